Context: an optimization exercise on an open-source flow, tuned for small area. The choices shown serve that exercise and are no tape-out recipe. Function was checked by simulation only, so behaviour that the tests miss may differ from the original. The runs stand in the order in which they began. Some may have run side by side, so a run need not build on the results above it, and the first need not be the original design. Not every run is shown, and edits may drop behaviour that the tests do not exercise. Power figures rest on the tool's default switching activity, not on a simulated workload.

<file path="flow/run.sh">
#!/bin/bash
# synth_recipe.tcl (not shown) runs the flow's synth.tcl, then flattens the netlist and writes it again
# the make line also repeats each setting of config.mk as NAME=value (left out here)
make -C /OpenROAD-flow-scripts/flow DESIGN_CONFIG=/design/flow/config.mk WORK_HOME=/design/flow/orfs CLKGATE_MAP_FILE= SYNTH_SCRIPT=/design/flow/synth_recipe.tcl finish
</file>
<file path="flow/config.mk">
export PLATFORM = sky130hd
export DESIGN_NAME = InternalNode
export DESIGN_NICKNAME = InternalNode
export VERILOG_FILES = /design/flow/design.v
export SDC_FILE = /design/flow/constraint.sdc
export NUM_CORES = 4
export LEC_CHECK = 0
export CAP_MARGIN = 20
export CORE_MARGIN = 2
export CORE_UTILIZATION = 40
export SLEW_MARGIN = 20
</file>
<file path="flow/constraint.sdc">
create_clock -name core_clock -period 10.0 [get_ports {clk}]
set_input_delay 2.0000 -clock core_clock [delete_from_list [all_inputs] [get_ports {clk}]]
set_output_delay 2.0000 -clock core_clock [all_outputs]
set_load 0.01 [all_outputs]
</file>
<file path="flow/design.v">
module fifo_sync # (
  parameter     BIT_WIDTH             = 8,           
  parameter     FIFO_DEPTH            = 8            
) (
  input wire                          clk,           
  input wire                          rst,           
  input wire                          read_en,       
  output wire   [BIT_WIDTH-1:0]       read_data,     
  input wire                          write_en,      
  input wire    [BIT_WIDTH-1:0]       write_data,    
  output wire                         fifo_empty,    
  output wire                         fifo_full,     
  output reg                          fifo_empty_next,
  output reg                          fifo_full_next
);
localparam ADDR_WIDTH = clog2(FIFO_DEPTH);
reg [BIT_WIDTH-1:0] fifo_array [FIFO_DEPTH-1:0];
reg fifo_full_reg ;
reg fifo_empty_reg ;
generate
if (FIFO_DEPTH == 1) begin: gen_depth_eq_1
always @ (posedge clk or posedge rst) begin
  if (rst) begin
    fifo_full_reg   <= 1'b0;
    fifo_empty_reg  <= 1'b1;
  end else begin
    fifo_full_reg   <= fifo_full_next;
    fifo_empty_reg  <= fifo_empty_next;
  end
end
assign fifo_empty = fifo_empty_reg;
assign fifo_full = fifo_full_reg;
always @ (posedge clk) begin
  if (write_en && ~fifo_full_reg) begin
    fifo_array[0] <= write_data;
  end
end
assign read_data = (~fifo_empty_reg) ? fifo_array[0] : 0;
always @ (*) begin
  fifo_full_next  = fifo_full_reg;
  fifo_empty_next = fifo_empty_reg;
  case({read_en, write_en})
    2'b00, 2'b11: begin
    end
    2'b01: begin
      if (~fifo_full_reg) begin
        fifo_empty_next = 1'b0;
        fifo_full_next  = 1'b1;
      end
    end
    2'b10: begin
      if (~fifo_empty_reg) begin
        fifo_empty_next = 1'b1;
        fifo_full_next  = 1'b0;
      end
    end
  endcase
end
end  
else begin: gen_depth_greater_1
reg [ADDR_WIDTH-1:0] read_ptr_reg, read_ptr_next;
reg [ADDR_WIDTH-1:0] write_ptr_reg, write_ptr_next;
wire [ADDR_WIDTH-1:0] read_ptr_incre = (read_ptr_reg == FIFO_DEPTH-1) ? 0 :
  read_ptr_reg + 1;
wire [ADDR_WIDTH-1:0] write_ptr_incre = (write_ptr_reg == FIFO_DEPTH-1) ? 0 :
  write_ptr_reg + 1;
always @ (posedge clk or posedge rst) begin
  if (rst) begin
    read_ptr_reg    <= 0;
    write_ptr_reg   <= 0;
    fifo_full_reg   <= 1'b0;
    fifo_empty_reg  <= 1'b1;
  end else begin
    read_ptr_reg    <= read_ptr_next;
    write_ptr_reg   <= write_ptr_next;
    fifo_full_reg   <= fifo_full_next;
    fifo_empty_reg  <= fifo_empty_next;
  end
end
assign fifo_empty = fifo_empty_reg;
assign fifo_full  = fifo_full_reg;
always @ (posedge clk) begin
  if (write_en && ~fifo_full_reg) begin
    fifo_array[write_ptr_reg] <= write_data;
  end
end
assign read_data = (~fifo_empty_reg) ? fifo_array[read_ptr_reg] : 0;
always @ (*) begin
  read_ptr_next   = read_ptr_reg;
  write_ptr_next  = write_ptr_reg;
  fifo_full_next  = fifo_full_reg;
  fifo_empty_next = fifo_empty_reg;
  case ({read_en, write_en})
    2'b00: begin
    end
    2'b01: begin
      if (~fifo_full_reg) begin
        write_ptr_next    = write_ptr_incre;
        fifo_empty_next   = 1'b0;
        if (write_ptr_incre == read_ptr_reg) begin
          fifo_full_next  = 1'b1;
        end
      end
    end
    2'b10: begin
      if (~fifo_empty_reg) begin
        read_ptr_next     = read_ptr_incre;
        fifo_full_next    = 1'b0;
        if (read_ptr_incre == write_ptr_reg) begin
          fifo_empty_next = 1'b1;
        end
      end
    end
    2'b11: begin
      read_ptr_next       = read_ptr_incre;
      write_ptr_next      = write_ptr_incre;
    end
  endcase
end
end  
endgenerate
function integer clog2(input integer x);
  integer i;
  begin
    clog2 = 0;
    for (i = x - 1; i > 0; i = i >> 1) begin
      clog2 = clog2 + 1;
    end
  end
endfunction
endmodule
module PriorityArbiter # (
  parameter                           N = 4        
) (
  input wire  [N-1:0]                 request,     
  input wire  [N-1:0]                 p,           
  output wire [N-1:0]                 grant        
);
genvar g;
wire [N:0] carry_0;
wire [N-1:0] grant_0;
wire [N:0] carry_1;
wire [N-1:0] grant_1;
assign carry_0[0] = 1'b0;
assign carry_1[0] = carry_0[N];
generate
for (g = 0; g < N; g = g + 1) begin: gen_priority_arbiter_0
  assign grant_0[g] = request[g] & (p[g] | carry_0[g]);
  assign carry_0[g+1] = (~request[g]) & (p[g] | carry_0[g]);
end
for (g = 0; g < N; g = g + 1) begin: gen_priority_arbiter_1
  assign grant_1[g] = request[g] & (p[g] | carry_1[g]);
  assign carry_1[g+1] = (~request[g]) & (p[g] | carry_1[g]);
end
endgenerate
assign grant = grant_0 | grant_1;
endmodule
module RoundRobinArbiter #(
  parameter                           N = 4          
) (
  input wire                          clk,           
  input wire                          rst,           
  input wire  [N-1:0]                 request,       
  output wire [N-1:0]                 grant          
);
reg [N-1:0] p;
wire [N-1:0] p_next;
always @ (posedge clk or posedge rst) begin
  if (rst) begin
    p       <= 1;
  end else begin
    p       <= p_next;
  end
end
assign p_next = (|grant) ? {grant[N-2:0], grant[N-1]} : p;
PriorityArbiter # (
  .N            (N)            
) priority_arbiter (
  .request      (request),     
  .p            (p),           
  .grant        (grant)        
);
endmodule
module InputUnitDemux (
  input wire                            clk,             
  input wire                            rst,             
  input wire                            in_data_valid,   
  input wire  [2-1:0]  fifo_read_en,    
  output reg  [2-1:0]  fifo_write_en    
);
generate
if (2 == 1) begin: gen_fifo_split_1
  always @(*) begin
    fifo_write_en = in_data_valid;
  end
end
else if (2 == 2) begin: gen_fifo_split_2
  reg [clog2(4):0] fifo_cnt_0, fifo_cnt_1;
  always @(posedge clk or posedge rst) begin
    if (rst) begin
      fifo_cnt_0      <= 0;
    end else begin
      case({fifo_read_en[0], fifo_write_en[0]})
        2'b10: begin
          fifo_cnt_0  <= fifo_cnt_0 - 1;
        end
        2'b01: begin
          fifo_cnt_0  <= fifo_cnt_0 + 1;
        end
      endcase
    end
  end
  always @ (posedge clk or posedge rst) begin
    if (rst) begin
      fifo_cnt_1      <= 0;
    end else begin
      case ({fifo_read_en[1], fifo_write_en[1]})
        2'b10: begin
          fifo_cnt_1  <= fifo_cnt_1 - 1;
        end
        2'b01: begin
          fifo_cnt_1  <= fifo_cnt_1 + 1;
        end
      endcase
    end
  end
  always @ (*) begin
    if (in_data_valid) begin
      if (fifo_cnt_1 < fifo_cnt_0) begin
        fifo_write_en = 2'b10;
      end else begin
        fifo_write_en = 2'b01;
      end
    end else begin
      fifo_write_en   = 2'b00;
    end
  end
end
else begin: gen_fifo_split_unsupported
  initial begin
    $display("[ERROR]: unsupported FIFO split");
  end
end
endgenerate
function integer clog2(input integer x);
  integer i;
  begin
    clog2 = 0;
    for (i = x - 1; i > 0; i = i >> 1) begin
      clog2 = clog2 + 1;
    end
  end
endfunction
endmodule
module InputUnitController (
  input wire                      clk,             
  input wire                      rst,             
  input wire                      fifo_write_en,   
  input wire                      fifo_empty,      
  input wire                      fifo_empty_next, 
  input wire  [(4+16+16)-1:0] fifo_data,       
  output reg                      fifo_read_en,    
  input wire  [5-1:0]    out_credit_avail,  
  output wire                     in_credit,       
  output reg [5-1:0]     out_credit_decre,  
  input wire                      rc_grant,        
  output reg                      rc_request,      
  output reg  [4-1:0]
                                  route_info,      
  output reg  [16-1:0]
                                  route_addr,      
  input wire  [5-1:0]    route_port,      
  output reg                      sa_request,      
  output reg  [4-1:0]
                                  sa_info,         
  output reg  [16-1:0]
                                  sa_addr,         
  input wire                      sa_grant,        
  output wire [(4+16+16)-1:0] st_data_in,      
  output wire [5-1:0]    st_ctrl_in       
);
localparam  STATE_IDLE              = 2'b00,
            STATE_ROUTING           = 2'b01,
            STATE_ACTIVE            = 2'b10;
reg [1:0] state_reg, state_next;
reg [5-1:0] route_reg, route_next;
reg in_credit_reg, in_credit_next;
reg [5-1:0] st_ctrl_in_reg, st_ctrl_in_next;
reg [(4+16+16)-1:0] st_data_in_reg, st_data_in_next;
reg [4-1:0] route_info_reg, route_info_next;
reg [16-1:0] route_addr_reg, route_addr_next;
always @ (posedge clk or posedge rst) begin
  if (rst) begin
    route_info_reg    <= 0;
    route_addr_reg    <= 0;
  end else begin
    route_info_reg    <= route_info_next;
    route_addr_reg    <= route_addr_next;
  end
end
always @ (posedge clk or posedge rst) begin
  if (rst) begin
    state_reg   <= STATE_IDLE;
  end else begin
    state_reg   <= state_next;
  end
end
always @ (posedge clk or posedge rst) begin
  if (rst) begin
    route_reg   <= 0;
  end else begin
    route_reg   <= route_next;
  end
end
always @ (posedge clk or posedge rst) begin
  if (rst) begin
    in_credit_reg <= 0;
  end else begin
    in_credit_reg <= in_credit_next;
  end
end
assign in_credit = in_credit_reg;
always @ (posedge clk or posedge rst) begin
  if (rst) begin
    st_ctrl_in_reg  <= 0;
    st_data_in_reg  <= 0;
  end else begin
    st_ctrl_in_reg  <= st_ctrl_in_next;
    st_data_in_reg  <= st_data_in_next;
  end
end
assign st_data_in = st_data_in_reg;
assign st_ctrl_in = st_ctrl_in_reg;
always @ (*) begin
  state_next        = state_reg;
  fifo_read_en      = 1'b0;
  in_credit_next    = 1'b0;
  out_credit_decre  = 0;
  route_next        = route_reg;
  rc_request        = 1'b0;
  route_info        = 0;
  route_addr        = 0;
  sa_request        = 1'b0;
  sa_info           = 0;
  sa_addr           = 0;
  st_ctrl_in_next   = 0;
  st_data_in_next   = 0;
  route_info_next   = route_info_reg;
  route_addr_next   = route_addr_reg;
  case (state_reg)
    STATE_IDLE: begin
      if (fifo_write_en || !fifo_empty) begin
        state_next  = STATE_ROUTING;
      end
    end
    STATE_ROUTING: begin
      rc_request    = 1'b1;
      route_info    = fifo_data[35:32];
      route_addr    = fifo_data[31:16];
      route_info_next = fifo_data[35:32];
      route_addr_next = fifo_data[31:16];
      if (rc_grant) begin
        route_next  = route_port;
        state_next  = STATE_ACTIVE;
      end
    end
    STATE_ACTIVE: begin
      sa_info           = route_info_reg;
      sa_addr           = route_addr_reg;
      if ((out_credit_avail & route_reg) == route_reg) begin
        sa_request      = 1'b1;
      end else begin
        sa_request      = 1'b0;
      end
      if (sa_grant) begin
        if (!fifo_empty_next) begin
          state_next    = STATE_ROUTING;
        end else begin
          state_next    = STATE_IDLE;
        end
        out_credit_decre= route_reg;   
        st_ctrl_in_next = route_reg;
        st_data_in_next = fifo_data;
        fifo_read_en    = 1'b1;  
        in_credit_next  = 1'b1;  
      end
    end
  endcase
end
endmodule
module InputUnitMux (
  input wire  [2-1:0]    in_credit_split,   
  input wire  [2*
                5-1:0]           out_credit_decre_split,
  output wire                             in_credit,         
  output wire [5-1:0]            out_credit_decre,  
  input wire  [2-1:0]    rc_grant_split,    
  input wire  [2*
                4-1:0]   route_info_split,  
  input wire  [2*
                16-1:0]   route_addr_split,  
  output wire                             rc_en,             
  output wire [4-1:0]    route_info,        
  output wire [16-1:0]    route_addr,        
  input wire  [2-1:0]    sa_grant_split,    
  input wire  [2*
                4-1:0]   sa_info_split,     
  input wire  [2*
                16-1:0]   sa_addr_split,     
  output wire                             sa_request,        
  output wire [4-1:0]    sa_info,           
  output wire [16-1:0]    sa_addr,           
  input wire  [2*
                (4+16+16)-1:0]        st_data_in_split,  
  input wire  [2*
                5-1:0]           st_ctrl_in_split,  
  output wire [(4+16+16)-1:0]         st_data_in,        
  output wire [5-1:0]            st_ctrl_in         
);
genvar g, h;
wire [2-1:0] out_credit_decre_split_2d [5-1:0];
assign in_credit = |in_credit_split;
generate
for (g = 0; g < 5; g = g + 1) begin: gen_out_credit_decre_2d_g
  for (h = 0; h < 2; h = h + 1) begin: gen_out_credit_decre_2d_h
    assign out_credit_decre_split_2d[g][h] =
      out_credit_decre_split[h*5+g];
  end
end
for (g = 0; g < 5; g = g + 1) begin: gen_out_credit_decre
  assign out_credit_decre[g] = |out_credit_decre_split_2d[g];
end
endgenerate
wire [2-1:0] route_info_split_mask [4-1:0];
wire [2-1:0] route_addr_split_mask [16-1:0];
assign rc_en = |rc_grant_split;
generate
for (g = 0; g < 4; g = g + 1) begin: gen_route_info_mask_g
  for (h = 0; h < 2; h = h + 1) begin: gen_route_info_mask_h
    assign route_info_split_mask[g][h] = rc_grant_split[h] &
      route_info_split[h*4+g];
  end
end
for (g = 0; g < 4; g = g + 1) begin: gen_route_info
  assign route_info[g] = |route_info_split_mask[g];
end
endgenerate
generate
for (g = 0; g < 16; g = g + 1) begin: gen_route_addr_mask_g
  for (h = 0; h < 2; h = h + 1) begin: gen_route_addr_mask_h
    assign route_addr_split_mask[g][h] = rc_grant_split[h] &
      route_addr_split[h*16+g];
  end
end
for (g = 0; g < 16; g = g + 1) begin: gen_route_addr
  assign route_addr[g] = |route_addr_split_mask[g];
end
endgenerate
wire [2-1:0] sa_info_split_mask [4-1:0];
wire [2-1:0] sa_addr_split_mask [16-1:0];
assign sa_request = |sa_grant_split;
generate
for (g = 0; g < 4; g = g + 1) begin: gen_sa_info_mask_g
  for (h = 0; h < 2; h = h + 1) begin: gen_sa_info_mask_h
    assign sa_info_split_mask[g][h] = sa_grant_split[h] &
      sa_info_split[h*4+g];
  end
end
for (g = 0; g < 4; g = g + 1) begin: gen_sa_info
  assign sa_info[g] = |sa_info_split_mask[g];
end
endgenerate
generate
for (g = 0; g < 16; g = g + 1) begin: gen_sa_addr_mask_g
  for (h = 0; h < 2; h = h + 1) begin: gen_sa_addr_mask_h
    assign sa_addr_split_mask[g][h] = sa_grant_split[h] &
      sa_addr_split[h*16+g];
  end
end
for (g = 0; g < 16; g = g + 1) begin: gen_sa_addr
  assign sa_addr[g] = |sa_addr_split_mask[g];
end
endgenerate
wire [2-1:0] st_data_in_2d [(4+16+16)-1:0];
wire [2-1:0] st_ctrl_in_2d [5-1:0];
generate
for (g = 0; g < (4+16+16); g = g + 1) begin: gen_st_data_in_2d_g
  for (h = 0; h < 2; h = h + 1) begin: gen_st_data_in_2d_h
    assign st_data_in_2d[g][h] = st_data_in_split[h*(4+16+16)+g];
  end
end
for (g = 0; g < (4+16+16); g = g + 1) begin: geb_st_data_in
  assign st_data_in[g] = |st_data_in_2d[g];
end
endgenerate
generate
for (g = 0; g < 5; g = g + 1) begin: gen_st_ctrl_in_2d_g
  for (h = 0; h < 2; h = h + 1) begin: gen_st_ctrl_in_2d_h
    assign st_ctrl_in_2d[g][h] = st_ctrl_in_split[h*5+g];
  end
end
for (g = 0; g < 5; g = g + 1) begin: gen_st_ctrl_in
  assign st_ctrl_in[g] = |st_ctrl_in_2d[g];
end
endgenerate
endmodule
module InputUnit (
  input wire                      clk,             
  input wire                      rst,             
  input wire                      in_data_valid,   
  input wire  [(4+16+16)-1:0] in_data,         
  input wire  [5-1:0]    out_credit_avail,  
  output wire                     in_credit,       
  output wire [5-1:0]    out_credit_decre,  
  output wire                     rc_en,           
  output wire [4-1:0]
                                  route_info,      
  output wire [16-1:0]
                                  route_addr,      
  input wire  [5-1:0]    route_port,      
  output wire                     sa_request,      
  output wire [4-1:0]
                                  sa_info,         
  output wire [16-1:0]
                                  sa_addr,         
  input wire                      sa_grant,        
  output wire [(4+16+16)-1:0] st_data_in,      
  output wire [5-1:0]    st_ctrl_in       
);
genvar g;
wire [2-1:0] in_credit_split;
wire [2*5-1:0] out_credit_decre_split;
wire [2-1:0] fifo_read_en;
wire [2-1:0] fifo_write_en;
wire [(4+16+16)-1:0] fifo_read_data [2-1:0];
wire fifo_empty [2-1:0];
wire fifo_full [2-1:0];
wire fifo_empty_next [2-1:0];
wire fifo_full_next [2-1:0];
wire [2-1:0] rc_request_split;
wire [2-1:0] rc_grant_split;
wire [2*4-1:0] route_info_split;
wire [2*16-1:0] route_addr_split;
wire [2-1:0] sa_request_split;
wire [2-1:0] sa_grant_split;
wire [2*4-1:0] sa_info_split;
wire [2*16-1:0] sa_addr_split;
wire [2*(4+16+16)-1:0] st_data_in_split;
wire [2*5-1:0] st_ctrl_in_split;
InputUnitDemux input_unit_demux (
  .clk              (clk),                         
  .rst              (rst),                         
  .in_data_valid    (in_data_valid),               
  .fifo_read_en     (fifo_read_en),                
  .fifo_write_en    (fifo_write_en)                
);
generate
for (g = 0; g < 2; g = g + 1) begin: gen_input_fifo
fifo_sync # (
  .BIT_WIDTH        ((4+16+16)),               
  .FIFO_DEPTH       (4)           
) input_fifo (
  .clk              (clk),                         
  .rst              (rst),                         
  .read_en          (fifo_read_en[g]),             
  .read_data        (fifo_read_data[g]),           
  .write_en         (fifo_write_en[g]),            
  .write_data       (in_data),                     
  .fifo_empty       (fifo_empty[g]),               
  .fifo_full        (fifo_full[g]),                
  .fifo_empty_next  (fifo_empty_next[g]),
  .fifo_full_next   (fifo_full_next[g])
);
end
endgenerate
generate
for (g = 0; g < 2; g = g + 1) begin: gen_input_controller
InputUnitController input_unit_controller (
  .clk              (clk),                         
  .rst              (rst),                         
  .fifo_write_en    (fifo_write_en[g]),            
  .fifo_empty       (fifo_empty[g]),               
  .fifo_empty_next  (fifo_empty_next[g]),          
  .fifo_data        (fifo_read_data[g]),           
  .fifo_read_en     (fifo_read_en[g]),             
  .out_credit_avail (out_credit_avail),            
  .in_credit        (in_credit_split[g]),          
  .out_credit_decre (out_credit_decre_split[g*5
                      +:5]),              
  .rc_grant         (rc_grant_split[g]),           
  .rc_request       (rc_request_split[g]),         
  .route_info       (route_info_split[g*4
                      +:4]),      
  .route_addr       (route_addr_split[g*16
                      +:16]),      
  .route_port       (route_port),                  
  .sa_request       (sa_request_split[g]),         
  .sa_info          (sa_info_split[g*4
                      +:4]),      
  .sa_addr          (sa_addr_split[g*16
                      +:16]),      
  .sa_grant         (sa_grant_split[g]&sa_grant),  
  .st_data_in       (st_data_in_split[g*(4+16+16)
                      +:(4+16+16)]),           
  .st_ctrl_in       (st_ctrl_in_split[g*5
                      +:5])               
);
end
endgenerate
generate
if (2 == 1) begin: gen_rc_arbiter_split_one
assign rc_grant_split = rc_request_split;
end else begin: gen_rc_arbiter_split_non_one
RoundRobinArbiter #(
  .N                (2)           
) rc_arbiter (
  .clk              (clk),                         
  .rst              (rst),                         
  .request          (rc_request_split),            
  .grant            (rc_grant_split)               
);
end
endgenerate
wire [2-1:0] sa_priority;
generate
if (2 == 1) begin: gen_sa_priority_split_1
  assign sa_priority = 1'b1;
end else if (2 == 2) begin: gen_sa_priority_split_2
  wire [4+12-1:0]  split_0_priority,
                                    split_1_priority;
  assign split_0_priority = {
    sa_info_split[4-1:0],
    sa_addr_split[11:0]
  };
  assign split_1_priority = {
    sa_info_split[2*4-1:4],
    sa_addr_split[16+11:16]
  };
  assign sa_priority = (split_0_priority < split_1_priority) ? 2'b01 : 2'b10;
end
else begin: gen_sa_priority_undef_split
  initial begin
    $display("ERROR: undefined input buffer split");
    $finish;
  end
end
endgenerate
PriorityArbiter # (
  .N                (2)           
) sa_arbiter (
  .request          (sa_request_split),            
  .p                (sa_priority),                 
  .grant            (sa_grant_split)               
);
InputUnitMux input_unit_mux (
  .in_credit_split  (in_credit_split),             
  .out_credit_decre_split
                    (out_credit_decre_split),
  .in_credit        (in_credit),                   
  .out_credit_decre (out_credit_decre),            
  .rc_grant_split   (rc_grant_split),              
  .route_info_split (route_info_split),            
  .route_addr_split (route_addr_split),            
  .rc_en            (rc_en),                       
  .route_info       (route_info),                  
  .route_addr       (route_addr),                  
  .sa_grant_split   (sa_grant_split),              
  .sa_info_split    (sa_info_split),               
  .sa_addr_split    (sa_addr_split),               
  .sa_request       (sa_request),                  
  .sa_info          (sa_info),                     
  .sa_addr          (sa_addr),                     
  .st_data_in_split (st_data_in_split),            
  .st_ctrl_in_split (st_ctrl_in_split),            
  .st_data_in       (st_data_in),                  
  .st_ctrl_in       (st_ctrl_in)                   
);
endmodule
module RoutingComputer #(
  parameter   level               = 0    
) (
  input wire  [3-1:0]    direction,       
  input wire                      rc_en,           
  input wire  [4-1:0]
                                  route_info,      
  input wire  [16-1:0]
                                  route_addr,      
  output reg  [5-1:0]    route_port       
);
generate
if (level == 0) begin: gen_root_rc
  always @ (*) begin
    route_port          = 5'b0;
    if (direction == 4) begin
      if ((rc_en && route_info == 4'd0) ||
          (rc_en && route_info == 4'd6)) begin
        case(route_addr[15:14])
          2'b00: begin
            route_port  = 5'b00001;
          end
          2'b01: begin
            route_port  = 5'b00010;
          end
          2'b10: begin
            route_port  = 5'b00100;
          end
          2'b11: begin
            route_port  = 5'b01000;
          end
        endcase
      end
      else if (rc_en && route_info == 4'd1) begin
        route_port      = 5'b01111;
      end
      else if (rc_en && route_info == 4'd4) begin
        route_port      = 5'b01111;
      end
      else if (rc_en && route_info == 4'd5) begin
        route_port      = 5'b01111;
      end
      else if (rc_en && route_info == 4'd2) begin
        route_port      = 5'b01111;
      end
    end else begin   
      if (rc_en && route_info == 4'd3) begin
        route_port      = 5'b01111;
      end
      else if (rc_en && route_info == 4'd4) begin
        route_port      = 5'b10000;
      end
      else if (rc_en && route_info == 4'd5) begin
        route_port      = 5'b10000;
      end
      else if (rc_en && route_info == 4'd6) begin
        route_port      = 5'b10000;
      end
      else if (rc_en && route_info == 4'd2) begin
        route_port      = 5'b10000;
      end
    end
  end
end
else if (level == 1) begin: gen_internal_rc
  always @ (*) begin
    route_port          = 5'b0;
    if (direction == 4) begin
      if ((rc_en && route_info == 4'd0) ||
          (rc_en && route_info == 4'd6)) begin
        case (route_addr[13:12])
          2'b00: begin
            route_port  = 5'b00001;
          end
          2'b01: begin
            route_port  = 5'b00010;
          end
          2'b10: begin
            route_port  = 5'b00100;
          end
          2'b11: begin
            route_port  = 5'b01000;
          end
        endcase
      end
      else if (rc_en && route_info == 4'd1) begin
        route_port      = 5'b01111;
      end
      else if (rc_en && route_info == 4'd3) begin
        route_port      = 5'b01111;
      end
      else if (rc_en && route_info == 4'd4) begin
        route_port      = 5'b01111;
      end
      else if (rc_en && route_info == 4'd5) begin
        route_port      = 5'b01111;
      end
      else if (rc_en && route_info == 4'd2) begin
        route_port      = 5'b01111;
      end
    end else begin     
      if (rc_en && route_info == 4'd3) begin
        route_port      = 5'b10000;
      end
      else if (rc_en && route_info == 4'd4) begin
        route_port      = 5'b10000;
      end
      else if (rc_en && route_info == 4'd5) begin
        route_port      = 5'b10000;
      end
      else if (rc_en && route_info == 4'd6) begin
        route_port      = 5'b10000;
      end
      else if (rc_en && route_info == 4'd2) begin
        route_port      = 5'b10000;
      end
    end
  end
end
else if (level == 2) begin: gen_internal_rc
  always @ (*) begin
    route_port          = 5'b0;
    if (direction == 4) begin
      if ((rc_en && route_info == 4'd0) ||
          (rc_en && route_info == 4'd6)) begin
        case (route_addr[11:10])
          2'b00: begin
            route_port  = 5'b00001;
          end
          2'b01: begin
            route_port  = 5'b00010;
          end
          2'b10: begin
            route_port  = 5'b00100;
          end
          2'b11: begin
            route_port  = 5'b01000;
          end
        endcase
      end
      else if (rc_en && route_info == 4'd1) begin
        route_port      = 5'b01111;
      end
      else if (rc_en && route_info == 4'd3) begin
        route_port      = 5'b01111;
      end
      else if (rc_en && route_info == 4'd4) begin
        route_port      = 5'b01111;
      end
      else if (rc_en && route_info == 4'd5) begin
        route_port      = 5'b01111;
      end
      else if (rc_en && route_info == 4'd2) begin
        route_port      = 5'b01111;
      end
    end else begin     
      if (rc_en && route_info == 4'd3) begin
        route_port      = 5'b10000;
      end
      else if (rc_en && route_info == 4'd4) begin
        route_port      = 5'b10000;
      end
      else if (rc_en && route_info == 4'd5) begin
        route_port      = 5'b10000;
      end
      else if (rc_en && route_info == 4'd6) begin
        route_port      = 5'b10000;
      end
      else if (rc_en && route_info == 4'd2) begin
        route_port      = 5'b10000;
      end
    end
  end
end
else begin: gen_undef
  initial begin
    $display("[ERROR]: unexpected DIR: %d", direction);
    $finish;
  end
end
endgenerate
endmodule
module SwitchAllocator (
  input wire  [5-1:0]      sa_request,            
  input wire  [5*4-1:0]
                                    sa_info,               
  input wire  [5*16-1:0]
                                    sa_addr,               
  output reg  [5-1:0]      sa_grant               
);
wire [4-1:0] sa_info_dir [5-1:0];
assign sa_info_dir[0] = sa_info[0*4 +:
                                      4];
assign sa_info_dir[1] = sa_info[1*4 +:
                                      4];
assign sa_info_dir[2] = sa_info[2*4 +:
                                      4];
assign sa_info_dir[3] = sa_info[3*4 +:
                                      4];
assign sa_info_dir[4] = sa_info[4*4 +:
                                      4];
always @ (*) begin
  sa_grant[4] = sa_request[4];
  if (sa_request[4] && sa_info_dir[4] ==
    4'd4) begin
    if ( (sa_request[0] && sa_info_dir[0] == 4'd3)
      || (sa_request[1] && sa_info_dir[1] == 4'd3)
      || (sa_request[2] && sa_info_dir[2] == 4'd3)
      || (sa_request[3] && sa_info_dir[3] == 4'd3)
      ) begin
      sa_grant[4] = 1'b0;
    end
  end
end
reg [2:0] dir_level_0_0, dir_level_0_1, dir_level_1;
wire [16-1:0] sa_addr_dir [5-2:0];
assign sa_addr_dir[0] = sa_addr[0*16 +:
                                      16];
assign sa_addr_dir[1] = sa_addr[1*16 +:
                                      16];
assign sa_addr_dir[2] = sa_addr[2*16 +:
                                      16];
assign sa_addr_dir[3] = sa_addr[3*16 +:
                                      16];
always @ (*) begin
  case (sa_request[1:0])
    2'b00: begin
      dir_level_0_0   = 5;
    end
    2'b01: begin
      dir_level_0_0   = 0;
    end
    2'b10: begin
      dir_level_0_0   = 1;
    end
    2'b11: begin
      if (sa_addr_dir[0] < sa_addr_dir[1]) begin
        dir_level_0_0 = 0;
      end else begin
        dir_level_0_0 = 1;
      end
    end
  endcase
end
always @ (*) begin
  case (sa_request[3:2])
    2'b00: begin
      dir_level_0_1   = 5;
    end
    2'b01: begin
      dir_level_0_1   = 2;
    end
    2'b10: begin
      dir_level_0_1   = 3;
    end
    2'b11: begin
      if (sa_addr_dir[2] < sa_addr_dir[3]) begin
        dir_level_0_1 = 2;
      end else begin
        dir_level_0_1 = 3;
      end
    end
  endcase
end
always @ (*) begin
  case ({dir_level_0_1, dir_level_0_0})
    {3'd5, 3'd5}: begin
      dir_level_1     = 5;
    end
    {3'd5, 3'd0}, {3'd5, 3'd1}: begin
      dir_level_1     = dir_level_0_0;
    end
    {3'd2, 3'd5}, {3'd3, 3'd5}: begin
      dir_level_1     = dir_level_0_1;
    end
    {3'd2, 3'd0}: begin
      if (sa_addr_dir[2] < sa_addr_dir[0]) begin
        dir_level_1   = 2;
      end else begin
        dir_level_1   = 0;
      end
    end
    {3'd2, 3'd1}: begin
      if (sa_addr_dir[2] < sa_addr_dir[1]) begin
        dir_level_1   = 2;
      end else begin
        dir_level_1   = 1;
      end
    end
    {3'd3, 3'd0}: begin
      if (sa_addr_dir[3] < sa_addr_dir[0]) begin
        dir_level_1   = 3;
      end else begin
        dir_level_1   = 0;
      end
    end
    {3'd3, 3'd1}: begin
      if (sa_addr_dir[3] < sa_addr_dir[1]) begin
        dir_level_1   = 3;
      end else begin
        dir_level_1   = 1;
      end
    end
    default: begin
      dir_level_1     = 5;
    end
  endcase
end
wire [3:0] sa_uv_merge;
assign sa_uv_merge[0] = (sa_info_dir[0] == 4'd2);
assign sa_uv_merge[1] = (sa_info_dir[1] == 4'd2);
assign sa_uv_merge[2] = (sa_info_dir[2] == 4'd2);
assign sa_uv_merge[3] = (sa_info_dir[3] == 4'd2);
wire sa_uv_addr_equal = (sa_addr_dir[0][6-1:0] ==
  sa_addr_dir[1][6-1:0]) && (sa_addr_dir[2][6-1:0] ==
  sa_addr_dir[3][6-1:0]) && (sa_addr_dir[0][6-1:0] ==
  sa_addr_dir[3][6-1:0]);
always @ (*) begin
  if (|sa_uv_merge) begin
    if (&sa_uv_merge && sa_uv_addr_equal) begin
      sa_grant[3:0]   = 4'b1111;
    end else begin
      sa_grant[3:0]   = 4'b0000;
    end
  end
  else if (dir_level_1 == 0) begin
    sa_grant[3:0]     = 4'b0001;
  end else if (dir_level_1 == 1) begin
    sa_grant[3:0]     = 4'b0010;
  end else if (dir_level_1 == 2) begin
    sa_grant[3:0]     = 4'b0100;
  end else if (dir_level_1 == 3) begin
    sa_grant[3:0]     = 4'b1000;
  end else begin
    sa_grant[3:0]     = 4'b0000;
  end
end
endmodule
module Switch (
  input wire  [5*(4+16+16)-1:0]  st_data_in,    
  input wire  [5*5-1:0]     st_ctrl_in,    
  output reg  [5-1:0]                out_unit_en,   
  output reg  [5*(4+16+16)-1:0]  st_data_out    
);
wire [(4+16+16)-1:0] st_data_in_2d [5-1:0];
wire [5-1:0] st_ctrl_in_2d [5-1:0];
genvar g;
generate
for (g = 0; g < 5; g = g + 1) begin: gen_in_2d
  assign st_data_in_2d[g] = st_data_in[g*(4+16+16) +: (4+16+16)];
  assign st_ctrl_in_2d[g] = st_ctrl_in[g*5 +: 5];
end
endgenerate
always @ (*) begin
  case ({st_ctrl_in_2d[0][4], st_ctrl_in_2d[1][4],
         st_ctrl_in_2d[2][4], st_ctrl_in_2d[3][4]})
    4'b1000: begin
      st_data_out[4*(4+16+16) +: (4+16+16)] =
        st_data_in_2d[0];
      out_unit_en[4] = 1'b1;
    end
    4'b0100: begin
      st_data_out[4*(4+16+16) +: (4+16+16)] =
        st_data_in_2d[1];
      out_unit_en[4] = 1'b1;
    end
    4'b0010: begin
      st_data_out[4*(4+16+16) +: (4+16+16)] =
        st_data_in_2d[2];
      out_unit_en[4] = 1'b1;
    end
    4'b0001: begin
      st_data_out[4*(4+16+16) +: (4+16+16)] =
        st_data_in_2d[3];
      out_unit_en[4] = 1'b1;
    end
    default: begin
      st_data_out[4*(4+16+16) +: (4+16+16)] =
        0;
      out_unit_en[4] = 1'b0;
    end
  endcase
end
always @ (*) begin
  case ({st_ctrl_in_2d[4][0], st_ctrl_in_2d[0][0],
         st_ctrl_in_2d[1][0], st_ctrl_in_2d[2][0],
         st_ctrl_in_2d[3][0]})
    5'b10000: begin
      st_data_out[0*(4+16+16) +: (4+16+16)] =
        st_data_in_2d[4];
      out_unit_en[0] = 1'b1;
    end
    5'b01000: begin
      st_data_out[0*(4+16+16) +: (4+16+16)] =
        st_data_in_2d[0];
      out_unit_en[0] = 1'b1;
    end
    5'b00100: begin
      st_data_out[0*(4+16+16) +: (4+16+16)] =
        st_data_in_2d[1];
      out_unit_en[0] = 1'b1;
    end
    5'b00010: begin
      st_data_out[0*(4+16+16) +: (4+16+16)] =
        st_data_in_2d[2];
      out_unit_en[0] = 1'b1;
    end
    5'b00001: begin
      st_data_out[0*(4+16+16) +: (4+16+16)] =
        st_data_in_2d[3];
      out_unit_en[0] = 1'b1;
    end
    default: begin
      st_data_out[0*(4+16+16) +: (4+16+16)] =
        0;
      out_unit_en[0] = 1'b0;
    end
  endcase
end
always @ (*) begin
  case ({st_ctrl_in_2d[4][1], st_ctrl_in_2d[0][1],
         st_ctrl_in_2d[1][1], st_ctrl_in_2d[2][1],
         st_ctrl_in_2d[3][1]})
    5'b10000: begin
      st_data_out[1*(4+16+16) +: (4+16+16)] =
        st_data_in_2d[4];
      out_unit_en[1] = 1'b1;
    end
    5'b01000: begin
      st_data_out[1*(4+16+16) +: (4+16+16)] =
        st_data_in_2d[0];
      out_unit_en[1] = 1'b1;
    end
    5'b00100: begin
      st_data_out[1*(4+16+16) +: (4+16+16)] =
        st_data_in_2d[1];
      out_unit_en[1] = 1'b1;
    end
    5'b00010: begin
      st_data_out[1*(4+16+16) +: (4+16+16)] =
        st_data_in_2d[2];
      out_unit_en[1] = 1'b1;
    end
    5'b00001: begin
      st_data_out[1*(4+16+16) +: (4+16+16)] =
        st_data_in_2d[3];
      out_unit_en[1] = 1'b1;
    end
    default: begin
      st_data_out[1*(4+16+16) +: (4+16+16)] =
        0;
      out_unit_en[1] = 1'b0;
    end
  endcase
end
always @ (*) begin
  case ({st_ctrl_in_2d[4][2], st_ctrl_in_2d[0][2],
         st_ctrl_in_2d[1][2], st_ctrl_in_2d[2][2],
         st_ctrl_in_2d[3][2]})
    5'b10000: begin
      st_data_out[2*(4+16+16) +: (4+16+16)] =
        st_data_in_2d[4];
      out_unit_en[2] = 1'b1;
    end
    5'b01000: begin
      st_data_out[2*(4+16+16) +: (4+16+16)] =
        st_data_in_2d[0];
      out_unit_en[2] = 1'b1;
    end
    5'b00100: begin
      st_data_out[2*(4+16+16) +: (4+16+16)] =
        st_data_in_2d[1];
      out_unit_en[2] = 1'b1;
    end
    5'b00010: begin
      st_data_out[2*(4+16+16) +: (4+16+16)] =
        st_data_in_2d[2];
      out_unit_en[2] = 1'b1;
    end
    5'b00001: begin
      st_data_out[2*(4+16+16) +: (4+16+16)] =
        st_data_in_2d[3];
      out_unit_en[2] = 1'b1;
    end
    default: begin
      st_data_out[2*(4+16+16) +: (4+16+16)] =
        0;
      out_unit_en[2] = 1'b0;
    end
  endcase
end
always @ (*) begin
  case ({st_ctrl_in_2d[4][3], st_ctrl_in_2d[0][3],
         st_ctrl_in_2d[1][3], st_ctrl_in_2d[2][3],
         st_ctrl_in_2d[3][3]})
    5'b10000: begin
      st_data_out[3*(4+16+16) +: (4+16+16)] =
        st_data_in_2d[4];
      out_unit_en[3] = 1'b1;
    end
    5'b01000: begin
      st_data_out[3*(4+16+16) +: (4+16+16)] =
        st_data_in_2d[0];
      out_unit_en[3] = 1'b1;
    end
    5'b00100: begin
      st_data_out[3*(4+16+16) +: (4+16+16)] =
        st_data_in_2d[1];
      out_unit_en[3] = 1'b1;
    end
    5'b00010: begin
      st_data_out[3*(4+16+16) +: (4+16+16)] =
        st_data_in_2d[2];
      out_unit_en[3] = 1'b1;
    end
    5'b00001: begin
      st_data_out[3*(4+16+16) +: (4+16+16)] =
        st_data_in_2d[3];
      out_unit_en[3] = 1'b1;
    end
    default: begin
      st_data_out[3*(4+16+16) +: (4+16+16)] =
        0;
      out_unit_en[3] = 1'b0;
    end
  endcase
end
endmodule
module RouterMerge (
  input wire    [(5-1)*(4+16+16)-1:0]
                                              st_data_in,  
  output reg                                  merge_en,    
  output reg    [(4+16+16)-1:0]           merge_data   
);
genvar g;
wire [(4+16+16)-1:0] st_data_in_2d [5-2:0];
wire [4-1:0] st_data_info [5-2:0];
wire [16-1:0] st_data_data [5-2:0];
reg [16-1:0] merge_result;
generate
for (g = 0; g < 5-1; g = g + 1) begin: gen_in_2d
  assign st_data_in_2d[g] = st_data_in[g*(4+16+16) +: (4+16+16)];
  assign st_data_info[g] = st_data_in_2d[g][35:32];
  assign st_data_data[g] = st_data_in_2d[g][15:0];
end
endgenerate
always @ (*) begin
  if (merge_en) begin
    merge_result  = st_data_data[0] + st_data_data[1] +
      st_data_data[3] + st_data_data[2];
  end else begin
    merge_result  = 0;
  end
end
always @ (*) begin
  if ((st_data_info[0] == 4'd2) &&
      (st_data_info[1] == 4'd2) &&
      (st_data_info[3] == 4'd2) &&
      (st_data_info[2] == 4'd2)) begin
    merge_en    = 1'b1;
  end else begin
    merge_en    = 1'b0;
  end
end
always @ (*) begin
  if (merge_en) begin
    merge_data[35:32] = 4'd2;
    merge_data[31:16] = st_data_in_2d[0][31:16];
    merge_data[15:0]  = merge_result;
  end else begin
    merge_data        = 0;
  end
end
endmodule
module OutputUnit #(
  parameter   level               = 0,   
  parameter   direction           = 4     
) (
  input wire                      clk,             
  input wire                      rst,             
  input wire                      credit_decre,    
  input wire                      credit_incre,    
  output wire                     credit_avail,    
  input wire                      out_unit_en,     
  input wire  [(4+16+16)-1:0] st_data_out,     
  input wire                      merge_en,        
  input wire  [(4+16+16)-1:0] merge_data,      
  output reg  [(4+16+16)-1:0] out_data,        
  output reg                      out_data_valid   
);
generate
if (direction == 4) begin: gen_output_datapath_local
always @ (posedge clk or posedge rst) begin
  if (rst) begin
    out_data_valid  <= 1'b0;
    out_data        <= 0;
  end else if (merge_en) begin
    out_data_valid  <= 1'b1;
    out_data        <= merge_data;
  end else if (out_unit_en) begin
    out_data_valid  <= 1'b1;
    out_data        <= st_data_out;
  end else begin
    out_data_valid  <= 1'b0;
    out_data        <= 0;
  end
end
end
else begin: gen_output_datapath_nonlocal
always @ (posedge clk or posedge rst) begin
  if (rst) begin
    out_data_valid  <= 1'b0;
    out_data        <= 0;
  end else if (out_unit_en) begin
    out_data_valid  <= 1'b1;
    out_data        <= st_data_out;
  end else begin
    out_data_valid  <= 1'b0;
    out_data        <= 0;
  end
end
end
endgenerate
generate
if (level == 2 && direction != 4)
begin: gen_output_unit_leaf_nonlocal
reg [4-1:0] credit_count_reg;
always @ (posedge clk or posedge rst) begin
  if (rst) begin
    credit_count_reg      <= 8;
  end else begin
    case({credit_decre, credit_incre})
      2'b00, 2'b11: begin
        credit_count_reg  <= credit_count_reg;
      end
      2'b01: begin
        credit_count_reg  <= credit_count_reg + 1;
      end
      2'b10: begin
        credit_count_reg  <= credit_count_reg - 1;
      end
    endcase
  end
end
assign credit_avail = (credit_count_reg > 0);
end  
else begin: gen_output_unit_non_leaf_nonlocal
reg [4-1:0] credit_count_reg;
always @ (posedge clk or posedge rst) begin
  if (rst) begin
    credit_count_reg      <= 4*2;
  end else begin
    case({credit_decre, credit_incre})
      2'b00, 2'b11: begin
        credit_count_reg  <= credit_count_reg;
      end
      2'b01: begin
        credit_count_reg  <= credit_count_reg + 1;
      end
      2'b10: begin
        credit_count_reg  <= credit_count_reg - 1;
      end
    endcase
  end
end
assign credit_avail = (credit_count_reg > 0);
end  
endgenerate
endmodule
module QuadtreeRouter #(
  parameter   level             = 0      
) (
  input wire                    clk,               
  input wire                    rst,               
  input wire  [5-1:0]  in_data_valid,     
  input wire  [5*(4+16+16)-1:0]
                                in_data,           
  output wire [5-1:0]  in_credit,         
  output wire [5-1:0]  out_data_valid,    
  output wire [5*(4+16+16)-1:0]
                                out_data,          
  input wire  [5-1:0]  out_credit         
);
genvar g;
wire [5-1:0] out_credit_avail;
wire [5-1:0] out_credit_decre [5-1:0];
wire [5-1:0] credit_decre;
wire [5-1:0] rc_en;
wire [4-1:0] route_info [5-1:0];
wire [16-1:0] route_addr [5-1:0];
wire [5-1:0] route_port [5-1:0];
wire [5-1:0] sa_request;
wire [5*4-1:0] sa_info;
wire [5*16-1:0] sa_addr;
wire [5-1:0] sa_grant;
wire [5*(4+16+16)-1:0] st_data_in;
wire [5*5-1:0] st_ctrl_in;
wire merge_en;
wire [(4+16+16)-1:0] merge_data;
wire [5-1:0] out_unit_en;
wire [5*(4+16+16)-1:0] st_data_out;
generate
for (g = 0; g < 5; g = g + 1) begin: gen_input_unit
InputUnit input_unit (
  .clk              (clk),                         
  .rst              (rst),                         
  .in_data_valid    (in_data_valid[g]),            
  .in_data          (in_data[g*(4+16+16)+:(4+16+16)]),
  .out_credit_avail (out_credit_avail),            
  .in_credit        (in_credit[g]),                
  .out_credit_decre (out_credit_decre[g]),         
  .rc_en            (rc_en[g]),                    
  .route_info       (route_info[g]),               
  .route_addr       (route_addr[g]),               
  .route_port       (route_port[g]),               
  .sa_request       (sa_request[g]),               
  .sa_info          (sa_info[g*4 +: 4]),
  .sa_addr          (sa_addr[g*16 +: 16]),
  .sa_grant         (sa_grant[g]),                 
  .st_data_in       (st_data_in[(4+16+16)*g +: (4+16+16)]),
  .st_ctrl_in       (st_ctrl_in[5*g +: 5])
);
end
endgenerate
generate
for (g = 0; g < 5; g = g + 1) begin: gen_rc
RoutingComputer #(
  .level            (level)                        
) rc (
  .direction        (g[2:0]),                      
  .rc_en            (rc_en[g]),                    
  .route_info       (route_info[g]),               
  .route_addr       (route_addr[g]),               
  .route_port       (route_port[g])                
);
end
endgenerate
SwitchAllocator sa (
  .sa_request       (sa_request),                  
  .sa_info          (sa_info),                     
  .sa_addr          (sa_addr),                     
  .sa_grant         (sa_grant)                     
);
Switch switch (
  .st_data_in       (st_data_in),                  
  .st_ctrl_in       (st_ctrl_in),                  
  .out_unit_en      (out_unit_en),                 
  .st_data_out      (st_data_out)                  
);
RouterMerge router_merge (
  .st_data_in       (st_data_in[(5-1)*(4+16+16)-1:0]),
  .merge_en         (merge_en),                    
  .merge_data       (merge_data)                   
);
assign credit_decre = out_credit_decre[0] | out_credit_decre[1] |
                      out_credit_decre[2] | out_credit_decre[3] |
                      out_credit_decre[4];
generate
for (g = 0; g < 5; g = g + 1) begin: gen_output_unit
OutputUnit #(
  .level            (level),                       
  .direction        (g)                            
) output_unit (
  .clk              (clk),                         
  .rst              (rst),                         
  .credit_decre     (credit_decre[g]),             
  .credit_incre     (out_credit[g]),               
  .credit_avail     (out_credit_avail[g]),         
  .out_unit_en      (out_unit_en[g]),              
  .st_data_out      (st_data_out[g*(4+16+16) +: (4+16+16)]),
  .merge_en         (merge_en),                    
  .merge_data       (merge_data),                  
  .out_data         (out_data[g*(4+16+16) +: (4+16+16)]),
  .out_data_valid   (out_data_valid[g])            
);
end
endgenerate
endmodule
module InternalNode (
  input wire                    clk,             
  input wire                    rst,             
  input wire  [5-1:0]  in_data_valid,   
  input wire  [5*(4+16+16)-1:0]
                                in_data,         
  output wire [5-1:0]  out_data_valid,  
  output wire [5*(4+16+16)-1:0]
                                out_data,        
  input wire  [5-1:0]  downstream_credit,   
  output wire [5-1:0]  upstream_credit      
);
QuadtreeRouter #(
  .level            (1)              
) internal_router (
  .clk              (clk),                         
  .rst              (rst),                         
  .in_data_valid    (in_data_valid),               
  .in_data          (in_data),                     
  .in_credit        (upstream_credit),             
  .out_data_valid   (out_data_valid),              
  .out_data         (out_data),                    
  .out_credit       (downstream_credit)            
);
endmodule
</file>
==> qor.yml, run 1 <==
synth_cell_types: 93
initialDrtViolationCount: 4169
grt_pass1_vias: 54800
final_cell_mix: "1440 x edfxtp_1, 879 x dfrtp_1, 517 x nor2_1"
cts_sinks: 2359
io_pins: 382
drt_wl_total_mm: 247
clock-root-buffer: "clkbuf_16"
drv_slew: 0
hold_path.class: "flip-flop to flip-flop"
setup.worst_path.end_class: "flip-flop"
maxSlewHeadroom: 0.263
ant_nets: 0
numCtsBuffers: 236
reg2reg_depth: 27
grt_overflow: 0
ys.flop_type: "edfxtp_1"
pre_cts_ws_ps: 1420
area_delta_synth_final_pct: 16.5
dieArea_um2: 244000
leakage_nw: 41.7
cp_max_fo: 28
grt_use_total: 0.202
synth_fp_nets: 6762
post-dp-hpwl_mm: 163
cts_setup_buffers: 0
cts_hold_buf: 0
gp_congestion: 0.910
synthAdderAreaFrac: 0.0467
fin_hold_ws_ps: 472
wl_per_cell_um: 24.5
ys_seq_area_frac: 0.691
synthCells: 6239
layout_commonest_cell: "edfxtp_1"
synth-compound-area-share: 0.0581
cts.clk_slew.worst_paths_ps: 60
synth_seq_cells: 2359
synthSimpleGateAreaFrac: 0.0883
hold_viol_final: 0
fin_ws_ps: 1480
final_nets: 7214
initial_core_util: 0.403
finalClockSkew_ps: 167
htree_levels: 4
avgSynthCellArea_um2: 15.4
antenna_found_initial: 52
peakVddDrop_mv: 0.184
fmax_mhz: 117
max-cap-violations: 0
outcome: "no timing/DRC/antenna violations"
cts_resized: 0
cts_tree: "done"
grt_first_pass_wirelength_mm: 365
fin_crit_ps: 8520
firstDrtPassIters: 6
async_flop_share: 0.390
ys_warn_count: 16
cts_buffer_depth: 3
reg2reg_slack_ps: 1480
synthTopCellsByArea: "edfxtp_1 45%, dfrtp_1 23%, mux4_2 8.4%, ha_1 3.7%, nor2_1 2.0%"
synthMuxAreaShare: 0.0886
cp.arrival_ps: 9280
tightest_slew_ps: 1110
powerDensity_nw_per_um2: 227
grt_max_degree: 175
rsz0062_at_grt: "no"
synth_top_area_frac: 0.451
drc_errors: 0
worstSkewPairLatency_ps: 970
total_power_mw: 25.4
netlist_area_um2: 96000
coreArea_um2: 238000
worstPathRequired_ps: 10760
synth_top_area_cell: "edfxtp_1"
die_y_um: 494
final-setup-viol-count: 0
viasPerCell: 5.31
synth_top_family_by_area: "multiplexers"
worstSetupPathType: "flip-flop to flip-flop"
portBuffers: 381
whs_path_depth: 2
via_count: 53500
synth-xor-area-share: 0.00904
synth_edf_count: 1440
dieWidth_um: 494
timing.final.crit_share: 0.852
fp-row-count: 179
crit_path_start_kind: "flip-flop"
drive_gt1_frac: 0.153
kinds of logic (layout without fill, tap and decap cells):
logic type      count (synthesis)  count (layout)
flops                        2359            2359
simple gates                 1727            1727
fa+ha+maj                     331             331
mux                           401             401
xor+xnor                       99              99
compound gates                868             868
other cells                     0               6
buf+inv                       454            1119
critical path, stage by stage (launching register included):
cell and delay, ps:
dfrtp_1 420, nor2b_1 850, and2_1 240, ha_1 170, o211ai_1 80, a41o_1 220
a2111oi_2 340, nor3_1 150, a21oi_2 800, a22o_1 330, ha_1 260, a211oi_1 240
nor2_1 90, o41ai_1 560, nand4bb_1 220, o211a_1 190, a32oi_1 240, o41a_1 260
o2111a_1 220, o21ai_1 170, nand2_1 560, buf_4 470, inv_1 110, ha_1 240
or3_1 380, o21ai_0 120, o211ai_1 130, a221oi_1 320
layout make-up:
class / count / area, um^2
antenna: 6 / 15.0
clock buffer: 327 / 6520
clock inverter: 124 / 1610
fill: 20500 / 127000
inverter: 175 / 661
multi-input combinational: 3426 / 28000
sequential: 2359 / 66300
tap: 3167 / 3960
timing repair buffer: 493 / 4720
worst max-delay path by stage:
stage                         start                    endpoint  slack (ps)  depth (start not counted)
after global routing      flip-flop                   flip-flop         870                         27
after global placement    flip-flop                   flip-flop        1760                         28
after floorplan                 rst  asynchronous set/reset pin       -4630                          1
after detailed placement  flip-flop                   flip-flop        1420                         28
after CTS                 flip-flop                   flip-flop        1380                         28
final                     flip-flop                   flip-flop        1480                         27
layer usage:
layer	vias up	routed length [um]	track usage
met1	27700	104000	0.270
li1	23900	-	-
met4	50	7730	0.0619
met2	1406	120000	0.332
met5	-	313	0
met3	394	15300	0.0430
synthesized netlist by cell type, types with 18 or more instances:
| cell type | instances |
|---|---|
| dfstp_2 | 20 |
| fa_1 | 45 |
| a21o_1 | 41 |
| nor3b_1 | 53 |
| buf_2 | 20 |
| a21oi_1 | 109 |
| xor2_1 | 35 |
| o211ai_1 | 18 |
| a22o_1 | 31 |
| clkbuf_1 | 201 |
| inv_1 | 175 |
| nor3_1 | 20 |
| and2_1 | 114 |
| nand2b_1 | 223 |
| a22oi_1 | 60 |
| nand2_1 | 446 |
| mux2_2 | 29 |
| nor2b_1 | 136 |
| xnor2_1 | 64 |
| o21ai_0 | 380 |
| mux4_2 | 356 |
| dfrtp_1 | 899 |
| nor2_1 | 521 |
| nand3_1 | 33 |
| ha_1 | 286 |
| buf_1 | 44 |
| a211oi_1 | 31 |
| or2_2 | 75 |
| edfxtp_1 | 1440 |
| nand4_1 | 27 |
| and3_1 | 20 |
| o22ai_1 | 33 |
metrics by stage:
stage          instances  setup TNS, ps  utilization  instance area, um^2
5_1_grt            10100              0        0.469               112000
2_1_floorplan       6239       -4181720            -                96000
4_1_cts            10100              0        0.469               112000
3_5_place_dp        9620              0        0.435               104000
3_3_place_gp        9620              0        0.435               104000
6_report           10100              0        0.469               112000
power by group:
part / switching, mW / total [mW] / leakage [nW] / internal [mW]
Combinational: 2.46 / 4.51 / 12.8 / 2.05
Clock: 3.85 / 9.04 / 3.88 / 5.19
Sequential: 0.719 / 11.8 / 25.0 / 11.1
Total: 7.02 / 25.4 / 41.7 / 18.4
==> run 2: changes to the inputs <==
==> flow/design.v (replaced) <==
module InternalNode (
  input wire          clk,
  input wire          rst,
  input wire  [4:0]   in_data_valid,
  input wire  [179:0] in_data,
  output wire [4:0]   out_data_valid,
  output wire [179:0] out_data,
  input wire  [4:0]   downstream_credit,
  output wire [4:0]   upstream_credit
);
localparam LOC = 4;
function [4:0] route_of;
  input        local_in;
  input [3:0]  info;
  input [1:0]  sel;
  begin
    route_of = 5'b0;
    if (local_in) begin
      case (info)
        4'd0, 4'd6: route_of = 5'b00001 << sel;
        4'd1, 4'd2, 4'd3, 4'd4, 4'd5: route_of = 5'b01111;
        default: route_of = 5'b0;
      endcase
    end else begin
      case (info)
        4'd2, 4'd3, 4'd4, 4'd5, 4'd6: route_of = 5'b10000;
        default: route_of = 5'b0;
      endcase
    end
  end
endfunction
wire [10*36-1:0] head;         
wire [10*5-1:0]  hroute;       
wire [9:0]       hact;         
wire [9:0]       sreq;         
wire [9:0]       gsel;         
wire [5*36-1:0]  phead;        
wire [5*5-1:0]   proute;       
wire [4:0]       preq;         
wire [4:0]       pg;           
wire [4:0]       avail;        
wire [5*36-1:0]  pdata;        
reg  [4:0]       ucred;        
reg  [4:0]       lasthalf;     
assign upstream_credit = ucred;
genvar p, h;
generate
for (p = 0; p < 5; p = p + 1) begin: g_port
  wire [2:0] cnt0, cnt1;
  wire       wsel1 = (cnt1 < cnt0);
  wire       vin   = in_data_valid[p];
  wire [35:0] din  = in_data[36*p +: 36];
  wire [1:0] routing;
  reg        rr;               
  wire       rcg0 = routing[0] & (~rr | ~routing[1]);
  wire       rcg1 = routing[1] & ( rr | ~routing[0]);
  wire [35:0] pd0, pd1;
  always @(posedge clk or posedge rst) begin
    if (rst)       rr <= 1'b0;
    else if (rcg0) rr <= 1'b1;
    else if (rcg1) rr <= 1'b0;
  end
  for (h = 0; h < 2; h = h + 1) begin: g_half
    reg  [2:0]  cnt;
    reg  [1:0]  rp;
    reg         act;
    reg  [35:0] q0, q1, q2, q3;
    wire [1:0]  wp  = rp + cnt[1:0];
    wire        wr  = vin & (h == 1 ? wsel1 : ~wsel1);
    wire        pop = gsel[2*p+h] & pg[p];
    wire        rcg = (h == 0) ? rcg0 : rcg1;
    wire [1:0]  rpm = rp - 2'd1;
    always @(posedge clk) begin
      if (wr && wp == 2'd0) q0 <= din;
      if (wr && wp == 2'd1) q1 <= din;
      if (wr && wp == 2'd2) q2 <= din;
      if (wr && wp == 2'd3) q3 <= din;
    end
    always @(posedge clk or posedge rst) begin
      if (rst) begin
        cnt <= 3'd0;
        rp  <= 2'd0;
        act <= 1'b0;
      end else begin
        cnt <= cnt + {2'b0, wr} - {2'b0, pop};
        if (pop) rp <= rp + 2'd1;
        if (pop)      act <= 1'b0;
        else if (rcg) act <= 1'b1;
      end
    end
    wire [35:0] hd = ({36{rp == 2'd0}} & q0) | ({36{rp == 2'd1}} & q1) |
                     ({36{rp == 2'd2}} & q2) | ({36{rp == 2'd3}} & q3);
    wire [35:0] pd = ({36{rpm == 2'd0}} & q0) | ({36{rpm == 2'd1}} & q1) |
                     ({36{rpm == 2'd2}} & q2) | ({36{rpm == 2'd3}} & q3);
    if (h == 0) begin: g_h0
      assign cnt0 = cnt;
      assign pd0  = pd;
    end else begin: g_h1
      assign cnt1 = cnt;
      assign pd1  = pd;
    end
    assign routing[h] = (cnt != 3'd0) & ~act;
    assign head[36*(2*p+h) +: 36] = hd;
    assign hroute[5*(2*p+h) +: 5] = route_of(p == LOC, hd[35:32], hd[29:28]);
    assign hact[2*p+h] = act;
    assign sreq[2*p+h] = act & ((avail & hroute[5*(2*p+h) +: 5]) ==
                                hroute[5*(2*p+h) +: 5]);
  end
  wire [15:0] pri0 = {head[36*(2*p)   + 32 +: 4], head[36*(2*p)   + 16 +: 12]};
  wire [15:0] pri1 = {head[36*(2*p+1) + 32 +: 4], head[36*(2*p+1) + 16 +: 12]};
  wire        lt   = pri0 < pri1;
  assign gsel[2*p]   = sreq[2*p]   & (~sreq[2*p+1] | lt);
  assign gsel[2*p+1] = sreq[2*p+1] & (~sreq[2*p]   | ~lt);
  assign preq[p]     = sreq[2*p] | sreq[2*p+1];
  assign phead[36*p +: 36] = sreq[2*p] & (~sreq[2*p+1] | lt) ?
                             head[36*(2*p) +: 36] : head[36*(2*p+1) +: 36];
  assign proute[5*p +: 5]  = sreq[2*p] & (~sreq[2*p+1] | lt) ?
                             hroute[5*(2*p) +: 5] : hroute[5*(2*p+1) +: 5];
  assign pdata[36*p +: 36] = lasthalf[p] ? pd1 : pd0;
  always @(posedge clk) begin
    lasthalf[p] <= gsel[2*p+1];
  end
  reg  [3:0] ocnt;
  wire       dec;
  if (p == LOC) begin: g_dec_up
    assign dec = |(pg[3:0] & {proute[5*3+4], proute[5*2+4], proute[5*1+4],
                              proute[5*0+4]});
  end else begin: g_dec_down
    assign dec = pg[LOC] & proute[5*LOC + p];
  end
  always @(posedge clk or posedge rst) begin
    if (rst) ocnt <= 4'd8;
    else     ocnt <= ocnt - {3'b0, dec} + {3'b0, downstream_credit[p]};
  end
  assign avail[p] = (ocnt != 4'd0);
end
endgenerate
always @(posedge clk or posedge rst) begin
  if (rst) ucred <= 5'b0;
  else     ucred <= pg;
end
wire [3:0]  info_c [0:3];
wire [15:0] addr_c [0:3];
genvar c;
generate
for (c = 0; c < 4; c = c + 1) begin: g_child
  assign info_c[c] = phead[36*c + 32 +: 4];
  assign addr_c[c] = phead[36*c + 16 +: 16];
end
endgenerate
wire [3:0] info_l = phead[36*LOC + 32 +: 4];
wire [3:0] bc_c, uv_c;
generate
for (c = 0; c < 4; c = c + 1) begin: g_kind
  assign bc_c[c] = preq[c] & (info_c[c] == 4'd3);
  assign uv_c[c] = preq[c] & (info_c[c] == 4'd2);
end
endgenerate
assign pg[LOC] = preq[LOC] & ~((info_l == 4'd4) & (|bc_c));
wire uv_eq = (addr_c[0][5:0] == addr_c[1][5:0]) &&
             (addr_c[2][5:0] == addr_c[3][5:0]) &&
             (addr_c[0][5:0] == addr_c[3][5:0]);
wire merge = (&uv_c) & uv_eq;
wire        w0_1 = preq[1] & (~preq[0] | ~(addr_c[0] < addr_c[1]));
wire [15:0] a01  = w0_1 ? addr_c[1] : addr_c[0];
wire        v01  = preq[0] | preq[1];
wire        w1_3 = preq[3] & (~preq[2] | ~(addr_c[2] < addr_c[3]));
wire [15:0] a23  = w1_3 ? addr_c[3] : addr_c[2];
wire        v23  = preq[2] | preq[3];
wire        hi   = v23 & (~v01 | (a23 < a01));
wire [3:0]  tgrant = hi  ? (w1_3 ? 4'b1000 : 4'b0100) :
                     v01 ? (w0_1 ? 4'b0010 : 4'b0001) : 4'b0000;
assign pg[3:0] = (|uv_c) ? {4{merge}} : tgrant;
reg  [3:0]  dvalid1;            
reg         uvalid1;            
reg  [17:0] dhdr1;              
reg  [19:0] uhdr1;              
wire [3:0]  usel = merge ? 4'b0001 : tgrant;
wire [19:0] uhdr = ({20{usel[0]}} & phead[36*0 + 16 +: 20]) |
                   ({20{usel[1]}} & phead[36*1 + 16 +: 20]) |
                   ({20{usel[2]}} & phead[36*2 + 16 +: 20]) |
                   ({20{usel[3]}} & phead[36*3 + 16 +: 20]);
always @(posedge clk or posedge rst) begin
  if (rst) begin
    dvalid1 <= 4'b0;
    uvalid1 <= 1'b0;
  end else begin
    dvalid1 <= {4{pg[LOC]}} & proute[5*LOC +: 4];
    uvalid1 <= |(pg[3:0] & {proute[5*3+4], proute[5*2+4], proute[5*1+4],
                            proute[5*0+4]});
  end
end
always @(posedge clk) begin
  dhdr1 <= {phead[36*LOC + 32 +: 4], phead[36*LOC + 16 +: 14]};
  uhdr1 <= uhdr;
end
reg  [4:0]  ovalid;
reg  [35:0] odown, oup;
wire [15:0] usum = ({16{ucred[0]}} & pdata[36*0 +: 16]) +
                   ({16{ucred[1]}} & pdata[36*1 +: 16]) +
                   ({16{ucred[2]}} & pdata[36*2 +: 16]) +
                   ({16{ucred[3]}} & pdata[36*3 +: 16]);
always @(posedge clk or posedge rst) begin
  if (rst) ovalid <= 5'b0;
  else     ovalid <= {uvalid1, dvalid1};
end
always @(posedge clk) begin
  odown <= {dhdr1[17:14], pdata[36*LOC + 30 +: 2], dhdr1[13:0],
            pdata[36*LOC +: 16]};
  oup   <= {uhdr1, usum};
end
assign out_data_valid = ovalid;
assign out_data = {oup, odown, odown, odown, odown};
endmodule
==> flow/flow/run.sh (new file) <==
#!/bin/bash
# Standard ORFS layout (standard.sh) with two changes in how it is built:
# - port buffers use the smallest buffer (buf_1) instead of the resizer's pick
# - CTS uses small clock buffers and no dummy balancing loads
set -euo pipefail
export BUFFER_PORTS_ARGS="-buffer_cell sky130_fd_sc_hd__buf_1"
export CTS_ARGS="-sink_clustering_enable -repair_clock_nets -dont_use_dummy_load -buf_list {sky130_fd_sc_hd__clkbuf_4 sky130_fd_sc_hd__clkbuf_8}"
bash standard.sh > standard.log 2>&1
==> flow/standard.sh (new file) <==
#!/bin/bash
# synth_recipe.tcl (not shown) runs the flow's synth.tcl, then flattens the netlist and writes it again
# the make line also repeats each setting of config.mk as NAME=value (left out here)
make -C /OpenROAD-flow-scripts/flow DESIGN_CONFIG=/design/flow/config.mk WORK_HOME=/design/flow/orfs CLKGATE_MAP_FILE= SYNTH_SCRIPT=/design/flow/synth_recipe.tcl "${@:-finish}"
removed: flow/run.sh
==> run 2 against run 1 <==
Compared with the run above: worst hold slack worse by 190 ps; global-route usage is 0.53 points higher; final area is 32% lower; first-iteration DRC count is 2.0% higher; die area is 29% lower; worst setup slack worse by 1000 ps; critical path depth is 14 higher; routed wire length is 26% lower; core utilization is 2.0 points lower; clock skew is 63 ps lower.
==> qor.yml, run 2 <==
tns_ps: 0  # unchanged
finalClockSkew_ps: 104  # -62.8 ps
reg2reg_from: "g_port[2].g_half[1].rp[0]$_DFFE_PP0P_"
drc_errors: 0  # unchanged
viasPerCell: 5.65  # +6.4%
antenna_found_initial: 54  # +3.8%
hp-start: "uhdr1[8]$_DFF_P_"
worstSkewPairLatency_ps: 1010  # +40 ps
timing.final.crit_share: 0.953  # +0.101
synth_top_area_frac: 0.638  # +0.187
coreArea_um2: 169000  # -29%
die_y_um: 416  # -16%
grt_max_degree: 60  # -66%
cts_sinks: 1655  # -30%
busiest_layer: "met2"
area_delta_synth_final_pct: 11.9
ant_nets: 0  # unchanged
synth_cell_types: 100  # +7.5%
fp-row-count: 151  # -16%
numCtsBuffers: 293  # +24%
fmax_mhz: 105  # -11%
reg2reg_depth: 41  # +52%
grt_pass1_vias: 40000  # -27%
cp.arrival_ps: 10390  # +1110 ps
via_count: 40900  # -23%
ys.flop_type: "edfxtp_1"
grt_use_total: 0.207  # +0.00525
dieWidth_um: 416  # -16%
async_flop_share: 0.0604  # -0.329
netlist_area_um2: 67800  # -29%
synthTopCellsByArea: "edfxtp_1 64%, ha_1 4.4%, a22oi_1 4.0%, dfrtp_1 3.5%, dfxtp_1 3.4%"
ys_seq_area_frac: 0.709  # +0.0181
io_pins: 382  # unchanged
globalRouteMet2Util: 0.337  # +0.00548
met3_usage: 0.0414  # -0.00163
crit_path_start_kind: "flip-flop"
initial_core_util: 0.401  # -0.00120
synth_top_area_cell: "edfxtp_1"
worstPathRequired_ps: 10860  # +100 ps
gp_congestion: 0.903  # -0.69%
initialDrtViolationCount: 4252  # +2.0%
htree_levels: 5  # +1
dieArea_um2: 173000  # -29%
final_cell_mix: "1440 x edfxtp_1, 381 x buf_1, 363 x nand2_1"
final-setup-viol-count: 0  # unchanged
portBuffers: 381  # unchanged
maxSlewHeadroom: 0.261  # -0.00146
cts.clk_slew.worst_paths_ps: 60  # about the same
synth_fp_nets: 4991  # -26%
cp_slowest_stage_delay_ps: 500  # -350 ps
crit_family: "compound AO/OA/AOI/OAI gates"
hold_end: "oup[24]$_DFF_P_"
layout_commonest_cell: "edfxtp_1"
post-dp-hpwl_mm: 117  # -28%
place_inst: 6932  # -28%
cts_buffer_depth: 4  # +1
synth_edf_count: 1440  # unchanged
drt_wl_total_mm: 184  # -26%
clock-root-buffer: "clkbuf_8"
worstSetupPathType: "flip-flop to flip-flop"
reg2reg_slack_ps: 470  # -1010 ps
path_buf_inv: 7  # +5
hold_path.class: "flip-flop to flip-flop"
drv_slew: 0  # unchanged
wl_per_cell_um: 25.3  # +3.3%
use_met1: 0.276  # +0.00630
stdcell_count: 7245  # -28%
synthMostInstantiatedCell: "edfxtp_1"
tightest_slew_ps: 1110  # +2.19 ps
synthCells: 4517  # -28%
cts_tree: "done"
ys_warn_count: 1  # -15
critPathLaunch: "g_port[2].g_half[1].rp[0]$_DFFE_PP0P_"
synth_seq_cells: 1655  # -30%
r2r-end: "g_port[1].g_half[0].cnt[2]$_DFF_PP0_"
drive_gt1_frac: 0.113  # -0.0399
avgSynthCellArea_um2: 15.0  # -2.4%
grt_overflow: 0  # unchanged
whs_path_depth: 0  # -2
setup.worst_path.end_class: "flip-flop"
grt_first_pass_wirelength_mm: 266  # -27%
crit_top_cell: "ha_1"
ys_top_cells_by_count: "1440 x edfxtp_1, 363 x nand2_1, 357 x a22oi_1"
cp_max_fo: 15  # -46%
cpMaxStageDelayCell: "ha_1"
firstDrtPassIters: 7  # +1
final_nets: 5488  # -24%
hold_viol_final: 0  # unchanged
outcome: "no timing/DRC/antenna violations"
fin_crit_ps: 9530  # +1010 ps
max-cap-violations: 0  # unchanged
run 2: cells by family (layout without fill, tap and decap cells):
group,count (synthesis),in the layout,share of synthesized area
DFF,1655,1655,0.709
AOI/OAI and AO/OA,1073,1073,0.121
and+or+nand+nor,793,793,0.0530
buffers and inverters,562,1057,0.0383
adders and majority gates,284,284,0.0573
xor gates and xnor gates,85,85,0.0110
muxes,65,65,0.0104
other,0,15,0
run 2: layout make-up:
type                    instances  area, um^2
diodes                         15        37.5
multi-input cells            2300       17500
well taps                    2218        2780
repair buffers                524        2560
clock buffers                 293        4030
fillers                     14900       93100
flip-flops and latches       1655       48100
inverters                     240         903
run 2: metrics by stage:
stage | utilization | hold slack [ps] | instance area (um^2) | setup WS, ps
2_1_floorplan | - | 310 | 67800 | 873
3_3_place_gp | 0.424 | 310 | 71600 | 412
3_5_place_dp | 0.424 | 312 | 71600 | 130
4_1_cts | 0.448 | 278 | 75600 | 97.1
5_1_grt | 0.449 | 290 | 75800 | -80.4
6_report | 0.449 | 278 | 75800 | 469
run 2: worst max path at each step:
stage,to,cells after the start
global route,g_port[1].g_half[0].cnt[2]$_DFF_PP0_,41
CTS,g_port[1].g_half[0].cnt[2]$_DFF_PP0_,40
floorplan,g_port[4].ocnt[2]$_DFF_PP0_,47
finish,g_port[1].g_half[0].cnt[2]$_DFF_PP0_,41
global placement,g_port[0].g_half[0].cnt[2]$_DFF_PP0_,39
detailed placement,g_port[0].g_half[0].cnt[2]$_DFF_PP0_,39
run 2: timing repair:
action / in CTS / in global routing
setup buffers: 0 / 4
setup endpoints to repair: 0 / 30
hold buffers: 0 / 0
endpoints found under the hold margin: 0 / 0
resized for setup: 0 / 20
run 2: per-layer routing:
| layer | part of all wire | up-vias |
|---|---|---|
| li1 | - | 18300 |
| met1 | 0.41 | 20600 |
| met2 | 0.48 | 1644 |
| met3 | 0.070 | 366 |
| met4 | 0.033 | 32 |
| met5 | 0.0011 | - |
Power of run 2 is left out: the tool's default activity adds up to more than one toggle a clock period on the data nets, which glitch-free logic cannot reach.
==> run 3: changes to the inputs <==
==> flow/run.sh (new file) <==
#!/bin/bash
# synth_recipe.tcl (not shown) runs the flow's synth.tcl, then flattens the netlist and writes it again
# the make line also repeats each setting of config.mk as NAME=value (left out here)
make -C /OpenROAD-flow-scripts/flow DESIGN_CONFIG=/design/flow/config.mk WORK_HOME=/design/flow/orfs CLKGATE_MAP_FILE= SYNTH_SCRIPT=/design/flow/synth_recipe.tcl finish
removed: flow/flow/run.sh
removed: flow/standard.sh
==> run 3 against run 2 <==
Compared with the run above: synthesized area unchanged; flip-flop and latch count did not move; fmax increased by 1.8%; final area rose by 5.2%; register-to-register slack gained 170 ps; cell count rose by 0.46%; synthesized cell count unchanged; largest cell class unchanged.
==> qor.yml, run 3 <==
outcome: "no timing/DRC/antenna violations"
drive_gt1_frac: 0.105  # -0.00747
cts_buffer_depth: 3  # -1
fin_ws_ps: 637  # +168 ps
cts_sinks: 1655  # unchanged
io_pins: 382  # unchanged
synth_top_area_cell: "edfxtp_1"
maxSlewHeadroom: 0.237  # -0.0247
worstSkewPairLatency_ps: 830  # -180 ps
coreArea_um2: 169000  # unchanged
clock-root-buffer: "clkbuf_16"
die_y_um: 416  # unchanged
tightest_slew_ps: 1140  # +31.8 ps
cts_tree: "done"
synthMostInstantiatedCell: "edfxtp_1"
viasPerCell: 5.54  # -1.9%
highest_layer: "met5"
numCtsBuffers: 169  # -42%
rsz0062_at_grt: "no"
ys.flop_type: "edfxtp_1"
synth_seq_cells: 1655  # unchanged
synth_top_area_frac: 0.638  # unchanged
grt_use_total: 0.208  # +0.000614
final_nets: 5381  # -1.9%
fp-row-count: 151  # unchanged
tns_ps: 0  # unchanged
cpMaxStageDelayCell: "o31a_1"
finalClockSkew_ps: 50.0  # -54.3 ps
netlist_area_um2: 67800  # unchanged
via_count: 40300  # -1.4%
wl_met3_mm: 11.5  # -11%
max-cap-violations: 0  # unchanged
cp.arrival_ps: 10060  # -330 ps
grt_pass1_vias: 39700  # -0.65%
n_fill_cell: 14500  # -2.8%
firstDrtPassIters: 9  # +2
ys_top_cells_by_count: "1440 x edfxtp_1, 363 x nand2_1, 357 x a22oi_1"
setup.worst_path.end_class: "flip-flop"
worstSetupPathType: "flip-flop to flip-flop"
fmax_mhz: 107  # +1.8%
final_cell_mix: "1440 x edfxtp_1, 381 x clkdlybuf4s50_1, 363 x nand2_1"
area_delta_synth_final_pct: 17.6
wl_met1_mm: 76.0  # about the same
multiInputGateArea_um2: 17400  # -0.31%
initial_core_util: 0.401  # unchanged
ant_nets: 0  # unchanged
initialDrtViolationCount: 4058  # -4.6%
hold_viol_final: 0  # unchanged
cp_slowest_stage_delay_ps: 520  # +20 ps
grt_overflow: 0  # unchanged
cts_setup_buffers: 0  # unchanged
cp_max_fo: 19  # +4
post-dp-hpwl_mm: 120  # +2.8%
fin_crit_ps: 9360  # -168 ps
crit_path_start_kind: "flip-flop"
grt_first_pass_wirelength_mm: 267  # +0.34%
reg2reg_from: "g_port[2].g_half[1].rp[1]$_DFFE_PP0P_"
portBuffers: 381  # unchanged
dieArea_um2: 173000  # unchanged
critPathLaunch: "g_port[2].g_half[1].rp[1]$_DFFE_PP0P_"
grt_max_degree: 63  # +5.0%
hold_path.class: "flip-flop to flip-flop"
ys_warn_count: 1  # unchanged
wl_met2_mm: 89.4  # +1.1%
synth_cell_types: 100  # unchanged
synthCells: 4517  # unchanged
synth_fp_nets: 4991  # unchanged
gp_congestion: 0.900  # -0.35%
drv_slew: 0  # unchanged
pre_cts_ws_ps: 244  # +114 ps
hp-start: "uhdr1[5]$_DFF_P_"
seq_area_um2: 48100  # unchanged
synthTopCellsByArea: "edfxtp_1 64%, ha_1 4.4%, a22oi_1 4.0%, dfrtp_1 3.5%, dfxtp_1 3.4%"
antenna_found_initial: 41  # -24%
timing.final.crit_share: 0.936  # -0.0168
ys_seq_area_frac: 0.709  # unchanged
wl_per_cell_um: 25.2  # -0.70%
drc_errors: 0  # unchanged
worstPathRequired_ps: 10700  # -160 ps
avgSynthCellArea_um2: 15.0  # unchanged
synth_edf_count: 1440  # unchanged
dieWidth_um: 416  # unchanged
cts.clk_slew.worst_paths_ps: 60  # about the same
drt_wl_total_mm: 183  # -0.25%
async_flop_share: 0.0604  # unchanged
htree_levels: 4  # -1
final-setup-viol-count: 0  # unchanged
layout_commonest_cell: "edfxtp_1"
run 3: cell types whose count changed in the layout (fill, tap and decap cells not counted), moves of 8 or more:
cell	change
buf_4	+20
diode_2	-9
clkdlybuf4s50_1	+381
clkinv_1	+23
clkbuf_1	+42
clkbuf_16	+170
buf_1	-381
clkinv_2	+29
clkinv_4	+8
bufinv_16	+8
clkbuf_8	-275
run 3: cell type report:
type / instances / share of cell area
clock inverters: 87 / 0.0110
clock buffers: 231 / 0.0585
inverters: 240 / 0.0113
repair buffers: 541 / 0.0632
multi-input cells: 2300 / 0.219
well taps: 2218 / 0.0348
diodes: 6 / 0.000188
flip-flops and latches: 1655 / 0.603
run 3: worst paths after layout:
path / end / slack, ps / depth (start not counted)
worst max register to register: g_port[1].g_half[0].cnt[2]$_DFF_PP0_ / 640 / 40
min in group asynchronous: g_port[3].ocnt[0]$_DFF_PP0_ / 1650 / 2
worst min-delay path: oup[21]$_DFF_P_ / 320 / 0
worst min register to register: oup[21]$_DFF_P_ / 320 / 0
max in group asynchronous: g_port[2].g_half[0].cnt[0]$_DFF_PP0_ / 6990 / 3
worst max-delay path: g_port[1].g_half[0].cnt[2]$_DFF_PP0_ / 640 / 40
run 3: logic make-up after synthesis:
group / count (synthesis) / synth area share
buffers and inverters: 562 / 0.0383
adders and majority gates: 284 / 0.0573
and+or+nand+nor: 793 / 0.0530
xor gates and xnor gates: 85 / 0.0110
DFF: 1655 / 0.709
muxes: 65 / 0.0104
AOI/OAI and AO/OA: 1073 / 0.121
run 3: metal layers:
metal	global-route usage	vias up
met1	0.274	20300
li1	-	18300
met2	0.343	1427
met5	0	-
met4	0.0744	32
met3	0.0400	315
run 3: stage by stage:
step | hold slack, ps | cells | util | instance area (um^2)
final | 321 | 7278 | 0.472 | 79800
after global placement | 310 | 6953 | 0.439 | 74100
after detailed placement | 312 | 6953 | 0.439 | 74100
after global routing | 326 | 7276 | 0.472 | 79700
after CTS | 321 | 7271 | 0.472 | 79700
after floorplan | 310 | 4517 | - | 67800
run 3: timing repair:
action                     CTS  global route
hold endpoints to repair     0             0
resized for setup            0             9
setup endpoints to repair    0            21
hold buffers                 0             0
run 3: critical path: cells and delay by family, from the launching register on:
kind / cells / cell delay (ps)
flops: 1 / 440
compound gates: 21 / 4100
fa+ha+maj: 7 / 2130
buf+inv: 8 / 1320
mux: 2 / 730
xor+xnor: 1 / 140
simple gates: 1 / 330
Power of run 3 is left out for the same reason.
==> run 4: changes to the inputs <==
--- a/flow/design.v
+++ b/flow/design.v
@@ -108,7 +108,8 @@
   end
   wire [15:0] pri0 = {head[36*(2*p)   + 32 +: 4], head[36*(2*p)   + 16 +: 12]};
   wire [15:0] pri1 = {head[36*(2*p+1) + 32 +: 4], head[36*(2*p+1) + 16 +: 12]};
-  wire        lt   = pri0 < pri1;
+  reg         lt;
+  always @(posedge clk) lt <= pri0 < pri1;
   assign gsel[2*p]   = sreq[2*p]   & (~sreq[2*p+1] | lt);
   assign gsel[2*p+1] = sreq[2*p+1] & (~sreq[2*p]   | ~lt);
   assign preq[p]     = sreq[2*p] | sreq[2*p+1];
@@ -129,10 +130,10 @@
     assign dec = pg[LOC] & proute[5*LOC + p];
   end
   always @(posedge clk or posedge rst) begin
-    if (rst) ocnt <= 4'd8;
-    else     ocnt <= ocnt - {3'b0, dec} + {3'b0, downstream_credit[p]};
-  end
-  assign avail[p] = (ocnt != 4'd0);
+    if (rst) ocnt <= 4'd0;
+    else     ocnt <= ocnt + {3'b0, dec} - {3'b0, downstream_credit[p]};
+  end
+  assign avail[p] = ~ocnt[3];
 end
 endgenerate
 always @(posedge clk or posedge rst) begin
==> flow/flow/run.sh (new file) <==
#!/bin/bash
# The standard ORFS layout (standard.sh), with these changes in how it is built:
# - synthesis maps with an area-oriented ABC script (flow/abc_area.script) in place
#   of ORFS's speed script; everything else in synthesis is unchanged, so the
#   registers are the standard synthesis's
# - port buffers use the smallest buffer (buf_1) instead of the resizer's pick
# - CTS clusters up to 15 sinks per clkbuf_8 leaf buffer, without dummy loads
# Each tool's output goes to ORFS's logs under orfs/logs; make's output to *.log here.
set -euo pipefail
W=$PWD
rm -rf "$W/scripts"
cp -r "$FLOW_HOME/scripts" "$W/scripts"
cp "$W/flow/abc_area.script" "$W/scripts/abc_speed.script"
export BUFFER_PORTS_ARGS="-buffer_cell sky130_fd_sc_hd__buf_1"
export CTS_ARGS="-sink_clustering_enable -repair_clock_nets -dont_use_dummy_load -sink_clustering_size 15 -sink_clustering_max_diameter 100 -buf_list {sky130_fd_sc_hd__clkbuf_8}"
bash standard.sh SCRIPTS_DIR="$W/scripts" finish > standard.log 2>&1
==> flow/flow/abc_area.script (new file) <==
&get -n
&st
&dc2
&syn3
&dch -f
&nf -a -R 1000
&put
topo
dnsize -c
==> flow/standard.sh (new file) <==
#!/bin/bash
# synth_recipe.tcl (not shown) runs the flow's synth.tcl, then flattens the netlist and writes it again
# the make line also repeats each setting of config.mk as NAME=value (left out here)
make -C /OpenROAD-flow-scripts/flow DESIGN_CONFIG=/design/flow/config.mk WORK_HOME=/design/flow/orfs CLKGATE_MAP_FILE= SYNTH_SCRIPT=/design/flow/synth_recipe.tcl "${@:-finish}"
removed: flow/run.sh
==> run 4 against run 3 <==
Compared with the run above: count of clock-buffer cells in the layout is 101 lower; routed wire length fell by 4.0%; global-route usage is 0.085 points lower; via count shrank 3.4%; die area down 3.5%; highest routed layer unchanged.
==> qor.yml, run 4 <==
setup.worst_path.end_class: "flip-flop"
drt_wl_total_mm: 176  # -4.0%
antenna_found_initial: 42  # +2.4%
initialDrtViolationCount: 4673  # +15%
final_nets: 5212  # -3.1%
grt_first_pass_wirelength_mm: 256  # -3.8%
outcome: "no timing/DRC/antenna violations"
wl_per_cell_um: 25.4  # +0.98%
cts_tree: "done"
htree_levels: 4  # unchanged
cp_slowest_stage_delay_ps: 530  # about the same
grt_use_total: 0.207  # -0.000846
worstPathRequired_ps: 10750  # +50 ps
synthMostInstantiatedCell: "edfxtp_1"
ys.flop_type: "edfxtp_1"
timing.final.crit_share: 0.912  # -0.0246
rsz0062_at_grt: "no"
final_cell_mix: "1440 x edfxtp_1, 452 x nand2_1, 381 x buf_1"
dieArea_um2: 167000  # -3.5%
path_buf_inv: 4  # -4
grt_max_degree: 55  # -13%
post-dp-hpwl_mm: 113  # -6.3%
tns_ps: 0  # unchanged
cts_sinks: 1660  # +0.30%
crit_path_start_kind: "flip-flop"
pre_cts_ws_ps: 118  # -126 ps
portBuffers: 381  # unchanged
hold_viol_final: 0  # unchanged
dieWidth_um: 408  # -1.8%
ys_top_cells_by_count: "1440 x edfxtp_1, 452 x nand2_1, 288 x a222oi_1"
cp_max_fo: 29  # +10
cts_hold_buf: 0  # unchanged
synth_cell_types: 46  # -54%
synth_top_area_frac: 0.661  # +0.0232
maxSlewHeadroom: 0.310  # +0.0737
clock-root-buffer: "clkbuf_8"
firstDrtPassIters: 9  # unchanged
cts_buffer_depth: 3  # unchanged
drive_gt1_frac: 0.0680  # -0.0373
drc_errors: 0  # unchanged
via_count: 39000  # -3.4%
synthTopCellsByArea: "edfxtp_1 66%, ha_1 4.5%, a222oi_1 4.4%, dfrtp_1 3.8%, dfxtp_1 3.7%"
synthCells: 4194  # -7.2%
gp_congestion: 0.889  # -1.2%
crit_family: "compound AO/OA/AOI/OAI gates"
final-setup-viol-count: 0  # unchanged
avgSynthCellArea_um2: 15.6  # +3.9%
fin_crit_ps: 9120  # -246 ps
grt_overflow: 0  # unchanged
hold_path.class: "flip-flop to flip-flop"
area_delta_synth_final_pct: 9.98
place_area_um2: 70100  # -5.4%
synth_edf_count: 1440  # unchanged
synth_top_area_cell: "edfxtp_1"
synth_seq_cells: 1660  # +0.30%
ys_warn_count: 1  # unchanged
initial_core_util: 0.402  # +0.000972
seq_area_um2: 48100  # +0.20%
worstSetupPathType: "flip-flop to flip-flop"
final_area_um2: 72000  # -9.8%
async_flop_share: 0.0602  # -0.000182
n_fill_cell: 14600  # +0.52%
max-cap-violations: 0  # unchanged
finalClockSkew_ps: 145  # +94.7 ps
multiInputGateArea_um2: 16200  # -7.3%
io_pins: 382  # unchanged
drv_slew: 0  # unchanged
grt_pass1_vias: 37900  # -4.6%
cts.clk_slew.worst_paths_ps: 100  # +40 ps
ys_seq_area_frac: 0.736  # +0.0272
tightest_slew_ps: 1030  # -105 ps
fin_hold_ws_ps: 316  # -5.85 ps
fmax_mhz: 110  # +2.7%
worstSkewPairLatency_ps: 930  # +100 ps
numCtsBuffers: 130  # -23%
coreArea_um2: 163000  # -3.7%
netlist_area_um2: 65400  # -3.5%
synth_fp_nets: 4666  # -6.5%
cp.arrival_ps: 9870  # -190 ps
cpMaxStageDelayCell: "ha_1"
layout_commonest_cell: "edfxtp_1"
die_y_um: 408  # -1.8%
viasPerCell: 5.63  # +1.6%
fin_ws_ps: 882  # +246 ps
fp-row-count: 148  # -2.0%
ant_nets: 0  # unchanged
run 4: cell types whose count changed in the layout (fill, tap and decap cells not counted), moves of 45 or more:
| cell | before | now |
|---|---|---|
| a21boi_0 | 2 | 81 |
| a22oi_1 | 357 | 119 |
| clkinv_1 | 23 | 161 |
| buf_1 | 0 | 381 |
| a31oi_1 | 68 | 23 |
| o21ai_0 | 49 | 115 |
| clkbuf_16 | 170 | 0 |
| a21oi_1 | 158 | 267 |
| inv_1 | 238 | 0 |
| clkdlybuf4s50_1 | 381 | 0 |
| a22o_1 | 80 | 5 |
| nand2_1 | 363 | 452 |
| a222oi_1 | 128 | 288 |
| clkbuf_8 | 18 | 130 |
run 4: cells by family (layout without fill, tap and decap cells):
family	after synthesis	count (layout)	share of synthesized area
fa+ha+maj	280	280	0.0587
buf+inv	270	813	0.0217
mux	10	10	0.00157
other cells	0	9	0
flops	1660	1660	0.736
xor+xnor	97	97	0.0130
simple gates	868	869	0.0572
compound gates	1009	1009	0.112
run 4: layer usage:
| layer | global-route usage | wire length, um | up-vias |
|---|---|---|---|
| met3 | 0.0508 | 15500 | 296 |
| met2 | 0.324 | 81400 | 1505 |
| met5 | 0 | 245 | - |
| li1 | - | - | 17500 |
| met4 | 0.0519 | 4330 | 38 |
| met1 | 0.290 | 74400 | 19600 |
run 4: per-stage QoR:
stage,std cells,utilization
floorplan,4194,-
global placement,6780,0.431
detailed placement,6780,0.431
CTS,6910,0.442
global route,6918,0.443
finish,6922,0.443
run 4: worst paths after layout:
path,from,endpoint,slack [ps],cells past startpoint
max in group asynchronous,rst,g_port[0].g_half[1].cnt[1]$_DFF_PP0_,7610,3
min in group asynchronous,rst,g_port[2].g_half[0].rp[0]$_DFFE_PP0P_,1190,2
min,uhdr1[18]$_DFF_P_,oup[34]$_DFF_P_,320,0
min reg2reg,uhdr1[18]$_DFF_P_,oup[34]$_DFF_P_,320,0
max reg2reg,g_port[1].g_half[1].rp[0]$_DFFE_PP0P_,g_port[4].ocnt[2]$_DFF_PP0_,880,45
max,g_port[1].g_half[1].rp[0]$_DFFE_PP0P_,g_port[4].ocnt[2]$_DFF_PP0_,880,45
run 4: layout make-up:
type                            count  area share
Antenna cell                        9    0.000313
Timing Repair Buffer              521      0.0347
Tap cell                         2175      0.0378
Sequential cell                  1660       0.669
Multi-Input combinational cell   2265       0.225
Clock buffer                      130      0.0249
Inverter                          162     0.00852
run 4: repair_timing:
action                     4_1_cts  5_1_grt
buffers inserted                 0        2
gates resized for setup          0       12
setup endpoints to repair        0       30
Power of run 4 is left out for the same reason.
==> run 5: changes to the inputs <==
--- a/flow/config.mk
+++ b/flow/config.mk
@@ -7,5 +7,5 @@
 export LEC_CHECK = 0
 export CAP_MARGIN = 20
 export CORE_MARGIN = 2
-export CORE_UTILIZATION = 40
+export CORE_UTILIZATION = 65
 export SLEW_MARGIN = 20
==> run 5 against run 4 <==
Compared with the run above: highest routed layer unchanged; die area is 38% lower; synthesized area stayed put; register-to-register slack hardly changed.
==> qor.yml, run 5 <==
outcome: "no timing/DRC/antenna violations"
viasPerCell: 6.50  # +15%
grt_use_total: 0.315  # +0.108
finish.utilization: 0.707  # +0.264
worstPathRequired_ps: 10690  # -60 ps
reg2reg_depth: 43  # -4.4%
synth_top_area_frac: 0.661  # unchanged
cts_sinks: 1660  # unchanged
clock-root-buffer: "clkbuf_8"
cts.clk_slew.worst_paths_ps: 100  # about the same
worstSkewPairLatency_ps: 830  # -100 ps
htree_levels: 3  # -1
ant_nets: 0  # unchanged
dieArea_um2: 103000  # -38%
area_delta_synth_final_pct: 8.04
whs_path_depth: 0  # unchanged
final_nets: 5192  # -0.38%
firstDrtPassIters: 8  # -1
async_flop_share: 0.0602  # unchanged
crit_path_start_kind: "flip-flop"
hold_path.class: "flip-flop to flip-flop"
synthMostInstantiatedCell: "edfxtp_1"
wl_per_cell_um: 27.1  # +6.5%
final-setup-viol-count: 0  # unchanged
initialDrtViolationCount: 5361  # +15%
initial_core_util: 0.654  # +0.252
cp_slowest_stage_delay_ps: 490  # -40 ps
tns_ps: 0  # unchanged
antenna_found_initial: 32  # -24%
portBuffers: 381  # unchanged
dieWidth_um: 321  # -21%
avgSynthCellArea_um2: 15.6  # unchanged
fmax_mhz: 110  # +0.14%
ys.flop_type: "edfxtp_1"
maxSlewHeadroom: 0.224  # -0.0862
drt_wl_total_mm: 163  # -7.3%
numCtsBuffers: 120  # -7.7%
synth_cell_types: 46  # unchanged
ys_warn_count: 1  # unchanged
rsz0062_at_grt: "no"
cp_max_fo: 13  # -55%
n_fill_cell: 6626  # -55%
stdcell_count: 6026  # -13%
grt_max_degree: 67  # +22%
cts_setup_buffers: 0  # unchanged
synth_top_area_cell: "edfxtp_1"
cts_tree: "done"
layout_commonest_cell: "edfxtp_1"
cpMaxStageDelayCell: "a21boi_0"
ys_seq_area_frac: 0.736  # unchanged
cp.arrival_ps: 9790  # -80 ps
synthCells: 4194  # unchanged
finalClockSkew_ps: 59.3  # -85.4 ps
drv_slew: 0  # unchanged
synth_seq_cells: 1660  # unchanged
synth_edf_count: 1440  # unchanged
hold_viol_final: 0  # unchanged
io_pins: 382  # unchanged
post-dp-hpwl_mm: 103  # -8.7%
die_y_um: 321  # -21%
drive_gt1_frac: 0.0636  # -0.00437
timing.final.crit_share: 0.911  # -0.00129
grt_pass1_vias: 37700  # -0.51%
grt_first_pass_wirelength_mm: 240  # -6.5%
synthTopCellsByArea: "edfxtp_1 66%, ha_1 4.5%, a222oi_1 4.4%, dfrtp_1 3.8%, dfxtp_1 3.7%"
max-cap-violations: 0  # unchanged
worstSetupPathType: "flip-flop to flip-flop"
place_inst: 5896  # -13%
ys_top_cells_by_count: "1440 x edfxtp_1, 452 x nand2_1, 288 x a222oi_1"
final_cell_mix: "1440 x edfxtp_1, 452 x nand2_1, 381 x buf_1"
fin_crit_ps: 9110  # -12.9 ps
synth_fp_nets: 4666  # unchanged
via_count: 39200  # +0.53%
tightest_slew_ps: 1160  # +129 ps
gp_congestion: 0.912  # +2.5%
netlist_area_um2: 65400  # unchanged
fp-row-count: 116  # -22%
cts_buffer_depth: 3  # unchanged
crit_top_cell: "a21oi_1"
coreArea_um2: 100000  # -38%
setup.worst_path.end_class: "flip-flop"
grt_overflow: 0  # unchanged
drc_errors: 0  # unchanged
run 5: cell counts after synthesis:
No cell type changed its count.
run 5: final cells by class:
type	instances	area, um^2	share of cell area
Antenna cell	10	25.0	0.000354
Clock buffer	120	1650	0.0234
Inverter	162	611	0.00864
Multi-Input combinational cell	2264	16200	0.229
Sequential cell	1660	48100	0.681
Tap cell	1298	1620	0.0230
Timing Repair Buffer	512	2460	0.0348
run 5: repair_timing:
action / in CTS / in global routing
hold buffers: 0 / 0
endpoints found under the setup margin: 0 / 11
gates resized for setup: 0 / 11
run 5: through the flow:
step / instance area (um^2) / setup WS [ps] / hold WS [ps]
finish: 70700 / 895 / 332
detailed placement: 69000 / 622 / 312
CTS: 70600 / 592 / 330
floorplan: 65400 / 25.8 / 310
global placement: 68900 / 709 / 310
global route: 70700 / 25.6 / 337
run 5: cell families after synthesis:
logic type,count (synthesis),synth area share
mux,10,0.00157
compound gates,1009,0.112
xor+xnor,97,0.0130
simple gates,868,0.0572
flops,1660,0.736
buf+inv,270,0.0217
fa+ha+maj,280,0.0587
run 5: path summary, 6_finish.rpt:
kind                                                       start                          end  slack (ps)
max                        g_port[1].g_half[1].rp[0]$_DFFE_PP0P_  g_port[4].ocnt[2]$_DFF_PP0_         890
min                                             dhdr1[3]$_DFF_P_            odown[19]$_DFF_P_         330
max reg2reg                g_port[1].g_half[1].rp[0]$_DFFE_PP0P_  g_port[4].ocnt[2]$_DFF_PP0_         890
min reg2reg                                     dhdr1[3]$_DFF_P_            odown[19]$_DFF_P_         330
max in group asynchronous                                    rst     g_port[2].rr$_DFFE_PP0P_        7470
min in group asynchronous                                    rst          ovalid[2]$_DFF_PP0_        1210
run 5: critical path, delay by kind of cell, from the launching register on:
family                     cells  cell delay (ps)
adders and majority gates      6             1690
AOI/OAI and AO/OA             22             5000
DFF                            1              430
buffers and inverters          3              440
and+or+nand+nor               11             1250
xor gates and xnor gates       1              170
run 5: layer usage:
metal	track usage	share of wire
met1	0.445	0.39
met2	0.506	0.48
met3	0.0646	0.10
met4	0.0904	0.026
met5	0	0.0014
Power of run 5 is left out for the same reason.
==> run 6: changes to the inputs <==
--- a/flow/design.v
+++ b/flow/design.v
@@ -27,6 +27,18 @@
         default: route_of = 5'b0;
       endcase
     end
+  end
+endfunction
+function lt16;
+  input [15:0] a;
+  input [15:0] b;
+  integer i;
+  reg c;
+  begin
+    c = 1'b0;
+    for (i = 0; i < 16; i = i + 1)
+      c = (~a[i] & b[i]) | ((~a[i] | b[i]) & c);
+    lt16 = c;
   end
 endfunction
 wire [10*36-1:0] head;         
@@ -69,7 +81,6 @@
     wire        wr  = vin & (h == 1 ? wsel1 : ~wsel1);
     wire        pop = gsel[2*p+h] & pg[p];
     wire        rcg = (h == 0) ? rcg0 : rcg1;
-    wire [1:0]  rpm = rp - 2'd1;
     always @(posedge clk) begin
       if (wr && wp == 2'd0) q0 <= din;
       if (wr && wp == 2'd1) q1 <= din;
@@ -88,10 +99,12 @@
         else if (rcg) act <= 1'b1;
       end
     end
-    wire [35:0] hd = ({36{rp == 2'd0}} & q0) | ({36{rp == 2'd1}} & q1) |
-                     ({36{rp == 2'd2}} & q2) | ({36{rp == 2'd3}} & q3);
-    wire [35:0] pd = ({36{rpm == 2'd0}} & q0) | ({36{rpm == 2'd1}} & q1) |
-                     ({36{rpm == 2'd2}} & q2) | ({36{rpm == 2'd3}} & q3);
+    wire [3:0]  rsel = {rp == 2'd3, rp == 2'd2, rp == 2'd1, rp == 2'd0};
+    wire [3:0]  psel = {4{ucred[p] & (lasthalf[p] == h)}} & {rsel[0], rsel[3:1]};
+    wire [35:0] hd = ({36{rsel[0]}} & q0) | ({36{rsel[1]}} & q1) |
+                     ({36{rsel[2]}} & q2) | ({36{rsel[3]}} & q3);
+    wire [35:0] pd = ({36{psel[0]}} & q0) | ({36{psel[1]}} & q1) |
+                     ({36{psel[2]}} & q2) | ({36{psel[3]}} & q3);
     if (h == 0) begin: g_h0
       assign cnt0 = cnt;
       assign pd0  = pd;
@@ -109,7 +122,7 @@
   wire [15:0] pri0 = {head[36*(2*p)   + 32 +: 4], head[36*(2*p)   + 16 +: 12]};
   wire [15:0] pri1 = {head[36*(2*p+1) + 32 +: 4], head[36*(2*p+1) + 16 +: 12]};
   reg         lt;
-  always @(posedge clk) lt <= pri0 < pri1;
+  always @(posedge clk) lt <= lt16(pri0, pri1);
   assign gsel[2*p]   = sreq[2*p]   & (~sreq[2*p+1] | lt);
   assign gsel[2*p+1] = sreq[2*p+1] & (~sreq[2*p]   | ~lt);
   assign preq[p]     = sreq[2*p] | sreq[2*p+1];
@@ -117,7 +130,7 @@
                              head[36*(2*p) +: 36] : head[36*(2*p+1) +: 36];
   assign proute[5*p +: 5]  = sreq[2*p] & (~sreq[2*p+1] | lt) ?
                              hroute[5*(2*p) +: 5] : hroute[5*(2*p+1) +: 5];
-  assign pdata[36*p +: 36] = lasthalf[p] ? pd1 : pd0;
+  assign pdata[36*p +: 36] = pd0 | pd1;
   always @(posedge clk) begin
     lasthalf[p] <= gsel[2*p+1];
   end
@@ -172,8 +185,6 @@
 wire [3:0]  tgrant = hi  ? (w1_3 ? 4'b1000 : 4'b0100) :
                      v01 ? (w0_1 ? 4'b0010 : 4'b0001) : 4'b0000;
 assign pg[3:0] = (|uv_c) ? {4{merge}} : tgrant;
-reg  [3:0]  dvalid1;            
-reg         uvalid1;            
 reg  [17:0] dhdr1;              
 reg  [19:0] uhdr1;              
 wire [3:0]  usel = merge ? 4'b0001 : tgrant;
@@ -181,26 +192,18 @@
                    ({20{usel[1]}} & phead[36*1 + 16 +: 20]) |
                    ({20{usel[2]}} & phead[36*2 + 16 +: 20]) |
                    ({20{usel[3]}} & phead[36*3 + 16 +: 20]);
-always @(posedge clk or posedge rst) begin
-  if (rst) begin
-    dvalid1 <= 4'b0;
-    uvalid1 <= 1'b0;
-  end else begin
-    dvalid1 <= {4{pg[LOC]}} & proute[5*LOC +: 4];
-    uvalid1 <= |(pg[3:0] & {proute[5*3+4], proute[5*2+4], proute[5*1+4],
-                            proute[5*0+4]});
-  end
-end
+wire [4:0]  rdown = route_of(1'b1, dhdr1[17:14], dhdr1[13:12]);
+wire [4:0]  rup   = route_of(1'b0, uhdr1[19:16], 2'b00);
+wire [3:0]  dvalid1 = {4{ucred[LOC]}} & rdown[3:0];
+wire        uvalid1 = (|ucred[3:0]) & rup[4];
 always @(posedge clk) begin
   dhdr1 <= {phead[36*LOC + 32 +: 4], phead[36*LOC + 16 +: 14]};
   uhdr1 <= uhdr;
 end
 reg  [4:0]  ovalid;
 reg  [35:0] odown, oup;
-wire [15:0] usum = ({16{ucred[0]}} & pdata[36*0 +: 16]) +
-                   ({16{ucred[1]}} & pdata[36*1 +: 16]) +
-                   ({16{ucred[2]}} & pdata[36*2 +: 16]) +
-                   ({16{ucred[3]}} & pdata[36*3 +: 16]);
+wire [15:0] usum = pdata[36*0 +: 16] + pdata[36*1 +: 16] +
+                   pdata[36*2 +: 16] + pdata[36*3 +: 16];
 always @(posedge clk or posedge rst) begin
   if (rst) ovalid <= 5'b0;
   else     ovalid <= {uvalid1, dvalid1};
--- a/flow/config.mk
+++ b/flow/config.mk
@@ -5,7 +5,7 @@
 export SDC_FILE = /design/flow/constraint.sdc
 export NUM_CORES = 4
 export LEC_CHECK = 0
-export CAP_MARGIN = 20
+export CAP_MARGIN = 0
 export CORE_MARGIN = 2
 export CORE_UTILIZATION = 65
-export SLEW_MARGIN = 20
+export SLEW_MARGIN = 0
==> run 6 against run 5 <==
Compared with the run above: largest cell class unchanged; cell count down 3.8%; clock skew up 3.1 ps; critical path depth is 1 lower; highest routed layer unchanged; worst hold slack about the same; synthesized cell count down 5.4%.
==> qor.yml, run 6 <==
maxSlewHeadroom: 0.203  # -0.0213
grt_overflow: 0  # unchanged
tns_ps: 0  # unchanged
synth_top_area_cell: "edfxtp_1"
grt_first_pass_wirelength_mm: 241  # +0.45%
hold_viol_final: 0  # unchanged
synthTopCellsByArea: "edfxtp_1 67%, a222oi_1 4.4%, dfxtp_1 3.7%, dfrtp_1 3.7%, ha_1 3.1%"
max-cap-violations: 0  # unchanged
seq_area_um2: 48000  # -0.26%
cts_sinks: 1655  # -0.30%
ant_nets: 0  # unchanged
synth_edf_count: 1440  # unchanged
async_flop_share: 0.0574  # -0.00284
path_buf_inv: 4  # +1
ys.flop_type: "edfxtp_1"
grt_max_degree: 62  # -7.5%
layout_commonest_cell: "edfxtp_1"
cts_tree: "done"
synthCells: 3966  # -5.4%
setup.worst_path.end_class: "flip-flop"
firstDrtPassIters: 10  # +2
n_fill_cell: 6527  # -1.5%
fin_hold_ws_ps: 332  # +0.206 ps
final-setup-viol-count: 0  # unchanged
htree_levels: 3  # unchanged
clock-root-buffer: "clkbuf_8"
multiInputGateArea_um2: 15100  # -6.7%
hold_path.class: "flip-flop to flip-flop"
coreArea_um2: 98100  # -1.9%
synth_fp_nets: 4363  # -6.5%
reg2reg_slack_ps: 620  # -270 ps
post-dp-hpwl_mm: 108  # +5.1%
antenna_found_initial: 28  # -13%
cp_slowest_stage_delay_ps: 540  # +50 ps
synth_seq_cells: 1655  # -0.30%
dieArea_um2: 101000  # -1.9%
via_count: 38400  # -1.9%
finalClockSkew_ps: 62.4  # +3.15 ps
die_y_um: 318  # -0.95%
cts.clk_slew.worst_paths_ps: 100  # about the same
area_delta_synth_final_pct: 8.17
dieWidth_um: 318  # -0.95%
crit_path_start_kind: "flip-flop"
grt_use_total: 0.322  # +0.00683
cts_buffer_depth: 3  # unchanged
drc_errors: 0  # unchanged
viasPerCell: 6.63  # +2.0%
final_cell_mix: "1440 x edfxtp_1, 381 x buf_1, 349 x nand2_1"
portBuffers: 381  # unchanged
tightest_slew_ps: 1190  # +25.5 ps
netlist_area_um2: 64200  # -1.9%
cpMaxStageDelayCell: "a21oi_1"
ys_warn_count: 1  # unchanged
crit_family: "compound AO/OA/AOI/OAI gates"
initialDrtViolationCount: 5493  # +2.5%
synth_cell_types: 52  # +13%
outcome: "no timing/DRC/antenna violations"
gp_congestion: 0.937  # +2.8%
fp-row-count: 115  # -0.86%
cts_setup_buffers: 0  # unchanged
final_nets: 4897  # -5.7%
numCtsBuffers: 120  # unchanged
place_area_um2: 67700  # -1.8%
cp_max_fo: 16  # +3
synthMostInstantiatedCell: "edfxtp_1"
worstPathRequired_ps: 10720  # +30 ps
grt_pass1_vias: 36800  # -2.3%
drive_gt1_frac: 0.0680  # +0.00444
cp.arrival_ps: 10100  # +310 ps
wl_per_cell_um: 28.4  # +4.9%
io_pins: 382  # unchanged
fmax_mhz: 107  # -2.9%
ys_top_cells_by_count: "1440 x edfxtp_1, 349 x nand2_1, 280 x a222oi_1"
synth_top_area_frac: 0.674  # +0.0129
drv_slew: 0  # unchanged
initial_core_util: 0.654  # about the same
worstSetupPathType: "flip-flop to flip-flop"
final_area_um2: 69400  # -1.8%
fin_crit_ps: 9380  # +272 ps
avgSynthCellArea_um2: 16.2  # +3.7%
ys_seq_area_frac: 0.748  # +0.0124
timing.final.crit_share: 0.938  # +0.0272
worstSkewPairLatency_ps: 870  # +40 ps
drt_wl_total_mm: 165  # +0.94%
-- run 6: repair_timing --
item,4_1_cts,5_1_grt
resized for setup,0,5
hold buffers,0,0
endpoints found under the setup margin,0,11
-- run 6: per-stage QoR --
step           worst slack [ps]  instances   util
5_1_grt                   -5.58       5795  0.707
6_report                    623       5797  0.707
2_1_floorplan               307       3966      -
3_5_place_dp                400       5665  0.690
3_3_place_gp                633       5665  0.690
4_1_cts                     376       5785  0.707
-- run 6: final cells by class --
| type | count | area share |
|---|---|---|
| antenna | 12 | 0.000433 |
| clock buffer | 120 | 0.0238 |
| inverter | 144 | 0.00782 |
| multi-input combinational | 2059 | 0.217 |
| sequential | 1655 | 0.692 |
| tap | 1287 | 0.0232 |
| timing repair buffer | 520 | 0.0356 |
-- run 6: routing by layer --
metal / share of wire / vias to the layer above / GRT usage
met3: 0.10 / 272 / 0.0591
met5: 0.0012 / - / 0
met1: 0.40 / 19200 / 0.466
li1: - / 16800 / -
met4: 0.025 / 30 / 0.0966
met2: 0.48 / 2119 / 0.508
-- run 6: cell families after synthesis --
logic type	share of synthesized area
xor+xnor	0.0132
simple gates	0.0523
buf+inv	0.0211
fa+ha+maj	0.0460
mux	0.00234
flops	0.748
compound gates	0.117
-- run 6: final timing paths --
check | start | end | depth (start not counted)
setup / recovery | g_port[0].g_half[0].rp[1]$_DFFE_PP0P_ | g_port[2].g_half[0].cnt[2]$_DFF_PP0_ | 42
hold / removal | dhdr1[3]$_DFF_P_ | odown[19]$_DFF_P_ | 0
setup reg to reg | g_port[0].g_half[0].rp[1]$_DFFE_PP0P_ | g_port[2].g_half[0].cnt[2]$_DFF_PP0_ | 42
hold reg to reg | dhdr1[3]$_DFF_P_ | odown[19]$_DFF_P_ | 0
max in group asynchronous | rst | g_port[1].g_half[0].rp[1]$_DFFE_PP0P_ | 3
min in group asynchronous | rst | g_port[0].g_half[1].cnt[0]$_DFF_PP0_ | 2
Power of run 6 is not shown: the default activity estimate is doubtful for this run.
==> run 7: changes to the inputs <==
--- a/flow/config.mk
+++ b/flow/config.mk
@@ -5,7 +5,7 @@
 export SDC_FILE = /design/flow/constraint.sdc
 export NUM_CORES = 4
 export LEC_CHECK = 0
-export CAP_MARGIN = 0
+export CAP_MARGIN = 20
 export CORE_MARGIN = 2
-export CORE_UTILIZATION = 65
-export SLEW_MARGIN = 0
+export CORE_UTILIZATION = 40
+export SLEW_MARGIN = 20
==> run 7 against run 6 <==
Compared with the run above: count of clock-buffer cells in the layout rose by 1; flip-flop and latch count unchanged; clock skew up 41 ps; die area increased by 62%; critical path type unchanged; largest cell class unchanged.
==> qor.yml, run 7 <==
outcome: "no timing/DRC/antenna violations"
fp-row-count: 147  # +28%
initial_core_util: 0.401  # -0.253
netlist_area_um2: 64200  # unchanged
whs_path_depth: 0  # unchanged
cts_resized: 0  # unchanged
cts_sinks: 1655  # unchanged
reg2reg_from: "g_port[3].g_half[0].rp[0]$_DFFE_PP0P_"
drv_slew: 0  # unchanged
hold_path.class: "flip-flop to flip-flop"
drive_gt1_frac: 0.0705  # +0.00246
via_count: 37900  # -1.3%
cp.arrival_ps: 10030  # -70 ps
drt_wl_total_mm: 173  # +5.4%
dieWidth_um: 405  # +27%
r2r-end: "g_port[2].g_half[0].cnt[2]$_DFF_PP0_"
grt_pass1_vias: 36900  # +0.36%
synth_fp_nets: 4363  # unchanged
ys.flop_type: "edfxtp_1"
synthTopCellsByArea: "edfxtp_1 67%, a222oi_1 4.4%, dfxtp_1 3.7%, dfrtp_1 3.7%, ha_1 3.1%"
synth_top_area_cell: "edfxtp_1"
final_nets: 4910  # +0.27%
wl_per_cell_um: 26.2  # -7.6%
max-cap-violations: 0  # unchanged
worstSkewPairLatency_ps: 910  # +40 ps
setup.worst_path.end_class: "flip-flop"
ys_warn_count: 1  # unchanged
synthMostInstantiatedCell: "edfxtp_1"
finalClockSkew_ps: 103  # +40.9 ps
die_y_um: 405  # +27%
numCtsBuffers: 121  # +0.83%
grt_first_pass_wirelength_mm: 251  # +4.4%
hold_end: "odown[20]$_DFF_P_"
seq_area_um2: 48000  # unchanged
portBuffers: 381  # unchanged
reg2reg_slack_ps: 710  # +80 ps
area_delta_synth_final_pct: 9.91
wl_met1_mm: 72.2  # +11%
grt_max_degree: 62  # unchanged
reg2reg_depth: 44  # +4.8%
cp_slowest_stage_delay_ps: 560  # +20 ps
multiInputGateArea_um2: 15100  # about the same
layout_commonest_cell: "edfxtp_1"
cts_buffer_depth: 3  # unchanged
fmax_mhz: 108  # +0.89%
maxSlewHeadroom: 0.305  # +0.102
wl_met2_mm: 82.8  # +5.3%
viasPerCell: 5.73  # -14%
timing.final.crit_share: 0.929  # -0.00830
cts.clk_slew.worst_paths_ps: 100  # about the same
tightest_slew_ps: 1040  # -146 ps
grt_use_total: 0.208  # -0.115
synth_seq_cells: 1655  # unchanged
antenna_found_initial: 40  # +43%
drc_errors: 0  # unchanged
dieArea_um2: 164000  # +62%
async_flop_share: 0.0574  # unchanged
ys_top_cells_by_count: "1440 x edfxtp_1, 349 x nand2_1, 280 x a222oi_1"
final_cell_mix: "1440 x edfxtp_1, 381 x buf_1, 349 x nand2_1"
final-setup-viol-count: 0  # unchanged
highest_layer: "met5"
wl_met3_mm: 13.7  # -17%
gp_congestion: 0.881  # -6.0%
crit_path_start_kind: "flip-flop"
hp-start: "dhdr1[4]$_DFF_P_"
clock-root-buffer: "clkbuf_8"
worstSetupPathType: "flip-flop to flip-flop"
cts_setup_buffers: 0  # unchanged
hold_viol_final: 0  # unchanged
rsz0062_at_grt: "no"
tns_ps: 0  # unchanged
ys_seq_area_frac: 0.748  # unchanged
cts_hold_buf: 0  # unchanged
post-dp-hpwl_mm: 113  # +4.2%
cts_tree: "done"
synth_cell_types: 52  # unchanged
synth_edf_count: 1440  # unchanged
grt_overflow: 0  # unchanged
io_pins: 382  # unchanged
firstDrtPassIters: 9  # -1
avgSynthCellArea_um2: 16.2  # unchanged
coreArea_um2: 160000  # +63%
synthCells: 3966  # unchanged
ant_nets: 0  # unchanged
cp_max_fo: 23  # +7
n_fill_cell: 14200  # +120%
htree_levels: 3  # unchanged
worstPathRequired_ps: 10730  # about the same
cpMaxStageDelayCell: "a21boi_0"
initialDrtViolationCount: 4425  # -19%
fin_crit_ps: 9290  # -83.0 ps
synth_top_area_frac: 0.674  # unchanged
[run 7: cell counts after synthesis]
Identical to the previous run, type by type.
[run 7: through the flow]
stage	area, um^2	hold slack [ps]	worst slack [ps]	utilization	cells
after floorplan	64200	310	307	-	3966
after global placement	68800	311	902	0.430	6476
after detailed placement	68800	312	788	0.430	6476
after CTS	70500	333	625	0.441	6597
after global routing	70500	337	1.49	0.441	6601
final	70500	332	706	0.441	6614
[run 7: per-layer routing]
metal | track usage | up-vias
li1 | - | 16900
met1 | 0.284 | 19200
met2 | 0.339 | 1581
met3 | 0.0371 | 260
met4 | 0.0611 | 22
met5 | 0 | -
[run 7: final cells by class]
class                   instances  area share
well taps                    2086      0.0370
clock buffers                 121      0.0236
diodes                         17    0.000603
flip-flops and latches       1655       0.681
repair buffers                532      0.0363
inverters                     144     0.00770
multi-input cells            2059       0.214
[run 7: logic make-up (layout without fill, tap and decap cells)]
| logic type | after synthesis | count (layout) | share of synthesized area |
|---|---|---|---|
| AOI/OAI and AO/OA | 984 | 984 | 0.117 |
| buffers and inverters | 252 | 797 | 0.0211 |
| xor gates and xnor gates | 97 | 97 | 0.0132 |
| DFF | 1655 | 1655 | 0.748 |
| adders and majority gates | 210 | 210 | 0.0460 |
| other | 0 | 17 | 0 |
| muxes | 15 | 15 | 0.00234 |
| and+or+nand+nor | 753 | 753 | 0.0523 |
[run 7: critical path, delay by kind of cell (launching register included)]
family,cells,cell delay [ps]
AOI/OAI and AO/OA,16,3560
xor gates and xnor gates,2,320
adders and majority gates,5,1480
buffers and inverters,6,990
DFF,1,420
muxes,1,160
and+or+nand+nor,14,2180
[run 7: how the worst max path moves through the flow]
stage	from	to	slack (ps)	depth (start not counted)
final	g_port[3].g_half[0].rp[0]$_DFFE_PP0P_	g_port[2].g_half[0].cnt[2]$_DFF_PP0_	710	44
after global routing	g_port[2].g_half[0].rp[0]$_DFFE_PP0P_	g_port[2].g_half[0].cnt[2]$_DFF_PP0_	1	42
after CTS	g_port[3].g_half[0].rp[0]$_DFFE_PP0P_	g_port[2].g_half[0].cnt[2]$_DFF_PP0_	620	44
after detailed placement	g_port[3].g_half[0].rp[0]$_DFFE_PP0P_	g_port[2].g_half[0].cnt[2]$_DFF_PP0_	790	44
after global placement	g_port[3].g_half[0].rp[0]$_DFFE_PP0P_	g_port[4].ocnt[1]$_DFF_PP0_	900	42
after floorplan	g_port[3].g_half[0].rp[0]$_DFFE_PP0P_	g_port[2].g_half[0].cnt[2]$_DFF_PP0_	310	42
Power of run 7 is not shown: the default activity estimate is doubtful for this run.
==> run 8: changes to the inputs <==
--- a/flow/design.v
+++ b/flow/design.v
@@ -192,27 +192,30 @@
                    ({20{usel[1]}} & phead[36*1 + 16 +: 20]) |
                    ({20{usel[2]}} & phead[36*2 + 16 +: 20]) |
                    ({20{usel[3]}} & phead[36*3 + 16 +: 20]);
-wire [4:0]  rdown = route_of(1'b1, dhdr1[17:14], dhdr1[13:12]);
-wire [4:0]  rup   = route_of(1'b0, uhdr1[19:16], 2'b00);
-wire [3:0]  dvalid1 = {4{ucred[LOC]}} & rdown[3:0];
-wire        uvalid1 = (|ucred[3:0]) & rup[4];
 always @(posedge clk) begin
   dhdr1 <= {phead[36*LOC + 32 +: 4], phead[36*LOC + 16 +: 14]};
   uhdr1 <= uhdr;
 end
-reg  [4:0]  ovalid;
+reg         dv2, uv2;           
 reg  [35:0] odown, oup;
 wire [15:0] usum = pdata[36*0 +: 16] + pdata[36*1 +: 16] +
                    pdata[36*2 +: 16] + pdata[36*3 +: 16];
 always @(posedge clk or posedge rst) begin
-  if (rst) ovalid <= 5'b0;
-  else     ovalid <= {uvalid1, dvalid1};
+  if (rst) begin
+    dv2 <= 1'b0;
+    uv2 <= 1'b0;
+  end else begin
+    dv2 <= ucred[LOC];
+    uv2 <= |ucred[3:0];
+  end
 end
 always @(posedge clk) begin
   odown <= {dhdr1[17:14], pdata[36*LOC + 30 +: 2], dhdr1[13:0],
             pdata[36*LOC +: 16]};
   oup   <= {uhdr1, usum};
 end
-assign out_data_valid = ovalid;
+wire [4:0]  rdown = route_of(1'b1, odown[35:32], odown[29:28]);
+wire [4:0]  rup   = route_of(1'b0, oup[35:32], 2'b00);
+assign out_data_valid = {uv2 & rup[4], {4{dv2}} & rdown[3:0]};
 assign out_data = {oup, odown, odown, odown, odown};
 endmodule
--- a/flow/config.mk
+++ b/flow/config.mk
@@ -7,5 +7,5 @@
 export LEC_CHECK = 0
 export CAP_MARGIN = 20
 export CORE_MARGIN = 2
-export CORE_UTILIZATION = 40
+export CORE_UTILIZATION = 65
 export SLEW_MARGIN = 20
==> run 8 against run 7 <==
Compared with the run above: still clean; non-clock buffer count down 13; fmax up 1.2%; synthesized area decreased by 0.18%.
==> qor.yml, run 8 <==
async_flop_share: 0.0557  # -0.00171
initial_core_util: 0.654  # +0.253
grt_first_pass_wirelength_mm: 234  # -7.0%
crit_family: "compound AO/OA/AOI/OAI gates"
layout_commonest_cell: "edfxtp_1"
critPathLaunch: "g_port[3].g_half[0].rp[0]$_DFFE_PP0P_"
cp.arrival_ps: 9840  # -190 ps
stdcell_count: 5798  # -12%
firstDrtPassIters: 9  # unchanged
synth_cell_types: 52  # unchanged
synth_seq_cells: 1652  # -0.18%
viasPerCell: 6.54  # +14%
via_count: 37900  # +0.084%
ys_top_cells_by_count: "1440 x edfxtp_1, 353 x nand2_1, 276 x a222oi_1"
avgSynthCellArea_um2: 16.1  # -0.23%
whs_path_depth: 0  # unchanged
cp_max_fo: 25  # +8.7%
final_cell_mix: "1440 x edfxtp_1, 381 x buf_1, 353 x nand2_1"
dieArea_um2: 101000  # -38%
hold_path.class: "flip-flop to flip-flop"
io_pins: 382  # unchanged
crit_path_start_kind: "flip-flop"
ant_nets: 0  # unchanged
multiInputGateArea_um2: 15100  # -0.27%
tns_ps: 0  # unchanged
max-cap-violations: 0  # unchanged
final_nets: 4898  # -0.24%
tightest_slew_ps: 1060  # +19.3 ps
n_fill_cell: 6508  # -54%
antenna_found_initial: 25  # -38%
outcome: "no timing/DRC/antenna violations"
synth_edf_count: 1440  # unchanged
drc_errors: 0  # unchanged
synth_top_area_frac: 0.675  # +0.00118
reg2reg_slack_ps: 820  # +110 ps
rsz0062_at_grt: "no"
hold_viol_final: 0  # unchanged
worstSetupPathType: "flip-flop to flip-flop"
seq_area_um2: 47900  # -0.16%
area_delta_synth_final_pct: 8.21
hold_end: "oup[24]$_DFF_P_"
r2r-end: "g_port[4].ocnt[1]$_DFF_PP0_"
ys.flop_type: "edfxtp_1"
coreArea_um2: 98000  # -39%
cts_setup_buffers: 0  # unchanged
final-setup-viol-count: 0  # unchanged
netlist_area_um2: 64100  # -0.18%
initialDrtViolationCount: 5026  # +14%
grt_overflow: 0  # unchanged
clock-root-buffer: "clkbuf_8"
timing.final.crit_share: 0.918  # -0.0111
setup.worst_path.end_class: "flip-flop"
post-dp-hpwl_mm: 101  # -11%
portBuffers: 381  # unchanged
fin_ws_ps: 817  # +111 ps
drive_gt1_frac: 0.0678  # -0.00270
grt_max_degree: 58  # -6.5%
reg2reg_from: "g_port[3].g_half[0].rp[0]$_DFFE_PP0P_"
die_y_um: 318  # -21%
fp-row-count: 115  # -22%
cts_buffer_depth: 3  # unchanged
grt_pass1_vias: 36700  # -0.64%
reg2reg_depth: 41  # -6.8%
grt_use_total: 0.313  # +0.105
synth_top_area_cell: "edfxtp_1"
hp-start: "uhdr1[8]$_DFF_P_"
place_inst: 5665  # -13%
ys_seq_area_frac: 0.748  # about the same
ys_warn_count: 1  # unchanged
path_buf_inv: 7  # +1
worstSkewPairLatency_ps: 850  # -60 ps
fin_crit_ps: 9180  # -111 ps
htree_levels: 3  # unchanged
gp_congestion: 0.937  # +6.3%
wl_per_cell_um: 27.4  # +4.5%
synthTopCellsByArea: "edfxtp_1 67%, a222oi_1 4.3%, dfxtp_1 3.7%, dfrtp_1 3.6%, ha_1 3.1%"
synthMostInstantiatedCell: "edfxtp_1"
finalClockSkew_ps: 93.0  # -10.3 ps
cts_sinks: 1652  # -0.18%
cts_hold_buf: 0  # unchanged
worstPathRequired_ps: 10660  # -70 ps
numCtsBuffers: 120  # -0.83%
pre_cts_ws_ps: 787  # -1.80 ps
drt_wl_total_mm: 159  # -8.4%
crit_top_cell: "a21oi_1"
synth_fp_nets: 4365  # +0.046%
cts.clk_slew.worst_paths_ps: 100  # about the same
drv_slew: 0  # unchanged
dieWidth_um: 318  # -21%
maxSlewHeadroom: 0.284  # -0.0203
cts_tree: "done"
finish.utilization: 0.708  # +0.267
synthCells: 3968  # +0.050%
cpMaxStageDelayCell: "o21ai_0"
cp_slowest_stage_delay_ps: 710  # +150 ps
fmax_mhz: 109  # +1.2%
[run 8: metrics by stage]
step	instance area (um^2)	hold slack, ps
after floorplan	64100	310
after global routing	69300	337
final	69300	332
after CTS	69300	332
after global placement	67600	312
after detailed placement	67600	312
[run 8: worst max path at each step]
stage,endpoint,slack (ps),cells after the start
4_1_cts,g_port[4].ocnt[1]$_DFF_PP0_,720,39
3_3_place_gp,g_port[4].ocnt[1]$_DFF_PP0_,900,37
2_1_floorplan,g_port[4].ocnt[1]$_DFF_PP0_,440,40
5_1_grt,g_port[4].ocnt[1]$_DFF_PP0_,20,40
3_5_place_dp,g_port[4].ocnt[1]$_DFF_PP0_,790,39
6_report,g_port[4].ocnt[1]$_DFF_PP0_,820,41
[run 8: timing repair]
| item | CTS | global route |
|---|---|---|
| endpoints found under the hold margin | 0 | 0 |
| gates resized for setup | 0 | 4 |
| setup endpoints to repair | 0 | 7 |
[run 8: final cells by class]
| cell class | count | area share |
|---|---|---|
| inverter | 148 | 0.00805 |
| timing repair buffer | 519 | 0.0358 |
| sequential | 1652 | 0.692 |
| antenna | 12 | 0.000433 |
| clock buffer | 120 | 0.0238 |
| multi-input combinational | 2060 | 0.217 |
| tap | 1287 | 0.0232 |
[run 8: cells by family after synthesis]
kind of cell,Yosys count,share of synthesized area
flops,1652,0.748
buf+inv,256,0.0213
mux,9,0.00141
simple gates,742,0.0517
compound gates,1006,0.119
xor+xnor,97,0.0133
fa+ha+maj,206,0.0455
[run 8: layer usage]
| layer | part of all wire | track usage | up-vias |
|---|---|---|---|
| met5 | 0.0012 | 0 | - |
| met4 | 0.032 | 0.0970 | 32 |
| met3 | 0.10 | 0.0688 | 273 |
| met2 | 0.48 | 0.500 | 1998 |
| met1 | 0.39 | 0.436 | 18800 |
| li1 | - | - | 16800 |
Power of run 8 is left out: the tool's default activity adds up to more than one toggle a clock period on the data nets, which glitch-free logic cannot reach.
==> run 9: changes to the inputs <==
--- a/flow/config.mk
+++ b/flow/config.mk
@@ -8,4 +8,5 @@
 export CAP_MARGIN = 20
 export CORE_MARGIN = 2
 export CORE_UTILIZATION = 65
+export GPL_TIMING_DRIVEN = 0
 export SLEW_MARGIN = 20
==> run 9 against run 8 <==
Compared with the run above: register-to-register slack got worse by 300 ps; sequential share of layout area decreased by 1.4 points; flip-flop and latch count unchanged; synthesized area unchanged; cell count increased by 1.3%; die area unchanged; first-iteration DRC count increased by 15%.
==> qor.yml, run 9 <==
crit_family: "compound AO/OA/AOI/OAI gates"
worst-path-stages: 40  # -2.4%
antenna_found_initial: 30  # +20%
post-dp-hpwl_mm: 106  # +5.2%
grt_overflow: 0  # unchanged
reg2reg_slack_ps: 510  # -300 ps
numCtsBuffers: 120  # unchanged
worstSkewPairLatency_ps: 840  # about the same
cp_slowest_stage_delay_ps: 510  # -200 ps
synthMostInstantiatedCell: "edfxtp_1"
reg2reg_from: "g_port[3].g_half[0].rp[0]$_DFFE_PP0P_"
cts.clk_slew.worst_paths_ps: 100  # about the same
cp_max_fo: 34  # +36%
whs_path_depth: 0  # unchanged
maxSlewHeadroom: 0.204  # -0.0807
timing.final.crit_share: 0.949  # +0.0304
synth_top_area_frac: 0.675  # unchanged
synth_cell_types: 52  # unchanged
synthTopCellsByArea: "edfxtp_1 67%, a222oi_1 4.3%, dfxtp_1 3.7%, dfrtp_1 3.6%, ha_1 3.1%"
cts_sinks: 1652  # unchanged
grt_first_pass_wirelength_mm: 235  # +0.64%
drv_slew: 0  # unchanged
ys_top_cells_by_count: "1440 x edfxtp_1, 353 x nand2_1, 276 x a222oi_1"
cts_hold_buf: 0  # unchanged
firstDrtPassIters: 10  # +1
avgSynthCellArea_um2: 16.1  # unchanged
coreArea_um2: 98000  # unchanged
seq_area_um2: 47900  # unchanged
ys_warn_count: 1  # unchanged
grt_use_total: 0.314  # +0.000899
fin_crit_ps: 9490  # +304 ps
tightest_slew_ps: 1180  # +120 ps
setup.worst_path.end_class: "flip-flop"
outcome: "no timing/DRC/antenna violations"
ant_nets: 0  # unchanged
final_nets: 4975  # +1.6%
portBuffers: 381  # unchanged
via_count: 38400  # +1.3%
synth_fp_nets: 4365  # unchanged
synth_edf_count: 1440  # unchanged
synthCells: 3968  # unchanged
fmax_mhz: 105  # -3.2%
io_pins: 382  # unchanged
reg2reg_depth: 40  # -2.4%
ys.flop_type: "edfxtp_1"
cpMaxStageDelayCell: "fa_1"
hold_path.class: "flip-flop to flip-flop"
critPathLaunch: "g_port[3].g_half[0].rp[0]$_DFFE_PP0P_"
wl_per_cell_um: 27.4  # -0.16%
final-setup-viol-count: 0  # unchanged
multiInputGateArea_um2: 15200  # +1.3%
area_delta_synth_final_pct: 10.5
hp-start: "dhdr1[0]$_DFF_P_"
n_fill_cell: 6298  # -3.2%
synth_top_area_cell: "edfxtp_1"
cts_buffer_depth: 3  # unchanged
htree_levels: 3  # unchanged
path_buf_inv: 7  # unchanged
dieArea_um2: 101000  # unchanged
grt_pass1_vias: 37400  # +1.9%
initialDrtViolationCount: 5760  # +15%
hold_viol_final: 0  # unchanged
fp-row-count: 115  # unchanged
drt_wl_total_mm: 161  # +1.2%
grt_max_degree: 66  # +14%
synth_seq_cells: 1652  # unchanged
final_cell_mix: "1440 x edfxtp_1, 382 x buf_1, 353 x nand2_1"
cts_tree: "done"
finalClockSkew_ps: 78.7  # -14.3 ps
worstPathRequired_ps: 10670  # about the same
dieWidth_um: 318  # unchanged
gp_congestion: 0.913  # -2.6%
netlist_area_um2: 64100  # unchanged
clock-root-buffer: "clkbuf_8"
cp.arrival_ps: 10150  # +310 ps
initial_core_util: 0.654  # unchanged
drc_errors: 0  # unchanged
die_y_um: 318  # unchanged
worstSetupPathType: "flip-flop to flip-flop"
async_flop_share: 0.0557  # unchanged
layout_commonest_cell: "edfxtp_1"
ys_seq_area_frac: 0.748  # unchanged
crit_path_start_kind: "flip-flop"
max-cap-violations: 0  # unchanged
viasPerCell: 6.54  # about the same
drive_gt1_frac: 0.0924  # +0.0246
fin_hold_ws_ps: 317  # -14.3 ps
crit_top_cell: "clkinv_1"
## run 9: cell counts after synthesis
Identical to the previous run, type by type.
## run 9: cells by family (layout without fill, tap and decap cells)
logic type,count (synthesis),count (layout),synth area share
compound gates,1006,1008,0.119
fa+ha+maj,206,206,0.0455
simple gates,742,742,0.0517
mux,9,9,0.00141
xor+xnor,97,97,0.0133
other cells,0,11,0
buf+inv,256,862,0.0213
flops,1652,1652,0.748
## run 9: area by class of cell
class	count	share of cell area
repair buffers	486	0.0414
plain buffers	108	0.0115
multi-input cells	2062	0.215
clock buffers	120	0.0233
flip-flops and latches	1652	0.677
inverters	148	0.00792
well taps	1287	0.0228
diodes	11	0.000389
## run 9: path summary, 6_finish.rpt
path	end
setup reg to reg	g_port[4].ocnt[1]$_DFF_PP0_
max in group asynchronous	g_port[2].g_half[1].cnt[1]$_DFF_PP0_
hold reg to reg	odown[16]$_DFF_P_
hold / removal	odown[16]$_DFF_P_
min in group asynchronous	g_port[3].g_half[0].cnt[2]$_DFF_PP0_
setup / recovery	g_port[4].ocnt[1]$_DFF_PP0_
## run 9: through the flow
stage           util  setup TNS [ps]  instance area (um^2)  std cells  setup slack [ps]
2_1_floorplan      -               0                 64100       3968               440
3_3_place_gp   0.685         -165520                 67100       5636             -3180
3_5_place_dp   0.703           -3520                 68900       5740              -619
4_1_cts        0.721               0                 70600       5861              8.15
5_1_grt        0.722           -35.9                 70800       5869             -30.7
6_report       0.722               0                 70800       5874               513
## run 9: what timing repair did
item	4_1_cts	5_1_grt
pin swaps	1	0
setup endpoints to repair	22	22
setup buffers	0	0
gates cloned	1	1
resized for setup	23	32
## run 9: layer usage
layer  wire, um  vias to the layer above  GRT usage  part of all wire
met4       5030                       34     0.0999             0.031
li1           -                    17000          -                 -
met2      77100                     1938      0.503              0.48
met3      15600                      279     0.0658             0.097
met1      62800                    19200      0.436              0.39
met5        218                        -          0            0.0014
Power of run 9 is left out for the same reason.
==> run 10: changes to the inputs <==
--- a/flow/config.mk
+++ b/flow/config.mk
@@ -7,6 +7,5 @@
 export LEC_CHECK = 0
 export CAP_MARGIN = 20
 export CORE_MARGIN = 2
-export CORE_UTILIZATION = 65
-export GPL_TIMING_DRIVEN = 0
+export CORE_UTILIZATION = 80
 export SLEW_MARGIN = 20
==> run 10 against run 9 <==
Compared with the run above: critical path depth unchanged; synthesized cell count stayed put; die area decreased by 19%; critical endpoint unchanged.
==> qor.yml, run 10 <==
synth_top_area_cell: "edfxtp_1"
path_buf_inv: 8  # +1
cts.clk_slew.worst_paths_ps: 90  # about the same
netlist_area_um2: 64100  # unchanged
rsz0062_at_grt: "no"
grt_max_degree: 55  # -17%
cp_slowest_stage_delay_ps: 670  # +160 ps
synthTopCellsByArea: "edfxtp_1 67%, a222oi_1 4.3%, dfxtp_1 3.7%, dfrtp_1 3.6%, ha_1 3.1%"
synthMostInstantiatedCell: "edfxtp_1"
n_fill_cell: 3321  # -47%
reg2reg_from: "g_port[3].g_half[0].rp[0]$_DFFE_PP0P_"
cts_hold_buf: 0  # unchanged
post-dp-hpwl_mm: 112  # +5.7%
synth_seq_cells: 1652  # unchanged
synth_top_area_frac: 0.675  # unchanged
clock-root-buffer: "clkbuf_8"
cp.arrival_ps: 10180  # +30 ps
dieArea_um2: 82400  # -19%
worstSkewPairLatency_ps: 810  # -30 ps
reg2reg_slack_ps: 450  # -60 ps
hp-start: "dhdr1[16]$_DFF_P_"
drive_gt1_frac: 0.0672  # -0.0253
synth_top_family_by_area: "compound AO/OA/AOI/OAI gates"
final_cell_mix: "1440 x edfxtp_1, 381 x buf_1, 353 x nand2_1"
htree_levels: 3  # unchanged
cts_sinks: 1652  # unchanged
grt_first_pass_wirelength_mm: 250  # +6.1%
r2r-end: "g_port[4].ocnt[1]$_DFF_PP0_"
gp_congestion: 0.965  # +5.7%
finalClockSkew_ps: 76.8  # -1.92 ps
drv_slew: 0  # unchanged
synthCells: 3968  # unchanged
synthSimpleGateAreaFrac: 0.0517  # unchanged
synth_cell_types: 52  # unchanged
fin_hold_ws_ps: 334  # +16.5 ps
synth-xor-area-share: 0.0133  # unchanged
synth_edf_count: 1440  # unchanged
via_count: 40900  # +6.3%
synth_fp_nets: 4365  # unchanged
tns_ps: 0  # unchanged
ys.flop_type: "edfxtp_1"
reg2reg_depth: 40  # unchanged
async_flop_share: 0.0557  # unchanged
synthMuxAreaShare: 0.00141  # unchanged
grt_use_total: 0.415  # +0.102
coreArea_um2: 79100  # -19%
wl_per_cell_um: 30.9  # +13%
dieWidth_um: 287  # -9.7%
die_y_um: 287  # -9.7%
synth-compound-area-share: 0.119  # unchanged
viasPerCell: 7.34  # +12%
hold_viol_final: 0  # unchanged
tightest_slew_ps: 1210  # +27.4 ps
drt_wl_total_mm: 172  # +7.1%
finish.utilization: 0.872  # +0.150
drc_errors: 0  # unchanged
portBuffers: 381  # unchanged
fp-row-count: 103  # -10%
cpMaxStageDelayCell: "o21bai_1"
worstPathRequired_ps: 10630  # -40 ps
hold_path.class: "flip-flop to flip-flop"
avgSynthCellArea_um2: 16.1  # unchanged
grt_overflow: 0  # unchanged
layout_commonest_cell: "edfxtp_1"
final_area_um2: 69000  # -2.5%
cts_buffer_depth: 3  # unchanged
final-setup-viol-count: 0  # unchanged
whs_path_depth: 0  # unchanged
initial_core_util: 0.810  # +0.156
ys_top_cells_by_count: "1440 x edfxtp_1, 353 x nand2_1, 276 x a222oi_1"
final_nets: 4894  # -1.6%
crit_family: "compound AO/OA/AOI/OAI gates"
setup.worst_path.end_class: "flip-flop"
synthAdderAreaFrac: 0.0455  # unchanged
timing.final.crit_share: 0.955  # +0.00626
fmax_mhz: 105  # -0.66%
ys_warn_count: 1  # unchanged
firstDrtPassIters: 11  # +1
initialDrtViolationCount: 7220  # +25%
numCtsBuffers: 120  # unchanged
ant_nets: 0  # unchanged
crit_path_start_kind: "flip-flop"
cp_max_fo: 35  # +2.9%
seq_area_um2: 47900  # unchanged
worstSetupPathType: "flip-flop to flip-flop"
fin_crit_ps: 9550  # +62.6 ps
place_area_um2: 67300  # -2.4%
grt_pass1_vias: 40200  # +7.6%
io_pins: 382  # unchanged
ys_seq_area_frac: 0.748  # unchanged
cts_tree: "done"
area_delta_synth_final_pct: 7.71
max-cap-violations: 0  # unchanged
hold_end: "odown[34]$_DFF_P_"
outcome: "no timing/DRC/antenna violations"
multiInputGateArea_um2: 15000  # -1.3%
antenna_found_initial: 32  # +6.7%
maxSlewHeadroom: 0.186  # -0.0172
## run 10: metrics by stage
stage               worst slack, ps  cells
floorplan                       440   3968
global placement                823   5420
detailed placement              595   5420
CTS                             345   5540
global route                   13.7   5563
finish                          450   5567
## run 10: what timing repair did
action | CTS | global route
gates resized for setup | 0 | 6
setup buffers | 0 | 5
endpoints found under the setup margin | 0 | 19
## run 10: cell families after synthesis
| group | count (synthesis) |
|---|---|
| DFF | 1652 |
| buffers and inverters | 256 |
| and+or+nand+nor | 742 |
| xor gates and xnor gates | 97 |
| adders and majority gates | 206 |
| muxes | 9 |
| AOI/OAI and AO/OA | 1006 |
## run 10: per-layer routing
metal,part of all wire,track usage,up-vias
met5,0.00066,0,-
met4,0.051,0.201,18
met3,0.14,0.103,615
met2,0.48,0.666,3744
met1,0.32,0.544,19700
li1,-,-,16800
## run 10: final cells by class
cell class,instances,share of cell area
inverters,148,0.00809
flip-flops and latches,1652,0.695
clock buffers,120,0.0239
well taps,1050,0.0190
multi-input cells,2060,0.218
diodes,22,0.000798
repair buffers,515,0.0353
## run 10: how the worst max path moves through the flow
stage	startpoint	to	slack (ps)	cells past startpoint
3_5_place_dp	g_port[0].g_half[0].rp[1]$_DFFE_PP0P_	g_port[4].ocnt[1]$_DFF_PP0_	590	41
3_3_place_gp	g_port[0].g_half[0].rp[0]$_DFFE_PP0P_	g_port[4].ocnt[1]$_DFF_PP0_	820	40
2_1_floorplan	g_port[1].g_half[1].rp[0]$_DFFE_PP0P_	g_port[4].ocnt[1]$_DFF_PP0_	440	40
4_1_cts	g_port[0].g_half[0].rp[1]$_DFFE_PP0P_	g_port[4].ocnt[1]$_DFF_PP0_	340	41
5_1_grt	g_port[3].g_half[0].rp[1]$_DFFE_PP0P_	g_port[4].ocnt[1]$_DFF_PP0_	10	43
6_report	g_port[3].g_half[0].rp[0]$_DFFE_PP0P_	g_port[4].ocnt[1]$_DFF_PP0_	450	40
## run 10: worst reg2reg max path: cells and delay by family, from the launching register on
family,cells,cell delay (ps)
buffers and inverters,8,1480
AO/OA/AOI/OAI,19,4420
AND/OR/NAND/NOR,7,1030
adder cells (fa/ha/maj),6,2030
flip-flops,1,460
Power of run 10 is left out for the same reason.
==> run 11: changes to the inputs <==
==> flow/flow/run.sh (replaced) <==
#!/bin/bash
# The standard ORFS layout (standard.sh), with these changes in how it is built:
# - synthesis maps with an area-oriented ABC script (flow/abc_area.script) in place
#   of ORFS's speed script; everything else in synthesis is unchanged, so the
#   registers are the standard synthesis's
# - port buffers use the smallest buffer (buf_1) instead of the resizer's pick
# - CTS clusters up to 10 sinks per clkbuf_4 leaf buffer, without dummy loads
# Each tool's output goes to ORFS's logs under orfs/logs; make's output to *.log here.
set -euo pipefail
W=$PWD
rm -rf "$W/scripts"
cp -r "$FLOW_HOME/scripts" "$W/scripts"
cp "$W/flow/abc_area.script" "$W/scripts/abc_speed.script"
export BUFFER_PORTS_ARGS="-buffer_cell sky130_fd_sc_hd__buf_1"
export CTS_ARGS="-sink_clustering_enable -repair_clock_nets -dont_use_dummy_load -sink_clustering_size 10 -sink_clustering_max_diameter 60 -buf_list {sky130_fd_sc_hd__clkbuf_4}"
bash standard.sh SCRIPTS_DIR="$W/scripts" finish > standard.log 2>&1
--- a/flow/config.mk
+++ b/flow/config.mk
@@ -7,5 +7,5 @@
 export LEC_CHECK = 0
 export CAP_MARGIN = 20
 export CORE_MARGIN = 2
-export CORE_UTILIZATION = 80
+export CORE_UTILIZATION = 65
 export SLEW_MARGIN = 20
==> run 11 against run 10 <==
Compared with the run above: cell count rose by 5.4%; via count fell by 6.2%; die area rose by 23%; critical endpoint is now g_port[4].ocnt[2]$_DFF_PP0_; routed wire length fell by 7.3%; still clean on timing, DRC and antenna; non-clock buffer count rose by 4; synthesized area did not move.
==> qor.yml, run 11 <==
outcome: "no timing/DRC/antenna violations"
async_flop_share: 0.0557  # unchanged
cts_hold_buf: 0  # unchanged
cts.clk_slew.worst_paths_ps: 110  # +20 ps
clock-root-buffer: "clkbuf_4"
cts_buffer_depth: 3  # unchanged
synth_edf_count: 1440  # unchanged
synth_seq_cells: 1652  # unchanged
final-setup-viol-count: 0  # unchanged
cts_setup_buffers: 0  # unchanged
synthAdderAreaFrac: 0.0455  # unchanged
place_inst: 5665  # +4.5%
hold_viol_final: 0  # unchanged
synth_fp_nets: 4365  # unchanged
rsz0062_at_grt: "no"
finalClockSkew_ps: 119  # +42.7 ps
drc_errors: 0  # unchanged
die_y_um: 318  # +11%
coreArea_um2: 98000  # +24%
ys.flop_type: "edfxtp_1"
synth_top_family_by_area: "compound AO/OA/AOI/OAI gates"
synthSimpleGateAreaFrac: 0.0517  # unchanged
setup.worst_path.end_class: "flip-flop"
worstSetupPathType: "flip-flop to flip-flop"
synthCells: 3968  # unchanged
stdcell_count: 5867  # +5.4%
hold_path.class: "flip-flop to flip-flop"
grt_max_degree: 58  # +5.5%
initial_core_util: 0.654  # -0.156
drt_wl_total_mm: 160  # -7.3%
synth_top_area_cell: "edfxtp_1"
layout_commonest_cell: "edfxtp_1"
grt_first_pass_wirelength_mm: 236  # -5.7%
ys_seq_area_frac: 0.748  # unchanged
timing.final.crit_share: 0.921  # -0.0345
grt_use_total: 0.316  # -0.0993
fin_hold_ws_ps: 286  # -48.0 ps
final_nets: 4962  # +1.4%
portBuffers: 381  # unchanged
tns_ps: 0  # unchanged
avgSynthCellArea_um2: 16.1  # unchanged
maxSlewHeadroom: 0.279  # +0.0928
gp_congestion: 0.937  # -2.9%
max-cap-violations: 0  # unchanged
synth_cell_types: 52  # unchanged
synth-compound-area-share: 0.119  # unchanged
cpMaxStageDelayCell: "a21boi_0"
synthMuxAreaShare: 0.00141  # unchanged
cts_tree: "done"
final_cell_mix: "1440 x edfxtp_1, 381 x buf_1, 353 x nand2_1"
antenna_found_initial: 27  # -16%
area_delta_synth_final_pct: 7.81  # about the same
place_area_um2: 67600  # +0.55%
drive_gt1_frac: 0.0809  # +0.0137
dieArea_um2: 101000  # +23%
initialDrtViolationCount: 5121  # -29%
ys_warn_count: 1  # unchanged
crit_top_cell: "ha_1"
dieWidth_um: 318  # +11%
io_pins: 382  # unchanged
cp.arrival_ps: 10160  # -20 ps
fmax_mhz: 109  # +3.7%
grt_pass1_vias: 37400  # -7.1%
synthMostInstantiatedCell: "edfxtp_1"
post-dp-hpwl_mm: 101  # -10%
ant_nets: 0  # unchanged
cts_sinks: 1652  # unchanged
firstDrtPassIters: 10  # -1
crit_path_start_kind: "flip-flop"
grt_overflow: 0  # unchanged
htree_levels: 4  # +1
worstSkewPairLatency_ps: 1130  # +320 ps
worstPathRequired_ps: 10950  # +320 ps
tightest_slew_ps: 1070  # -140 ps
drv_slew: 0  # unchanged
final_area_um2: 69100  # about the same
ys_top_cells_by_count: "1440 x edfxtp_1, 353 x nand2_1, 276 x a222oi_1"
cp_max_fo: 28  # -20%
synthTopCellsByArea: "edfxtp_1 67%, a222oi_1 4.3%, dfxtp_1 3.7%, dfrtp_1 3.6%, ha_1 3.1%"
wl_per_cell_um: 27.2  # -12%
numCtsBuffers: 184  # +53%
viasPerCell: 6.54  # -11%
cts_resized: 0  # unchanged
fin_crit_ps: 9210  # -345 ps
fp-row-count: 115  # +12%
cp_slowest_stage_delay_ps: 510  # -160 ps
netlist_area_um2: 64100  # unchanged
synth_top_area_frac: 0.675  # unchanged
n_fill_cell: 6600  # +99%
via_count: 38300  # -6.2%
synth-xor-area-share: 0.0133  # unchanged
## run 11: cell counts after synthesis
No cell type changed its count.
## run 11: per-layer routing
metal | vias to the layer above | wire length, um | GRT usage
met5 | - | 184 | 0
met4 | 30 | 4820 | 0.107
met3 | 290 | 16400 | 0.0688
met2 | 2029 | 76400 | 0.503
met1 | 19000 | 61900 | 0.440
li1 | 17000 | - | -
## run 11: area by class of cell
class	count	area, um^2	area share
inverter	148	558	0.00808
multi-input combinational	2060	15100	0.218
antenna	17	42.5	0.000616
timing repair buffer	519	2480	0.0359
sequential	1652	47900	0.694
tap	1287	1610	0.0233
clock buffer	184	1380	0.0200
## run 11: worst paths after layout
kind	from	endpoint	slack [ps]	cells after the start
max	g_port[1].g_half[1].rp[0]$_DFFE_PP0P_	g_port[4].ocnt[2]$_DFF_PP0_	790	43
min	uhdr1[16]$_DFF_P_	oup[32]$_DFF_P_	290	0
max reg2reg	g_port[1].g_half[1].rp[0]$_DFFE_PP0P_	g_port[4].ocnt[2]$_DFF_PP0_	790	43
min reg2reg	uhdr1[16]$_DFF_P_	oup[32]$_DFF_P_	290	0
max in group asynchronous	rst	g_port[2].g_half[1].rp[1]$_DFFE_PP0P_	7780	3
min in group asynchronous	rst	g_port[0].g_half[1].act$_DFFE_PP0P_	960	2
## run 11: cell families after synthesis
kind of cell             count (synthesis)
AND/OR/NAND/NOR                        742
XOR/XNOR                                97
flip-flops                            1652
multiplexers                             9
buffers and inverters                  256
AO/OA/AOI/OAI                         1006
adder cells (fa/ha/maj)                206
## run 11: metrics by stage
step	utilization	worst slack, ps
global route	0.705	30.2
floorplan	-	440
global placement	0.690	896
CTS	0.704	769
finish	0.705	795
detailed placement	0.690	787
## run 11: critical path, delay by kind of cell (launching register included)
kind | cells | cell delay (ps)
adder cells (fa/ha/maj) | 6 | 1790
buffers and inverters | 7 | 1300
multiplexers | 1 | 130
XOR/XNOR | 1 | 140
flip-flops | 1 | 420
AO/OA/AOI/OAI | 21 | 4550
AND/OR/NAND/NOR | 7 | 680
Power of run 11 is left out for the same reason.

-- re-timing with driven ports --
In the flow no input, the clock included, has a driving cell. The finished layouts below were timed again as built, in two steps. Step 1 assumes that a clkbuf_16 drives the clock port and a buf_2 every other input. Step 2 adds t to the input delays and takes it off the output delays; t is the mean of the earliest and latest rising clock arrival at the registers after step 1. Input paths then give back, and output paths get back, about the clock's delay inside the block. Three values: ideal, step 1, step 2; two values: the first two.
run	shift t [ns]	setup slack, ns	worst setup path at the end	worst register clock-pin slew, ns	pins driven straight from the clock port
run 1	0.990	1.482 / 1.482 / 1.482	register to register	0.07 / 0.07	1
run 2	1.042	0.469 / 0.469 / 0.469	register to register	0.06 / 0.06	1
run 3	0.887	0.637 / 0.637 / 0.637	register to register	0.07 / 0.07	1
run 4	0.934	0.882 / 0.882 / 0.882	register to register	0.10 / 0.10	1
run 5	0.876	0.895 / 0.895 / 0.895	register to register	0.11 / 0.11	1
run 6	0.910	0.623 / 0.623 / 0.623	register to register	0.11 / 0.11	1
run 7	0.947	0.706 / 0.706 / 0.706	register to register	0.11 / 0.11	1
run 8	0.881	0.817 / 0.817 / 0.817	register to register	0.11 / 0.11	1
run 9	0.869	0.513 / 0.513 / 0.513	register to register	0.11 / 0.11	1
run 10	0.836	0.450 / 0.450 / 0.450	register to register	0.12 / 0.12	1
run 11	1.140	0.795 / 0.795 / 0.795	register to register	0.12 / 0.12	1
After both steps every run listed still meets setup and hold.
